This design comes from an exercise in tuning for small area on the open sky130 flow, not from production work. Where RTL was checked, it was by simulation tests only, not by an equivalence proof against the original. Runs are listed by start time; runs that overlapped did not see each other's results, and the first one shown may already differ from the original design. Some runs may be left out. An edit can pass the tests and still lose a function that they never use. For runs 6, 11, 12 and 14, only the layout was checked, not whether the RTL still works. Power figures rest on the tool's default switching activity, not on a simulated workload.

`constraint.sdc`:
```
create_clock -name core_clock -period 20.0 [get_ports {AUD_BCLK}]
set_input_delay 4.0000 -clock core_clock [delete_from_list [all_inputs] [get_ports {AUD_BCLK}]]
set_output_delay 4.0000 -clock core_clock [all_outputs]
set_load 0.01 [all_outputs]
```
`design.v`:
```
module distortion (
    input  wire signed [15:0] in_sample,
    input  wire [1:0]         mode,
    output reg  signed [15:0] out_sample
);
    function signed [31:0] abs32;
        input signed [31:0] x;
        begin
            if (x < 0)
                abs32 = -x;
            else
                abs32 = x;
        end
    endfunction
    function signed [15:0] sat16;
        input signed [31:0] x;
        begin
            if (x > 32'sd32767)
                sat16 = 16'sd32767;
            else if (x < -32'sd32768)
                sat16 = 16'sh8000;
            else
                sat16 = x[15:0];
        end
    endfunction
    reg signed [31:0] x;
    reg signed [31:0] x_gain;
    reg signed [31:0] y;
    reg signed [31:0] thr;
    reg signed [31:0] sgn;
    reg [31:0]        a;
    reg [31:0]        d;
    reg [31:0]        gate_thr;
    always @(*) begin
        x        = {{16{in_sample[15]}}, in_sample};
        x_gain   = 32'sd0;
        y        = 32'sd0;
        thr      = 32'sd32767;
        sgn      = 32'sd1;
        a        = 32'd0;
        d        = 32'd0;
        gate_thr = 32'd256;
        case (mode)
            2'b00: gate_thr = 32'd256;
            2'b01: gate_thr = 32'd512;
            2'b10: gate_thr = 32'd768;
            default: gate_thr = 32'd1024;
        endcase
        if (abs32(x) < gate_thr) begin
            out_sample = 16'sd0;
        end else begin
            case (mode)
                2'b00: begin
                    x_gain = x;
                    thr    = 32'sd32767;
                end
                2'b01: begin
                    x_gain = x <<< 1;
                    thr    = 32'sd20000;
                end
                2'b10: begin
                    x_gain = x <<< 2;
                    thr    = 32'sd13500;
                end
                default: begin
                    x_gain = x <<< 3;
                    thr    = 32'sd9000;
                end
            endcase
            if (x_gain < 0)
                sgn = -32'sd1;
            else
                sgn = 32'sd1;
            a = abs32(x_gain);
            if (mode == 2'b00) begin
                y = x_gain;
            end else if (a <= thr[31:0]) begin
                y = x_gain;
            end else if (a <= (thr <<< 1)) begin
                d = a - thr[31:0];
                y = sgn * (thr + (d >>> 2));
            end else begin
                y = sgn * (thr + (thr >>> 2));
            end
            out_sample = sat16(y);
        end
    end
endmodule
module audio_in(
    input  BCLK,                
    input  reset,               
    input  LRCLK,               
    input  ADCDAT,              
    output reg signed [15:0] left,
    output reg signed [15:0] right
);
    reg [15:0] shift_reg;
    reg [4:0]  bit_count;
    reg        lrclk_prev;
    always @(posedge BCLK) begin
        if (reset) begin
            shift_reg  <= 16'd0;
            bit_count  <= 5'd0;
            lrclk_prev <= 1'b0;
            left       <= 16'sd0;
            right      <= 16'sd0;
        end else begin
        lrclk_prev <= LRCLK;
        if (LRCLK != lrclk_prev) begin
            bit_count <= 5'd0;
        end else if (bit_count < 5'd16) begin
            shift_reg <= {shift_reg[14:0], ADCDAT};
            if (bit_count == 5'd15) begin
                if (LRCLK)
                    left  <= {shift_reg[14:0], ADCDAT};
                else
                    right <= {shift_reg[14:0], ADCDAT};
            end
            bit_count <= bit_count + 5'd1;
        end
        end
    end
endmodule
module audio_out(
    input                BCLK,         
    input                reset,        
    input                LRCLK,        
    input  signed [15:0] left,         
    input  signed [15:0] right,        
    output reg           DACDAT        
);
    reg [15:0] shift_reg;
    reg [4:0]  bit_count;
    reg        lrclk_prev;
    always @(posedge BCLK) begin
        if (reset) begin
            shift_reg  <= 16'd0;
            bit_count  <= 5'd0;
            lrclk_prev <= 1'b0;
            DACDAT     <= 1'b0;
        end else begin
        lrclk_prev <= LRCLK;
        if (LRCLK != lrclk_prev) begin
            bit_count <= 5'd0;
            if (LRCLK)
                shift_reg <= left;
            else
                shift_reg <= right;
            DACDAT <= 1'b0;
        end else if (bit_count < 5'd16) begin
            DACDAT    <= shift_reg[15];
            shift_reg <= {shift_reg[14:0], 1'b0};
            bit_count <= bit_count + 5'd1;
        end else begin
            DACDAT <= 1'b0;
        end
        end
    end
endmodule
module pedal_audio(
    input  wire        AUD_BCLK,
    input  wire        reset,
    input  wire [1:0]  SW,
    input  wire        AUD_ADCLRCK,
    input  wire        AUD_ADCDAT,
    output wire        AUD_DACLRCK,
    output wire        AUD_DACDAT
);
    wire signed [15:0] adc_left, adc_right;
    wire signed [15:0] dac_left, dac_right;
    reg [1:0] mode_bclk_ff1, mode_bclk_ff2;
    always @(posedge AUD_BCLK) begin
        if (reset) begin
            mode_bclk_ff1 <= 2'b00;
            mode_bclk_ff2 <= 2'b00;
        end else begin
            mode_bclk_ff1 <= SW;
            mode_bclk_ff2 <= mode_bclk_ff1;
        end
    end
    distortion u_dist_L (
        .in_sample(adc_left),
        .mode(mode_bclk_ff2),
        .out_sample(dac_left)
    );
    distortion u_dist_R (
        .in_sample(adc_right),
        .mode(mode_bclk_ff2),
        .out_sample(dac_right)
    );
    audio_in adc_interface (
        .BCLK(AUD_BCLK),
        .reset(reset),
        .LRCLK(AUD_ADCLRCK),
        .ADCDAT(AUD_ADCDAT),
        .left(adc_left),
        .right(adc_right)
    );
    audio_out dac_interface (
        .BCLK(AUD_BCLK),
        .reset(reset),
        .LRCLK(AUD_DACLRCK),
        .left(dac_left),
        .right(dac_right),
        .DACDAT(AUD_DACDAT)
    );
    assign AUD_DACLRCK = AUD_ADCLRCK;
endmodule
```
`run.sh`:
```
#!/bin/bash
# synth_recipe.tcl (not shown) runs the flow's synth.tcl, then flattens the netlist and writes it again
# the make line also repeats each setting of config.mk as NAME=value (left out here)
make -C /OpenROAD-flow-scripts/flow DESIGN_CONFIG=/design/flow/config.mk WORK_HOME=/design/flow/orfs CLKGATE_MAP_FILE= SYNTH_SCRIPT=/design/flow/synth_recipe.tcl finish
```
`config.mk`:
```
export PLATFORM = sky130hd
export DESIGN_NAME = pedal_audio
export DESIGN_NICKNAME = pedal_audio
export VERILOG_FILES = /design/flow/design.v
export SDC_FILE = /design/flow/constraint.sdc
export NUM_CORES = 4
export LEC_CHECK = 0
export CAP_MARGIN = 20
export CORE_MARGIN = 2
export CORE_UTILIZATION = 40
export SLEW_MARGIN = 20
```
==> results of run 1 <==
[logic make-up after synthesis]
kind of cell / Yosys count / synth area share (%)
mux: 41 / 1.49
simple gates: 735 / 12.2
compound gates: 745 / 17.5
fa+ha+maj: 797 / 43.9
xor+xnor: 299 / 9.27
flops: 79 / 5.60
buf+inv: 736 / 10.0
other cells: 1 / 0.0133
[critical path: cells and delay by family, from the launching register on]
kind                       cells  cell delay (ns)
AOI/OAI and AO/OA             22             5.14
xor gates and xnor gates       4             1.26
adders and majority gates     11             4.96
buffers and inverters          7             1.05
DFF                            1             0.76
muxes                          1             0.38
and+or+nand+nor               11             2.39
[cell type report]
type | count | area, µm²
Timing Repair Buffer | 36 | 283
Multi-Input combinational cell | 2619 | 23900
Fill cell | 7188 | 40500
Inverter | 620 | 2330
Clock inverter | 4 | 95.1
Clock buffer | 11 | 233
Sequential cell | 79 | 1580
Tap cell | 940 | 1180
[stage by stage]
stage	hold slack, ns	cells	util (%)	total power, mW	area [µm²]
final	0.442	4309	42.2	0.721	29600
after global routing	0.472	4309	42.2	0.783	29600
after CTS	0.451	4309	42.2	0.727	29600
after detailed placement	0.431	4294	41.7	0.537	29200
after global placement	0.436	4294	41.7	0.536	29200
after floorplan	0.414	3434	-	0.440	28300
[Yosys cell counts (all sizes together), types with 25 or more instances]
master	n
inv	617
ha	467
fa	326
nand2	301
a21oi	232
xnor2	219
nor2	147
o21ai	136
clkbuf	80
xor2	80
dfxtp	79
a21o	65
nand3	51
nor2b	37
buf	36
nor3	35
mux2i	32
nand4	29
a31oi	28
and3	26
o21a	26
a211oi	25
[placed cells by master (no fill, tap or decap), types with 19 or more instances in the layout]
cell type and count:
o21ai_0 130, nor3_1 34, nor2_1 146, fa_1 326
dfxtp_1 77, a21o_1 65, a22oi_1 19, nand3_1 51
buf_4 29, o21a_1 24, nand2_1 300, and3_1 25
o21bai_1 22, a31oi_1 28, xnor2_1 219, a211oi_1 25
inv_1 614, ha_1 465, mux2i_1 32, nor2b_1 37
nand4_1 29, xor2_1 80, a21oi_1 231
[final timing paths]
kind                                              endpoint  cells after the start                   startpoint  slack (ns)
setup reg to reg  dac_interface.shift_reg[10]$_SDFFE_PP0P_                     56  mode_bclk_ff2[0]$_SDFF_PP0_        3.83
hold / removal                 mode_bclk_ff2[1]$_SDFF_PP0_                      1  mode_bclk_ff1[1]$_SDFF_PP0_        0.44
setup / recovery  dac_interface.shift_reg[10]$_SDFFE_PP0P_                     56  mode_bclk_ff2[0]$_SDFF_PP0_        3.83
hold reg to reg                mode_bclk_ff2[1]$_SDFF_PP0_                      1  mode_bclk_ff1[1]$_SDFF_PP0_        0.44
[power by group]
group	total (mW)	internal [mW]	switching, mW
registers	0.165	0.161	0.00383
logic	0.369	0.141	0.228
clock network	0.187	0.121	0.0654
total	0.721	0.424	0.297
[per-layer routing]
layer	GRT usage [%]	part of all wire (%)	vias to the layer above
met2	35.7	49	472
met5	0	0	-
met3	0.801	3.3	78
met4	4.27	2.1	0
met1	27.4	46	11165
li1	-	-	11349
==> impl_metrics.py, run 1 <==
metrics = {
    "run_status": {
        "outcome": "timing/DRC/antenna clean",
    },
    "sta": {
        "relSlewSlack_pct": 36.3,
        "tns_ns": 0,
        "min_period_ns": 16.17,
        "period_share_pct": 80.9,
        "worst_slew_pin_slew_ns": 0.952,
        "max_freq_mhz": 61.8,
        "setup_slack_ns": 3.83,
        "fin_skew_ns": 0.00913,
        "rsz0062_at_grt": "no",
        "slew_viol_final": 0,
        "final_hold_viol_count": 0,
        "setup_viol": 0,
    },
    "layout": {
        "nets": 4164,
        "areaGrowthSynthToFinish_pct": 4.66,
        "num_antenna_cells": 0,
        "drive_gt1_share_pct": 3.12,
    },
    "yosys": {
        "async_reset_ff_share_pct": 0,
        "ys.flop_type": "dfxtp_1",
        "synth-edff-count": 0,
        "seq_area_frac_synth_pct": 5.60,
        "ys_ff_latch": 79,
        "syn_inst": 3433,
        "synth_area_mm2": 0.0282,
        "syn_avg_cell_area_um2": 8.23,
        "synth_top_area_share_pct": 23.1,
        "yosys_warnings": 4,
        "synth_area_leaders": "fa_1 (23%), ha_1 (21%), inv_1 (8.2%), xnor2_1 (6.8%), dfxtp_1 (5.6%)",
        "yosysUniqueCellTypes": 97,
        "yosysTopAreaCell": "fa_1",
    },
    "critical_path": {
        "critPathKind": "flop to flop",
        "endpoint_kind": "flop",
        "critPathRequiredTime_ns": 20.18,
        "critPathMaxFanout": 57,
        "cp_slowest_stage_delay_ns": 0.78,
        "path_common_cell": "fa_1",
        "worstPathArrival_ns": 16.35,
        "crit_path_start_kind": "flop",
        "cp_slowest_cell": "xnor2_1",
    },
    "grt": {
        "grtUsageTotal_pct": 20.2,
        "grt_pass1_wl_mm": 121,
        "grt_start_max_net_pins": 70,
        "grt_pass1_vias": 22989,
        "grt_antenna_before_repair": 0,
        "grt-ovfl-total": 0,
    },
    "clock_tree": {
        "cts_sinks": 79,
        "clockRootBuffer": "clkbuf_16",
        "clock_latency_ns": 0.34,
        "ctsResizeCount": 0,
        "postCtsSetupBuffers": 0,
        "clk_path_buf_depth": 2,
        "h-tree-depth": 3,
        "cts_tree": "done",
        "path_clk_slew_ns": 0.06,
        "numCtsBuffers": 9,
        "ctsHoldBuffers": 0,
    },
    "die": {
        "die_w_um": 270,
        "dieArea_mm2": 0.0728,
        "core-area_mm2": 0.0700,
        "start_util_pct": 40.3,
        "rows": 97,
        "pin_count": 8,
        "die_y_um": 270,
    },
    "route": {
        "drt.antenna.violating_nets": 0,
        "via_per_inst": 5.35,
        "drt-total-wl_mm": 73.5,
        "wire_per_inst_um": 17.0,
        "drtPass1Iterations": 7,
        "vias": 23064,
        "drt_iter0_drc": 1601,
        "drc": 0,
    },
    "run": {
        "drv_cap": 0,
    },
    "placement": {
        "hpwl_mm": 62.0,
        "place.gp.congestion": 0.934,
        "place_ws_ns": 3.88,
        "port_buffers": 7,
    },
    "power_and_ir_drop": {
        "ir_drop_mv": 0.0302,
        "p_leak_nw": 15.1,
        "power_density_mw_per_mm2": 24.4,
    },
    "worst_hold_path": {
        "hp-class": "flop to flop",
    },
}
==> run 2: changes to the inputs <==
==> design.v (replaced) <==
module distortion (
    input  wire signed [15:0] in_sample,
    input  wire [1:0]         mode,
    output wire signed [15:0] out_sample
);
    wire [15:0] x = in_sample;
    wire        s = x[15];
    function ge;
        input [15:0] v;
        input [15:0] c;
        integer i;
        reg r;
        begin
            r = 1'b1;
            for (i = 0; i < 16; i = i + 1)
                if (c[i]) r = v[i] & r;
                else      r = v[i] | r;
            ge = r;
        end
    endfunction
    wire m0 = (mode == 2'd0), m1 = (mode == 2'd1), m2 = (mode == 2'd2), m3 = (mode == 2'd3);
    wire pass = m0 & (s ? ~ge(x, 16'd65536 - (256) + 16'd1) : ge(x, (256))) | m1 & (s ? ~ge(x, 16'd65536 - (512) + 16'd1) : ge(x, (512))) | m2 & (s ? ~ge(x, 16'd65536 - (768) + 16'd1) : ge(x, (768))) | m3 & (s ? ~ge(x, 16'd65536 - (1024) + 16'd1) : ge(x, (1024)));
    wire lin_c = m1 & (s ? ge(x, 16'd65536 - (10000)) : ~ge(x, (10000) + 16'd1)) | m2 & (s ? ge(x, 16'd65536 - (3375)) : ~ge(x, (3375) + 16'd1)) | m3 & (s ? ge(x, 16'd65536 - (1125)) : ~ge(x, (1125) + 16'd1));
    wire mid_c = m1 & (s ? ge(x, 16'd65536 - (20000)) : ~ge(x, (20000) + 16'd1)) | m2 & (s ? ge(x, 16'd65536 - (6750)) : ~ge(x, (6750) + 16'd1)) | m3 & (s ? ge(x, 16'd65536 - (2250)) : ~ge(x, (2250) + 16'd1));
    wire lin  = pass & ~m0 & lin_c;
    wire mid  = pass & ~m0 & ~lin_c & mid_c;
    wire flat = pass & ~m0 & ~mid_c;
    wire z    = pass & m0;
    wire sr1 = mid & m1;
    wire s0  = z | mid & m2;
    wire sl1 = lin & m1 | mid & m3;
    wire sl2 = lin & m2;
    wire sl3 = lin & m3;
    wire [18:0] xe = {{3{s}}, x};
    reg  [15:0] a;
    integer i;
    always @(*) begin
        a[15] = xe[16] & sr1 | x[15] & s0 | x[14] & sl1 | x[13] & sl2 | x[12] & sl3;
        for (i = 0; i < 15; i = i + 1)
            a[i] = xe[i+1] & sr1 | x[i] & s0 | (i >= 1 ? x[i-1] : 1'b0) & sl1
                 | (i >= 2 ? x[i-2] : 1'b0) & sl2 | (i >= 3 ? x[i-3] : 1'b0) & sl3;
    end
    wire [15:0] k_mid = m1 ? (s ? -16'sd15000 : 16'sd15000)
                      : m2 ? (s ? -16'sd10125 : 16'sd10125)
                      :      (s ? -16'sd6750  : 16'sd6750);
    wire [15:0] k_flat = m1 ? (s ? -16'sd25000 : 16'sd25000)
                       : m2 ? (s ? -16'sd16875 : 16'sd16875)
                       :      (s ? -16'sd11250 : 16'sd11250);
    wire [15:0] b = (mid ? k_mid : 16'd0) | (flat ? k_flat : 16'd0);
    wire cin = mid & m1 & s & x[0];
    reg [15:0] sum;
    reg c;
    always @(*) begin
        c = cin;
        for (i = 0; i < 16; i = i + 1) begin
            sum[i] = a[i] ^ b[i] ^ c;
            c = a[i] & b[i] | a[i] & c | b[i] & c;
        end
    end
    assign out_sample = sum;
endmodule
module pedal_audio(
    input  wire        AUD_BCLK,
    input  wire        reset,
    input  wire [1:0]  SW,
    input  wire        AUD_ADCLRCK,
    input  wire        AUD_ADCDAT,
    output wire        AUD_DACLRCK,
    output wire        AUD_DACDAT
);
    reg [1:0] mode_bclk_ff1, mode_bclk_ff2;
    always @(posedge AUD_BCLK) begin
        if (reset) begin
            mode_bclk_ff1 <= 2'b00;
            mode_bclk_ff2 <= 2'b00;
        end else begin
            mode_bclk_ff1 <= SW;
            mode_bclk_ff2 <= mode_bclk_ff1;
        end
    end
    reg        lrclk_prev;
    reg [4:0]  bit_count;
    reg [15:0] cur, oth;
    reg        oth_ok;
    reg        dacdat;
    wire boundary = AUD_ADCLRCK ^ lrclk_prev;
    wire load     = boundary | reset;
    wire signed [15:0] dist_out;
    distortion u_dist (
        .in_sample(oth),
        .mode(mode_bclk_ff2),
        .out_sample(dist_out)
    );
    wire [15:0] load_val = dist_out & {16{oth_ok & ~reset}};
    always @(posedge AUD_BCLK) begin
        lrclk_prev <= AUD_ADCLRCK & ~reset;
        if (load)
            bit_count <= 5'd0;
        else if (!bit_count[4])
            bit_count <= bit_count + 5'd1;
        if (load)
            cur <= load_val;
        else if (!bit_count[4])
            cur <= {cur[14:0], AUD_ADCDAT};
        if (boundary)
            oth <= cur;
        if (reset)
            oth_ok <= 1'b0;
        else if (boundary)
            oth_ok <= bit_count[4];
        if (load)
            dacdat <= 1'b0;
        else
            dacdat <= cur[15] & ~bit_count[4];
    end
    assign AUD_DACDAT  = dacdat;
    assign AUD_DACLRCK = AUD_ADCLRCK;
endmodule
--- a/config.mk
+++ b/config.mk
@@ -6,4 +6,5 @@
 export NUM_CORES = 4
 export LEC_CHECK = 0
+export ABC_AREA = 1
 export CAP_MARGIN = 20
 export CORE_MARGIN = 2
==> impl_metrics.py, run 2 <==
metrics = {
    "grt": {
        "grt-ovfl-total": 0,
        "grt_pass1_vias": 2764,
        "grt_antenna_before_repair": 0,
        "grt_pass1_wl_mm": 14.0,
        "grtUsageTotal_pct": 19.7,
        "grt_start_max_net_pins": 21,
    },
    "layout": {
        "mostFrequentLayoutCells": "nand2_1 (110), inv_1 (41), nor2_1 (35)",
        "multi_input_area_mm2": 0.00190,
        "fillerInstances": 804,
        "layout_commonest_cell": "nand2_1",
        "areaGrowthSynthToFinish_pct": 6.55,
        "nets": 463,
        "drive_gt1_share_pct": 8.03,
        "regArea_mm2": 0.00120,
        "final_area_mm2": 0.00362,
        "num_antenna_cells": 0,
    },
    "critical_path": {
        "r2r-start": "oth[15]$_DFFE_PP_",
        "reg2reg_slack_ns": 11.15,
        "critPathRequiredTime_ns": 16.00,
        "path_common_cell": "clkdlybuf4s50_1",
        "cp_slowest_cell": "clkdlybuf4s50_1",
        "path_delay_family": "buffers and inverters",
        "r2r-end": "cur[15]$_DFFE_PP_",
        "crit_path_start_kind": "input pin",
        "crit_chain": "clkdlybuf4s50_1, clkdlybuf4s50_1",
        "cp_num_buf_inv": 2,
        "endpoint_kind": "output port",
        "cp_slowest_stage_delay_ns": 0.55,
        "ff2ff_path_depth": 33,
        "critPathKind": "input pin to output port",
        "critPathMaxFanout": 3,
        "worstPathArrival_ns": 5.06,
        "cp.depth": 2,
    },
    "die": {
        "pin_count": 8,
        "start_util_pct": 41.4,
        "dieArea_mm2": 0.00925,
        "core-area_mm2": 0.00822,
        "die_w_um": 96.2,
        "rows": 33,
        "die_y_um": 96.2,
    },
    "yosys": {
        "ys_top_cells_by_count": "nand2_1 (110), inv_1 (41), nor2_1 (35)",
        "async_reset_ff_share_pct": 0,
        "yosysUniqueCellTypes": 35,
        "synth_area_mm2": 0.00340,
        "synth-edff-count": 32,
        "ys_ff_latch": 44,
        "yosys_warnings": 12,
        "synth.most_common_cell": "nand2_1",
        "synth_area_leaders": "edfxtp_1 (28%), nand2_1 (12%), fa_1 (8.8%), dfxtp_1 (7.1%), inv_1 (4.5%)",
        "seq_area_frac_synth_pct": 35.3,
        "syn_avg_cell_area_um2": 7.76,
        "yosysTopAreaCell": "edfxtp_1",
        "syn_inst": 438,
        "ys.flop_type": "edfxtp_1",
        "synth_top_area_share_pct": 28.3,
    },
    "route": {
        "wire_per_inst_um": 15.5,
        "drtPass1Iterations": 5,
        "routed-wl-met2_mm": 3.89,
        "drt.antenna.violating_nets": 0,
        "drt-met1-wl_mm": 3.81,
        "via_per_inst": 5.48,
        "drt_iter0_drc": 274,
        "vias": 2963,
        "drc": 0,
        "route.met3.wl_um": 499,
        "drt-total-wl_mm": 8.37,
        "top_layer": "met4",
    },
    "sta": {
        "period_share_pct": 45.3,
        "max_freq_mhz": 110,
        "setup_slack_ns": 10.94,
        "tns_ns": 0,
        "fin_skew_ns": 0.0110,
        "rsz0062_at_grt": "no",
        "slew_viol_final": 0,
        "final_hold_viol_count": 0,
        "relSlewSlack_pct": 51.4,
        "setup_viol": 0,
        "min_period_ns": 9.06,
        "worst_slew_pin_slew_ns": 0.727,
        "whs_ns": 0.408,
    },
    "placement": {
        "hpwl_mm": 6.41,
        "place_ws_ns": 10.94,
        "dpl-instance-area_mm2": 0.00350,
        "port_buffers": 7,
        "place.gp.congestion": 0.905,
    },
    "clock_tree": {
        "postCtsSetupBuffers": 0,
        "clk_path_buf_depth": 2,
        "cts_sinks": 44,
        "h-tree-depth": 2,
        "ctsHoldBuffers": 0,
        "path_clk_slew_ns": 0.08,
        "clockRootBuffer": "clkbuf_8",
        "cts_tree": "done",
        "clock_latency_ns": 0.30,
        "ctsResizeCount": 0,
        "numCtsBuffers": 5,
    },
    "run_status": {
        "outcome": "timing/DRC/antenna clean",
    },
    "worst_hold_path": {
        "hp-class": "flop to flop",
        "min_from": "mode_bclk_ff1[1]$_SDFF_PP0_",
        "hold_depth": 2,
        "holdPathEnd": "mode_bclk_ff2[1]$_SDFF_PP0_",
    },
    "power_and_ir_drop": {
        "ir_drop_mv": 0.0400,
        "power_density_mw_per_mm2": 63.7,
        "p_leak_nw": 1.53,
        "power.total_mw": 0.231,
    },
    "run": {
        "drv_cap": 0,
    },
}
run 2: kinds of logic after synthesis:
logic type      after synthesis  share of synthesized area (%)
flops                        44                           35.3
buf+inv                      68                           8.80
fa+ha+maj                    22                           11.4
simple gates                209                           27.1
xor+xnor                      1                          0.258
compound gates               94                           17.1
run 2: layer usage:
layer  global-route usage [%]  vias to the layer above
li1                         -                     1477
met1                     27.0                     1372
met2                     30.8                       97
met3                     4.46                       17
met4                     6.19                        0
met5                        0                        -
run 2: worst max path at each step:
stage | to | startpoint | slack [ns]
2_1_floorplan | AUD_DACLRCK | AUD_ADCLRCK | 11.88
3_3_place_gp | AUD_DACLRCK | AUD_ADCLRCK | 10.94
3_5_place_dp | AUD_DACLRCK | AUD_ADCLRCK | 10.94
4_1_cts | AUD_DACLRCK | AUD_ADCLRCK | 10.94
5_1_grt | cur[15]$_DFFE_PP_ | oth[15]$_DFFE_PP_ | 10.62
6_report | AUD_DACLRCK | AUD_ADCLRCK | 10.94
run 2: report_power, final:
group          internal, mW  switching [mW]
Combinational        0.0158          0.0306
Sequential            0.103         0.00947
Clock                0.0409          0.0310
Total                 0.160          0.0710
run 2: stage by stage:
stage,util [%],std cells
4_1_cts,44.1,541
5_1_grt,44.1,541
2_1_floorplan,-,438
3_5_place_dp,42.6,533
6_report,44.1,541
3_3_place_gp,42.6,533
run 2: worst register-to-register path: cells and delay by family (launching register included):
| kind | cells | cell delay [ns] |
|---|---|---|
| fa+ha+maj | 15 | 5.46 |
| simple gates | 9 | 1.08 |
| buf+inv | 6 | 0.93 |
| flops | 1 | 0.80 |
| compound gates | 3 | 0.35 |
run 2: cell type report:
cell class | count | area share, %
multi-input combinational | 326 | 52.4
sequential | 44 | 33.2
inverter | 49 | 5.08
tap | 105 | 3.63
timing repair buffer | 9 | 2.35
clock buffer | 6 | 2.28
clock inverter | 2 | 1.07
==> run 3: changes to the inputs <==
==> design.v (replaced) <==
module distortion (
    input  wire signed [15:0] in_sample,
    input  wire [1:0]         mode,
    input  wire               en,
    output reg  [15:0]        v,        
    output wire               v16,      
    output reg                sh_neg,   
    output reg  [1:0]         sh_amt    
);
    wire [15:0] x = in_sample;
    wire        s = x[15];
    wire [14:0] u = x[14:0] ^ {15{s}};    
    function lev;
        input [14:0] a;
        input [14:0] c;
        integer i;
        reg r;
        begin
            r = 1'b1;
            for (i = 0; i < 15; i = i + 1)
                r = c[i] ? (~a[i] | r) : (~a[i] & r);
            lev = r;
        end
    endfunction
    reg [14:0] cg, cl, cm;
    always @(*) begin
        case ({mode, s})
            3'b000: begin cg = 15'd255;  cl = 15'd0;     cm = 15'd0;     end
            3'b001: begin cg = 15'd254;  cl = 15'd0;     cm = 15'd0;     end
            3'b010: begin cg = 15'd511;  cl = 15'd10000; cm = 15'd20000; end
            3'b011: begin cg = 15'd510;  cl = 15'd9999;  cm = 15'd19999; end
            3'b100: begin cg = 15'd767;  cl = 15'd3375;  cm = 15'd6750;  end
            3'b101: begin cg = 15'd766;  cl = 15'd3374;  cm = 15'd6749;  end
            3'b110: begin cg = 15'd1023; cl = 15'd1125;  cm = 15'd2250;  end
            default: begin cg = 15'd1022; cl = 15'd1124; cm = 15'd2249;  end
        endcase
    end
    wire m0    = (mode == 2'd0);
    wire pass  = en & ~lev(u, cg);
    wire lin_c = lev(u, cl);
    wire mid_c = lev(u, cm);
    wire z    = pass & m0;
    wire lin  = pass & ~m0 & lin_c;
    wire mid  = pass & ~m0 & ~lin_c & mid_c;
    wire flat = pass & ~m0 & ~mid_c;
    reg [15:0] k;
    always @(*) begin
        k = 16'd0;
        if (mid)
            case (mode)
                2'd1:    k = s ? -16'sd29999 : 16'sd30000;
                2'd2:    k = s ? -16'sd10125 : 16'sd10125;
                default: k = s ? -16'sd3375  : 16'sd3375;
            endcase
        else if (flat)
            case (mode)
                2'd1:    k = s ? -16'sd25000 : 16'sd25000;
                2'd2:    k = s ? -16'sd16875 : 16'sd16875;
                default: k = s ? -16'sd11250 : 16'sd11250;
            endcase
    end
    wire [15:0] a = x & {16{z | lin | mid}};
    integer i;
    reg c;
    always @(*) begin
        c = 1'b0;
        for (i = 0; i < 16; i = i + 1) begin
            v[i] = a[i] ^ k[i] ^ c;
            c = a[i] & k[i] | a[i] & c | k[i] & c;
        end
    end
    assign v16 = s & mid;
    always @(*) begin
        sh_neg = mid & (mode == 2'd1);
        if (lin)
            sh_amt = mode;
        else if (mid & (mode == 2'd3))
            sh_amt = 2'd1;
        else
            sh_amt = 2'd0;
    end
endmodule
module pedal_audio(
    input  wire        AUD_BCLK,
    input  wire        reset,
    input  wire [1:0]  SW,
    input  wire        AUD_ADCLRCK,
    input  wire        AUD_ADCDAT,
    output wire        AUD_DACLRCK,
    output wire        AUD_DACDAT
);
    reg [1:0] mode_bclk_ff1, mode_bclk_ff2;
    always @(posedge AUD_BCLK) begin
        if (reset) begin
            mode_bclk_ff1 <= 2'b00;
            mode_bclk_ff2 <= 2'b00;
        end else begin
            mode_bclk_ff1 <= SW;
            mode_bclk_ff2 <= mode_bclk_ff1;
        end
    end
    reg        lrclk_prev;
    reg [4:0]  bit_count;
    reg [16:0] cur;
    reg [15:0] oth;
    reg        oth_ok;
    reg        sh_neg;
    reg [1:0]  sh_amt;
    reg        dacdat;
    wire boundary = AUD_ADCLRCK ^ lrclk_prev;
    wire load     = boundary | reset;
    wire [15:0] d_v;
    wire        d_v16, d_sh_neg;
    wire [1:0]  d_sh_amt;
    distortion u_dist (
        .in_sample(oth),
        .mode(mode_bclk_ff2),
        .en(oth_ok & ~reset),
        .v(d_v),
        .v16(d_v16),
        .sh_neg(d_sh_neg),
        .sh_amt(d_sh_amt)
    );
    reg tap, late;
    always @(*) begin
        case (sh_amt)
            2'd0: tap = cur[15];
            2'd1: tap = cur[14];
            2'd2: tap = cur[13];
            default: tap = cur[12];
        endcase
        if (sh_neg)
            tap = cur[16];
        case (sh_amt)
            2'd0: late = 1'b0;
            2'd1: late = (bit_count[3:0] == 4'd15);
            2'd2: late = (bit_count[3:1] == 3'd7);
            default: late = (bit_count[3:2] == 2'd3) & (bit_count[1] | bit_count[0]);
        endcase
        if (sh_neg)
            late = 1'b0;
    end
    always @(posedge AUD_BCLK) begin
        lrclk_prev <= AUD_ADCLRCK & ~reset;
        if (load)
            bit_count <= 5'd0;
        else if (!bit_count[4])
            bit_count <= bit_count + 5'd1;
        if (load)
            cur <= {d_v16, d_v};
        else if (!bit_count[4])
            cur <= {cur[15:0], AUD_ADCDAT};
        if (boundary)
            oth <= cur[15:0];
        if (reset)
            oth_ok <= 1'b0;
        else if (boundary)
            oth_ok <= bit_count[4];
        if (load) begin
            sh_neg <= d_sh_neg;
            sh_amt <= d_sh_amt;
        end
        if (load)
            dacdat <= 1'b0;
        else
            dacdat <= tap & ~late & ~bit_count[4];
    end
    assign AUD_DACDAT  = dacdat;
    assign AUD_DACLRCK = AUD_ADCLRCK;
endmodule
==> impl_metrics.py, run 3 <==
metrics = {
    "yosys": {
        "synth_area_leaders": "edfxtp_1 (32%), nand2_1 (15%), fa_1 (8.3%), inv_1 (7.2%), dfxtp_1 (7.1%)",
        "yosys_warnings": 2,
        "synth_top_area_share_pct": 31.9,
        "yosysUniqueCellTypes": 40,
        "synth-edff-count": 36,
        "syn_avg_cell_area_um2": 7.95,
        "async_reset_ff_share_pct": 0,
        "ys.flop_type": "edfxtp_1",
        "yosysTopAreaCell": "edfxtp_1",
        "synth_area_mm2": 0.00339,
        "ys_top_cells_by_count": "nand2_1 (132), inv_1 (65), edfxtp_1 (36)",
        "synth.most_common_cell": "nand2_1",
        "ys_ff_latch": 48,
        "syn_inst": 426,
        "seq_area_frac_synth_pct": 39.0,
    },
    "placement": {
        "hpwl_mm": 5.50,
        "dpl-instance-area_mm2": 0.00352,
        "place.gp.congestion": 0.963,
        "port_buffers": 7,
        "place_ws_ns": 8.03,
        "place_inst": 528,
    },
    "critical_path": {
        "crit_path_start_kind": "input pin",
        "endpoint": "cur[15]$_DFFE_PP_",
        "cp_num_buf_inv": 10,
        "path_delay_family": "adder cells",
        "path_common_cell": "fa_1",
        "worstPathArrival_ns": 11.76,
        "critPathMaxFanout": 17,
        "reg2reg_slack_ns": 10.93,
        "critPathRequiredTime_ns": 20.06,
        "r2r-start": "mode_bclk_ff2[1]$_SDFF_PP0_",
        "critPathLaunch": "reset",
        "cp_slowest_stage_delay_ns": 0.55,
        "r2r-end": "cur[15]$_DFFE_PP_",
        "endpoint_kind": "flop",
        "cp_slowest_cell": "clkdlybuf4s50_1",
        "critPathKind": "input pin to flop",
        "cp.depth": 36,
        "ff2ff_path_depth": 46,
    },
    "layout": {
        "regMostFlops": "cur",
        "areaGrowthSynthToFinish_pct": 7.35,
        "regArea_mm2": 0.00132,
        "mostFrequentLayoutCells": "nand2_1 (132), inv_1 (65), edfxtp_1 (36)",
        "largest_reg_flops": 17,
        "multi_input_area_mm2": 0.00175,
        "nets": 458,
        "drive_gt1_share_pct": 7.19,
        "layout_commonest_cell": "nand2_1",
        "num_antenna_cells": 0,
        "final_area_mm2": 0.00364,
        "layout.cells.non_filler": 536,
        "fillerInstances": 835,
        "final_util_pct": 44.3,
    },
    "grt": {
        "grt_pass1_vias": 2482,
        "grt_antenna_before_repair": 0,
        "grt_pass1_wl_mm": 12.4,
        "grt-ovfl-total": 0,
        "grtUsageTotal_pct": 17.5,
        "grt_start_max_net_pins": 34,
    },
    "sta": {
        "setup_viol": 0,
        "tns_ns": 0,
        "whs_ns": 0.406,
        "setup_slack_ns": 8.30,
        "fin_skew_ns": 0.00850,
        "period_share_pct": 58.5,
        "min_period_ns": 11.70,
        "slew_viol_final": 0,
        "worst_slew_pin_slew_ns": 0.789,
        "rsz0062_at_grt": "no",
        "relSlewSlack_pct": 47.3,
        "final_hold_viol_count": 0,
        "max_freq_mhz": 85.4,
    },
    "power_and_ir_drop": {
        "p_leak_nw": 1.53,
        "power.total_mw": 0.228,
        "switchingPower_mw": 0.0673,
        "p_seq_share_pct": 52.2,
        "clockPowerShare_pct": 27.5,
        "p_int_mw": 0.160,
        "combPwrFrac_pct": 20.4,
        "power_density_mw_per_mm2": 62.6,
        "ir_drop_mv": 0.0502,
        "swShare_pct": 29.6,
    },
    "route": {
        "via_per_inst": 4.96,
        "vias": 2661,
        "drtPass1Iterations": 5,
        "wire_per_inst_um": 13.4,
        "drt_iter0_drc": 193,
        "drc": 0,
        "drt-total-wl_mm": 7.16,
        "drt.antenna.violating_nets": 0,
    },
    "clock_tree": {
        "postCtsSetupBuffers": 0,
        "cts_sinks": 48,
        "numCtsBuffers": 5,
        "path_clk_slew_ns": 0.08,
        "ctsResizeCount": 0,
        "clock_latency_ns": 0.30,
        "clk_path_buf_depth": 2,
        "ctsHoldBuffers": 0,
        "clockRootBuffer": "clkbuf_8",
        "h-tree-depth": 2,
        "cts_tree": "done",
    },
    "die": {
        "core-area_mm2": 0.00822,
        "die_y_um": 96.0,
        "dieArea_mm2": 0.00922,
        "rows": 33,
        "die_w_um": 96.0,
        "pin_count": 8,
        "start_util_pct": 41.2,
    },
    "run": {
        "drv_cap": 0,
    },
    "run_status": {
        "outcome": "timing/DRC/antenna clean",
    },
    "worst_hold_path": {
        "hp-class": "flop to flop",
    },
}
==> run 3: cell families (layout without fill, tap and decap cells) <==
kind of cell	after synthesis	after routing	share of synthesized area (%)
buffers and inverters	80	85	10.3
adder cells (fa/ha/maj)	22	22	11.2
flip-flops	48	48	39.0
XOR/XNOR	12	12	3.32
AO/OA/AOI/OAI	70	70	12.1
AND/OR/NAND/NOR	194	194	24.1
==> run 3: how the worst min path moves through the flow <==
| stage | from | to | slack (ns) | cells past startpoint |
|---|---|---|---|---|
| after global placement | mode_bclk_ff1[1]$_SDFF_PP0_ | mode_bclk_ff2[1]$_SDFF_PP0_ | 0.39 | 2 |
| final | mode_bclk_ff1[1]$_SDFF_PP0_ | mode_bclk_ff2[1]$_SDFF_PP0_ | 0.41 | 2 |
| after CTS | mode_bclk_ff1[1]$_SDFF_PP0_ | mode_bclk_ff2[1]$_SDFF_PP0_ | 0.40 | 2 |
| after detailed placement | mode_bclk_ff1[1]$_SDFF_PP0_ | mode_bclk_ff2[1]$_SDFF_PP0_ | 0.39 | 2 |
| after global routing | mode_bclk_ff1[0]$_SDFF_PP0_ | mode_bclk_ff2[0]$_SDFF_PP0_ | 0.43 | 2 |
| after floorplan | mode_bclk_ff1[0]$_SDFF_PP0_ | mode_bclk_ff2[0]$_SDFF_PP0_ | 0.39 | 2 |
==> run 3: tightest hold or removal path, cell delays in order, from the launching register on <==
cell and delay, ns:
dfxtp_1 0.30, inv_1 0.04, nor2_1 0.03
==> run 3: power by group through the flow <==
stage,combinational (mW),sequential (mW),clock (mW)
after floorplan,0.0372,0.119,0
after global placement,0.0455,0.121,0
after detailed placement,0.0459,0.121,0
after CTS,0.0462,0.119,0.0638
after global routing,0.0534,0.120,0.0679
final,0.0463,0.119,0.0625
==> run 3: layout make-up <==
| class | instances | area share, % |
|---|---|---|
| Sequential cell | 48 | 36.3 |
| Multi-Input combinational cell | 298 | 48.0 |
| Tap cell | 105 | 3.61 |
| Inverter | 69 | 7.19 |
| Timing Repair Buffer | 8 | 2.13 |
| Clock buffer | 8 | 2.75 |
==> run 3: metal layers <==
layer / part of all wire (%) / track usage [%]
met1: 51 / 26.7
met2: 44 / 26.0
met3: 3.6 / 1.64
met4: 2.0 / 5.83
met5: 0 / 0
==> run 4: changes to the inputs <==
--- a/config.mk
+++ b/config.mk
@@ -10,3 +10,6 @@
 export CORE_MARGIN = 2
 export CORE_UTILIZATION = 40
+export CTS_BUF_LIST = sky130_fd_sc_hd__clkbuf_16
+export CTS_CLUSTER_DIAMETER = 500
+export CTS_CLUSTER_SIZE = 64
 export SLEW_MARGIN = 20
==> impl_metrics.py, run 4 <==
metrics = {
    "run_status": {
        "outcome": "timing/DRC/antenna clean",
    },
    "sta": {
        "slew_viol_final": 0,
        "tns_ns": 0,
        "min_period_ns": 11.72,
        "setup_slack_ns": 8.28,
        "final_hold_viol_count": 0,
        "fin_skew_ns": 0.00633,
        "setup_viol": 0,
        "period_share_pct": 58.6,
        "whs_ns": 0.403,
        "worst_slew_pin_slew_ns": 0.779,
        "relSlewSlack_pct": 48.0,
        "rsz0062_at_grt": "no",
        "max_freq_mhz": 85.3,
    },
    "yosys": {
        "ys_top_cells_by_count": "nand2_1 (132), inv_1 (65), edfxtp_1 (36)",
        "synth_top_area_share_pct": 31.9,
        "synthAdderAreaFrac_pct": 11.2,
        "synth.mux.area_fraction_pct": 0,
        "synth.most_common_cell": "nand2_1",
        "ys.flop_type": "edfxtp_1",
        "yosys_warnings": 2,
        "yosysUniqueCellTypes": 40,
        "syn_avg_cell_area_um2": 7.95,
        "seq_area_frac_synth_pct": 39.0,
        "yosys.area_share.xor_xnor_pct": 3.32,
        "synth-compound-area-share_pct": 12.1,
        "yosysTopAreaCell": "edfxtp_1",
        "synth_top_family_by_area": "simple AND/OR/NAND/NOR gates",
        "syn_inst": 426,
        "synth-edff-count": 36,
        "synth_area_mm2": 0.00339,
        "ys_ff_latch": 48,
        "async_reset_ff_share_pct": 0,
        "synth_area_leaders": "edfxtp_1 (32%), nand2_1 (15%), fa_1 (8.3%), inv_1 (7.2%), dfxtp_1 (7.1%)",
        "yosys.area_share.simple_pct": 24.1,
    },
    "layout": {
        "largest_reg_flops": 17,
        "layout.cells.non_filler": 536,
        "num_antenna_cells": 0,
        "areaGrowthSynthToFinish_pct": 8.42,
        "drive_gt1_share_pct": 7.19,
        "layout_commonest_cell": "nand2_1",
        "mostFrequentLayoutCells": "nand2_1 (132), inv_1 (66), edfxtp_1 (36)",
        "regMostFlops": "cur",
        "final_area_mm2": 0.00367,
        "final_util_pct": 44.7,
        "nets": 458,
    },
    "placement": {
        "place.gp.congestion": 0.963,
        "place_ws_ns": 8.03,
        "port_buffers": 7,
        "hpwl_mm": 5.50,
        "place_inst": 528,
        "dpl-instance-area_mm2": 0.00352,
    },
    "critical_path": {
        "critPathKind": "input pin to flop",
        "r2r-start": "mode_bclk_ff2[1]$_SDFF_PP0_",
        "ff2ff_path_depth": 46,
        "critPathRequiredTime_ns": 20.04,
        "crit_path_start_kind": "input pin",
        "path_common_cell": "fa_1",
        "endpoint_kind": "flop",
        "cp_slowest_cell": "clkdlybuf4s50_1",
        "critPathMaxFanout": 17,
        "cp_slowest_stage_delay_ns": 0.55,
        "reg2reg_slack_ns": 10.94,
        "worstPathArrival_ns": 11.76,
        "r2r-end": "cur[15]$_DFFE_PP_",
    },
    "route": {
        "wire_per_inst_um": 13.4,
        "drt-met1-wl_mm": 3.58,
        "drt.antenna.violating_nets": 0,
        "via_per_inst": 4.98,
        "vias": 2669,
        "drt_iter0_drc": 154,
        "drt-total-wl_mm": 7.17,
        "drtPass1Iterations": 5,
        "top_layer": "met4",
        "route.met3.wl_um": 359,
        "routed-wl-met2_mm": 3.05,
        "drc": 0,
    },
    "grt": {
        "grt_start_max_net_pins": 34,
        "grtUsageTotal_pct": 17.6,
        "grt-ovfl-total": 0,
        "grt_pass1_wl_mm": 12.5,
        "grt_pass1_vias": 2535,
        "grt_antenna_before_repair": 0,
    },
    "die": {
        "core-area_mm2": 0.00822,
        "start_util_pct": 41.2,
        "dieArea_mm2": 0.00922,
        "die_y_um": 96.0,
        "rows": 33,
        "pin_count": 8,
        "die_w_um": 96.0,
    },
    "power_and_ir_drop": {
        "power_density_mw_per_mm2": 66.6,
        "power.total_mw": 0.244,
        "p_leak_nw": 1.56,
        "ir_drop_mv": 0.0548,
    },
    "clock_tree": {
        "h-tree-depth": 2,
        "clockRootBuffer": "clkbuf_16",
        "postCtsSetupBuffers": 0,
        "ctsResizeCount": 0,
        "clock_latency_ns": 0.29,
        "ctsHoldBuffers": 0,
        "cts_sinks": 48,
        "cts_tree": "done",
        "numCtsBuffers": 5,
        "path_clk_slew_ns": 0.06,
        "clk_path_buf_depth": 2,
    },
    "worst_hold_path": {
        "hold_depth": 2,
        "hp-class": "flop to flop",
        "min_from": "mode_bclk_ff1[0]$_SDFF_PP0_",
        "holdPathEnd": "mode_bclk_ff2[0]$_SDFF_PP0_",
    },
    "run": {
        "drv_cap": 0,
    },
}
run 4: power breakdown:
part	internal, mW	switching [mW]
combinational	0.0153	0.0309
clock	0.0452	0.0340
sequential	0.114	0.00540
run 4: logic make-up (layout without fill, tap and decap cells):
| family | count (synthesis) | in the layout |
|---|---|---|
| compound gates | 70 | 70 |
| buf+inv | 80 | 85 |
| simple gates | 194 | 194 |
| fa+ha+maj | 22 | 22 |
| flops | 48 | 48 |
| xor+xnor | 12 | 12 |
run 4: layer usage:
layer,up-vias,global-route usage (%)
met5,-,0
met4,0,6.43
met3,11,2.27
met2,73,25.9
met1,1217,26.3
li1,1368,-
run 4: critical path, delay by kind of cell:
kind,cells,cell delay [ns]
fa+ha+maj,15,5.17
buf+inv,10,1.21
simple gates,10,1.19
compound gates,1,0.16
run 4: worst max-delay path by stage:
stage,slack (ns),endpoint,startpoint
after floorplan,9.34,cur[15]$_DFFE_PP_,reset
after global placement,8.29,cur[15]$_DFFE_PP_,reset
after detailed placement,8.03,cur[15]$_DFFE_PP_,reset
after CTS,8.30,cur[15]$_DFFE_PP_,reset
after global routing,7.73,cur[15]$_DFFE_PP_,reset
final,8.28,cur[15]$_DFFE_PP_,reset
run 4: final cells by class:
cell class              count  area (µm²)
repair buffers              8        77.6
flip-flops and latches     48        1320
inverters                  69         262
well taps                 105         131
fillers                   831        4540
clock buffers               5         125
clock inverters             3        11.3
multi-input cells         298        1750
==> run 5: changes to the inputs <==
--- a/config.mk
+++ b/config.mk
@@ -10,6 +10,6 @@
 export CORE_MARGIN = 2
 export CORE_UTILIZATION = 40
-export CTS_BUF_LIST = sky130_fd_sc_hd__clkbuf_16
-export CTS_CLUSTER_DIAMETER = 500
-export CTS_CLUSTER_SIZE = 64
+export CTS_BUF_LIST = sky130_fd_sc_hd__clkbuf_8
+export CTS_CLUSTER_DIAMETER = 200
+export CTS_CLUSTER_SIZE = 30
 export SLEW_MARGIN = 20
==> impl_metrics.py, run 5 <==
metrics = {
    "grt": {
        "globalRouteMet1Util_pct": 26.7,
        "grtUsageTotal_pct": 17.5,
        "grt-ovfl-total": 0,
        "grt_pass1_vias": 2482,
        "grt_busiest_layer": "met1",
        "grt_pass1_wl_mm": 12.4,
        "gr-usage-met3_pct": 1.64,
        "grt_start_max_net_pins": 34,
        "grt_antenna_before_repair": 0,
        "gr-usage-met2_pct": 26.0,
    },
    "yosys": {
        "ys_top_cells_by_count": "nand2_1 (132), inv_1 (65), edfxtp_1 (36)",
        "synth-edff-count": 36,
        "seq_area_frac_synth_pct": 39.0,
        "synth-compound-area-share_pct": 12.1,
        "synth.mux.area_fraction_pct": 0,
        "synth_top_area_share_pct": 31.9,
        "synth_area_mm2": 0.00339,
        "syn_avg_cell_area_um2": 7.95,
        "synth_top_family_by_area": "simple AND/OR/NAND/NOR gates",
        "yosysUniqueCellTypes": 40,
        "syn_inst": 426,
        "async_reset_ff_share_pct": 0,
        "yosys_warnings": 2,
        "synth.most_common_cell": "nand2_1",
        "synth_area_leaders": "edfxtp_1 (32%), nand2_1 (15%), fa_1 (8.3%), inv_1 (7.2%), dfxtp_1 (7.1%)",
        "yosys.area_share.xor_xnor_pct": 3.32,
        "ys.flop_type": "edfxtp_1",
        "ys_ff_latch": 48,
        "yosys.area_share.simple_pct": 24.1,
        "yosysTopAreaCell": "edfxtp_1",
        "synthAdderAreaFrac_pct": 11.2,
    },
    "sta": {
        "worst_slew_pin_slew_ns": 0.789,
        "slew_viol_final": 0,
        "fin_skew_ns": 0.00850,
        "setup_slack_ns": 8.30,
        "setup_viol": 0,
        "max_freq_mhz": 85.4,
        "whs_ns": 0.406,
        "relSlewSlack_pct": 47.3,
        "period_share_pct": 58.5,
        "final_hold_viol_count": 0,
        "tns_ns": 0,
        "rsz0062_at_grt": "no",
        "min_period_ns": 11.70,
    },
    "layout": {
        "layout_commonest_cell": "nand2_1",
        "final_util_pct": 44.3,
        "num_antenna_cells": 0,
        "final_area_mm2": 0.00364,
        "mostFrequentLayoutCells": "nand2_1 (132), inv_1 (66), edfxtp_1 (36)",
        "regArea_mm2": 0.00132,
        "regMostFlops": "cur",
        "areaGrowthSynthToFinish_pct": 7.35,
        "multi_input_area_mm2": 0.00175,
        "nets": 458,
        "fillerInstances": 835,
        "drive_gt1_share_pct": 7.19,
        "largest_reg_flops": 17,
    },
    "die": {
        "rows": 33,
        "die_y_um": 96.0,
        "pin_count": 8,
        "dieArea_mm2": 0.00922,
        "start_util_pct": 41.2,
        "die_w_um": 96.0,
        "core-area_mm2": 0.00822,
    },
    "route": {
        "drt.antenna.violating_nets": 0,
        "vias": 2661,
        "wire_per_inst_um": 13.4,
        "drc": 0,
        "via_per_inst": 4.96,
        "drt_iter0_drc": 193,
        "drtPass1Iterations": 5,
        "drt-total-wl_mm": 7.16,
    },
    "power_and_ir_drop": {
        "switchingPower_mw": 0.0673,
        "p_leak_nw": 1.54,
        "clockPowerShare_pct": 27.3,
        "combPwrFrac_pct": 20.4,
        "ir_drop_mv": 0.0498,
        "p_int_mw": 0.160,
        "power_density_mw_per_mm2": 62.5,
        "p_seq_share_pct": 52.3,
        "swShare_pct": 29.6,
    },
    "clock_tree": {
        "h-tree-depth": 2,
        "path_clk_slew_ns": 0.08,
        "clk_path_buf_depth": 2,
        "clock_latency_ns": 0.30,
        "clockRootBuffer": "clkbuf_8",
        "ctsHoldBuffers": 0,
        "numCtsBuffers": 5,
        "cts_tree": "done",
        "ctsResizeCount": 0,
        "postCtsSetupBuffers": 0,
        "cts_sinks": 48,
    },
    "critical_path": {
        "path_common_cell": "fa_1",
        "cp_slowest_cell": "clkdlybuf4s50_1",
        "crit_path_start_kind": "input pin",
        "path_delay_family": "adder cells",
        "critPathKind": "input pin to flop",
        "critPathRequiredTime_ns": 20.06,
        "cp_slowest_stage_delay_ns": 0.55,
        "worstPathArrival_ns": 11.76,
        "critPathMaxFanout": 17,
        "endpoint_kind": "flop",
        "cp_num_buf_inv": 10,
    },
    "placement": {
        "port_buffers": 7,
        "place.gp.congestion": 0.963,
        "place_ws_ns": 8.03,
        "hpwl_mm": 5.50,
        "dpl-instance-area_mm2": 0.00352,
    },
    "worst_hold_path": {
        "hp-class": "flop to flop",
    },
    "run_status": {
        "outcome": "timing/DRC/antenna clean",
    },
    "run": {
        "drv_cap": 0,
    },
}
[run 5: cell counts after synthesis]
No cell type changed its count.
[run 5: worst reg2reg max path: cells and delay by family (launching register included)]
kind	cells	cell delay, ns
AO/OA/AOI/OAI	2	0.29
adder cells (fa/ha/maj)	15	5.17
buffers and inverters	9	0.86
flip-flops	1	0.71
AND/OR/NAND/NOR	20	1.75
[run 5: final timing paths]
path,from,endpoint,slack [ns],cells after the start
worst max register to register,mode_bclk_ff2[1]$_SDFF_PP0_,cur[15]$_DFFE_PP_,10.93,46
worst min-delay path,mode_bclk_ff1[1]$_SDFF_PP0_,mode_bclk_ff2[1]$_SDFF_PP0_,0.41,2
worst min register to register,mode_bclk_ff1[1]$_SDFF_PP0_,mode_bclk_ff2[1]$_SDFF_PP0_,0.41,2
worst max-delay path,reset,cur[15]$_DFFE_PP_,8.30,36
[run 5: metal layers]
layer  vias up  part of all wire (%)
met2        62                    44
met3        10                   3.6
li1       1363                     -
met1      1226                    51
met5         -                     0
met4         0                   2.0
[run 5: through the flow]
stage / std cells / power, mW
after floorplan: 426 / 0.156
after global placement: 528 / 0.167
after global routing: 536 / 0.241
final: 536 / 0.227
after CTS: 536 / 0.228
after detailed placement: 528 / 0.167
[run 5: cell type report]
cell class / instances / share of cell area (%)
Inverter: 69 / 7.19
Multi-Input combinational cell: 298 / 48.0
Timing Repair Buffer: 8 / 2.13
Sequential cell: 48 / 36.3
Tap cell: 105 / 3.61
Clock buffer: 7 / 2.65
Clock inverter: 1 / 0.103
[run 5: cells by family (layout without fill, tap and decap cells)]
logic type / count (synthesis) / count (layout)
XOR/XNOR: 12 / 12
flip-flops: 48 / 48
AND/OR/NAND/NOR: 194 / 194
AO/OA/AOI/OAI: 70 / 70
adder cells (fa/ha/maj): 22 / 22
buffers and inverters: 80 / 85
[run 5: power groups by stage]
stage	logic (mW)	registers, mW	clock network [mW]
after global routing	0.0534	0.120	0.0675
after global placement	0.0455	0.121	0
final	0.0463	0.119	0.0620
after CTS	0.0462	0.119	0.0633
after floorplan	0.0372	0.119	0
after detailed placement	0.0459	0.121	0
==> run 6: changes to the inputs <==
--- a/design.v
+++ b/design.v
@@ -36,8 +36,26 @@
         endcase
     end
+    function le_s;
+        input [14:0] v;
+        input [14:0] c;
+        input        sg;
+        integer i;
+        reg r;
+        reg [14:0] c1;
+        begin
+            c1 = c - 15'd1;
+            r = 1'b1;
+            for (i = 0; i < 15; i = i + 1)
+                if (c[i] & c1[i])        r = ~v[i] | r;
+                else if (!c[i] && !c1[i]) r = ~v[i] & r;
+                else if (c[i])           r = sg ? (~v[i] & r) : (~v[i] | r);
+                else                     r = sg ? (~v[i] | r) : (~v[i] & r);
+            le_s = r;
+        end
+    endfunction
     wire m0    = (mode == 2'd0);
-    wire pass  = en & ~lev(u, cg);
-    wire lin_c = lev(u, cl);
-    wire mid_c = lev(u, cm);
+    wire pass  = en & ~(mode==0 ? le_s(u,15'd255,s) : mode==1 ? le_s(u,15'd511,s) : mode==2 ? le_s(u,15'd767,s) : le_s(u,15'd1023,s));
+    wire lin_c = mode==1 ? le_s(u,15'd10000,s) : mode==2 ? le_s(u,15'd3375,s) : le_s(u,15'd1125,s);
+    wire mid_c = mode==1 ? le_s(u,15'd20000,s) : mode==2 ? le_s(u,15'd6750,s) : le_s(u,15'd2250,s);
     wire z    = pass & m0;
     wire lin  = pass & ~m0 & lin_c;
@@ -92,11 +110,6 @@
     reg [1:0] mode_bclk_ff1, mode_bclk_ff2;
     always @(posedge AUD_BCLK) begin
-        if (reset) begin
-            mode_bclk_ff1 <= 2'b00;
-            mode_bclk_ff2 <= 2'b00;
-        end else begin
-            mode_bclk_ff1 <= SW;
-            mode_bclk_ff2 <= mode_bclk_ff1;
-        end
+        mode_bclk_ff1 <= SW;
+        mode_bclk_ff2 <= mode_bclk_ff1;
     end
     reg        lrclk_prev;
@@ -146,5 +159,9 @@
             bit_count <= 5'd0;
         else if (!bit_count[4])
-            bit_count <= bit_count + 5'd1;
+            bit_count <= {bit_count[4] | (&bit_count[3:0]),
+                          bit_count[3] ^ (&bit_count[2:0]),
+                          bit_count[2] ^ (&bit_count[1:0]),
+                          bit_count[1] ^ bit_count[0],
+                          ~bit_count[0]};
         if (load)
             cur <= {d_v16, d_v};
--- a/config.mk
+++ b/config.mk
@@ -10,6 +10,4 @@
 export CORE_MARGIN = 2
 export CORE_UTILIZATION = 40
-export CTS_BUF_LIST = sky130_fd_sc_hd__clkbuf_8
-export CTS_CLUSTER_DIAMETER = 200
-export CTS_CLUSTER_SIZE = 30
+export CTS_BUF_LIST = sky130_fd_sc_hd__clkbuf_4 sky130_fd_sc_hd__clkbuf_8
 export SLEW_MARGIN = 20
==> impl_metrics.py, run 6 <==
metrics = {
    "run_status": {
        "outcome": "timing/DRC/antenna clean",
    },
    "run": {
        "drv_cap": 0,
    },
    "layout": {
        "regMostFlops": "cur",
        "areaGrowthSynthToFinish_pct": 8.50,
        "fillerInstances": 744,
        "mostFrequentLayoutCells": "nand2_1 (122), inv_1 (45), edfxtp_1 (36)",
        "layout_commonest_cell": "nand2_1",
        "num_antenna_cells": 0,
        "drive_gt1_share_pct": 9.34,
        "largest_reg_flops": 17,
        "nets": 424,
    },
    "yosys": {
        "ys_ff_latch": 48,
        "yosysTopAreaCell": "edfxtp_1",
        "ys.flop_type": "edfxtp_1",
        "synth_top_area_share_pct": 33.1,
        "yosysUniqueCellTypes": 41,
        "synth.most_common_cell": "nand2_1",
        "syn_avg_cell_area_um2": 8.47,
        "seq_area_frac_synth_pct": 40.4,
        "syn_inst": 386,
        "synth-edff-count": 36,
        "yosys_warnings": 2,
        "synth_area_leaders": "edfxtp_1 (33%), nand2_1 (14%), fa_1 (8.6%), dfxtp_1 (7.4%), inv_1 (5.2%)",
        "synth_area_mm2": 0.00327,
        "async_reset_ff_share_pct": 0,
        "ys_top_cells_by_count": "nand2_1 (122), inv_1 (45), edfxtp_1 (36)",
    },
    "die": {
        "pin_count": 8,
        "dieArea_mm2": 0.00891,
        "die_y_um": 94.4,
        "core-area_mm2": 0.00781,
        "die_w_um": 94.4,
        "start_util_pct": 41.9,
        "rows": 32,
    },
    "worst_hold_path": {
        "holdPathEnd": "mode_bclk_ff2[1]$_DFF_P_",
        "hold_depth": 0,
        "hp-class": "flop to flop",
        "min_from": "mode_bclk_ff1[1]$_DFF_P_",
    },
    "route": {
        "vias": 2499,
        "drt-total-wl_mm": 6.73,
        "drt.antenna.violating_nets": 0,
        "drc": 0,
        "wire_per_inst_um": 13.5,
        "drt_iter0_drc": 171,
        "via_per_inst": 5.02,
        "drtPass1Iterations": 4,
    },
    "power_and_ir_drop": {
        "clockPowerShare_pct": 30.0,
        "ir_drop_mv": 0.0484,
        "p_seq_share_pct": 48.2,
        "power_density_mw_per_mm2": 71.0,
        "combPwrFrac_pct": 21.8,
        "switchingPower_mw": 0.0738,
        "swShare_pct": 29.3,
        "p_int_mw": 0.178,
        "p_leak_nw": 1.47,
    },
    "critical_path": {
        "r2r-start": "oth[15]$_DFFE_PP_",
        "cp_slowest_stage_delay_ns": 0.43,
        "critPathKind": "input pin to flop",
        "cp_slowest_cell": "clkdlybuf4s50_1",
        "path_common_cell": "fa_1",
        "r2r-end": "cur[14]$_DFFE_PP_",
        "crit_path_start_kind": "input pin",
        "endpoint_kind": "flop",
        "ff2ff_path_depth": 37,
        "reg2reg_slack_ns": 11.90,
        "worstPathArrival_ns": 10.83,
        "critPathMaxFanout": 11,
        "critPathRequiredTime_ns": 20.03,
    },
    "sta": {
        "period_share_pct": 54.0,
        "rsz0062_at_grt": "no",
        "fin_skew_ns": 0.00796,
        "slew_viol_final": 0,
        "max_freq_mhz": 92.6,
        "relSlewSlack_pct": 44.3,
        "min_period_ns": 10.80,
        "tns_ns": 0,
        "final_hold_viol_count": 0,
        "setup_viol": 0,
        "whs_ns": 0.333,
        "worst_slew_pin_slew_ns": 0.834,
    },
    "grt": {
        "grt_pass1_wl_mm": 11.2,
        "grt_pass1_vias": 2275,
        "grt_antenna_before_repair": 0,
        "grt-ovfl-total": 0,
        "grtUsageTotal_pct": 16.4,
        "grt_start_max_net_pins": 28,
    },
    "clock_tree": {
        "numCtsBuffers": 5,
        "cts_sinks": 48,
        "ctsResizeCount": 0,
        "clockRootBuffer": "clkbuf_8",
        "postCtsSetupBuffers": 0,
        "clk_path_buf_depth": 2,
        "cts_tree": "done",
        "h-tree-depth": 2,
        "clock_latency_ns": 0.30,
        "path_clk_slew_ns": 0.09,
        "ctsHoldBuffers": 0,
    },
    "placement": {
        "port_buffers": 7,
        "place.gp.congestion": 0.913,
        "hpwl_mm": 5.31,
    },
}
[run 6: cell types whose count changed after synthesis, sizes merged, moves of 4 or more]
cell   change
o21ai     -10
o22ai      -5
nor2       +9
nand2     -13
xnor2      -4
inv       -19
nand3      +6
[run 6: cell type report]
type | instances | area [µm²] | share of cell area (%)
Clock buffer | 7 | 96.3 | 2.72
Inverter | 51 | 194 | 5.47
Sequential cell | 48 | 1320 | 37.3
Clock inverter | 1 | 30.0 | 0.847
Tap cell | 102 | 128 | 3.60
Timing Repair Buffer | 10 | 92.6 | 2.61
Multi-Input combinational cell | 279 | 1680 | 47.5
[run 6: worst max path at each step]
stage	startpoint	endpoint	slack, ns	depth (start not counted)
3_3_place_gp	reset	cur[14]$_DFFE_PP_	9.02	29
2_1_floorplan	reset	cur[14]$_DFFE_PP_	9.94	28
3_5_place_dp	reset	cur[14]$_DFFE_PP_	8.86	29
6_report	reset	cur[14]$_DFFE_PP_	9.20	29
4_1_cts	reset	cur[14]$_DFFE_PP_	9.24	29
5_1_grt	reset	cur[15]$_DFFE_PP_	8.86	32
[run 6: critical path, delay by kind of cell]
kind,cells,cell delay (ns)
AND/OR/NAND/NOR,6,0.79
adder cells (fa/ha/maj),15,4.99
buffers and inverters,6,0.83
AO/OA/AOI/OAI,2,0.22
[run 6: power by group through the flow]
stage                     registers [mW]  clock network [mW]  logic [mW]
final                              0.121              0.0756      0.0549
after global routing               0.122              0.0814      0.0619
after CTS                          0.121              0.0777      0.0548
after detailed placement           0.124                   0      0.0543
after global placement             0.123                   0      0.0544
after floorplan                    0.121                   0      0.0435
[run 6: kinds of logic after synthesis]
| group | Yosys count | share of synthesized area [%] |
|---|---|---|
| adders and majority gates | 23 | 12.0 |
| AOI/OAI and AO/OA | 48 | 8.69 |
| DFF | 48 | 40.4 |
| and+or+nand+nor | 200 | 26.8 |
| buffers and inverters | 59 | 8.04 |
| xor gates and xnor gates | 8 | 3.98 |
[run 6: per-layer routing]
layer  up-vias  share of wire [%]  global-route usage (%)
met5         -                  0                       0
met1      1184                 53                    25.1
met3         9                4.7                    2.55
li1       1263                  -                       -
met4         0                1.5                    5.19
met2        43                 41                    24.0
[run 6: per-stage QoR]
stage / std cells / util (%) / setup WS (ns) / power [mW] / instance area, µm²
after floorplan: 386 / - / 9.94 / 0.165 / 3270
after CTS: 498 / 45.4 / 9.24 / 0.254 / 3550
after global routing: 498 / 45.4 / 8.86 / 0.265 / 3550
final: 498 / 45.4 / 9.20 / 0.252 / 3550
after global placement: 490 / 43.8 / 9.02 / 0.178 / 3420
after detailed placement: 490 / 43.8 / 8.86 / 0.178 / 3420
==> run 7: changes to the inputs <==
==> design.v (replaced) <==
module distortion(in_sample, mode, en, v, neg, sh_neg, sh_amt);
  input [15:0] in_sample;
  wire [15:0] in_sample;
  input [1:0] mode;
  wire [1:0] mode;
  input en;
  wire en;
  output [15:0] v;
  wire [15:0] v;
  output neg;
  wire neg;
  output sh_neg;
  wire sh_neg;
  output [1:0] sh_amt;
  wire [1:0] sh_amt;
  wire _000_;
  wire _001_;
  wire _002_;
  wire _003_;
  wire _004_;
  wire _005_;
  wire _006_;
  wire _007_;
  wire _008_;
  wire _009_;
  wire _010_;
  wire _011_;
  wire _012_;
  wire _013_;
  wire _014_;
  wire _015_;
  wire _016_;
  wire _017_;
  wire _018_;
  wire _019_;
  wire _020_;
  wire _021_;
  wire _022_;
  wire _023_;
  wire _024_;
  wire _025_;
  wire _026_;
  wire _027_;
  wire _028_;
  wire _029_;
  wire _030_;
  wire _031_;
  wire _032_;
  wire _033_;
  wire _034_;
  wire _035_;
  wire _036_;
  wire _037_;
  wire _038_;
  wire _039_;
  wire _040_;
  wire _041_;
  wire _042_;
  wire _043_;
  wire _044_;
  wire _045_;
  wire _046_;
  wire _047_;
  wire _048_;
  wire _049_;
  wire _050_;
  wire _051_;
  wire _052_;
  wire _053_;
  wire _054_;
  wire _055_;
  wire _056_;
  wire _057_;
  wire _058_;
  wire _059_;
  wire _060_;
  wire _061_;
  wire _062_;
  wire _063_;
  wire _064_;
  wire _065_;
  wire _066_;
  wire _067_;
  wire _068_;
  wire _069_;
  wire _070_;
  wire _071_;
  wire _072_;
  wire _073_;
  wire _074_;
  wire _075_;
  wire _076_;
  wire _077_;
  wire _078_;
  wire _079_;
  wire _080_;
  wire _081_;
  wire _082_;
  wire _083_;
  wire _084_;
  wire _085_;
  wire _086_;
  wire _087_;
  wire _088_;
  wire _089_;
  wire _090_;
  wire _091_;
  wire _092_;
  wire _093_;
  wire _094_;
  wire _095_;
  wire _096_;
  wire _097_;
  wire _098_;
  wire _099_;
  wire [3:0] _0_;
  wire _100_;
  wire _101_;
  wire _102_;
  wire _103_;
  wire _104_;
  wire _105_;
  wire _106_;
  wire _107_;
  wire _108_;
  wire _109_;
  wire [3:0] _10_;
  wire _110_;
  wire _111_;
  wire _112_;
  wire _113_;
  wire _114_;
  wire _115_;
  wire _116_;
  wire _117_;
  wire _118_;
  wire _119_;
  wire [3:0] _11_;
  wire _120_;
  wire _121_;
  wire _122_;
  wire _123_;
  wire _124_;
  wire _125_;
  wire _126_;
  wire _127_;
  wire _128_;
  wire _129_;
  wire [3:0] _12_;
  wire _130_;
  wire _131_;
  wire _132_;
  wire _133_;
  wire _134_;
  wire _135_;
  wire _136_;
  wire _137_;
  wire _138_;
  wire _139_;
  wire [3:0] _13_;
  wire _140_;
  wire _141_;
  wire _142_;
  wire _143_;
  wire _144_;
  wire _145_;
  wire _146_;
  wire _147_;
  wire _148_;
  wire _149_;
  wire [3:0] _14_;
  wire _150_;
  wire _151_;
  wire _152_;
  wire _153_;
  wire _154_;
  wire _155_;
  wire _156_;
  wire _157_;
  wire _158_;
  wire _159_;
  wire [3:0] _15_;
  wire _160_;
  wire _161_;
  wire _162_;
  wire _163_;
  wire _164_;
  wire _165_;
  wire _166_;
  wire _167_;
  wire _168_;
  wire _169_;
  wire [3:0] _16_;
  wire _170_;
  wire _171_;
  wire _172_;
  wire _173_;
  wire _174_;
  wire _175_;
  wire _176_;
  wire _177_;
  wire _178_;
  wire _179_;
  wire [3:0] _17_;
  wire _180_;
  wire _181_;
  wire _182_;
  wire _183_;
  wire _184_;
  wire _185_;
  wire _186_;
  wire _187_;
  wire _188_;
  wire _189_;
  wire [3:0] _18_;
  wire _190_;
  wire _191_;
  wire _192_;
  wire _193_;
  wire _194_;
  wire _195_;
  wire _196_;
  wire _197_;
  wire _198_;
  wire _199_;
  wire [3:0] _19_;
  wire [3:0] _1_;
  wire _200_;
  wire _201_;
  wire _202_;
  wire _203_;
  wire _204_;
  wire _205_;
  wire _206_;
  wire _207_;
  wire _208_;
  wire _209_;
  wire [3:0] _20_;
  wire _210_;
  wire _211_;
  wire _212_;
  wire _213_;
  wire _214_;
  wire _215_;
  wire _216_;
  wire _217_;
  wire _218_;
  wire _219_;
  wire [3:0] _21_;
  wire _220_;
  wire _221_;
  wire _222_;
  wire _223_;
  wire _224_;
  wire _225_;
  wire _226_;
  wire _227_;
  wire _228_;
  wire _229_;
  wire [3:0] _22_;
  wire _230_;
  wire _231_;
  wire _232_;
  wire _233_;
  wire _234_;
  wire _235_;
  wire _236_;
  wire _237_;
  wire _238_;
  wire _239_;
  wire [3:0] _23_;
  wire _240_;
  wire _241_;
  wire _242_;
  wire _243_;
  wire _244_;
  wire _245_;
  wire _246_;
  wire _247_;
  wire _248_;
  wire _249_;
  wire [3:0] _24_;
  wire _250_;
  wire _251_;
  wire _252_;
  wire _253_;
  wire _254_;
  wire _255_;
  wire _256_;
  wire _257_;
  wire _258_;
  wire _259_;
  wire [3:0] _25_;
  wire _260_;
  wire _261_;
  wire _262_;
  wire _263_;
  wire _264_;
  wire _265_;
  wire [3:0] _266_;
  wire [3:0] _267_;
  wire [3:0] _268_;
  wire [3:0] _269_;
  wire [3:0] _26_;
  wire [3:0] _270_;
  wire [3:0] _271_;
  wire [3:0] _272_;
  wire [3:0] _273_;
  wire [3:0] _274_;
  wire [3:0] _275_;
  wire [3:0] _276_;
  wire [3:0] _277_;
  wire [3:0] _278_;
  wire [3:0] _279_;
  wire [3:0] _27_;
  wire [3:0] _280_;
  wire [3:0] _281_;
  wire [3:0] _282_;
  wire [3:0] _283_;
  wire [3:0] _284_;
  wire [3:0] _285_;
  wire [3:0] _286_;
  wire [3:0] _287_;
  wire [3:0] _288_;
  wire [3:0] _289_;
  wire [3:0] _28_;
  wire [3:0] _290_;
  wire [3:0] _291_;
  wire [3:0] _292_;
  wire [3:0] _293_;
  wire [3:0] _294_;
  wire [3:0] _295_;
  wire [3:0] _296_;
  wire [3:0] _297_;
  wire [3:0] _298_;
  wire [3:0] _299_;
  wire [3:0] _29_;
  wire [3:0] _2_;
  wire [3:0] _300_;
  wire [3:0] _301_;
  wire [3:0] _302_;
  wire [3:0] _303_;
  wire [3:0] _304_;
  wire [3:0] _305_;
  wire [3:0] _306_;
  wire [3:0] _307_;
  wire [3:0] _308_;
  wire [3:0] _309_;
  wire [3:0] _30_;
  wire [3:0] _310_;
  wire [3:0] _311_;
  wire [3:0] _312_;
  wire [3:0] _313_;
  wire [3:0] _314_;
  wire [3:0] _315_;
  wire [3:0] _316_;
  wire [3:0] _317_;
  wire [3:0] _318_;
  wire [3:0] _319_;
  wire [3:0] _31_;
  wire [3:0] _320_;
  wire [3:0] _321_;
  wire [3:0] _322_;
  wire [3:0] _323_;
  wire [3:0] _324_;
  wire [3:0] _325_;
  wire [3:0] _326_;
  wire [3:0] _327_;
  wire [3:0] _328_;
  wire [3:0] _329_;
  wire [3:0] _32_;
  wire [3:0] _330_;
  wire [3:0] _331_;
  wire [3:0] _332_;
  wire [3:0] _333_;
  wire [3:0] _334_;
  wire [3:0] _335_;
  wire [3:0] _336_;
  wire [3:0] _337_;
  wire [3:0] _338_;
  wire [3:0] _339_;
  wire [3:0] _33_;
  wire [3:0] _340_;
  wire [3:0] _341_;
  wire [3:0] _342_;
  wire [3:0] _343_;
  wire [3:0] _344_;
  wire [3:0] _345_;
  wire [3:0] _346_;
  wire [3:0] _347_;
  wire [3:0] _348_;
  wire [3:0] _349_;
  wire [3:0] _34_;
  wire [3:0] _350_;
  wire [3:0] _351_;
  wire [3:0] _352_;
  wire [3:0] _353_;
  wire [3:0] _354_;
  wire [3:0] _355_;
  wire [3:0] _356_;
  wire [3:0] _357_;
  wire [3:0] _358_;
  wire [3:0] _359_;
  wire [3:0] _35_;
  wire [3:0] _360_;
  wire [3:0] _361_;
  wire [3:0] _362_;
  wire [3:0] _363_;
  wire [3:0] _364_;
  wire [3:0] _365_;
  wire [3:0] _366_;
  wire [3:0] _367_;
  wire [3:0] _368_;
  wire [3:0] _369_;
  wire [3:0] _36_;
  wire [3:0] _370_;
  wire [3:0] _371_;
  wire [3:0] _372_;
  wire [3:0] _373_;
  wire [3:0] _374_;
  wire [3:0] _375_;
  wire [3:0] _376_;
  wire [3:0] _377_;
  wire [3:0] _378_;
  wire [3:0] _379_;
  wire [3:0] _37_;
  wire [3:0] _380_;
  wire [3:0] _381_;
  wire [3:0] _382_;
  wire [3:0] _383_;
  wire [3:0] _384_;
  wire [3:0] _385_;
  wire [3:0] _386_;
  wire [3:0] _387_;
  wire [3:0] _388_;
  wire [3:0] _389_;
  wire [3:0] _38_;
  wire [3:0] _390_;
  wire [3:0] _391_;
  wire [3:0] _392_;
  wire [3:0] _393_;
  wire [3:0] _394_;
  wire [3:0] _395_;
  wire [3:0] _396_;
  wire [3:0] _397_;
  wire [3:0] _398_;
  wire [3:0] _399_;
  wire [3:0] _39_;
  wire [3:0] _3_;
  wire [3:0] _400_;
  wire [3:0] _401_;
  wire [3:0] _402_;
  wire [3:0] _403_;
  wire [3:0] _404_;
  wire [3:0] _405_;
  wire [3:0] _406_;
  wire [3:0] _407_;
  wire [3:0] _408_;
  wire [3:0] _409_;
  wire [3:0] _40_;
  wire [3:0] _410_;
  wire [3:0] _411_;
  wire [3:0] _412_;
  wire [3:0] _413_;
  wire [3:0] _414_;
  wire [3:0] _415_;
  wire [3:0] _416_;
  wire [3:0] _417_;
  wire [3:0] _418_;
  wire [3:0] _419_;
  wire [3:0] _41_;
  wire [3:0] _420_;
  wire [3:0] _421_;
  wire [3:0] _422_;
  wire [3:0] _423_;
  wire [3:0] _424_;
  wire [3:0] _425_;
  wire [3:0] _426_;
  wire [3:0] _427_;
  wire [3:0] _428_;
  wire [3:0] _429_;
  wire [3:0] _42_;
  wire [3:0] _430_;
  wire [3:0] _431_;
  wire [3:0] _432_;
  wire [3:0] _433_;
  wire [3:0] _434_;
  wire [3:0] _435_;
  wire [3:0] _436_;
  wire [3:0] _437_;
  wire [3:0] _438_;
  wire [3:0] _439_;
  wire [3:0] _43_;
  wire [3:0] _440_;
  wire [3:0] _441_;
  wire [3:0] _442_;
  wire [3:0] _443_;
  wire [3:0] _444_;
  wire [3:0] _445_;
  wire [3:0] _446_;
  wire [3:0] _447_;
  wire [3:0] _448_;
  wire [3:0] _449_;
  wire [3:0] _44_;
  wire [3:0] _450_;
  wire [3:0] _45_;
  wire [3:0] _46_;
  wire [3:0] _47_;
  wire [3:0] _48_;
  wire [3:0] _49_;
  wire [3:0] _4_;
  wire [3:0] _50_;
  wire [3:0] _51_;
  wire [3:0] _52_;
  wire [3:0] _53_;
  wire [3:0] _54_;
  wire [3:0] _55_;
  wire [3:0] _56_;
  wire [3:0] _57_;
  wire [3:0] _58_;
  wire [3:0] _59_;
  wire [3:0] _5_;
  wire [3:0] _60_;
  wire [3:0] _61_;
  wire [3:0] _62_;
  wire [3:0] _63_;
  wire [3:0] _64_;
  wire [3:0] _65_;
  wire [3:0] _66_;
  wire [3:0] _67_;
  wire [3:0] _68_;
  wire [3:0] _69_;
  wire [3:0] _6_;
  wire [3:0] _70_;
  wire [3:0] _71_;
  wire [3:0] _72_;
  wire [3:0] _73_;
  wire [3:0] _74_;
  wire [3:0] _75_;
  wire [3:0] _76_;
  wire [3:0] _77_;
  wire [3:0] _78_;
  wire [3:0] _79_;
  wire [3:0] _7_;
  wire [3:0] _80_;
  wire [3:0] _81_;
  wire [3:0] _82_;
  wire [3:0] _83_;
  wire [3:0] _84_;
  wire [3:0] _85_;
  wire [3:0] _86_;
  wire [3:0] _87_;
  wire [3:0] _88_;
  wire [3:0] _89_;
  wire [3:0] _8_;
  wire [3:0] _90_;
  wire [3:0] _91_;
  wire [3:0] _92_;
  wire [3:0] _93_;
  wire [3:0] _94_;
  wire [3:0] _95_;
  wire [3:0] _96_;
  wire [3:0] _97_;
  wire [3:0] _98_;
  wire [3:0] _99_;
  wire [3:0] _9_;
  assign { _450_[3:1], v[0] } = 4'h1 >> { _205_, _204_ };
  assign { _449_[3:1], _205_ } = 4'h1 >> { _203_, _126_ };
  assign { _448_[3:1], _204_ } = 4'h8 >> { _203_, _126_ };
  assign { _447_[3:1], _203_ } = 4'h1 >> { _202_, _125_ };
  assign { _446_[3:1], _202_ } = 4'h2 >> { _124_, _122_ };
  assign { _445_[3:1], v[1] } = 4'h1 >> { _201_, _137_ };
  assign { _444_[3:1], _201_ } = 4'h2 >> { _136_, _127_ };
  assign { _443_[3:1], v[2] } = 4'he >> { _200_, _140_ };
  assign { _442_[3:1], _200_ } = 4'h2 >> { _139_, _117_ };
  assign { _441_[3:1], v[3] } = 4'he >> { _199_, _143_ };
  assign { _440_[3:1], _199_ } = 4'h2 >> { _142_, _116_ };
  assign { _439_[3:1], v[4] } = 4'h1 >> { _198_, _146_ };
  assign { _438_[3:1], _198_ } = 4'h4 >> { _197_, _144_ };
  assign { _437_[3:1], _197_ } = 4'h1 >> { _145_, _088_ };
  assign { _436_[3:1], v[5] } = 4'he >> { _196_, _149_ };
  assign { _435_[3:1], _196_ } = 4'h2 >> { _148_, _146_ };
  assign { _434_[3:1], v[6] } = 4'h1 >> { _195_, _152_ };
  assign { _433_[3:1], _195_ } = 4'h4 >> { _194_, _150_ };
  assign { _432_[3:1], _194_ } = 4'h1 >> { _151_, _086_ };
  assign { _431_[3:1], v[7] } = 4'he >> { _193_, _192_ };
  assign { _430_[3:1], _193_ } = 4'h4 >> { _191_, _152_ };
  assign { _429_[3:1], _192_ } = 4'h2 >> { _191_, _152_ };
  assign { _428_[3:1], _191_ } = 4'h1 >> { _107_, _106_ };
  assign { _427_[3:1], v[8] } = 4'he >> { _190_, _189_ };
  assign { _426_[3:1], _190_ } = 4'h2 >> { _188_, _154_ };
  assign { _425_[3:1], _189_ } = 4'h4 >> { _188_, _154_ };
  assign { _424_[3:1], _188_ } = 4'h1 >> { _187_, _103_ };
  assign { _423_[3:1], _187_ } = 4'h1 >> { _102_, _052_ };
  assign { _422_[3:1], v[9] } = 4'he >> { _186_, _185_ };
  assign { _421_[3:1], _186_ } = 4'h8 >> { _184_, _155_ };
  assign { _420_[3:1], _185_ } = 4'h1 >> { _184_, _155_ };
  assign { _419_[3:1], _184_ } = 4'h1 >> { _101_, _100_ };
  assign { _418_[3:1], v[10] } = 4'he >> { _183_, _182_ };
  assign { _417_[3:1], _183_ } = 4'h1 >> { _181_, _157_ };
  assign { _416_[3:1], _182_ } = 4'h8 >> { _181_, _157_ };
  assign { _415_[3:1], _181_ } = 4'h1 >> { _180_, _096_ };
  assign { _414_[3:1], _180_ } = 4'h1 >> { _179_, _077_ };
  assign { _413_[3:1], _179_ } = 4'h4 >> { _082_, _257_ };
  assign { _412_[3:1], v[11] } = 4'h1 >> { _178_, _162_ };
  assign { _411_[3:1], _178_ } = 4'h2 >> { _161_, _158_ };
  assign { _410_[3:1], v[12] } = 4'he >> { _177_, _165_ };
  assign { _409_[3:1], _177_ } = 4'h2 >> { _164_, _162_ };
  assign { _408_[3:1], v[13] } = 4'h1 >> { _176_, _175_ };
  assign { _407_[3:1], _176_ } = 4'h8 >> { _174_, _083_ };
  assign { _406_[3:1], _175_ } = 4'h1 >> { _174_, _083_ };
  assign { _405_[3:1], _174_ } = 4'h1 >> { _166_, _089_ };
  assign { _404_[3:1], v[14] } = 4'h1 >> { _173_, _090_ };
  assign { _403_[3:1], _173_ } = 4'h8 >> { _172_, _167_ };
  assign { _402_[3:1], _172_ } = 4'h1 >> { _171_, _170_ };
  assign { _401_[3:1], _171_ } = 4'h2 >> { _169_, _168_ };
  assign { _400_[3:1], _170_ } = 4'h4 >> { _169_, _168_ };
  assign { _399_[3:1], _169_ } = 4'h4 >> { _085_, _078_ };
  assign { _398_[3:1], _168_ } = 4'h4 >> { _082_, _263_ };
  assign { _0_[3:1], _167_ } = 4'h1 >> { _166_, _090_ };
  assign { _1_[3:1], _166_ } = 4'h1 >> { _165_, _092_ };
  assign { _2_[3:1], _165_ } = 4'h4 >> { _164_, _162_ };
  assign { _3_[3:1], _164_ } = 4'h1 >> { _163_, _092_ };
  assign { _4_[3:1], _163_ } = 4'h8 >> { _091_, sh_neg };
  assign { _5_[3:1], _162_ } = 4'h1 >> { _161_, _095_ };
  assign { _6_[3:1], _161_ } = 4'h8 >> { _160_, _158_ };
  assign { _7_[3:1], _160_ } = 4'h1 >> { _159_, _095_ };
  assign { _8_[3:1], _159_ } = 4'h8 >> { _094_, _093_ };
  assign { _9_[3:1], _158_ } = 4'h4 >> { _157_, _096_ };
  assign { _10_[3:1], _157_ } = 4'h1 >> { _156_, _100_ };
  assign { _11_[3:1], _156_ } = 4'h1 >> { _155_, _101_ };
  assign { _12_[3:1], _155_ } = 4'h1 >> { _154_, _103_ };
  assign { _13_[3:1], _154_ } = 4'h1 >> { _153_, _106_ };
  assign { _14_[3:1], _153_ } = 4'h1 >> { _152_, _107_ };
  assign { _15_[3:1], _152_ } = 4'h8 >> { _151_, _150_ };
  assign { _16_[3:1], _151_ } = 4'h4 >> { _082_, _234_ };
  assign { _17_[3:1], _150_ } = 4'h1 >> { _149_, _110_ };
  assign { _18_[3:1], _149_ } = 4'h4 >> { _148_, _146_ };
  assign { _19_[3:1], _148_ } = 4'h1 >> { _147_, _110_ };
  assign { _20_[3:1], _147_ } = 4'h8 >> { _109_, _108_ };
  assign { _21_[3:1], _146_ } = 4'h8 >> { _145_, _144_ };
  assign { _22_[3:1], _145_ } = 4'h4 >> { _082_, _221_ };
  assign { _23_[3:1], _144_ } = 4'h1 >> { _143_, _115_ };
  assign { _24_[3:1], _143_ } = 4'h4 >> { _142_, _116_ };
  assign { _25_[3:1], _142_ } = 4'h1 >> { _141_, _115_ };
  assign { _26_[3:1], _141_ } = 4'h2 >> { _140_, _077_ };
  assign { _27_[3:1], _140_ } = 4'h4 >> { _139_, _117_ };
  assign { _28_[3:1], _139_ } = 4'h4 >> { _138_, _137_ };
  assign { _29_[3:1], _138_ } = 4'h1 >> { _134_, _130_ };
  assign { _30_[3:1], _137_ } = 4'h4 >> { _136_, _127_ };
  assign { _31_[3:1], _136_ } = 4'h1 >> { _135_, _134_ };
  assign { _32_[3:1], _135_ } = 4'h4 >> { _133_, _128_ };
  assign { _33_[3:1], _134_ } = 4'h2 >> { _133_, _128_ };
  assign { _34_[3:1], _133_ } = 4'h1 >> { _132_, _131_ };
  assign { _35_[3:1], _132_ } = 4'h2 >> { _118_, _086_ };
  assign { _36_[3:1], _131_ } = 4'h2 >> { _130_, mode[0] };
  assign { _37_[3:1], _130_ } = 4'h1 >> { _129_, _077_ };
  assign { _38_[3:1], _129_ } = 4'h8 >> { _111_, _081_ };
  assign { _39_[3:1], _128_ } = 4'h8 >> { _082_, _213_ };
  assign { _40_[3:1], _127_ } = 4'h1 >> { _126_, _125_ };
  assign { _41_[3:1], _126_ } = 4'h4 >> { sh_neg, in_sample[15] };
  assign { _42_[3:1], _125_ } = 4'h4 >> { _124_, _122_ };
  assign { _43_[3:1], _124_ } = 4'h8 >> { _123_, _082_ };
  assign { _44_[3:1], _123_ } = 4'h1 >> { _027_, _210_ };
  assign { _45_[3:1], _122_ } = 4'h1 >> { _121_, _077_ };
  assign { _46_[3:1], _121_ } = 4'h2 >> { _120_, _081_ };
  assign { _47_[3:1], _120_ } = 4'h1 >> { _119_, _118_ };
  assign { _48_[3:1], _119_ } = 4'h1 >> { mode[0], in_sample[15] };
  assign { _49_[3:1], _118_ } = 4'h8 >> { mode[0], in_sample[15] };
  assign { _50_[3:1], _117_ } = 4'h4 >> { _082_, _225_ };
  assign { _51_[3:1], _116_ } = 4'h4 >> { _082_, _209_ };
  assign { _52_[3:1], _115_ } = 4'h1 >> { _114_, _077_ };
  assign { _53_[3:1], _114_ } = 4'h8 >> { _113_, _081_ };
  assign { _54_[3:1], _113_ } = 4'h4 >> { _112_, _111_ };
  assign { _55_[3:1], _112_ } = 4'h1 >> { _084_, _206_ };
  assign { _56_[3:1], _111_ } = 4'h2 >> { mode[1], in_sample[15] };
  assign { _57_[3:1], _110_ } = 4'h1 >> { _109_, _108_ };
  assign { _58_[3:1], _109_ } = 4'h4 >> { _082_, _218_ };
  assign { _59_[3:1], _108_ } = 4'h2 >> { _097_, _052_ };
  assign { _60_[3:1], _107_ } = 4'h8 >> { _104_, _097_ };
  assign { _61_[3:1], _106_ } = 4'h4 >> { _105_, _097_ };
  assign { _62_[3:1], _105_ } = 4'h1 >> { _104_, _081_ };
  assign { _63_[3:1], _104_ } = 4'h4 >> { _082_, _231_ };
  assign { _64_[3:1], _103_ } = 4'h8 >> { _102_, _052_ };
  assign { _65_[3:1], _102_ } = 4'h4 >> { _082_, _245_ };
  assign { _66_[3:1], _101_ } = 4'h2 >> { _099_, _098_ };
  assign { _67_[3:1], _100_ } = 4'h4 >> { _099_, _098_ };
  assign { _68_[3:1], _099_ } = 4'h4 >> { _082_, _250_ };
  assign { _69_[3:1], _098_ } = 4'h1 >> { _097_, _088_ };
  assign { _70_[3:1], _097_ } = 4'h4 >> { _078_, mode[0] };
  assign { _71_[3:1], _096_ } = 4'h4 >> { _077_, _257_ };
  assign { _72_[3:1], _095_ } = 4'h1 >> { _094_, _093_ };
  assign { _73_[3:1], _094_ } = 4'h8 >> { _084_, _052_ };
  assign { _74_[3:1], _093_ } = 4'h4 >> { _082_, _002_ };
  assign { _75_[3:1], _092_ } = 4'h1 >> { _091_, sh_neg };
  assign { _76_[3:1], _091_ } = 4'h4 >> { _082_, _005_ };
  assign { _77_[3:1], _090_ } = 4'h2 >> { _089_, _083_ };
  assign { _78_[3:1], _089_ } = 4'h1 >> { _088_, _087_ };
  assign { _79_[3:1], _088_ } = 4'h8 >> { _084_, _081_ };
  assign { _80_[3:1], _087_ } = 4'h2 >> { _086_, _085_ };
  assign { _81_[3:1], _086_ } = 4'h8 >> { _081_, mode[1] };
  assign { _82_[3:1], _085_ } = 4'h2 >> { _084_, _052_ };
  assign { _83_[3:1], _084_ } = 4'h8 >> mode;
  assign { _84_[3:1], _083_ } = 4'h4 >> { _082_, _260_ };
  assign { _85_[3:1], _082_ } = 4'h2 >> { _081_, _011_ };
  assign { _86_[3:1], _081_ } = 4'h8 >> { _076_, _012_ };
  assign { _87_[3:1], neg } = 4'h8 >> { _011_, in_sample[15] };
  assign { _88_[3:1], sh_neg } = 4'h4 >> { _077_, mode[1] };
  assign { _89_[3:1], sh_amt[1] } = 4'h8 >> { _079_, mode[1] };
  assign { _90_[3:1], sh_amt[0] } = 4'h2 >> { _080_, mode[0] };
  assign { _91_[3:1], _080_ } = 4'h1 >> { _079_, _078_ };
  assign { _92_[3:1], _079_ } = 4'h8 >> { _051_, _012_ };
  assign { _93_[3:1], _078_ } = 4'h8 >> { _077_, mode[1] };
  assign { _94_[3:1], _077_ } = 4'h2 >> { _076_, _052_ };
  assign { _95_[3:1], _076_ } = 4'h1 >> { _075_, _062_ };
  assign { _96_[3:1], _075_ } = 4'h4 >> { _074_, _068_ };
  assign { _97_[3:1], _074_ } = 4'h2 >> { _073_, _264_ };
  assign { _98_[3:1], _073_ } = 4'h4 >> { _072_, _071_ };
  assign { _99_[3:1], _072_ } = 4'h2 >> { _006_, mode[0] };
  assign { _266_[3:1], _071_ } = 4'h4 >> { _070_, _236_ };
  assign { _267_[3:1], _070_ } = 4'h8 >> { _069_, _034_ };
  assign { _268_[3:1], _069_ } = 4'h8 >> { _005_, _257_ };
  assign { _269_[3:1], _068_ } = 4'h4 >> { _067_, _066_ };
  assign { _270_[3:1], _067_ } = 4'h1 >> { _005_, _002_ };
  assign { _271_[3:1], _066_ } = 4'h2 >> { _065_, _257_ };
  assign { _272_[3:1], _065_ } = 4'h4 >> { _064_, _063_ };
  assign { _273_[3:1], _064_ } = 4'h1 >> { _056_, _250_ };
  assign { _274_[3:1], _063_ } = 4'h8 >> { _055_, _015_ };
  assign { _275_[3:1], _062_ } = 4'h1 >> { _061_, mode[1] };
  assign { _276_[3:1], _061_ } = 4'h1 >> { _060_, _263_ };
  assign { _277_[3:1], _060_ } = 4'h2 >> { _059_, _047_ };
  assign { _278_[3:1], _059_ } = 4'h4 >> { _058_, _057_ };
  assign { _279_[3:1], _058_ } = 4'h4 >> { _020_, _002_ };
  assign { _280_[3:1], _057_ } = 4'h4 >> { _056_, _054_ };
  assign { _281_[3:1], _056_ } = 4'h8 >> { _055_, _234_ };
  assign { _282_[3:1], _055_ } = 4'h8 >> { _245_, _231_ };
  assign { _283_[3:1], _054_ } = 4'h1 >> { _053_, _218_ };
  assign { _284_[3:1], _053_ } = 4'h8 >> { _026_, _239_ };
  assign { _285_[3:1], _052_ } = 4'h2 >> { _051_, _012_ };
  assign { _286_[3:1], _051_ } = 4'h2 >> { _050_, _263_ };
  assign { _287_[3:1], _050_ } = 4'h1 >> { _049_, _025_ };
  assign { _288_[3:1], _049_ } = 4'h4 >> { _048_, _045_ };
  assign { _289_[3:1], _048_ } = 4'h4 >> { _047_, _046_ };
  assign { _290_[3:1], _047_ } = 4'h8 >> { _005_, _260_ };
  assign { _291_[3:1], _046_ } = 4'h2 >> { _002_, mode[0] };
  assign { _292_[3:1], _045_ } = 4'h1 >> { _044_, _257_ };
  assign { _293_[3:1], _044_ } = 4'h1 >> { _043_, _037_ };
  assign { _294_[3:1], _043_ } = 4'h4 >> { _042_, _041_ };
  assign { _295_[3:1], _042_ } = 4'h1 >> { _034_, _002_ };
  assign { _296_[3:1], _041_ } = 4'h8 >> { _040_, _038_ };
  assign { _297_[3:1], _040_ } = 4'h2 >> { _039_, _017_ };
  assign { _298_[3:1], _039_ } = 4'h1 >> { _221_, _218_ };
  assign { _299_[3:1], _038_ } = 4'h4 >> { _250_, _240_ };
  assign { _300_[3:1], _037_ } = 4'h2 >> { _036_, mode[0] };
  assign { _301_[3:1], _036_ } = 4'h4 >> { _035_, _033_ };
  assign { _302_[3:1], _035_ } = 4'h8 >> { _034_, _231_ };
  assign { _303_[3:1], _034_ } = 4'h8 >> { _250_, _245_ };
  assign { _304_[3:1], _033_ } = 4'h4 >> { _032_, _031_ };
  assign { _305_[3:1], _032_ } = 4'h1 >> { _234_, _218_ };
  assign { _306_[3:1], _031_ } = 4'h2 >> { _030_, _026_ };
  assign { _307_[3:1], _030_ } = 4'h1 >> { _029_, _225_ };
  assign { _308_[3:1], _029_ } = 4'h1 >> { _028_, _237_ };
  assign { _309_[3:1], _028_ } = 4'h2 >> { _027_, in_sample[1] };
  assign { _310_[3:1], _027_ } = 4'h8 >> { in_sample[0], in_sample[15] };
  assign { _311_[3:1], _026_ } = 4'h8 >> { _221_, _209_ };
  assign { _312_[3:1], _025_ } = 4'h1 >> { _024_, mode[1] };
  assign { _313_[3:1], _024_ } = 4'h1 >> { _023_, _260_ };
  assign { _314_[3:1], _023_ } = 4'h2 >> { _022_, _006_ };
  assign { _315_[3:1], _022_ } = 4'h4 >> { _021_, _019_ };
  assign { _316_[3:1], _021_ } = 4'h4 >> { _020_, _245_ };
  assign { _317_[3:1], _020_ } = 4'h1 >> { _257_, _250_ };
  assign { _318_[3:1], _019_ } = 4'h8 >> { _018_, _015_ };
  assign { _319_[3:1], _018_ } = 4'h4 >> { _017_, _016_ };
  assign { _320_[3:1], _017_ } = 4'h8 >> { _234_, _231_ };
  assign { _321_[3:1], _016_ } = 4'h1 >> { _239_, _221_ };
  assign { _322_[3:1], _015_ } = 4'h2 >> { _014_, _218_ };
  assign { _323_[3:1], _014_ } = 4'h8 >> { _013_, _226_ };
  assign { _324_[3:1], _013_ } = 4'h2 >> { _221_, _214_ };
  assign { _325_[3:1], _012_ } = 4'h4 >> { _011_, _206_ };
  assign { _326_[3:1], _011_ } = 4'h2 >> { _010_, en };
  assign { _327_[3:1], _010_ } = 4'h4 >> { _009_, _254_ };
  assign { _328_[3:1], _009_ } = 4'h8 >> { _008_, _265_ };
  assign { _329_[3:1], _008_ } = 4'h2 >> { _007_, _006_ };
  assign { _330_[3:1], _007_ } = 4'h1 >> { _250_, mode[1] };
  assign { _331_[3:1], _006_ } = 4'h8 >> { _005_, _002_ };
  assign { _332_[3:1], _005_ } = 4'h1 >> { _004_, _003_ };
  assign { _333_[3:1], _004_ } = 4'h4 >> { in_sample[15], in_sample[12] };
  assign { _334_[3:1], _003_ } = 4'h2 >> { in_sample[15], in_sample[12] };
  assign { _335_[3:1], _002_ } = 4'h1 >> { _001_, _000_ };
  assign { _336_[3:1], _001_ } = 4'h4 >> { in_sample[11], in_sample[15] };
  assign { _337_[3:1], _000_ } = 4'h2 >> { in_sample[11], in_sample[15] };
  assign { _338_[3:1], _265_ } = 4'h8 >> { _264_, _257_ };
  assign { _339_[3:1], _264_ } = 4'h8 >> { _263_, _260_ };
  assign { _340_[3:1], _263_ } = 4'h1 >> { _262_, _261_ };
  assign { _341_[3:1], _262_ } = 4'h4 >> { in_sample[14], in_sample[15] };
  assign { _342_[3:1], _261_ } = 4'h2 >> { in_sample[14], in_sample[15] };
  assign { _343_[3:1], _260_ } = 4'h1 >> { _259_, _258_ };
  assign { _344_[3:1], _259_ } = 4'h4 >> { in_sample[13], in_sample[15] };
  assign { _345_[3:1], _258_ } = 4'h2 >> { in_sample[13], in_sample[15] };
  assign { _346_[3:1], _257_ } = 4'h1 >> { _256_, _255_ };
  assign { _347_[3:1], _256_ } = 4'h4 >> { in_sample[10], in_sample[15] };
  assign { _348_[3:1], _255_ } = 4'h2 >> { in_sample[10], in_sample[15] };
  assign { _349_[3:1], _254_ } = 4'h4 >> { _253_, _247_ };
  assign { _350_[3:1], _253_ } = 4'h1 >> { _252_, _251_ };
  assign { _351_[3:1], _252_ } = 4'h8 >> { mode[0], in_sample[8] };
  assign { _352_[3:1], _251_ } = 4'h8 >> { _250_, mode[1] };
  assign { _353_[3:1], _250_ } = 4'h1 >> { _249_, _248_ };
  assign { _354_[3:1], _249_ } = 4'h4 >> { in_sample[9], in_sample[15] };
  assign { _355_[3:1], _248_ } = 4'h2 >> { in_sample[9], in_sample[15] };
  assign { _356_[3:1], _247_ } = 4'h1 >> { _246_, _242_ };
  assign { _357_[3:1], _246_ } = 4'h1 >> { _245_, mode[0] };
  assign { _358_[3:1], _245_ } = 4'h1 >> { _244_, _243_ };
  assign { _359_[3:1], _244_ } = 4'h4 >> { in_sample[8], in_sample[15] };
  assign { _360_[3:1], _243_ } = 4'h2 >> { in_sample[8], in_sample[15] };
  assign { _361_[3:1], _242_ } = 4'h8 >> { _241_, _236_ };
  assign { _362_[3:1], _241_ } = 4'h4 >> { _240_, in_sample[4] };
  assign { _363_[3:1], _240_ } = 4'h8 >> { _239_, _216_ };
  assign { _364_[3:1], _239_ } = 4'h8 >> { _238_, _237_ };
  assign { _365_[3:1], _238_ } = 4'h1 >> { in_sample[0], in_sample[3] };
  assign { _366_[3:1], _237_ } = 4'h1 >> { in_sample[1], in_sample[2] };
  assign { _367_[3:1], _236_ } = 4'h4 >> { _235_, _228_ };
  assign { _368_[3:1], _235_ } = 4'h1 >> { _234_, _231_ };
  assign { _369_[3:1], _234_ } = 4'h1 >> { _233_, _232_ };
  assign { _370_[3:1], _233_ } = 4'h4 >> { in_sample[6], in_sample[15] };
  assign { _371_[3:1], _232_ } = 4'h2 >> { in_sample[6], in_sample[15] };
  assign { _372_[3:1], _231_ } = 4'h1 >> { _230_, _229_ };
  assign { _373_[3:1], _230_ } = 4'h4 >> { in_sample[7], in_sample[15] };
  assign { _374_[3:1], _229_ } = 4'h2 >> { in_sample[7], in_sample[15] };
  assign { _375_[3:1], _228_ } = 4'h4 >> { _227_, _215_ };
  assign { _376_[3:1], _227_ } = 4'h2 >> { _226_, _222_ };
  assign { _377_[3:1], _226_ } = 4'h1 >> { _225_, _209_ };
  assign { _378_[3:1], _225_ } = 4'h1 >> { _224_, _223_ };
  assign { _379_[3:1], _224_ } = 4'h4 >> { in_sample[2], in_sample[15] };
  assign { _380_[3:1], _223_ } = 4'h2 >> { in_sample[2], in_sample[15] };
  assign { _381_[3:1], _222_ } = 4'h8 >> { _221_, _218_ };
  assign { _382_[3:1], _221_ } = 4'h1 >> { _220_, _219_ };
  assign { _383_[3:1], _220_ } = 4'h4 >> { in_sample[4], in_sample[15] };
  assign { _384_[3:1], _219_ } = 4'h2 >> { in_sample[4], in_sample[15] };
  assign { _385_[3:1], _218_ } = 4'h1 >> { _217_, _216_ };
  assign { _386_[3:1], _217_ } = 4'h4 >> { in_sample[5], in_sample[15] };
  assign { _387_[3:1], _216_ } = 4'h2 >> { in_sample[5], in_sample[15] };
  assign { _388_[3:1], _215_ } = 4'h4 >> { _214_, _209_ };
  assign { _389_[3:1], _214_ } = 4'h4 >> { _213_, _210_ };
  assign { _390_[3:1], _213_ } = 4'h1 >> { _212_, _211_ };
  assign { _391_[3:1], _212_ } = 4'h8 >> { in_sample[1], in_sample[15] };
  assign { _392_[3:1], _211_ } = 4'h1 >> { in_sample[1], in_sample[15] };
  assign { _393_[3:1], _210_ } = 4'h1 >> { in_sample[0], in_sample[15] };
  assign { _394_[3:1], _209_ } = 4'h1 >> { _208_, _207_ };
  assign { _395_[3:1], _208_ } = 4'h4 >> { in_sample[3], in_sample[15] };
  assign { _396_[3:1], _207_ } = 4'h2 >> { in_sample[3], in_sample[15] };
  assign { _397_[3:1], _206_ } = 4'h1 >> mode;
  assign _0_[0] = _167_;
  assign _1_[0] = _166_;
  assign _2_[0] = _165_;
  assign _3_[0] = _164_;
  assign _4_[0] = _163_;
  assign _5_[0] = _162_;
  assign _6_[0] = _161_;
  assign _7_[0] = _160_;
  assign _8_[0] = _159_;
  assign _9_[0] = _158_;
  assign _10_[0] = _157_;
  assign _11_[0] = _156_;
  assign _12_[0] = _155_;
  assign _13_[0] = _154_;
  assign _14_[0] = _153_;
  assign _15_[0] = _152_;
  assign _16_[0] = _151_;
  assign _17_[0] = _150_;
  assign _18_[0] = _149_;
  assign _19_[0] = _148_;
  assign _20_[0] = _147_;
  assign _21_[0] = _146_;
  assign _22_[0] = _145_;
  assign _23_[0] = _144_;
  assign _24_[0] = _143_;
  assign _25_[0] = _142_;
  assign _26_[0] = _141_;
  assign _27_[0] = _140_;
  assign _28_[0] = _139_;
  assign _29_[0] = _138_;
  assign _30_[0] = _137_;
  assign _31_[0] = _136_;
  assign _32_[0] = _135_;
  assign _33_[0] = _134_;
  assign _34_[0] = _133_;
  assign _35_[0] = _132_;
  assign _36_[0] = _131_;
  assign _37_[0] = _130_;
  assign _38_[0] = _129_;
  assign _39_[0] = _128_;
  assign _40_[0] = _127_;
  assign _41_[0] = _126_;
  assign _42_[0] = _125_;
  assign _43_[0] = _124_;
  assign _44_[0] = _123_;
  assign _45_[0] = _122_;
  assign _46_[0] = _121_;
  assign _47_[0] = _120_;
  assign _48_[0] = _119_;
  assign _49_[0] = _118_;
  assign _50_[0] = _117_;
  assign _51_[0] = _116_;
  assign _52_[0] = _115_;
  assign _53_[0] = _114_;
  assign _54_[0] = _113_;
  assign _55_[0] = _112_;
  assign _56_[0] = _111_;
  assign _57_[0] = _110_;
  assign _58_[0] = _109_;
  assign _59_[0] = _108_;
  assign _60_[0] = _107_;
  assign _61_[0] = _106_;
  assign _62_[0] = _105_;
  assign _63_[0] = _104_;
  assign _64_[0] = _103_;
  assign _65_[0] = _102_;
  assign _66_[0] = _101_;
  assign _67_[0] = _100_;
  assign _68_[0] = _099_;
  assign _69_[0] = _098_;
  assign _70_[0] = _097_;
  assign _71_[0] = _096_;
  assign _72_[0] = _095_;
  assign _73_[0] = _094_;
  assign _74_[0] = _093_;
  assign _75_[0] = _092_;
  assign _76_[0] = _091_;
  assign _77_[0] = _090_;
  assign _78_[0] = _089_;
  assign _79_[0] = _088_;
  assign _80_[0] = _087_;
  assign _81_[0] = _086_;
  assign _82_[0] = _085_;
  assign _83_[0] = _084_;
  assign _84_[0] = _083_;
  assign _85_[0] = _082_;
  assign _86_[0] = _081_;
  assign _87_[0] = neg;
  assign _88_[0] = sh_neg;
  assign _89_[0] = sh_amt[1];
  assign _90_[0] = sh_amt[0];
  assign _91_[0] = _080_;
  assign _92_[0] = _079_;
  assign _93_[0] = _078_;
  assign _94_[0] = _077_;
  assign _95_[0] = _076_;
  assign _96_[0] = _075_;
  assign _97_[0] = _074_;
  assign _98_[0] = _073_;
  assign _99_[0] = _072_;
  assign _266_[0] = _071_;
  assign _267_[0] = _070_;
  assign _268_[0] = _069_;
  assign _269_[0] = _068_;
  assign _270_[0] = _067_;
  assign _271_[0] = _066_;
  assign _272_[0] = _065_;
  assign _273_[0] = _064_;
  assign _274_[0] = _063_;
  assign _275_[0] = _062_;
  assign _276_[0] = _061_;
  assign _277_[0] = _060_;
  assign _278_[0] = _059_;
  assign _279_[0] = _058_;
  assign _280_[0] = _057_;
  assign _281_[0] = _056_;
  assign _282_[0] = _055_;
  assign _283_[0] = _054_;
  assign _284_[0] = _053_;
  assign _285_[0] = _052_;
  assign _286_[0] = _051_;
  assign _287_[0] = _050_;
  assign _288_[0] = _049_;
  assign _289_[0] = _048_;
  assign _290_[0] = _047_;
  assign _291_[0] = _046_;
  assign _292_[0] = _045_;
  assign _293_[0] = _044_;
  assign _294_[0] = _043_;
  assign _295_[0] = _042_;
  assign _296_[0] = _041_;
  assign _297_[0] = _040_;
  assign _298_[0] = _039_;
  assign _299_[0] = _038_;
  assign _300_[0] = _037_;
  assign _301_[0] = _036_;
  assign _302_[0] = _035_;
  assign _303_[0] = _034_;
  assign _304_[0] = _033_;
  assign _305_[0] = _032_;
  assign _306_[0] = _031_;
  assign _307_[0] = _030_;
  assign _308_[0] = _029_;
  assign _309_[0] = _028_;
  assign _310_[0] = _027_;
  assign _311_[0] = _026_;
  assign _312_[0] = _025_;
  assign _313_[0] = _024_;
  assign _314_[0] = _023_;
  assign _315_[0] = _022_;
  assign _316_[0] = _021_;
  assign _317_[0] = _020_;
  assign _318_[0] = _019_;
  assign _319_[0] = _018_;
  assign _320_[0] = _017_;
  assign _321_[0] = _016_;
  assign _322_[0] = _015_;
  assign _323_[0] = _014_;
  assign _324_[0] = _013_;
  assign _325_[0] = _012_;
  assign _326_[0] = _011_;
  assign _327_[0] = _010_;
  assign _328_[0] = _009_;
  assign _329_[0] = _008_;
  assign _330_[0] = _007_;
  assign _331_[0] = _006_;
  assign _332_[0] = _005_;
  assign _333_[0] = _004_;
  assign _334_[0] = _003_;
  assign _335_[0] = _002_;
  assign _336_[0] = _001_;
  assign _337_[0] = _000_;
  assign _338_[0] = _265_;
  assign _339_[0] = _264_;
  assign _340_[0] = _263_;
  assign _341_[0] = _262_;
  assign _342_[0] = _261_;
  assign _343_[0] = _260_;
  assign _344_[0] = _259_;
  assign _345_[0] = _258_;
  assign _346_[0] = _257_;
  assign _347_[0] = _256_;
  assign _348_[0] = _255_;
  assign _349_[0] = _254_;
  assign _350_[0] = _253_;
  assign _351_[0] = _252_;
  assign _352_[0] = _251_;
  assign _353_[0] = _250_;
  assign _354_[0] = _249_;
  assign _355_[0] = _248_;
  assign _356_[0] = _247_;
  assign _357_[0] = _246_;
  assign _358_[0] = _245_;
  assign _359_[0] = _244_;
  assign _360_[0] = _243_;
  assign _361_[0] = _242_;
  assign _362_[0] = _241_;
  assign _363_[0] = _240_;
  assign _364_[0] = _239_;
  assign _365_[0] = _238_;
  assign _366_[0] = _237_;
  assign _367_[0] = _236_;
  assign _368_[0] = _235_;
  assign _369_[0] = _234_;
  assign _370_[0] = _233_;
  assign _371_[0] = _232_;
  assign _372_[0] = _231_;
  assign _373_[0] = _230_;
  assign _374_[0] = _229_;
  assign _375_[0] = _228_;
  assign _376_[0] = _227_;
  assign _377_[0] = _226_;
  assign _378_[0] = _225_;
  assign _379_[0] = _224_;
  assign _380_[0] = _223_;
  assign _381_[0] = _222_;
  assign _382_[0] = _221_;
  assign _383_[0] = _220_;
  assign _384_[0] = _219_;
  assign _385_[0] = _218_;
  assign _386_[0] = _217_;
  assign _387_[0] = _216_;
  assign _388_[0] = _215_;
  assign _389_[0] = _214_;
  assign _390_[0] = _213_;
  assign _391_[0] = _212_;
  assign _392_[0] = _211_;
  assign _393_[0] = _210_;
  assign _394_[0] = _209_;
  assign _395_[0] = _208_;
  assign _396_[0] = _207_;
  assign _397_[0] = _206_;
  assign _398_[0] = _168_;
  assign _399_[0] = _169_;
  assign _400_[0] = _170_;
  assign _401_[0] = _171_;
  assign _402_[0] = _172_;
  assign _403_[0] = _173_;
  assign _404_[0] = v[14];
  assign _405_[0] = _174_;
  assign _406_[0] = _175_;
  assign _407_[0] = _176_;
  assign _408_[0] = v[13];
  assign _409_[0] = _177_;
  assign _410_[0] = v[12];
  assign _411_[0] = _178_;
  assign _412_[0] = v[11];
  assign _413_[0] = _179_;
  assign _414_[0] = _180_;
  assign _415_[0] = _181_;
  assign _416_[0] = _182_;
  assign _417_[0] = _183_;
  assign _418_[0] = v[10];
  assign _419_[0] = _184_;
  assign _420_[0] = _185_;
  assign _421_[0] = _186_;
  assign _422_[0] = v[9];
  assign _423_[0] = _187_;
  assign _424_[0] = _188_;
  assign _425_[0] = _189_;
  assign _426_[0] = _190_;
  assign _427_[0] = v[8];
  assign _428_[0] = _191_;
  assign _429_[0] = _192_;
  assign _430_[0] = _193_;
  assign _431_[0] = v[7];
  assign _432_[0] = _194_;
  assign _433_[0] = _195_;
  assign _434_[0] = v[6];
  assign _435_[0] = _196_;
  assign _436_[0] = v[5];
  assign _437_[0] = _197_;
  assign _438_[0] = _198_;
  assign _439_[0] = v[4];
  assign _440_[0] = _199_;
  assign _441_[0] = v[3];
  assign _442_[0] = _200_;
  assign _443_[0] = v[2];
  assign _444_[0] = _201_;
  assign _445_[0] = v[1];
  assign _446_[0] = _202_;
  assign _447_[0] = _203_;
  assign _448_[0] = _204_;
  assign _449_[0] = _205_;
  assign _450_[0] = v[0];
  assign v[15] = sh_neg;
endmodule
module pedal_audio(
    input  wire        AUD_BCLK,
    input  wire        reset,
    input  wire [1:0]  SW,
    input  wire        AUD_ADCLRCK,
    input  wire        AUD_ADCDAT,
    output wire        AUD_DACLRCK,
    output wire        AUD_DACDAT
);
    reg [1:0] mode_bclk_ff1, mode_bclk_ff2;
    always @(posedge AUD_BCLK) begin
        mode_bclk_ff1 <= SW;
        mode_bclk_ff2 <= mode_bclk_ff1;
    end
    reg        lrclk_prev;
    reg [4:0]  bit_count;
    reg [16:0] cur;
    reg [15:0] oth;
    reg        oth_ok;
    reg        sh_neg;
    reg        neg;
    reg [1:0]  sh_amt;
    reg        dacdat;
    wire boundary = AUD_ADCLRCK ^ lrclk_prev;
    wire load     = boundary | reset;
    wire [15:0] d_v;
    wire        d_neg, d_sh_neg;
    wire [1:0]  d_sh_amt;
    distortion u_dist (
        .in_sample(oth),
        .mode(mode_bclk_ff2),
        .en(oth_ok & ~reset),
        .v(d_v),
        .neg(d_neg),
        .sh_neg(d_sh_neg),
        .sh_amt(d_sh_amt)
    );
    reg tap, late;
    always @(*) begin
        case (sh_amt)
            2'd0: tap = cur[15];
            2'd1: tap = cur[14];
            2'd2: tap = cur[13];
            default: tap = cur[12];
        endcase
        if (sh_neg)
            tap = cur[16];
        case (sh_amt)
            2'd0: late = 1'b0;
            2'd1: late = (bit_count[3:0] == 4'd15);
            2'd2: late = (bit_count[3:1] == 3'd7);
            default: late = (bit_count[3:2] == 2'd3) & (bit_count[1] | bit_count[0]);
        endcase
        if (sh_neg)
            late = 1'b0;
    end
    always @(posedge AUD_BCLK) begin
        lrclk_prev <= AUD_ADCLRCK & ~reset;
        if (load)
            bit_count <= 5'd0;
        else if (!bit_count[4])
            bit_count <= {bit_count[4] | (&bit_count[3:0]),
                          bit_count[3] ^ (&bit_count[2:0]),
                          bit_count[2] ^ (&bit_count[1:0]),
                          bit_count[1] ^ bit_count[0],
                          ~bit_count[0]};
        if (load)
            cur <= {1'b0, d_v};
        else if (!bit_count[4])
            cur <= {cur[15:0], AUD_ADCDAT};
        if (boundary)
            oth <= cur[15:0];
        if (reset)
            oth_ok <= 1'b0;
        else if (boundary)
            oth_ok <= bit_count[4];
        if (load) begin
            neg    <= d_neg;
            sh_neg <= d_sh_neg;
            sh_amt <= d_sh_amt;
        end
        if (load)
            dacdat <= 1'b0;
        else
            dacdat <= (tap ^ neg) & ~late & ~bit_count[4];
    end
    assign AUD_DACDAT  = dacdat;
    assign AUD_DACLRCK = AUD_ADCLRCK;
endmodule
--- a/config.mk
+++ b/config.mk
@@ -10,4 +10,3 @@
 export CORE_MARGIN = 2
 export CORE_UTILIZATION = 40
-export CTS_BUF_LIST = sky130_fd_sc_hd__clkbuf_4 sky130_fd_sc_hd__clkbuf_8
 export SLEW_MARGIN = 20
==> impl_metrics.py, run 7 <==
metrics = {
    "route": {
        "drt.antenna.violating_nets": 0,
        "drt-total-wl_mm": 6.75,
        "wire_per_inst_um": 13.5,
        "drtPass1Iterations": 4,
        "vias": 2470,
        "drt_iter0_drc": 194,
        "via_per_inst": 4.94,
        "drc": 0,
    },
    "die": {
        "die_w_um": 92.3,
        "die_y_um": 92.3,
        "dieArea_mm2": 0.00852,
        "core-area_mm2": 0.00765,
        "rows": 32,
        "pin_count": 8,
        "start_util_pct": 40.8,
    },
    "power_and_ir_drop": {
        "swShare_pct": 31.3,
        "p_int_mw": 0.164,
        "switchingPower_mw": 0.0748,
        "p_leak_nw": 1.54,
        "p_seq_share_pct": 52.0,
        "ir_drop_mv": 0.0333,
        "clockPowerShare_pct": 25.6,
        "combPwrFrac_pct": 22.3,
        "power_density_mw_per_mm2": 70.5,
    },
    "sta": {
        "final_hold_viol_count": 0,
        "period_share_pct": 45.9,
        "fin_skew_ns": 0.00634,
        "tns_ns": 0,
        "max_freq_mhz": 109,
        "slew_viol_final": 0,
        "relSlewSlack_pct": 44.8,
        "setup_viol": 0,
        "rsz0062_at_grt": "no",
        "min_period_ns": 9.17,
        "worst_slew_pin_slew_ns": 0.827,
    },
    "critical_path": {
        "ff2ff_path_depth": 40,
        "r2r-start": "oth[15]$_DFFE_PP_",
        "critPathLaunch": "AUD_ADCLRCK",
        "cp_slowest_cell": "clkdlybuf4s50_1",
        "r2r-end": "cur[14]$_DFFE_PP_",
        "critPathMaxFanout": 3,
        "path_common_cell": "clkdlybuf4s50_1",
        "cp_slowest_stage_delay_ns": 0.59,
        "reg2reg_slack_ns": 14.04,
        "worstPathArrival_ns": 5.17,
        "path_delay_family": "buffers and inverters",
        "crit_chain": "clkdlybuf4s50_1, clkdlybuf4s50_1",
        "cp_num_buf_inv": 2,
        "critPathKind": "input pin to output port",
        "endpoint_kind": "output port",
        "crit_path_start_kind": "input pin",
        "critPathRequiredTime_ns": 16.00,
    },
    "yosys": {
        "async_reset_ff_share_pct": 0,
        "synth.most_common_cell": "nand2_1",
        "syn_avg_cell_area_um2": 8.04,
        "ys.flop_type": "edfxtp_1",
        "syn_inst": 388,
        "synth_area_leaders": "edfxtp_1 (35%), nand2_1 (15%), dfxtp_1 (8.3%), ha_1 (6.4%), inv_1 (5.3%)",
        "yosysTopAreaCell": "edfxtp_1",
        "synth_area_mm2": 0.00312,
        "seq_area_frac_synth_pct": 43.0,
        "yosys_warnings": 1,
        "synth-edff-count": 36,
        "synth_top_area_share_pct": 34.7,
        "yosysUniqueCellTypes": 38,
        "ys_ff_latch": 49,
        "ys_top_cells_by_count": "nand2_1 (125), inv_1 (44), edfxtp_1 (36), nor2_1 (36), nand3_1 (30)",
    },
    "layout": {
        "fillerInstances": 781,
        "final_area_mm2": 0.00339,
        "drive_gt1_share_pct": 9.55,
        "num_antenna_cells": 0,
        "mostFrequentLayoutCells": "nand2_1 (125), inv_1 (44), nor2_1 (36), edfxtp_1 (36), nand3_1 (30)",
        "layout_commonest_cell": "nand2_1",
        "areaGrowthSynthToFinish_pct": 8.71,
        "nets": 422,
        "regMostFlops": "cur",
        "largest_reg_flops": 17,
    },
    "clock_tree": {
        "path_clk_slew_ns": 0.09,
        "h-tree-depth": 2,
        "clk_path_buf_depth": 2,
        "clock_latency_ns": 0.30,
        "cts_tree": "done",
        "postCtsSetupBuffers": 0,
        "ctsResizeCount": 0,
        "cts_sinks": 49,
        "numCtsBuffers": 5,
        "clockRootBuffer": "clkbuf_8",
        "ctsHoldBuffers": 0,
    },
    "worst_hold_path": {
        "holdPathEnd": "mode_bclk_ff2[0]$_DFF_P_",
        "hp-class": "flop to flop",
        "hold_depth": 0,
        "min_from": "mode_bclk_ff1[0]$_DFF_P_",
    },
    "placement": {
        "dpl-instance-area_mm2": 0.00328,
        "hpwl_mm": 5.03,
        "port_buffers": 7,
        "place.gp.congestion": 0.890,
    },
    "grt": {
        "gr-usage-met2_pct": 27.6,
        "globalRouteMet1Util_pct": 24.0,
        "grt_antenna_before_repair": 0,
        "gr-usage-met3_pct": 2.44,
        "grt_busiest_layer": "met2",
        "grt_pass1_vias": 2413,
        "grt-ovfl-total": 0,
        "grt_start_max_net_pins": 27,
        "grt_pass1_wl_mm": 11.4,
        "grtUsageTotal_pct": 17.2,
    },
    "run": {
        "drv_cap": 0,
    },
    "run_status": {
        "outcome": "timing/DRC/antenna clean",
    },
}
==> run 7: changes by cell type in the layout (fill, tap and decap cells not counted), sizes merged, moves of 3 or more <==
cell,delta
fa,-11
nand2,+9
nand4,-3
o21ai,-12
and2,-3
ha,+7
nand3,+11
a211oi,+3
nand3b,-3
clkinv,+3
==> run 7: worst max-delay path by stage <==
stage                              to  cells past startpoint
floorplan                 AUD_DACLRCK                      1
global placement          AUD_DACLRCK                      2
detailed placement        AUD_DACLRCK                      2
CTS                       AUD_DACLRCK                      2
global route        cur[13]$_DFFE_PP_                     34
finish                    AUD_DACLRCK                      2
==> run 7: layout make-up <==
class	count	area, µm²	area share (%)
multi-input combinational	280	1540	45.5
sequential	49	1340	39.6
inverter	52	198	5.83
tap	102	128	3.77
timing repair buffer	9	85.1	2.51
clock buffer	6	82.6	2.44
clock inverter	2	13.8	0.406
==> run 7: power groups by stage <==
| stage | combinational (mW) | sequential (mW) | clock (mW) |
|---|---|---|---|
| 3_5_place_dp | 0.0532 | 0.127 | 0 |
| 4_1_cts | 0.0535 | 0.124 | 0.0635 |
| 6_report | 0.0534 | 0.124 | 0.0613 |
| 5_1_grt | 0.0616 | 0.126 | 0.0670 |
| 3_3_place_gp | 0.0526 | 0.127 | 0 |
| 2_1_floorplan | 0.0416 | 0.125 | 0 |
==> run 7: kinds of logic after synthesis <==
group                    count (synthesis)  synth area share [%]
flip-flops                              49                  43.0
adder cells (fa/ha/maj)                 19                  8.35
AO/OA/AOI/OAI                           42                  7.78
XOR/XNOR                                 9                  3.97
AND/OR/NAND/NOR                        210                  28.7
buffers and inverters                   59                  8.15
==> run 7: per-stage QoR <==
stage	power [mW]	util, %	hold WS, ns	instances	setup WS (ns)
final	0.239	44.3	0.332	500	10.83
after global routing	0.254	44.3	0.351	500	10.72
after CTS	0.242	44.2	0.337	500	10.90
after detailed placement	0.180	42.9	0.312	492	10.90
after global placement	0.179	42.9	0.311	492	10.91
after floorplan	0.167	-	0.310	388	11.88
==> run 7: routing by layer <==
metal	share of wire [%]	vias up	routed length [µm]
li1	-	1270	-
met1	48	1147	3220
met2	46	43	3130
met3	3.7	10	252
met4	2.2	0	146
met5	0	-	0
==> run 8: changes to the inputs <==
==> flow/run.sh (new file) <==
#!/bin/bash
# Own layout flow: the standard flow (standard.sh), with
#  * area-only ABC mapping in synthesis (flow/abc_area_only.tcl),
#  * the smallest buffer on each port,
#  * clock tree synthesis without dummy loads.
# Each step's full output is in orfs/logs/; make's output is in flow_make.log.
set -euo pipefail
W=$(pwd)
F=$W/flow
export AREA_ABC_SCRIPT=$F/area.script
cat $F/abc_area_only.tcl $W/synth_recipe.tcl > $W/area_synth.tcl
sed "s#$W/synth_recipe.tcl#$W/area_synth.tcl#g" $W/standard.sh > $W/area_standard.sh
grep -q area_synth.tcl $W/area_standard.sh
cat >> $W/config.mk <<'EOC'
export BUFFER_PORTS_ARGS = -buffer_cell sky130_fd_sc_hd__buf_1
export CTS_ARGS = -sink_clustering_enable -repair_clock_nets -dont_use_dummy_load -buf_list sky130_fd_sc_hd__clkbuf_8
EOC
bash $W/area_standard.sh > $W/flow_make.log 2>&1
==> flow/abc_area_only.tcl (new file) <==
# Area-only technology mapping: ABC gets flow/area.script (plain area
# mapping) in place of ORFS's script, which also buffers and upsizes gates
# for speed; the clock period here leaves a wide margin. Everything else in
# the standard synthesis is unchanged, so the registers keep their names and
# cell types.
proc abc {args} {
  set i [lsearch -exact $args -script]
  if { $i >= 0 } {
    set args [lreplace $args [expr {$i + 1}] [expr {$i + 1}] $::env(AREA_ABC_SCRIPT)]
  }
  set j [lsearch -exact $args -D]
  if { $j >= 0 } {
    set args [lreplace $args $j [expr {$j + 1}]]
  }
  yosys abc {*}$args
}
==> flow/area.script (new file) <==
strash
dch
map -a
topo
==> standard.sh (new file) <==
#!/bin/bash
# synth_recipe.tcl (not shown) runs the flow's synth.tcl, then flattens the netlist and writes it again
# the make line also repeats each setting of config.mk as NAME=value (left out here)
make -C /OpenROAD-flow-scripts/flow DESIGN_CONFIG=/design/flow/config.mk WORK_HOME=/design/flow/orfs CLKGATE_MAP_FILE= SYNTH_SCRIPT=/design/flow/synth_recipe.tcl "${@:-finish}"
--- a/config.mk
+++ b/config.mk
@@ -11,2 +11,4 @@
 export CORE_UTILIZATION = 40
 export SLEW_MARGIN = 20
+export BUFFER_PORTS_ARGS = -buffer_cell sky130_fd_sc_hd__buf_1
+export CTS_ARGS = -sink_clustering_enable -repair_clock_nets -dont_use_dummy_load -buf_list sky130_fd_sc_hd__clkbuf_8
removed: run.sh
==> impl_metrics.py, run 8 <==
metrics = {
    "yosys": {
        "synth_top_area_share_pct": 38.2,
        "syn_inst": 328,
        "synth-edff-count": 36,
        "synth-compound-area-share_pct": 12.5,
        "ys_ff_latch": 49,
        "synth.most_common_cell": "nand2_1",
        "async_reset_ff_share_pct": 0,
        "synthAdderAreaFrac_pct": 9.20,
        "seq_area_frac_synth_pct": 47.4,
        "yosys.area_share.xor_xnor_pct": 4.03,
        "yosysTopAreaCell": "edfxtp_1",
        "synth_top_family_by_area": "simple AND/OR/NAND/NOR gates",
        "ys.flop_type": "edfxtp_1",
        "synth_area_mm2": 0.00283,
        "synth.mux.area_fraction_pct": 0,
        "yosys_warnings": 1,
        "yosys.area_share.simple_pct": 20.7,
        "syn_avg_cell_area_um2": 8.62,
        "synth_area_leaders": "edfxtp_1 (38%), nand2_1 (9.8%), dfxtp_1 (9.2%), ha_1 (7.1%), clkinv_1 (5.8%)",
        "ys_top_cells_by_count": "nand2_1 (74), clkinv_1 (44), nor2_1 (38)",
        "yosysUniqueCellTypes": 30,
    },
    "layout": {
        "layout_commonest_cell": "nand2_1",
        "drive_gt1_share_pct": 4.41,
        "num_antenna_cells": 0,
        "mostFrequentLayoutCells": "nand2_1 (74), clkinv_1 (44), nor2_1 (38)",
        "regArea_mm2": 0.00134,
        "fillerInstances": 684,
        "largest_reg_flops": 17,
        "regMostFlops": "cur",
        "areaGrowthSynthToFinish_pct": 8.27,
        "multi_input_area_mm2": 0.00133,
        "nets": 367,
    },
    "grt": {
        "grt_start_max_net_pins": 30,
        "grt-ovfl-total": 0,
        "grt_pass1_wl_mm": 10.5,
        "grtUsageTotal_pct": 17.8,
        "grt_pass1_vias": 2200,
        "grt_antenna_before_repair": 0,
    },
    "critical_path": {
        "endpoint": "cur[14]$_DFFE_PP_",
        "ff2ff_path_depth": 38,
        "cp_slowest_stage_delay_ns": 0.57,
        "critPathMaxFanout": 7,
        "cp_slowest_cell": "nor3b_1",
        "r2r-end": "cur[14]$_DFFE_PP_",
        "critPathLaunch": "reset",
        "critPathRequiredTime_ns": 20.04,
        "endpoint_kind": "flop",
        "r2r-start": "oth[15]$_DFFE_PP_",
        "path_common_cell": "nand2_1",
        "reg2reg_slack_ns": 12.04,
        "worstPathArrival_ns": 9.08,
        "crit_path_start_kind": "input pin",
        "critPathKind": "input pin to flop",
    },
    "die": {
        "dieArea_mm2": 0.00776,
        "start_util_pct": 41.4,
        "pin_count": 8,
        "die_w_um": 88.1,
        "core-area_mm2": 0.00683,
        "rows": 30,
        "die_y_um": 88.1,
    },
    "clock_tree": {
        "ctsResizeCount": 0,
        "postCtsSetupBuffers": 0,
        "path_clk_slew_ns": 0.08,
        "h-tree-depth": 2,
        "numCtsBuffers": 5,
        "clockRootBuffer": "clkbuf_8",
        "clock_latency_ns": 0.30,
        "clk_path_buf_depth": 2,
        "cts_tree": "done",
        "cts_sinks": 49,
        "ctsHoldBuffers": 0,
    },
    "route": {
        "drt.antenna.violating_nets": 0,
        "vias": 2261,
        "via_per_inst": 5.19,
        "drt_iter0_drc": 176,
        "wire_per_inst_um": 14.2,
        "drt-total-wl_mm": 6.18,
        "drc": 0,
        "drtPass1Iterations": 5,
    },
    "sta": {
        "whs_ns": 0.333,
        "min_period_ns": 9.04,
        "worst_slew_pin_slew_ns": 0.841,
        "max_freq_mhz": 111,
        "final_hold_viol_count": 0,
        "setup_viol": 0,
        "rsz0062_at_grt": "no",
        "period_share_pct": 45.2,
        "tns_ns": 0,
        "relSlewSlack_pct": 43.9,
        "slew_viol_final": 0,
        "fin_skew_ns": 0.0122,
    },
    "run_status": {
        "outcome": "timing/DRC/antenna clean",
    },
    "placement": {
        "place.gp.congestion": 0.978,
        "hpwl_mm": 4.65,
        "port_buffers": 7,
    },
    "power_and_ir_drop": {
        "ir_drop_mv": 0.0413,
        "p_leak_nw": 1.19,
        "power_density_mw_per_mm2": 71.7,
    },
    "worst_hold_path": {
        "hp-class": "flop to flop",
    },
    "run": {
        "drv_cap": 0,
    },
}
## run 8: cell type report
cell class,instances,share of cell area [%]
Timing Repair Buffer,8,1.10
Clock buffer,5,2.25
Tap cell,96,3.92
Multi-Input combinational cell,234,43.5
Sequential cell,49,43.8
Inverter,44,5.39
## run 8: kinds of logic (layout without fill, tap and decap cells)
kind of cell,count (synthesis),after routing
simple gates,142,142
flops,49,49
fa+ha+maj,19,19
xor+xnor,13,13
buf+inv,45,57
compound gates,60,60
## run 8: critical path, delay by kind of cell
| family | cells | cell delay, ns |
|---|---|---|
| compound gates | 8 | 1.05 |
| simple gates | 12 | 1.84 |
| fa+ha+maj | 7 | 1.81 |
| buf+inv | 4 | 0.39 |
## run 8: how the worst min path moves through the flow
| stage | start | cells after the start | slack (ns) | to |
|---|---|---|---|---|
| after global placement | mode_bclk_ff1[0]$_DFF_P_ | 0 | 0.31 | mode_bclk_ff2[0]$_DFF_P_ |
| final | mode_bclk_ff1[1]$_DFF_P_ | 0 | 0.33 | mode_bclk_ff2[1]$_DFF_P_ |
| after floorplan | mode_bclk_ff1[0]$_DFF_P_ | 0 | 0.31 | mode_bclk_ff2[0]$_DFF_P_ |
| after detailed placement | mode_bclk_ff1[1]$_DFF_P_ | 0 | 0.31 | mode_bclk_ff2[1]$_DFF_P_ |
| after global routing | mode_bclk_ff1[1]$_DFF_P_ | 0 | 0.34 | mode_bclk_ff2[1]$_DFF_P_ |
| after CTS | mode_bclk_ff1[1]$_DFF_P_ | 0 | 0.33 | mode_bclk_ff2[1]$_DFF_P_ |
## run 8: metal layers
layer  share of wire, %  wire length [µm]  vias to the layer above  global-route usage, %
li1                   -                 -                     1136                      -
met4                2.1               127                        0                   6.06
met2                 43              2650                       77                   27.5
met1                 49              3000                     1037                   25.4
met5                  0                 0                        -                      0
met3                6.5               404                       11                   3.20
## run 8: through the flow
stage / power [mW] / std cells / cell area [µm²] / setup slack [ns] / utilization [%]
finish: 0.219 / 436 / 3060 / 10.96 / 44.8
floorplan: 0.157 / 328 / 2830 / 11.49 / -
detailed placement: 0.170 / 431 / 2980 / 10.62 / 43.6
CTS: 0.221 / 436 / 3050 / 10.92 / 44.7
global route: 0.232 / 436 / 3060 / 10.26 / 44.8
global placement: 0.170 / 431 / 2980 / 10.62 / 43.6
## run 8: where the power goes
part | internal [mW] | switching, mW | leakage (nW)
Sequential | 0.119 | 0.00682 | 0.511
Clock | 0.0226 | 0.0288 | 0.0359
Combinational | 0.0138 | 0.0286 | 0.640
Total | 0.155 | 0.0643 | 1.19
==> run 9: changes to the inputs <==
--- a/flow/run.sh
+++ b/flow/run.sh
@@ -14,5 +14,5 @@
 cat >> $W/config.mk <<'EOC'
 export BUFFER_PORTS_ARGS = -buffer_cell sky130_fd_sc_hd__buf_1
-export CTS_ARGS = -sink_clustering_enable -repair_clock_nets -dont_use_dummy_load -buf_list sky130_fd_sc_hd__clkbuf_8
+export CTS_ARGS = -sink_clustering_enable -repair_clock_nets -dont_use_dummy_load -buf_list sky130_fd_sc_hd__clkbuf_2 -root_buf sky130_fd_sc_hd__clkbuf_8
 EOC
 bash $W/area_standard.sh > $W/flow_make.log 2>&1
==> flow/area.script (replaced) <==
strash
dch
amap
topo
--- a/config.mk
+++ b/config.mk
@@ -12,3 +12,3 @@
 export SLEW_MARGIN = 20
 export BUFFER_PORTS_ARGS = -buffer_cell sky130_fd_sc_hd__buf_1
-export CTS_ARGS = -sink_clustering_enable -repair_clock_nets -dont_use_dummy_load -buf_list sky130_fd_sc_hd__clkbuf_8
+export CTS_ARGS = -sink_clustering_enable -repair_clock_nets -dont_use_dummy_load -buf_list sky130_fd_sc_hd__clkbuf_2 -root_buf sky130_fd_sc_hd__clkbuf_8
==> impl_metrics.py, run 9 <==
metrics = {
    "layout": {
        "layout_commonest_cell": "nor2_1",
        "num_antenna_cells": 0,
        "areaGrowthSynthToFinish_pct": 7.50,
        "mostFrequentLayoutCells": "nor2_1 (53), edfxtp_1 (36), nand2_1 (30)",
        "fillerInstances": 643,
        "regMostFlops": "cur",
        "drive_gt1_share_pct": 2.30,
        "largest_reg_flops": 17,
        "nets": 332,
    },
    "sta": {
        "setup_viol": 0,
        "worst_slew_pin_slew_ns": 0.931,
        "rsz0062_at_grt": "no",
        "relSlewSlack_pct": 37.9,
        "slew_viol_final": 0,
        "period_share_pct": 47.0,
        "tns_ns": 0,
        "fin_skew_ns": 0.0171,
        "min_period_ns": 9.41,
        "whs_ns": 0.333,
        "final_hold_viol_count": 0,
        "max_freq_mhz": 106,
    },
    "yosys": {
        "async_reset_ff_share_pct": 0,
        "yosysUniqueCellTypes": 40,
        "synth_area_leaders": "edfxtp_1 (39%), dfxtp_1 (9.5%), ha_1 (7.3%), nor2_1 (7.2%), nand2_1 (4.1%)",
        "ys_top_cells_by_count": "nor2_1 (53), edfxtp_1 (36), nand2_1 (30)",
        "seq_area_frac_synth_pct": 48.7,
        "ys_ff_latch": 49,
        "synth_top_area_share_pct": 39.3,
        "syn_inst": 293,
        "synth-edff-count": 36,
        "syn_avg_cell_area_um2": 9.40,
        "synth_area_mm2": 0.00275,
        "yosys_warnings": 1,
        "ys.flop_type": "edfxtp_1",
        "yosysTopAreaCell": "edfxtp_1",
        "synth.most_common_cell": "nor2_1",
    },
    "die": {
        "pin_count": 8,
        "start_util_pct": 41.0,
        "die_y_um": 87.0,
        "core-area_mm2": 0.00672,
        "die_w_um": 87.0,
        "rows": 30,
        "dieArea_mm2": 0.00756,
    },
    "clock_tree": {
        "postCtsSetupBuffers": 0,
        "path_clk_slew_ns": 0.09,
        "ctsResizeCount": 0,
        "numCtsBuffers": 5,
        "clock_latency_ns": 0.29,
        "cts_tree": "done",
        "cts_sinks": 49,
        "ctsHoldBuffers": 0,
        "clk_path_buf_depth": 2,
        "h-tree-depth": 2,
        "clockRootBuffer": "clkbuf_8",
    },
    "route": {
        "drtPass1Iterations": 4,
        "vias": 2118,
        "drt_iter0_drc": 135,
        "via_per_inst": 5.50,
        "drt.antenna.violating_nets": 0,
        "drt-total-wl_mm": 5.79,
        "drc": 0,
        "wire_per_inst_um": 15.0,
    },
    "critical_path": {
        "path_common_cell": "nor2_1",
        "critPathKind": "input pin to flop",
        "critPathLaunch": "reset",
        "worstPathArrival_ns": 9.56,
        "critPathMaxFanout": 19,
        "cp_slowest_cell": "or2_0",
        "crit_path_start_kind": "input pin",
        "r2r-start": "oth[15]$_DFFE_PP_",
        "endpoint_kind": "flop",
        "critPathRequiredTime_ns": 20.15,
        "cp_slowest_stage_delay_ns": 0.75,
    },
    "placement": {
        "port_buffers": 7,
        "place.gp.congestion": 0.915,
        "hpwl_mm": 4.32,
    },
    "power_and_ir_drop": {
        "p_leak_nw": 1.09,
        "ir_drop_mv": 0.0411,
        "power_density_mw_per_mm2": 71.9,
    },
    "grt": {
        "grt_pass1_vias": 1925,
        "grt_antenna_before_repair": 0,
        "grt-ovfl-total": 0,
        "grt_start_max_net_pins": 24,
        "grt_pass1_wl_mm": 9.73,
        "grtUsageTotal_pct": 16.7,
    },
    "worst_hold_path": {
        "hp-class": "flop to flop",
        "min_from": "mode_bclk_ff1[1]$_DFF_P_",
    },
    "run": {
        "drv_cap": 0,
    },
    "run_status": {
        "outcome": "timing/DRC/antenna clean",
    },
}
==> run 9: path summary, 6_finish.rpt <==
kind                         endpoint  slack (ns)  cells after the start
max                 cur[13]$_DFFE_PP_       10.59                     29
min reg2reg  mode_bclk_ff2[1]$_DFF_P_        0.33                      0
max reg2reg         cur[13]$_DFFE_PP_       11.55                     35
min          mode_bclk_ff2[1]$_DFF_P_        0.33                      0
==> run 9: cell families (layout without fill, tap and decap cells) <==
group           Yosys count  count (layout)  synth area share (%)
simple gates            116             116                  18.4
compound gates           79              79                  19.2
flops                    49              49                  48.7
buf+inv                  30              42                  4.23
fa+ha+maj                19              19                  9.45
==> run 9: final cells by class <==
| type | instances | area (µm²) | share of cell area (%) |
|---|---|---|---|
| multi-input combinational | 214 | 1310 | 44.2 |
| inverter | 29 | 109 | 3.68 |
| sequential | 49 | 1340 | 45.3 |
| timing repair buffer | 8 | 33.8 | 1.14 |
| clock buffer | 5 | 68.8 | 2.32 |
| tap | 80 | 100 | 3.38 |
==> run 9: stage by stage <==
stage | instances | setup slack (ns) | power, mW | utilization, % | area (µm²)
finish | 385 | 10.59 | 0.213 | 44.1 | 2960
floorplan | 293 | 11.07 | 0.152 | - | 2750
CTS | 385 | 10.69 | 0.214 | 43.9 | 2950
global route | 385 | 9.99 | 0.225 | 44.1 | 2960
detailed placement | 380 | 10.39 | 0.163 | 42.9 | 2880
global placement | 380 | 10.54 | 0.163 | 42.9 | 2880
==> run 9: where the power goes <==
part,total [mW],switching (mW),internal [mW]
registers,0.124,0.00592,0.118
clock network,0.0513,0.0287,0.0226
logic,0.0374,0.0249,0.0125
total,0.213,0.0595,0.153
==> run 9: critical path: cells and delay by family <==
kind,cells,cell delay [ns]
AO/OA/AOI/OAI,5,0.68
buffers and inverters,1,0.12
AND/OR/NAND/NOR,16,2.95
adder cells (fa/ha/maj),7,1.80
==> run 9: routing by layer <==
| metal | share of wire, % | vias to the layer above | track usage [%] |
|---|---|---|---|
| met5 | 0 | - | 0 |
| met4 | 1.3 | 0 | 4.40 |
| met3 | 3.1 | 6 | 2.84 |
| met2 | 43 | 36 | 24.4 |
| met1 | 53 | 976 | 25.4 |
| li1 | - | 1100 | - |
==> run 10: changes to the inputs <==
--- a/flow/run.sh
+++ b/flow/run.sh
@@ -14,5 +14,5 @@
 cat >> $W/config.mk <<'EOC'
 export BUFFER_PORTS_ARGS = -buffer_cell sky130_fd_sc_hd__buf_1
-export CTS_ARGS = -sink_clustering_enable -repair_clock_nets -dont_use_dummy_load -buf_list sky130_fd_sc_hd__clkbuf_2 -root_buf sky130_fd_sc_hd__clkbuf_8
+export CTS_ARGS = -sink_clustering_enable -repair_clock_nets -dont_use_dummy_load -buf_list sky130_fd_sc_hd__clkbuf_4 -root_buf sky130_fd_sc_hd__clkbuf_8
 EOC
 bash $W/area_standard.sh > $W/flow_make.log 2>&1
--- a/config.mk
+++ b/config.mk
@@ -12,3 +12,3 @@
 export SLEW_MARGIN = 20
 export BUFFER_PORTS_ARGS = -buffer_cell sky130_fd_sc_hd__buf_1
-export CTS_ARGS = -sink_clustering_enable -repair_clock_nets -dont_use_dummy_load -buf_list sky130_fd_sc_hd__clkbuf_2 -root_buf sky130_fd_sc_hd__clkbuf_8
+export CTS_ARGS = -sink_clustering_enable -repair_clock_nets -dont_use_dummy_load -buf_list sky130_fd_sc_hd__clkbuf_4 -root_buf sky130_fd_sc_hd__clkbuf_8
==> impl_metrics.py, run 10 <==
metrics = {
    "route": {
        "wire_per_inst_um": 15.0,
        "drtPass1Iterations": 4,
        "drt_iter0_drc": 135,
        "drt.antenna.violating_nets": 0,
        "via_per_inst": 5.50,
        "drt-total-wl_mm": 5.79,
        "drc": 0,
        "vias": 2118,
    },
    "sta": {
        "final_hold_viol_count": 0,
        "relSlewSlack_pct": 37.9,
        "period_share_pct": 47.0,
        "tns_ns": 0,
        "slew_viol_final": 0,
        "rsz0062_at_grt": "no",
        "fin_skew_ns": 0.0171,
        "max_freq_mhz": 106,
        "whs_ns": 0.333,
        "worst_slew_pin_slew_ns": 0.931,
        "min_period_ns": 9.41,
        "setup_viol": 0,
        "setup_slack_ns": 10.59,
    },
    "layout": {
        "fillerInstances": 643,
        "mostFrequentLayoutCells": "nor2_1 (53), edfxtp_1 (36), nand2_1 (30)",
        "largest_reg_flops": 17,
        "regMostFlops": "cur",
        "final_util_pct": 44.1,
        "nets": 332,
        "final_area_mm2": 0.00296,
        "regArea_mm2": 0.00134,
        "layout.cells.non_filler": 385,
        "multi_input_area_mm2": 0.00131,
        "areaGrowthSynthToFinish_pct": 7.50,
        "num_antenna_cells": 0,
        "drive_gt1_share_pct": 2.30,
        "layout_commonest_cell": "nor2_1",
    },
    "critical_path": {
        "cp_slowest_cell": "or2_0",
        "endpoint_kind": "flop",
        "critPathRequiredTime_ns": 20.15,
        "crit_path_start_kind": "input pin",
        "cp_num_buf_inv": 1,
        "critPathMaxFanout": 19,
        "worstPathArrival_ns": 9.56,
        "critPathKind": "input pin to flop",
        "path_common_cell": "nor2_1",
        "path_delay_family": "simple AND/OR/NAND/NOR gates",
        "cp_slowest_stage_delay_ns": 0.75,
    },
    "grt": {
        "grt_pass1_wl_mm": 9.73,
        "grtUsageTotal_pct": 16.7,
        "grt_start_max_net_pins": 24,
        "grt_antenna_before_repair": 0,
        "grt-ovfl-total": 0,
        "grt_pass1_vias": 1925,
    },
    "die": {
        "dieArea_mm2": 0.00756,
        "die_y_um": 87.0,
        "start_util_pct": 41.0,
        "core-area_mm2": 0.00672,
        "die_w_um": 87.0,
        "rows": 30,
        "pin_count": 8,
    },
    "yosys": {
        "syn_inst": 293,
        "yosysUniqueCellTypes": 40,
        "synth.most_common_cell": "nor2_1",
        "syn_avg_cell_area_um2": 9.40,
        "synth_area_leaders": "edfxtp_1 (39%), dfxtp_1 (9.5%), ha_1 (7.3%), nor2_1 (7.2%), nand2_1 (4.1%)",
        "synth_top_area_share_pct": 39.3,
        "ys.flop_type": "edfxtp_1",
        "yosysTopAreaCell": "edfxtp_1",
        "async_reset_ff_share_pct": 0,
        "yosys_warnings": 1,
        "synth-edff-count": 36,
        "seq_area_frac_synth_pct": 48.7,
        "synth_area_mm2": 0.00275,
        "ys_top_cells_by_count": "nor2_1 (53), edfxtp_1 (36), nand2_1 (30)",
        "ys_ff_latch": 49,
    },
    "power_and_ir_drop": {
        "p_leak_nw": 1.09,
        "ir_drop_mv": 0.0411,
        "power.total_mw": 0.213,
        "power_density_mw_per_mm2": 71.9,
    },
    "placement": {
        "port_buffers": 7,
        "place_ws_ns": 10.39,
        "place_inst": 380,
        "dpl-instance-area_mm2": 0.00288,
        "place.gp.congestion": 0.915,
        "hpwl_mm": 4.32,
    },
    "clock_tree": {
        "clock_latency_ns": 0.29,
        "postCtsSetupBuffers": 0,
        "clk_path_buf_depth": 2,
        "clockRootBuffer": "clkbuf_8",
        "cts_tree": "done",
        "path_clk_slew_ns": 0.09,
        "ctsResizeCount": 0,
        "h-tree-depth": 2,
        "numCtsBuffers": 5,
        "cts_sinks": 49,
        "ctsHoldBuffers": 0,
    },
    "run": {
        "drv_cap": 0,
    },
    "run_status": {
        "outcome": "timing/DRC/antenna clean",
    },
    "worst_hold_path": {
        "hp-class": "flop to flop",
    },
}
[run 10: layout make-up]
class                      count  share of cell area [%]
sequential                    49                    45.3
multi-input combinational    214                    44.2
inverter                      29                    3.68
tap                           80                    3.38
clock buffer                   5                    2.32
timing repair buffer           8                    1.14
[run 10: kinds of logic after synthesis]
family / synth area share (%)
compound gates: 19.2
simple gates: 18.4
fa+ha+maj: 9.45
flops: 48.7
buf+inv: 4.23
[run 10: metal layers]
metal	global-route usage [%]	routed length, µm	vias to the layer above
li1	-	-	1100
met1	25.4	3050	976
met2	24.4	2470	36
met3	2.84	182	6
met4	4.40	78	0
met5	0	0	-
[run 10: worst paths after layout]
path | startpoint | depth (start not counted) | slack (ns) | to
max | reset | 29 | 10.59 | cur[13]$_DFFE_PP_
min | mode_bclk_ff1[1]$_DFF_P_ | 0 | 0.33 | mode_bclk_ff2[1]$_DFF_P_
min reg2reg | mode_bclk_ff1[1]$_DFF_P_ | 0 | 0.33 | mode_bclk_ff2[1]$_DFF_P_
max reg2reg | oth[15]$_DFFE_PP_ | 35 | 11.55 | cur[13]$_DFFE_PP_
[run 10: power breakdown]
group	switching (mW)	internal, mW	total (mW)	leakage (nW)
Clock	0.0287	0.0226	0.0513	0.0359
Combinational	0.0249	0.0125	0.0374	0.543
Sequential	0.00592	0.118	0.124	0.511
Total	0.0595	0.153	0.213	1.09
==> run 11: changes to the inputs <==
--- a/design.v
+++ b/design.v
@@ -1193,4 +1193,9 @@
             late = 1'b0;
     end
+    wire        c_shift = ~load & ~bit_count[4];
+    wire        c_hold  = ~load & bit_count[4];
+    wire [16:0] cur_next = ({17{load}} & {1'b0, d_v})
+                         | ({17{c_shift}} & {cur[15:0], AUD_ADCDAT})
+                         | ({17{c_hold}} & cur);
     always @(posedge AUD_BCLK) begin
         lrclk_prev <= AUD_ADCLRCK & ~reset;
@@ -1203,8 +1208,5 @@
                           bit_count[1] ^ bit_count[0],
                           ~bit_count[0]};
-        if (load)
-            cur <= {1'b0, d_v};
-        else if (!bit_count[4])
-            cur <= {cur[15:0], AUD_ADCDAT};
+        cur <= cur_next;
         if (boundary)
             oth <= cur[15:0];
--- a/flow/run.sh
+++ b/flow/run.sh
@@ -14,5 +14,5 @@
 cat >> $W/config.mk <<'EOC'
 export BUFFER_PORTS_ARGS = -buffer_cell sky130_fd_sc_hd__buf_1
-export CTS_ARGS = -sink_clustering_enable -repair_clock_nets -dont_use_dummy_load -buf_list sky130_fd_sc_hd__clkbuf_4 -root_buf sky130_fd_sc_hd__clkbuf_8
+export CTS_ARGS = -sink_clustering_enable -repair_clock_nets -dont_use_dummy_load -buf_list sky130_fd_sc_hd__clkbuf_2 -root_buf sky130_fd_sc_hd__clkbuf_8
 EOC
 bash $W/area_standard.sh > $W/flow_make.log 2>&1
--- a/config.mk
+++ b/config.mk
@@ -12,3 +12,3 @@
 export SLEW_MARGIN = 20
 export BUFFER_PORTS_ARGS = -buffer_cell sky130_fd_sc_hd__buf_1
-export CTS_ARGS = -sink_clustering_enable -repair_clock_nets -dont_use_dummy_load -buf_list sky130_fd_sc_hd__clkbuf_4 -root_buf sky130_fd_sc_hd__clkbuf_8
+export CTS_ARGS = -sink_clustering_enable -repair_clock_nets -dont_use_dummy_load -buf_list sky130_fd_sc_hd__clkbuf_2 -root_buf sky130_fd_sc_hd__clkbuf_8
==> impl_metrics.py, run 11 <==
metrics = {
    "critical_path": {
        "reg2reg_slack_ns": 11.08,
        "ff2ff_path_depth": 38,
        "critPathMaxFanout": 19,
        "endpoint_kind": "flop",
        "worstPathArrival_ns": 10.31,
        "critPathLaunch": "reset",
        "critPathKind": "input pin to flop",
        "cp_slowest_cell": "or2_0",
        "critPathRequiredTime_ns": 20.20,
        "crit_path_start_kind": "input pin",
        "endpoint": "cur[13]$_DFF_P_",
        "r2r-end": "cur[13]$_DFF_P_",
        "r2r-start": "oth[15]$_DFFE_PP_",
        "cp_slowest_stage_delay_ns": 0.76,
    },
    "layout": {
        "areaGrowthSynthToFinish_pct": 8.14,
        "mostFrequentLayoutCells": "nor2_1 (60), clkinv_1 (41), dfxtp_1 (29)",
        "largest_reg_flops": 17,
        "drive_gt1_share_pct": 3.14,
        "num_antenna_cells": 0,
        "layout.cells.non_filler": 395,
        "layout_commonest_cell": "nor2_1",
        "nets": 345,
        "regMostFlops": "cur",
    },
    "power_and_ir_drop": {
        "ir_drop_mv": 0.0365,
        "p_leak_nw": 1.04,
        "power_density_mw_per_mm2": 70.1,
        "power.total_mw": 0.203,
    },
    "route": {
        "drt.antenna.violating_nets": 0,
        "drt-total-wl_mm": 5.97,
        "drt_iter0_drc": 204,
        "drc": 0,
        "vias": 2240,
        "wire_per_inst_um": 15.1,
        "via_per_inst": 5.67,
        "drtPass1Iterations": 5,
    },
    "placement": {
        "place.gp.congestion": 0.927,
        "hpwl_mm": 4.52,
        "port_buffers": 7,
        "place_inst": 390,
    },
    "yosys": {
        "async_reset_ff_share_pct": 0,
        "synth.most_common_cell": "nor2_1",
        "synth_area_leaders": "edfxtp_1 (22%), dfxtp_1 (22%), nor2_1 (8.4%), ha_1 (7.5%), clkinv_1 (5.8%)",
        "seq_area_frac_synth_pct": 44.2,
        "yosysTopAreaCell": "edfxtp_1",
        "syn_avg_cell_area_um2": 8.82,
        "synth_top_area_share_pct": 22.5,
        "synth_area_mm2": 0.00267,
        "ys.flop_type": "dfxtp_1",
        "yosysUniqueCellTypes": 37,
        "synth-edff-count": 20,
        "yosys_warnings": 1,
        "syn_inst": 303,
        "ys_ff_latch": 49,
        "ys_top_cells_by_count": "nor2_1 (60), clkinv_1 (41), dfxtp_1 (29)",
    },
    "grt": {
        "grt-ovfl-total": 0,
        "grt_antenna_before_repair": 0,
        "grt_start_max_net_pins": 20,
        "grtUsageTotal_pct": 17.9,
        "grt_pass1_vias": 2164,
        "grt_pass1_wl_mm": 10.5,
    },
    "clock_tree": {
        "cts_tree": "done",
        "path_clk_slew_ns": 0.09,
        "numCtsBuffers": 5,
        "h-tree-depth": 2,
        "postCtsSetupBuffers": 0,
        "ctsResizeCount": 0,
        "clk_path_buf_depth": 2,
        "clock_latency_ns": 0.30,
        "clockRootBuffer": "clkbuf_8",
        "cts_sinks": 49,
        "ctsHoldBuffers": 0,
    },
    "run": {
        "drv_cap": 0,
    },
    "sta": {
        "tns_ns": 0,
        "min_period_ns": 10.10,
        "slew_viol_final": 0,
        "relSlewSlack_pct": 38.7,
        "setup_viol": 0,
        "fin_skew_ns": 0.0181,
        "period_share_pct": 50.5,
        "worst_slew_pin_slew_ns": 0.920,
        "max_freq_mhz": 99.0,
        "rsz0062_at_grt": "no",
        "final_hold_viol_count": 0,
    },
    "die": {
        "start_util_pct": 41.6,
        "die_w_um": 85.8,
        "rows": 29,
        "die_y_um": 85.8,
        "dieArea_mm2": 0.00735,
        "pin_count": 8,
        "core-area_mm2": 0.00642,
    },
    "worst_hold_path": {
        "hp-class": "flop to flop",
    },
    "run_status": {
        "outcome": "timing/DRC/antenna clean",
    },
}
## run 11: cell types whose count changed in the layout (fill, tap and decap cells not counted), sizes merged, moves of 5 or more
cell    delta
nand3      +5
a221o      +9
nor2       +7
dfxtp     +16
nand2     -18
edfxtp    -16
clkinv    +12
nor3       +8
## run 11: worst max-delay path: cells and delay by family
| kind | cells | cell delay, ns |
|---|---|---|
| AOI/OAI and AO/OA | 6 | 0.82 |
| buffers and inverters | 5 | 0.38 |
| adders and majority gates | 7 | 2.00 |
| and+or+nand+nor | 13 | 3.05 |
## run 11: cell type report
class	count	area [µm²]
multi-input cells	212	1340
inverters	41	154
clock buffers	5	68.8
fillers	641	3530
repair buffers	11	56.3
well taps	77	96.3
flip-flops and latches	49	1180
## run 11: worst min path at each step
stage,endpoint,slack [ns],cells past startpoint,start
CTS,mode_bclk_ff2[0]$_DFF_P_,0.33,0,mode_bclk_ff1[0]$_DFF_P_
detailed placement,mode_bclk_ff2[1]$_DFF_P_,0.32,0,mode_bclk_ff1[1]$_DFF_P_
global route,mode_bclk_ff2[1]$_DFF_P_,0.35,0,mode_bclk_ff1[1]$_DFF_P_
finish,mode_bclk_ff2[0]$_DFF_P_,0.33,0,mode_bclk_ff1[0]$_DFF_P_
global placement,mode_bclk_ff2[0]$_DFF_P_,0.31,0,mode_bclk_ff1[0]$_DFF_P_
floorplan,mode_bclk_ff2[0]$_DFF_P_,0.31,0,mode_bclk_ff1[0]$_DFF_P_
## run 11: metrics by stage
stage / cell area, µm² / utilization (%) / hold slack (ns) / setup WS (ns)
floorplan: 2670 / - / 0.310 / 10.42
global route: 2890 / 45.0 / 0.346 / 9.28
detailed placement: 2820 / 44.0 / 0.316 / 9.58
CTS: 2890 / 45.0 / 0.333 / 9.90
finish: 2890 / 45.0 / 0.331 / 9.90
global placement: 2820 / 44.0 / 0.311 / 9.79
## run 11: routing by layer
| metal | share of wire (%) | track usage, % | vias up |
|---|---|---|---|
| li1 | - | - | 1137 |
| met1 | 53 | 26.7 | 1056 |
| met2 | 42 | 26.4 | 38 |
| met3 | 2.8 | 2.60 | 9 |
| met4 | 2.0 | 6.20 | 0 |
| met5 | 0 | 0 | - |
## run 11: logic make-up (layout without fill, tap and decap cells)
group | count (synthesis) | count (layout) | synth area share, %
and+or+nand+nor | 109 | 109 | 17.7
AOI/OAI and AO/OA | 83 | 83 | 22.0
DFF | 49 | 49 | 44.2
buffers and inverters | 42 | 57 | 6.04
adders and majority gates | 19 | 19 | 9.73
xor gates and xnor gates | 1 | 1 | 0.328
## run 11: power breakdown
group | internal (mW) | total (mW) | leakage [nW] | switching (mW)
Sequential | 0.111 | 0.117 | 0.449 | 0.00589
Combinational | 0.0113 | 0.0332 | 0.556 | 0.0219
Clock | 0.0226 | 0.0521 | 0.0359 | 0.0295
==> run 12: changes to the inputs <==
--- a/config.mk
+++ b/config.mk
@@ -7,8 +7,8 @@
 export LEC_CHECK = 0
 export ABC_AREA = 1
-export CAP_MARGIN = 20
+export CAP_MARGIN = 0
 export CORE_MARGIN = 2
 export CORE_UTILIZATION = 40
-export SLEW_MARGIN = 20
+export SLEW_MARGIN = 0
 export BUFFER_PORTS_ARGS = -buffer_cell sky130_fd_sc_hd__buf_1
 export CTS_ARGS = -sink_clustering_enable -repair_clock_nets -dont_use_dummy_load -buf_list sky130_fd_sc_hd__clkbuf_2 -root_buf sky130_fd_sc_hd__clkbuf_8
==> impl_metrics.py, run 12 <==
metrics = {
    "layout": {
        "drive_gt1_share_pct": 3.14,
        "regArea_mm2": 0.00118,
        "areaGrowthSynthToFinish_pct": 8.14,
        "num_antenna_cells": 0,
        "mostFrequentLayoutCells": "nor2_1 (60), clkinv_1 (41), dfxtp_1 (29)",
        "multi_input_area_mm2": 0.00134,
        "final_util_pct": 45.0,
        "final_area_mm2": 0.00289,
        "regMostFlops": "cur",
        "fillerInstances": 641,
        "nets": 345,
        "layout_commonest_cell": "nor2_1",
        "largest_reg_flops": 17,
    },
    "sta": {
        "relSlewSlack_pct": 38.7,
        "worst_slew_pin_slew_ns": 0.920,
        "max_freq_mhz": 99.0,
        "final_hold_viol_count": 0,
        "tns_ns": 0,
        "setup_viol": 0,
        "rsz0062_at_grt": "no",
        "period_share_pct": 50.5,
        "fin_skew_ns": 0.0181,
        "slew_viol_final": 0,
        "min_period_ns": 10.10,
        "setup_slack_ns": 9.90,
    },
    "worst_hold_path": {
        "hold_depth": 0,
        "holdPathEnd": "mode_bclk_ff2[0]$_DFF_P_",
        "min_from": "mode_bclk_ff1[0]$_DFF_P_",
        "hp-class": "flop to flop",
    },
    "critical_path": {
        "cp_num_buf_inv": 5,
        "cp_slowest_stage_delay_ns": 0.76,
        "critPathMaxFanout": 19,
        "r2r-end": "cur[13]$_DFF_P_",
        "ff2ff_path_depth": 38,
        "critPathRequiredTime_ns": 20.20,
        "endpoint_kind": "flop",
        "worstPathArrival_ns": 10.31,
        "reg2reg_slack_ns": 11.08,
        "r2r-start": "oth[15]$_DFFE_PP_",
        "crit_path_start_kind": "input pin",
        "cp_slowest_cell": "or2_0",
        "path_delay_family": "simple AND/OR/NAND/NOR gates",
        "critPathKind": "input pin to flop",
    },
    "placement": {
        "place.gp.congestion": 0.927,
        "place_ws_ns": 9.58,
        "dpl-instance-area_mm2": 0.00282,
        "port_buffers": 7,
        "hpwl_mm": 4.52,
    },
    "clock_tree": {
        "cts_sinks": 49,
        "clockRootBuffer": "clkbuf_8",
        "clock_latency_ns": 0.30,
        "h-tree-depth": 2,
        "path_clk_slew_ns": 0.09,
        "ctsResizeCount": 0,
        "postCtsSetupBuffers": 0,
        "ctsHoldBuffers": 0,
        "clk_path_buf_depth": 2,
        "numCtsBuffers": 5,
        "cts_tree": "done",
    },
    "yosys": {
        "synth_top_area_share_pct": 22.5,
        "ys_ff_latch": 49,
        "syn_inst": 303,
        "synth_area_leaders": "edfxtp_1 (22%), dfxtp_1 (22%), nor2_1 (8.4%), ha_1 (7.5%), clkinv_1 (5.8%)",
        "syn_avg_cell_area_um2": 8.82,
        "seq_area_frac_synth_pct": 44.2,
        "synth_area_mm2": 0.00267,
        "yosysTopAreaCell": "edfxtp_1",
        "synth-edff-count": 20,
        "async_reset_ff_share_pct": 0,
        "yosys_warnings": 1,
        "ys.flop_type": "dfxtp_1",
        "yosysUniqueCellTypes": 37,
        "ys_top_cells_by_count": "nor2_1 (60), clkinv_1 (41), dfxtp_1 (29)",
        "synth.most_common_cell": "nor2_1",
    },
    "route": {
        "drt-total-wl_mm": 5.97,
        "wire_per_inst_um": 15.1,
        "drt.antenna.violating_nets": 0,
        "drtPass1Iterations": 5,
        "via_per_inst": 5.67,
        "vias": 2240,
        "drt_iter0_drc": 204,
        "drc": 0,
    },
    "grt": {
        "grt-ovfl-total": 0,
        "grt_pass1_vias": 2164,
        "gr-usage-met3_pct": 2.60,
        "grt_antenna_before_repair": 0,
        "grt_pass1_wl_mm": 10.5,
        "gr-usage-met2_pct": 26.4,
        "globalRouteMet1Util_pct": 26.7,
        "grtUsageTotal_pct": 17.9,
        "grt_start_max_net_pins": 20,
        "grt_busiest_layer": "met1",
    },
    "die": {
        "rows": 29,
        "core-area_mm2": 0.00642,
        "die_y_um": 85.8,
        "die_w_um": 85.8,
        "start_util_pct": 41.6,
        "dieArea_mm2": 0.00735,
        "pin_count": 8,
    },
    "power_and_ir_drop": {
        "switchingPower_mw": 0.0573,
        "power_density_mw_per_mm2": 70.1,
        "p_seq_share_pct": 57.9,
        "ir_drop_mv": 0.0365,
        "p_int_mw": 0.145,
        "combPwrFrac_pct": 16.4,
        "swShare_pct": 28.3,
        "p_leak_nw": 1.04,
        "clockPowerShare_pct": 25.7,
    },
    "run": {
        "drv_cap": 0,
    },
    "run_status": {
        "outcome": "timing/DRC/antenna clean",
    },
}
[run 12: cell counts in the layout (fill, tap and decap cells not counted)]
No cell type changed its count.
[run 12: through the flow]
| step | power, mW | hold slack, ns | instances |
|---|---|---|---|
| finish | 0.203 | 0.331 | 395 |
| global route | 0.213 | 0.346 | 395 |
| CTS | 0.203 | 0.333 | 395 |
| detailed placement | 0.152 | 0.316 | 390 |
| global placement | 0.152 | 0.311 | 390 |
| floorplan | 0.142 | 0.310 | 303 |
[run 12: area by class of cell]
cell class	instances	share of cell area, %
Multi-Input combinational cell	212	46.2
Sequential cell	49	40.8
Inverter	41	5.32
Tap cell	77	3.33
Clock buffer	5	2.38
Timing Repair Buffer	11	1.95
[run 12: power groups by stage]
stage	combinational (mW)	clock [mW]	sequential, mW
2_1_floorplan	0.0243	0	0.118
3_3_place_gp	0.0329	0	0.119
3_5_place_dp	0.0328	0	0.119
4_1_cts	0.0331	0.0529	0.117
5_1_grt	0.0379	0.0568	0.118
6_report	0.0332	0.0521	0.117
[run 12: worst max path at each step]
stage                      from               to  depth (start not counted)
after global routing      reset  cur[13]$_DFF_P_                         31
after floorplan           reset  cur[13]$_DFF_P_                         30
final                     reset  cur[13]$_DFF_P_                         31
after detailed placement  reset  cur[13]$_DFF_P_                         31
after global placement    reset  cur[13]$_DFF_P_                         31
after CTS                 reset  cur[13]$_DFF_P_                         31
[run 12: layer usage]
layer	part of all wire [%]	vias up	wire length, µm
li1	-	1137	-
met1	53	1056	3180
met2	42	38	2500
met3	2.8	9	169
met4	2.0	0	119
met5	0	-	0
[run 12: worst reg2reg max path, delay by kind of cell (launching register included)]
| kind | cells | cell delay, ns |
|---|---|---|
| compound gates | 12 | 2.64 |
| simple gates | 13 | 2.21 |
| fa+ha+maj | 7 | 2.05 |
| buf+inv | 6 | 1.17 |
| flops | 1 | 0.73 |
[run 12: kinds of logic (layout without fill, tap and decap cells)]
logic type	after synthesis	in the layout	synth area share, %
and+or+nand+nor	109	109	17.7
AOI/OAI and AO/OA	83	83	22.0
DFF	49	49	44.2
buffers and inverters	42	57	6.04
adders and majority gates	19	19	9.73
xor gates and xnor gates	1	1	0.328
==> run 13: changes to the inputs <==
==> design.v (replaced) <==
module distortion(in_sample, mode, en, v, neg, sh_neg, sh_amt);
  input [15:0] in_sample;
  wire [15:0] in_sample;
  input [1:0] mode;
  wire [1:0] mode;
  input en;
  wire en;
  output [15:0] v;
  wire [15:0] v;
  output neg;
  wire neg;
  output sh_neg;
  wire sh_neg;
  output [1:0] sh_amt;
  wire [1:0] sh_amt;
  wire _0_;
  wire _100_;
  wire _101_;
  wire _102_;
  wire _103_;
  wire _104_;
  wire _105_;
  wire _106_;
  wire _107_;
  wire _108_;
  wire _109_;
  wire _10_;
  wire _110_;
  wire _111_;
  wire _112_;
  wire _113_;
  wire _114_;
  wire _115_;
  wire _116_;
  wire _117_;
  wire _118_;
  wire _119_;
  wire _11_;
  wire _120_;
  wire _121_;
  wire _122_;
  wire _123_;
  wire _124_;
  wire _125_;
  wire _126_;
  wire _127_;
  wire _128_;
  wire _129_;
  wire _12_;
  wire _130_;
  wire _131_;
  wire _132_;
  wire _133_;
  wire _134_;
  wire _135_;
  wire _136_;
  wire _137_;
  wire _138_;
  wire _139_;
  wire _13_;
  wire _140_;
  wire _141_;
  wire _142_;
  wire _143_;
  wire _144_;
  wire _145_;
  wire _146_;
  wire _147_;
  wire _148_;
  wire _149_;
  wire _14_;
  wire _150_;
  wire _151_;
  wire _152_;
  wire _153_;
  wire _154_;
  wire _155_;
  wire _156_;
  wire _157_;
  wire _158_;
  wire _159_;
  wire _15_;
  wire _160_;
  wire _161_;
  wire _162_;
  wire _163_;
  wire _164_;
  wire _165_;
  wire _166_;
  wire _167_;
  wire _168_;
  wire _169_;
  wire _16_;
  wire _170_;
  wire _171_;
  wire _172_;
  wire _173_;
  wire _174_;
  wire _175_;
  wire _176_;
  wire _177_;
  wire _178_;
  wire _179_;
  wire _17_;
  wire _180_;
  wire _181_;
  wire _182_;
  wire _183_;
  wire _184_;
  wire _185_;
  wire _186_;
  wire _187_;
  wire _188_;
  wire _189_;
  wire _18_;
  wire _190_;
  wire _191_;
  wire _192_;
  wire _193_;
  wire _194_;
  wire _195_;
  wire _196_;
  wire _197_;
  wire _198_;
  wire _199_;
  wire _19_;
  wire _1_;
  wire _200_;
  wire _201_;
  wire _202_;
  wire _203_;
  wire _204_;
  wire _205_;
  wire _206_;
  wire _207_;
  wire _208_;
  wire _209_;
  wire _20_;
  wire _210_;
  wire _211_;
  wire _212_;
  wire _213_;
  wire _214_;
  wire _215_;
  wire _216_;
  wire _217_;
  wire _218_;
  wire _219_;
  wire _21_;
  wire _220_;
  wire _221_;
  wire _222_;
  wire _223_;
  wire _224_;
  wire _225_;
  wire _226_;
  wire _227_;
  wire _228_;
  wire _229_;
  wire _22_;
  wire _230_;
  wire _231_;
  wire _232_;
  wire _233_;
  wire _234_;
  wire _235_;
  wire _236_;
  wire _237_;
  wire _238_;
  wire _239_;
  wire _23_;
  wire _240_;
  wire _241_;
  wire _242_;
  wire _243_;
  wire _244_;
  wire _245_;
  wire _246_;
  wire _247_;
  wire _248_;
  wire _249_;
  wire _24_;
  wire _250_;
  wire _251_;
  wire _252_;
  wire _253_;
  wire _254_;
  wire _255_;
  wire _256_;
  wire _257_;
  wire _258_;
  wire _259_;
  wire _25_;
  wire _26_;
  wire _27_;
  wire _28_;
  wire _29_;
  wire _2_;
  wire _30_;
  wire _31_;
  wire _32_;
  wire _33_;
  wire _34_;
  wire _35_;
  wire _36_;
  wire _37_;
  wire _38_;
  wire _39_;
  wire _3_;
  wire _40_;
  wire _41_;
  wire _42_;
  wire _43_;
  wire _44_;
  wire _45_;
  wire _46_;
  wire _47_;
  wire _48_;
  wire _49_;
  wire _4_;
  wire _50_;
  wire _51_;
  wire _52_;
  wire _53_;
  wire _54_;
  wire _55_;
  wire _56_;
  wire _57_;
  wire _58_;
  wire _59_;
  wire _5_;
  wire _60_;
  wire _61_;
  wire _62_;
  wire _63_;
  wire _64_;
  wire _65_;
  wire _66_;
  wire _67_;
  wire _68_;
  wire _69_;
  wire _6_;
  wire _70_;
  wire _71_;
  wire _72_;
  wire _73_;
  wire _74_;
  wire _75_;
  wire _76_;
  wire _77_;
  wire _78_;
  wire _79_;
  wire _7_;
  wire _80_;
  wire _81_;
  wire _82_;
  wire _83_;
  wire _84_;
  wire _85_;
  wire _86_;
  wire _87_;
  wire _88_;
  wire _89_;
  wire _8_;
  wire _90_;
  wire _91_;
  wire _92_;
  wire _93_;
  wire _94_;
  wire _95_;
  wire _96_;
  wire _97_;
  wire _98_;
  wire _99_;
  wire _9_;
  assign _220_ = 4'h1 >> { in_sample[8], in_sample[15] };
  assign _219_ = 4'h8 >> { in_sample[8], in_sample[15] };
  assign _218_ = 4'h1 >> { _219_, _220_ };
  assign _217_ = 4'h4 >> { _218_, mode[0] };
  assign _216_ = 4'h1 >> { in_sample[6], in_sample[15] };
  assign _215_ = 4'h8 >> { in_sample[6], in_sample[15] };
  assign _214_ = 4'h1 >> { _215_, _216_ };
  assign _213_ = 4'h1 >> { in_sample[7], in_sample[15] };
  assign _212_ = 4'h8 >> { in_sample[7], in_sample[15] };
  assign _211_ = 4'h1 >> { _212_, _213_ };
  assign _210_ = 4'h8 >> { _211_, _214_ };
  assign _209_ = 4'h2 >> { in_sample[5], in_sample[15] };
  assign _208_ = 4'h1 >> { in_sample[2], in_sample[3] };
  assign _207_ = 4'h1 >> { in_sample[0], in_sample[1] };
  assign _206_ = 4'h8 >> { _207_, _208_ };
  assign _205_ = 4'h8 >> { _206_, _209_ };
  assign _204_ = 4'h4 >> { _205_, in_sample[4] };
  assign _203_ = 4'h8 >> { _204_, _210_ };
  assign _202_ = 4'h1 >> { _203_, _217_ };
  assign _201_ = 4'h1 >> { in_sample[9], in_sample[15] };
  assign _200_ = 4'h8 >> { in_sample[9], in_sample[15] };
  assign _199_ = 4'h1 >> { _200_, _201_ };
  assign _198_ = 4'h2 >> { _199_, mode[1] };
  assign _197_ = 4'h2 >> { _218_, mode[0] };
  assign _196_ = 4'h1 >> { _197_, _198_ };
  assign _195_ = 4'h4 >> { _196_, _202_ };
  assign _194_ = 4'h1 >> { in_sample[10], in_sample[15] };
  assign _193_ = 4'h8 >> { in_sample[10], in_sample[15] };
  assign _192_ = 4'h1 >> { _193_, _194_ };
  assign _191_ = 4'h4 >> { _199_, mode[1] };
  assign _190_ = 4'h1 >> { _191_, _192_ };
  assign _189_ = 4'h1 >> { in_sample[13], in_sample[15] };
  assign _188_ = 4'h8 >> { in_sample[13], in_sample[15] };
  assign _187_ = 4'h1 >> { _188_, _189_ };
  assign _186_ = 4'h2 >> { in_sample[14], in_sample[15] };
  assign _185_ = 4'h4 >> { in_sample[14], in_sample[15] };
  assign _184_ = 4'h1 >> { _185_, _186_ };
  assign _183_ = 4'h4 >> { _184_, _187_ };
  assign _182_ = 4'h1 >> { in_sample[11], in_sample[15] };
  assign _181_ = 4'h8 >> { in_sample[11], in_sample[15] };
  assign _180_ = 4'h1 >> { _181_, _182_ };
  assign _179_ = 4'h1 >> { in_sample[12], in_sample[15] };
  assign _178_ = 4'h8 >> { in_sample[12], in_sample[15] };
  assign _177_ = 4'h1 >> { _178_, _179_ };
  assign _176_ = 4'h1 >> { _177_, _180_ };
  assign _175_ = 4'h8 >> { _176_, _183_ };
  assign _174_ = 4'h8 >> { _175_, _190_ };
  assign _173_ = 4'h4 >> { _174_, _195_ };
  assign _172_ = 4'h2 >> { _173_, en };
  assign _171_ = 4'h1 >> mode;
  assign _170_ = 4'h2 >> { _171_, _172_ };
  assign _169_ = 4'h4 >> { in_sample[5], in_sample[15] };
  assign _168_ = 4'h1 >> { _169_, _209_ };
  assign _167_ = 4'h2 >> { in_sample[1], in_sample[15] };
  assign _166_ = 4'h4 >> { in_sample[0], in_sample[15] };
  assign _165_ = 4'h8 >> { _166_, in_sample[1] };
  assign _164_ = 4'h1 >> { _165_, _167_ };
  assign _163_ = 4'h4 >> { in_sample[2], in_sample[15] };
  assign _162_ = 4'h1 >> { _163_, _208_ };
  assign _161_ = 4'h1 >> { in_sample[4], in_sample[15] };
  assign _160_ = 4'h2 >> { in_sample[3], in_sample[4] };
  assign _159_ = 4'h1 >> { _160_, _161_ };
  assign _158_ = 4'h4 >> { _159_, _162_ };
  assign _157_ = 4'h4 >> { _158_, _164_ };
  assign _156_ = 4'h2 >> { _157_, _168_ };
  assign _155_ = 4'h1 >> { _211_, _214_ };
  assign _154_ = 4'h8 >> { in_sample[4], in_sample[15] };
  assign _153_ = 4'h1 >> { _154_, _161_ };
  assign _152_ = 4'h4 >> { _153_, _206_ };
  assign _151_ = 4'h2 >> { _152_, _155_ };
  assign _150_ = 4'h8 >> { _151_, _156_ };
  assign _149_ = 4'h8 >> { _192_, _199_ };
  assign _148_ = 4'h8 >> { _149_, _218_ };
  assign _147_ = 4'h4 >> { _148_, _150_ };
  assign _146_ = 4'h2 >> { _147_, _176_ };
  assign _145_ = 4'h2 >> { _146_, _187_ };
  assign _144_ = 4'h1 >> { _145_, mode[1] };
  assign _143_ = 4'h2 >> { in_sample[3], in_sample[15] };
  assign _142_ = 4'h4 >> { in_sample[3], in_sample[15] };
  assign _141_ = 4'h1 >> { _142_, _143_ };
  assign _140_ = 4'h4 >> { _141_, _153_ };
  assign _139_ = 4'h2 >> { in_sample[2], in_sample[15] };
  assign _138_ = 4'h1 >> { _139_, _163_ };
  assign _137_ = 4'h4 >> { in_sample[1], in_sample[15] };
  assign _136_ = 4'h1 >> { _137_, _167_ };
  assign _135_ = 4'h2 >> { in_sample[0], in_sample[15] };
  assign _134_ = 4'h2 >> { _135_, _136_ };
  assign _133_ = 4'h1 >> { _134_, _138_ };
  assign _132_ = 4'h2 >> { _133_, _140_ };
  assign _131_ = 4'h2 >> { _168_, _214_ };
  assign _130_ = 4'h4 >> { _131_, _132_ };
  assign _129_ = 4'h1 >> { _211_, _218_ };
  assign _128_ = 4'h4 >> { _129_, _199_ };
  assign _127_ = 4'h4 >> { _128_, _130_ };
  assign _126_ = 4'h2 >> { _127_, mode[0] };
  assign _125_ = 4'h1 >> { _199_, _205_ };
  assign _124_ = 4'h4 >> { _153_, _168_ };
  assign _123_ = 4'h2 >> { _124_, _155_ };
  assign _122_ = 4'h8 >> { _123_, _125_ };
  assign _121_ = 4'h1 >> { _199_, _218_ };
  assign _120_ = 4'h2 >> { _121_, _180_ };
  assign _119_ = 4'h4 >> { _120_, _122_ };
  assign _118_ = 4'h1 >> { _119_, _126_ };
  assign _117_ = 4'h2 >> { _118_, _192_ };
  assign _116_ = 4'h1 >> { _177_, _187_ };
  assign _115_ = 4'h8 >> { _180_, mode[0] };
  assign _114_ = 4'h2 >> { _115_, _116_ };
  assign _113_ = 4'h4 >> { _114_, _117_ };
  assign _112_ = 4'h1 >> { _113_, _144_ };
  assign _111_ = 4'h2 >> { _112_, _184_ };
  assign _110_ = 4'h8 >> { _111_, _170_ };
  assign _109_ = 4'h8 >> { _110_, mode[0] };
  assign _108_ = 4'h2 >> { _111_, _170_ };
  assign _107_ = 4'h8 >> { _129_, _156_ };
  assign _106_ = 4'h4 >> { _129_, _214_ };
  assign _105_ = 4'h2 >> { _106_, _199_ };
  assign _104_ = 4'h4 >> { _105_, _107_ };
  assign _103_ = 4'h1 >> { _104_, _192_ };
  assign _102_ = 4'h2 >> { _103_, _180_ };
  assign _101_ = 4'h1 >> { _102_, mode[0] };
  assign _100_ = 4'h8 >> { _138_, _164_ };
  assign _99_ = 4'h1 >> { _100_, _141_ };
  assign _98_ = 4'h2 >> { _153_, _168_ };
  assign _97_ = 4'h4 >> { _98_, _99_ };
  assign _96_ = 4'h2 >> { _97_, _210_ };
  assign _95_ = 4'h4 >> { _121_, _192_ };
  assign _94_ = 4'h4 >> { _95_, _96_ };
  assign _93_ = 4'h2 >> { _94_, _115_ };
  assign _92_ = 4'h1 >> { _93_, _177_ };
  assign _91_ = 4'h1 >> { _92_, _101_ };
  assign _90_ = 4'h2 >> { _91_, _183_ };
  assign _89_ = 4'h8 >> { _140_, _206_ };
  assign _88_ = 4'h1 >> { _89_, _168_ };
  assign _87_ = 4'h2 >> { _88_, _106_ };
  assign _86_ = 4'h8 >> { _149_, _180_ };
  assign _85_ = 4'h4 >> { _86_, _87_ };
  assign _84_ = 4'h2 >> { _85_, _116_ };
  assign _83_ = 4'h1 >> { _84_, _184_ };
  assign _82_ = 4'h1 >> { _83_, mode[1] };
  assign _81_ = 4'h1 >> { _82_, _90_ };
  assign _80_ = 4'h2 >> { _81_, _108_ };
  assign _79_ = 4'h8 >> mode;
  assign _78_ = 4'h8 >> { _79_, _80_ };
  assign sh_amt[0] = 4'he >> { _78_, _109_ };
  assign sh_amt[1] = 4'h8 >> { _110_, mode[1] };
  assign sh_neg = 4'h4 >> { _80_, mode[1] };
  assign neg = 4'h8 >> { _172_, in_sample[15] };
  assign _77_ = 4'h8 >> { _79_, _108_ };
  assign _76_ = 4'h8 >> { _81_, _170_ };
  assign _75_ = 4'h2 >> { _76_, _172_ };
  assign _74_ = 4'h8 >> { _75_, _180_ };
  assign _73_ = 4'h1 >> { _74_, _77_ };
  assign _72_ = 4'h8 >> { _74_, _77_ };
  assign _71_ = 4'h8 >> { _80_, _192_ };
  assign _70_ = 4'h8 >> { _80_, _218_ };
  assign _69_ = 4'h4 >> { _80_, mode[0] };
  assign _68_ = 4'h8 >> { _172_, _211_ };
  assign _67_ = 4'h1 >> { _68_, _76_ };
  assign _66_ = 4'h4 >> { _67_, _69_ };
  assign _65_ = 4'h8 >> { _69_, _211_ };
  assign _64_ = 4'h4 >> { _76_, mode[1] };
  assign _63_ = 4'h8 >> { _172_, _214_ };
  assign _62_ = 4'h1 >> { _63_, _76_ };
  assign _61_ = 4'h1 >> { _62_, _64_ };
  assign _60_ = 4'h4 >> { _75_, _168_ };
  assign _59_ = 4'h4 >> { _75_, _141_ };
  assign _58_ = 4'h8 >> { _59_, _80_ };
  assign _57_ = 4'h1 >> { _64_, _80_ };
  assign _56_ = 4'h4 >> { _75_, _138_ };
  assign _55_ = 4'h4 >> { _75_, _136_ };
  assign _54_ = 4'h4 >> { _76_, mode[0] };
  assign _53_ = 4'h1 >> { _54_, _80_ };
  assign _52_ = 4'h4 >> { _53_, _64_ };
  assign _51_ = 4'h1 >> { _52_, _69_ };
  assign _50_ = 4'h1 >> { _51_, _55_ };
  assign _49_ = 4'h1 >> { _76_, sh_neg };
  assign _48_ = 4'h2 >> { _49_, mode[0] };
  assign _47_ = 4'h1 >> { _48_, _80_ };
  assign _46_ = 4'h1 >> { _135_, _166_ };
  assign _45_ = 4'h2 >> { _46_, _75_ };
  assign _44_ = 4'h4 >> { _45_, _47_ };
  assign _43_ = 4'h1 >> { _49_, in_sample[15] };
  assign _42_ = 4'h2 >> { _45_, _47_ };
  assign _41_ = 4'h1 >> { _42_, _44_ };
  assign _40_ = 4'h8 >> { _41_, _43_ };
  assign _39_ = 4'h1 >> { _40_, _44_ };
  assign _38_ = 4'h8 >> { _51_, _55_ };
  assign _37_ = 4'h1 >> { _38_, _50_ };
  assign _36_ = 4'h8 >> { _37_, _39_ };
  assign _35_ = 4'h1 >> { _36_, _50_ };
  assign _34_ = 4'h1 >> { _35_, _57_ };
  assign _33_ = 4'h4 >> { _34_, _56_ };
  assign _32_ = 4'h1 >> { _33_, _57_ };
  assign _31_ = 4'h4 >> { _53_, _59_ };
  assign _30_ = 4'h1 >> { _31_, _58_ };
  assign _29_ = 4'h8 >> { _30_, _32_ };
  assign _28_ = 4'h1 >> { _29_, _58_ };
  assign _27_ = 4'h2 >> { _28_, _153_ };
  assign _26_ = 4'h8 >> { _27_, _60_ };
  assign _25_ = 4'h1 >> { _27_, _60_ };
  assign _24_ = 4'h2 >> { _69_, _108_ };
  assign _23_ = 4'h4 >> { _24_, _25_ };
  assign _22_ = 4'h1 >> { _23_, _26_ };
  assign _21_ = 4'h2 >> { _22_, _61_ };
  assign _20_ = 4'h1 >> { _21_, _65_ };
  assign _19_ = 4'h1 >> { _20_, _66_ };
  assign _18_ = 4'h1 >> { _19_, _70_ };
  assign _17_ = 4'h8 >> { _76_, _79_ };
  assign _16_ = 4'h1 >> { _17_, _69_ };
  assign _15_ = 4'h1 >> { _16_, _18_ };
  assign _14_ = 4'h8 >> { _75_, _199_ };
  assign _13_ = 4'h8 >> { _16_, _18_ };
  assign _12_ = 4'h1 >> { _13_, _15_ };
  assign _11_ = 4'h8 >> { _12_, _14_ };
  assign _10_ = 4'h1 >> { _11_, _15_ };
  assign _9_ = 4'h4 >> { _10_, _71_ };
  assign _8_ = 4'h4 >> { _9_, _72_ };
  assign _7_ = 4'h1 >> { _8_, _73_ };
  assign _6_ = 4'h8 >> { _7_, sh_neg };
  assign _5_ = 4'h1 >> { _7_, sh_neg };
  assign _4_ = 4'h2 >> { _5_, _177_ };
  assign _3_ = 4'h1 >> { _4_, _6_ };
  assign _2_ = 4'h1 >> { _3_, _187_ };
  assign _1_ = 4'h4 >> { _51_, _75_ };
  assign _0_ = 4'h4 >> { _75_, _184_ };
  assign _259_ = 4'h4 >> { _0_, _51_ };
  assign _258_ = 4'h1 >> { _259_, _1_ };
  assign v[14] = 4'hb >> { _258_, _2_ };
  assign _257_ = 4'h8 >> { _75_, _187_ };
  assign _256_ = 4'h1 >> { _48_, _69_ };
  assign _255_ = 4'h4 >> { _256_, _257_ };
  assign _254_ = 4'h2 >> { _256_, _257_ };
  assign _253_ = 4'h1 >> { _254_, _255_ };
  assign _252_ = 4'h2 >> { _253_, _3_ };
  assign v[13] = 4'h1 >> { _252_, _2_ };
  assign _251_ = 4'h8 >> { _75_, _177_ };
  assign _250_ = 4'h1 >> { _5_, _6_ };
  assign _249_ = 4'h4 >> { _250_, _251_ };
  assign _248_ = 4'h2 >> { _250_, _251_ };
  assign v[12] = 4'he >> { _248_, _249_ };
  assign _247_ = 4'h8 >> { _9_, _73_ };
  assign v[11] = 4'h1 >> { _247_, _7_ };
  assign _246_ = 4'h8 >> { _75_, _192_ };
  assign _245_ = 4'h1 >> { _246_, _80_ };
  assign _244_ = 4'h1 >> { _245_, _71_ };
  assign _243_ = 4'h1 >> { _244_, _10_ };
  assign _242_ = 4'h8 >> { _244_, _10_ };
  assign v[10] = 4'he >> { _242_, _243_ };
  assign _241_ = 4'h1 >> { _12_, _14_ };
  assign v[9] = 4'h1 >> { _241_, _11_ };
  assign _240_ = 4'h8 >> { _75_, _218_ };
  assign _239_ = 4'h1 >> { _240_, _108_ };
  assign _238_ = 4'h1 >> { _239_, _70_ };
  assign _237_ = 4'h4 >> { _238_, _19_ };
  assign _236_ = 4'h2 >> { _238_, _19_ };
  assign v[8] = 4'he >> { _236_, _237_ };
  assign _235_ = 4'h1 >> { _65_, _66_ };
  assign _234_ = 4'h8 >> { _235_, _21_ };
  assign _233_ = 4'h1 >> { _235_, _21_ };
  assign v[7] = 4'h1 >> { _233_, _234_ };
  assign _232_ = 4'h4 >> { _22_, _61_ };
  assign v[6] = 4'h1 >> { _232_, _21_ };
  assign _231_ = 4'h1 >> { _25_, _26_ };
  assign _230_ = 4'h8 >> { _231_, _24_ };
  assign _229_ = 4'h1 >> { _231_, _24_ };
  assign v[5] = 4'h1 >> { _229_, _230_ };
  assign _228_ = 4'h8 >> { _75_, _153_ };
  assign _227_ = 4'h1 >> { _228_, _17_ };
  assign _226_ = 4'h4 >> { _227_, _28_ };
  assign _225_ = 4'h2 >> { _227_, _28_ };
  assign v[4] = 4'he >> { _225_, _226_ };
  assign _224_ = 4'h1 >> { _30_, _32_ };
  assign v[3] = 4'h1 >> { _224_, _29_ };
  assign _223_ = 4'h2 >> { _34_, _56_ };
  assign v[2] = 4'he >> { _223_, _33_ };
  assign _222_ = 4'h1 >> { _37_, _39_ };
  assign v[1] = 4'he >> { _222_, _36_ };
  assign _221_ = 4'h1 >> { _41_, _43_ };
  assign v[0] = 4'h1 >> { _221_, _40_ };
  assign v[15] = sh_neg;
endmodule
module pedal_audio(
    input  wire        AUD_BCLK,
    input  wire        reset,
    input  wire [1:0]  SW,
    input  wire        AUD_ADCLRCK,
    input  wire        AUD_ADCDAT,
    output wire        AUD_DACLRCK,
    output wire        AUD_DACDAT
);
    reg [1:0] mode_bclk_ff1, mode_bclk_ff2;
    always @(posedge AUD_BCLK) begin
        mode_bclk_ff1 <= SW;
        mode_bclk_ff2 <= mode_bclk_ff1;
    end
    reg        lrclk_prev;
    reg [4:0]  bit_count;
    reg [16:0] cur;
    reg [15:0] oth;
    reg        oth_ok;
    reg        sh_neg;
    reg        neg;
    reg [1:0]  sh_amt;
    reg        dacdat;
    wire boundary = AUD_ADCLRCK ^ lrclk_prev;
    wire load     = boundary | reset;
    wire [15:0] d_v;
    wire        d_neg, d_sh_neg;
    wire [1:0]  d_sh_amt;
    distortion u_dist (
        .in_sample(oth),
        .mode(mode_bclk_ff2),
        .en(oth_ok & ~reset),
        .v(d_v),
        .neg(d_neg),
        .sh_neg(d_sh_neg),
        .sh_amt(d_sh_amt)
    );
    reg tap, late;
    always @(*) begin
        case (sh_amt)
            2'd0: tap = cur[15];
            2'd1: tap = cur[14];
            2'd2: tap = cur[13];
            default: tap = cur[12];
        endcase
        if (sh_neg)
            tap = cur[16];
        case (sh_amt)
            2'd0: late = 1'b0;
            2'd1: late = (bit_count[3:0] == 4'd15);
            2'd2: late = (bit_count[3:1] == 3'd7);
            default: late = (bit_count[3:2] == 2'd3) & (bit_count[1] | bit_count[0]);
        endcase
        if (sh_neg)
            late = 1'b0;
    end
    wire        c_shift = ~load & ~bit_count[4];
    wire        c_hold  = ~load & bit_count[4];
    wire [16:0] cur_next = ({17{load}} & {1'b0, d_v})
                         | ({17{c_shift}} & {cur[15:0], AUD_ADCDAT})
                         | ({17{c_hold}} & cur);
    always @(posedge AUD_BCLK) begin
        lrclk_prev <= AUD_ADCLRCK & ~reset;
        if (load)
            bit_count <= 5'd0;
        else if (!bit_count[4])
            bit_count <= {bit_count[4] | (&bit_count[3:0]),
                          bit_count[3] ^ (&bit_count[2:0]),
                          bit_count[2] ^ (&bit_count[1:0]),
                          bit_count[1] ^ bit_count[0],
                          ~bit_count[0]};
        cur <= cur_next;
        if (boundary)
            oth <= cur[15:0];
        if (reset)
            oth_ok <= 1'b0;
        else if (boundary)
            oth_ok <= bit_count[4];
        if (load) begin
            neg    <= d_neg;
            sh_neg <= d_sh_neg;
            sh_amt <= d_sh_amt;
        end
        if (load)
            dacdat <= 1'b0;
        else
            dacdat <= (tap ^ neg) & ~late & ~bit_count[4];
    end
    assign AUD_DACDAT  = dacdat;
    assign AUD_DACLRCK = AUD_ADCLRCK;
endmodule
--- a/config.mk
+++ b/config.mk
@@ -7,8 +7,8 @@
 export LEC_CHECK = 0
 export ABC_AREA = 1
-export CAP_MARGIN = 0
+export CAP_MARGIN = 20
 export CORE_MARGIN = 2
 export CORE_UTILIZATION = 40
-export SLEW_MARGIN = 0
+export SLEW_MARGIN = 20
 export BUFFER_PORTS_ARGS = -buffer_cell sky130_fd_sc_hd__buf_1
 export CTS_ARGS = -sink_clustering_enable -repair_clock_nets -dont_use_dummy_load -buf_list sky130_fd_sc_hd__clkbuf_2 -root_buf sky130_fd_sc_hd__clkbuf_8
==> impl_metrics.py, run 13 <==
metrics = {
    "run_status": {
        "outcome": "timing/DRC/antenna clean",
    },
    "critical_path": {
        "critPathRequiredTime_ns": 20.20,
        "reg2reg_slack_ns": 10.78,
        "cp_slowest_stage_delay_ns": 0.80,
        "cp_slowest_cell": "nor3b_1",
        "path_common_cell": "nor2_1",
        "crit_path_start_kind": "input pin",
        "ff2ff_path_depth": 41,
        "worstPathArrival_ns": 11.23,
        "critPathMaxFanout": 7,
        "endpoint_kind": "flop",
        "critPathKind": "input pin to flop",
    },
    "layout": {
        "mostFrequentLayoutCells": "nor2_1 (54), clkinv_1 (38), dfxtp_1 (29)",
        "areaGrowthSynthToFinish_pct": 8.38,
        "nets": 339,
        "regMostFlops": "cur",
        "final_util_pct": 44.8,
        "layout_commonest_cell": "nor2_1",
        "drive_gt1_share_pct": 3.16,
        "largest_reg_flops": 17,
        "num_antenna_cells": 0,
    },
    "sta": {
        "min_period_ns": 11.03,
        "fin_skew_ns": 0.0192,
        "rsz0062_at_grt": "no",
        "max_freq_mhz": 90.7,
        "slew_viol_final": 0,
        "final_hold_viol_count": 0,
        "setup_viol": 0,
        "relSlewSlack_pct": 36.1,
        "tns_ns": 0,
        "worst_slew_pin_slew_ns": 0.957,
        "period_share_pct": 55.1,
        "setup_slack_ns": 8.97,
    },
    "yosys": {
        "yosysTopAreaCell": "edfxtp_1",
        "synth_area_mm2": 0.00264,
        "synth_area_leaders": "edfxtp_1 (23%), dfxtp_1 (22%), nor2_1 (7.7%), clkinv_1 (5.4%), ha_1 (5.2%)",
        "ys_top_cells_by_count": "nor2_1 (54), clkinv_1 (38), dfxtp_1 (29)",
        "ys.flop_type": "dfxtp_1",
        "yosysUniqueCellTypes": 37,
        "synth.most_common_cell": "nor2_1",
        "syn_inst": 301,
        "seq_area_frac_synth_pct": 44.7,
        "syn_avg_cell_area_um2": 8.78,
        "ys_ff_latch": 49,
        "yosys_warnings": 1,
        "async_reset_ff_share_pct": 0,
        "synth_top_area_share_pct": 22.7,
        "synth-edff-count": 20,
    },
    "placement": {
        "port_buffers": 7,
        "hpwl_mm": 4.60,
        "place_ws_ns": 8.75,
        "place.gp.congestion": 0.853,
    },
    "grt": {
        "grt_start_max_net_pins": 22,
        "grt_pass1_wl_mm": 10.4,
        "grt_antenna_before_repair": 0,
        "grt_pass1_vias": 2039,
        "grtUsageTotal_pct": 18.0,
        "grt-ovfl-total": 0,
    },
    "die": {
        "dieArea_mm2": 0.00727,
        "rows": 29,
        "die_y_um": 85.3,
        "pin_count": 8,
        "start_util_pct": 41.4,
        "die_w_um": 85.3,
        "core-area_mm2": 0.00639,
    },
    "route": {
        "drtPass1Iterations": 4,
        "vias": 2191,
        "drt-total-wl_mm": 6.19,
        "wire_per_inst_um": 15.7,
        "via_per_inst": 5.58,
        "drc": 0,
        "drt.antenna.violating_nets": 0,
        "drt_iter0_drc": 228,
    },
    "worst_hold_path": {
        "hp-class": "flop to flop",
        "hold_depth": 0,
    },
    "clock_tree": {
        "clock_latency_ns": 0.30,
        "ctsResizeCount": 0,
        "h-tree-depth": 2,
        "cts_sinks": 49,
        "postCtsSetupBuffers": 0,
        "clockRootBuffer": "clkbuf_8",
        "clk_path_buf_depth": 2,
        "ctsHoldBuffers": 0,
        "path_clk_slew_ns": 0.09,
        "numCtsBuffers": 5,
        "cts_tree": "done",
    },
    "run": {
        "drv_cap": 0,
    },
    "power_and_ir_drop": {
        "power_density_mw_per_mm2": 71.7,
        "p_leak_nw": 1.02,
        "ir_drop_mv": 0.0348,
    },
}
==> run 13: stage by stage <==
step	cell area, µm²	hold WS (ns)	cells	power, mW
6_report	2860	0.330	393	0.205
5_1_grt	2860	0.339	393	0.216
4_1_cts	2860	0.330	393	0.207
3_5_place_dp	2800	0.313	388	0.155
3_3_place_gp	2780	0.311	387	0.154
2_1_floorplan	2640	0.310	301	0.144
==> run 13: path summary, 6_finish.rpt <==
| path | from | end |
|---|---|---|
| worst max register to register | oth[15]$_DFFE_PP_ | cur[13]$_DFF_P_ |
| worst min-delay path | mode_bclk_ff1[0]$_DFF_P_ | mode_bclk_ff2[0]$_DFF_P_ |
| worst max-delay path | reset | cur[13]$_DFF_P_ |
| worst min register to register | mode_bclk_ff1[0]$_DFF_P_ | mode_bclk_ff2[0]$_DFF_P_ |
==> run 13: report_power, final <==
group | switching (mW) | total [mW] | internal, mW | leakage [nW]
clock | 0.0299 | 0.0525 | 0.0226 | 0.0359
combinational | 0.0228 | 0.0348 | 0.0120 | 0.535
sequential | 0.00620 | 0.118 | 0.112 | 0.449
==> run 13: worst max-delay path, delay by kind of cell <==
kind | cells | cell delay, ns
AOI/OAI and AO/OA | 7 | 1.63
and+or+nand+nor | 13 | 2.67
buffers and inverters | 7 | 0.96
adders and majority gates | 8 | 1.97
==> run 13: layout make-up <==
| type | instances | area, µm² |
|---|---|---|
| tap | 77 | 96.3 |
| inverter | 38 | 143 |
| sequential | 49 | 1180 |
| fill | 627 | 3520 |
| timing repair buffer | 11 | 60.1 |
| clock buffer | 5 | 68.8 |
| multi-input combinational | 213 | 1320 |
==> run 13: kinds of logic (layout without fill, tap and decap cells) <==
family,after synthesis,after routing,synth area share (%)
AOI/OAI and AO/OA,99,99,25.5
and+or+nand+nor,99,99,15.9
adders and majority gates,15,15,8.24
buffers and inverters,39,54,5.68
DFF,49,49,44.7
==> run 13: metal layers <==
layer  up-vias  global-route usage, %  part of all wire, %
met1       991                   27.2                   52
met3        11                   3.21                  4.6
met2        51                   25.9                   42
met4         0                   5.63                  1.8
met5         -                      0                    0
li1       1138                      -                    -
==> run 14: changes to the inputs <==
==> design.v: back to that of run 11 <==
--- a/flow/run.sh
+++ b/flow/run.sh
@@ -14,5 +14,5 @@
 cat >> $W/config.mk <<'EOC'
 export BUFFER_PORTS_ARGS = -buffer_cell sky130_fd_sc_hd__buf_1
-export CTS_ARGS = -sink_clustering_enable -repair_clock_nets -dont_use_dummy_load -buf_list sky130_fd_sc_hd__clkbuf_2 -root_buf sky130_fd_sc_hd__clkbuf_8
+export CTS_ARGS = -sink_clustering_enable -dont_use_dummy_load -buf_list sky130_fd_sc_hd__clkbuf_4 -root_buf sky130_fd_sc_hd__clkbuf_8
 EOC
 bash $W/area_standard.sh > $W/flow_make.log 2>&1
==> config.mk (replaced) <==
export PLATFORM = sky130hd
export DESIGN_NAME = pedal_audio
export DESIGN_NICKNAME = pedal_audio
export VERILOG_FILES = /design/flow/design.v
export SDC_FILE = /design/flow/constraint.sdc
export NUM_CORES = 4
export LEC_CHECK = 0
export ABC_AREA = 1
export CAP_MARGIN = 0
export CORE_MARGIN = 2
export CORE_UTILIZATION = 40
export SLEW_MARGIN = 0
export BUFFER_PORTS_ARGS = -buffer_cell sky130_fd_sc_hd__buf_1
export CTS_ARGS = -sink_clustering_enable -dont_use_dummy_load -buf_list sky130_fd_sc_hd__clkbuf_4 -root_buf sky130_fd_sc_hd__clkbuf_8
==> impl_metrics.py, run 14 <==
metrics = {
    "power_and_ir_drop": {
        "ir_drop_mv": 0.0365,
        "p_seq_share_pct": 57.9,
        "p_leak_nw": 1.04,
        "swShare_pct": 28.3,
        "p_int_mw": 0.145,
        "power_density_mw_per_mm2": 70.1,
        "clockPowerShare_pct": 25.7,
        "switchingPower_mw": 0.0573,
        "combPwrFrac_pct": 16.4,
    },
    "sta": {
        "whs_ns": 0.331,
        "relSlewSlack_pct": 38.7,
        "final_hold_viol_count": 0,
        "period_share_pct": 50.5,
        "fin_skew_ns": 0.0181,
        "rsz0062_at_grt": "no",
        "min_period_ns": 10.10,
        "worst_slew_pin_slew_ns": 0.920,
        "slew_viol_final": 0,
        "max_freq_mhz": 99.0,
        "setup_viol": 0,
        "tns_ns": 0,
        "setup_slack_ns": 9.90,
    },
    "clock_tree": {
        "ctsResizeCount": 0,
        "numCtsBuffers": 5,
        "cts_tree": "done",
        "postCtsSetupBuffers": 0,
        "h-tree-depth": 2,
        "clockRootBuffer": "clkbuf_8",
        "ctsHoldBuffers": 0,
        "clk_path_buf_depth": 2,
        "clock_latency_ns": 0.30,
        "path_clk_slew_ns": 0.09,
        "cts_sinks": 49,
    },
    "critical_path": {
        "ff2ff_path_depth": 38,
        "critPathKind": "input pin to flop",
        "crit_path_start_kind": "input pin",
        "r2r-end": "cur[13]$_DFF_P_",
        "r2r-start": "oth[15]$_DFFE_PP_",
        "critPathMaxFanout": 19,
        "reg2reg_slack_ns": 11.08,
        "worstPathArrival_ns": 10.31,
        "critPathLaunch": "reset",
        "path_delay_family": "simple AND/OR/NAND/NOR gates",
        "cp_num_buf_inv": 5,
        "cp_slowest_cell": "or2_0",
        "endpoint_kind": "flop",
        "critPathRequiredTime_ns": 20.20,
        "cp_slowest_stage_delay_ns": 0.76,
    },
    "yosys": {
        "synth_top_area_share_pct": 22.5,
        "synth_area_mm2": 0.00267,
        "synth_area_leaders": "edfxtp_1 (22%), dfxtp_1 (22%), nor2_1 (8.4%), ha_1 (7.5%), clkinv_1 (5.8%)",
        "ys_top_cells_by_count": "nor2_1 (60), clkinv_1 (41), dfxtp_1 (29)",
        "ys_ff_latch": 49,
        "syn_avg_cell_area_um2": 8.82,
        "syn_inst": 303,
        "async_reset_ff_share_pct": 0,
        "yosys_warnings": 1,
        "ys.flop_type": "dfxtp_1",
        "seq_area_frac_synth_pct": 44.2,
        "yosysTopAreaCell": "edfxtp_1",
        "synth.most_common_cell": "nor2_1",
        "yosysUniqueCellTypes": 37,
        "synth-edff-count": 20,
    },
    "route": {
        "drt_iter0_drc": 204,
        "drt.antenna.violating_nets": 0,
        "vias": 2240,
        "drtPass1Iterations": 5,
        "wire_per_inst_um": 15.1,
        "drt-total-wl_mm": 5.97,
        "via_per_inst": 5.67,
        "drc": 0,
    },
    "layout": {
        "fillerInstances": 641,
        "regMostFlops": "cur",
        "mostFrequentLayoutCells": "nor2_1 (60), clkinv_1 (41), dfxtp_1 (29)",
        "drive_gt1_share_pct": 3.14,
        "num_antenna_cells": 0,
        "multi_input_area_mm2": 0.00134,
        "regArea_mm2": 0.00118,
        "largest_reg_flops": 17,
        "areaGrowthSynthToFinish_pct": 8.14,
        "nets": 345,
        "layout_commonest_cell": "nor2_1",
    },
    "worst_hold_path": {
        "hold_depth": 0,
        "holdPathEnd": "mode_bclk_ff2[0]$_DFF_P_",
        "hp-class": "flop to flop",
        "min_from": "mode_bclk_ff1[0]$_DFF_P_",
    },
    "placement": {
        "hpwl_mm": 4.52,
        "place.gp.congestion": 0.927,
        "port_buffers": 7,
        "place_ws_ns": 9.58,
    },
    "grt": {
        "grtUsageTotal_pct": 17.9,
        "grt_pass1_vias": 2164,
        "grt_start_max_net_pins": 20,
        "grt_pass1_wl_mm": 10.5,
        "grt-ovfl-total": 0,
        "grt_antenna_before_repair": 0,
    },
    "die": {
        "dieArea_mm2": 0.00735,
        "die_w_um": 85.8,
        "die_y_um": 85.8,
        "start_util_pct": 41.6,
        "core-area_mm2": 0.00642,
        "pin_count": 8,
        "rows": 29,
    },
    "run_status": {
        "outcome": "timing/DRC/antenna clean",
    },
    "run": {
        "drv_cap": 0,
    },
}
[run 14: power by group through the flow]
| stage | clock, mW | combinational, mW | sequential [mW] |
|---|---|---|---|
| CTS | 0.0529 | 0.0331 | 0.117 |
| global route | 0.0568 | 0.0379 | 0.118 |
| detailed placement | 0 | 0.0328 | 0.119 |
| finish | 0.0521 | 0.0332 | 0.117 |
| global placement | 0 | 0.0329 | 0.119 |
| floorplan | 0 | 0.0243 | 0.118 |
[run 14: routing by layer]
metal  wire length (µm)  up-vias  GRT usage, %  part of all wire [%]
met2               2500       38          26.4                    42
li1                   -     1137             -                     -
met1               3180     1056          26.7                    53
met4                119        0          6.20                   2.0
met3                169        9          2.60                   2.8
met5                  0        -             0                     0
[run 14: worst max-delay path by stage]
| stage | slack [ns] | cells past startpoint | to |
|---|---|---|---|
| after global placement | 9.79 | 31 | cur[13]$_DFF_P_ |
| after global routing | 9.28 | 31 | cur[13]$_DFF_P_ |
| after detailed placement | 9.58 | 31 | cur[13]$_DFF_P_ |
| final | 9.90 | 31 | cur[13]$_DFF_P_ |
| after CTS | 9.90 | 31 | cur[13]$_DFF_P_ |
| after floorplan | 10.42 | 30 | cur[13]$_DFF_P_ |
[run 14: stage by stage]
step | util (%) | instance area [µm²] | instances | total power, mW
5_1_grt | 45.0 | 2890 | 395 | 0.213
6_report | 45.0 | 2890 | 395 | 0.203
4_1_cts | 45.0 | 2890 | 395 | 0.203
3_5_place_dp | 44.0 | 2820 | 390 | 0.152
2_1_floorplan | - | 2670 | 303 | 0.142
3_3_place_gp | 44.0 | 2820 | 390 | 0.152
[run 14: logic make-up after synthesis]
| family | Yosys count | share of synthesized area (%) |
|---|---|---|
| DFF | 49 | 44.2 |
| AOI/OAI and AO/OA | 83 | 22.0 |
| adders and majority gates | 19 | 9.73 |
| xor gates and xnor gates | 1 | 0.328 |
| buffers and inverters | 42 | 6.04 |
| and+or+nand+nor | 109 | 17.7 |
[run 14: area by class of cell]
type                    instances  share of cell area, %
clock buffers                   5                   2.38
inverters                      41                   5.32
repair buffers                 11                   1.95
well taps                      77                   3.33
flip-flops and latches         49                   40.8
multi-input cells             212                   46.2
==> run 15: changes to the inputs <==
==> design.v: back to that of run 13 <==
--- a/flow/run.sh
+++ b/flow/run.sh
@@ -14,5 +14,5 @@
 cat >> $W/config.mk <<'EOC'
 export BUFFER_PORTS_ARGS = -buffer_cell sky130_fd_sc_hd__buf_1
-export CTS_ARGS = -sink_clustering_enable -dont_use_dummy_load -buf_list sky130_fd_sc_hd__clkbuf_4 -root_buf sky130_fd_sc_hd__clkbuf_8
+export CTS_ARGS = -sink_clustering_enable -repair_clock_nets -dont_use_dummy_load -buf_list sky130_fd_sc_hd__clkbuf_2 -root_buf sky130_fd_sc_hd__clkbuf_8
 EOC
 bash $W/area_standard.sh > $W/flow_make.log 2>&1
==> config.mk (replaced) <==
export PLATFORM = sky130hd
export DESIGN_NAME = pedal_audio
export DESIGN_NICKNAME = pedal_audio
export VERILOG_FILES = /design/flow/design.v
export SDC_FILE = /design/flow/constraint.sdc
export NUM_CORES = 4
export LEC_CHECK = 0
export ABC_AREA = 1
export CAP_MARGIN = 20
export CORE_MARGIN = 2
export CORE_UTILIZATION = 40
export GPL_TIMING_DRIVEN = 0
export SLEW_MARGIN = 20
export BUFFER_PORTS_ARGS = -buffer_cell sky130_fd_sc_hd__buf_1
export CTS_ARGS = -sink_clustering_enable -repair_clock_nets -dont_use_dummy_load -buf_list sky130_fd_sc_hd__clkbuf_2 -root_buf sky130_fd_sc_hd__clkbuf_8
==> impl_metrics.py, run 15 <==
metrics = {
    "die": {
        "core-area_mm2": 0.00639,
        "start_util_pct": 41.4,
        "rows": 29,
        "pin_count": 8,
        "dieArea_mm2": 0.00727,
        "die_y_um": 85.3,
        "die_w_um": 85.3,
    },
    "critical_path": {
        "crit_path_start_kind": "input pin",
        "critPathLaunch": "reset",
        "cp_slowest_stage_delay_ns": 0.71,
        "critPathMaxFanout": 7,
        "path_common_cell": "nor2_1",
        "endpoint": "cur[13]$_DFF_P_",
        "cp_slowest_cell": "nor3b_1",
        "reg2reg_slack_ns": 10.82,
        "r2r-start": "oth[15]$_DFFE_PP_",
        "critPathKind": "input pin to flop",
        "ff2ff_path_depth": 41,
        "worstPathArrival_ns": 11.22,
        "r2r-end": "cur[13]$_DFF_P_",
        "critPathRequiredTime_ns": 20.20,
        "endpoint_kind": "flop",
    },
    "layout": {
        "regArea_mm2": 0.00118,
        "drive_gt1_share_pct": 3.49,
        "final_area_mm2": 0.00287,
        "layout_commonest_cell": "nor2_1",
        "largest_reg_flops": 17,
        "regMostFlops": "cur",
        "final_util_pct": 44.9,
        "nets": 338,
        "mostFrequentLayoutCells": "nor2_1 (52), clkinv_1 (38), dfxtp_1 (29)",
        "multi_input_area_mm2": 0.00132,
        "num_antenna_cells": 0,
        "fillerInstances": 631,
        "areaGrowthSynthToFinish_pct": 8.43,
    },
    "yosys": {
        "synth_top_area_share_pct": 22.7,
        "synth.most_common_cell": "nor2_1",
        "ys.flop_type": "dfxtp_1",
        "seq_area_frac_synth_pct": 44.7,
        "synth_area_mm2": 0.00264,
        "ys_ff_latch": 49,
        "yosysTopAreaCell": "edfxtp_1",
        "syn_avg_cell_area_um2": 8.78,
        "async_reset_ff_share_pct": 0,
        "ys_top_cells_by_count": "nor2_1 (54), clkinv_1 (38), dfxtp_1 (29)",
        "yosysUniqueCellTypes": 37,
        "synth-edff-count": 20,
        "yosys_warnings": 1,
        "syn_inst": 301,
        "synth_area_leaders": "edfxtp_1 (23%), dfxtp_1 (22%), nor2_1 (7.7%), clkinv_1 (5.4%), ha_1 (5.2%)",
    },
    "sta": {
        "final_hold_viol_count": 0,
        "setup_viol": 0,
        "min_period_ns": 11.03,
        "whs_ns": 0.329,
        "worst_slew_pin_slew_ns": 0.941,
        "fin_skew_ns": 0.0141,
        "slew_viol_final": 0,
        "relSlewSlack_pct": 37.0,
        "rsz0062_at_grt": "no",
        "period_share_pct": 55.1,
        "tns_ns": 0,
        "max_freq_mhz": 90.7,
    },
    "route": {
        "drc": 0,
        "vias": 2181,
        "drt.antenna.violating_nets": 0,
        "drt-total-wl_mm": 6.15,
        "wire_per_inst_um": 15.7,
        "drtPass1Iterations": 6,
        "via_per_inst": 5.56,
        "drt_iter0_drc": 213,
    },
    "clock_tree": {
        "numCtsBuffers": 5,
        "ctsResizeCount": 0,
        "cts_sinks": 49,
        "ctsHoldBuffers": 0,
        "postCtsSetupBuffers": 0,
        "clk_path_buf_depth": 2,
        "clockRootBuffer": "clkbuf_8",
        "h-tree-depth": 2,
        "clock_latency_ns": 0.30,
        "cts_tree": "done",
        "path_clk_slew_ns": 0.09,
    },
    "grt": {
        "grtUsageTotal_pct": 18.3,
        "grt-ovfl-total": 0,
        "grt_start_max_net_pins": 22,
        "grt_pass1_wl_mm": 10.5,
        "grt_pass1_vias": 2049,
        "grt_antenna_before_repair": 0,
    },
    "power_and_ir_drop": {
        "power.total_mw": 0.205,
        "ir_drop_mv": 0.0398,
        "power_density_mw_per_mm2": 71.4,
        "p_leak_nw": 1.01,
    },
    "run_status": {
        "outcome": "timing/DRC/antenna clean",
    },
    "placement": {
        "dpl-instance-area_mm2": 0.00280,
        "hpwl_mm": 4.62,
        "place.gp.congestion": 0.929,
        "port_buffers": 7,
    },
    "worst_hold_path": {
        "hp-class": "flop to flop",
    },
    "run": {
        "drv_cap": 0,
    },
}
-- run 15: changes by cell type in the layout (fill, tap and decap cells not counted), moves of 3 or more --
cell,previous run,this run
a211oi_1,5,9
a221o_1,9,6
a22oi_1,4,8
buf_4,4,1
clkinv_1,41,38
ha_1,16,11
nand2_1,12,22
nor2_1,60,52
nor3_1,16,5
o21a_1,0,4
o21ai_0,15,21
o22ai_1,3,6
o311ai_0,3,0
or2_0,8,4
-- run 15: final cells by class --
class / instances / area share (%)
multi-input combinational: 213 / 46.1
sequential: 49 / 41.2
inverter: 38 / 4.98
tap: 77 / 3.36
clock buffer: 5 / 2.40
timing repair buffer: 9 / 1.70
buffer: 1 / 0.262
-- run 15: per-stage QoR --
step | worst slack, ns | instances
after floorplan | 10.12 | 301
after global placement | 8.63 | 385
after detailed placement | 8.69 | 387
after CTS | 9.03 | 392
after global routing | 8.01 | 392
final | 8.97 | 392
-- run 15: report_power, final --
group          internal (mW)  switching, mW  leakage (nW)  total (mW)
sequential             0.112        0.00617         0.449       0.118
combinational         0.0120         0.0226         0.529      0.0346
clock                 0.0226         0.0294        0.0359      0.0519
-- run 15: cells by family after synthesis --
| kind of cell | count (synthesis) | synth area share, % |
|---|---|---|
| AO/OA/AOI/OAI | 99 | 25.5 |
| AND/OR/NAND/NOR | 99 | 15.9 |
| flip-flops | 49 | 44.7 |
| buffers and inverters | 39 | 5.68 |
| adder cells (fa/ha/maj) | 15 | 8.24 |
-- run 15: routing by layer --
metal  track usage, %  vias to the layer above  wire (µm)
met1             27.1                      984       3120
met2             27.7                       54       2670
li1                 -                     1134          -
met5                0                        -          0
met3             3.40                        9        275
met4             4.47                        0         85
-- run 15: how the worst min path moves through the flow --
stage	startpoint	end	slack [ns]	cells after the start
2_1_floorplan	mode_bclk_ff1[0]$_DFF_P_	mode_bclk_ff2[0]$_DFF_P_	0.31	0
3_3_place_gp	mode_bclk_ff1[0]$_DFF_P_	mode_bclk_ff2[0]$_DFF_P_	0.31	0
3_5_place_dp	mode_bclk_ff1[1]$_DFF_P_	mode_bclk_ff2[1]$_DFF_P_	0.31	0
4_1_cts	mode_bclk_ff1[0]$_DFF_P_	mode_bclk_ff2[0]$_DFF_P_	0.33	0
5_1_grt	mode_bclk_ff1[0]$_DFF_P_	mode_bclk_ff2[0]$_DFF_P_	0.34	0
6_report	mode_bclk_ff1[0]$_DFF_P_	mode_bclk_ff2[0]$_DFF_P_	0.33	0
-- run 15: worst max-delay path: cells and delay by family --
kind	cells	cell delay (ns)
compound gates	7	1.68
fa+ha+maj	8	1.95
buf+inv	7	1.01
simple gates	13	2.60
==> run 16: changes to the inputs <==
==> flow/abc_area_only.tcl (replaced) <==
# Area-only technology mapping. ABC gets flow/area.script (plain area
# mapping) in place of ORFS's script, which also buffers and upsizes gates
# for speed; the clock period here leaves a wide margin. Full and half adders
# are not extracted into fixed fa/ha cells first, so ABC maps that logic
# with the rest. Everything else in the standard synthesis is unchanged, so
# the registers keep their names and cell types.
unset -nocomplain ::env(ADDER_MAP_FILE)
proc abc {args} {
  set i [lsearch -exact $args -script]
  if { $i >= 0 } {
    set args [lreplace $args [expr {$i + 1}] [expr {$i + 1}] $::env(AREA_ABC_SCRIPT)]
  }
  set j [lsearch -exact $args -D]
  if { $j >= 0 } {
    set args [lreplace $args $j [expr {$j + 1}]]
  }
  yosys abc {*}$args
}
--- a/config.mk
+++ b/config.mk
@@ -10,5 +10,4 @@
 export CORE_MARGIN = 2
 export CORE_UTILIZATION = 40
-export GPL_TIMING_DRIVEN = 0
 export SLEW_MARGIN = 20
 export BUFFER_PORTS_ARGS = -buffer_cell sky130_fd_sc_hd__buf_1
==> impl_metrics.py, run 16 <==
metrics = {
    "run_status": {
        "outcome": "timing/DRC/antenna clean",
    },
    "run": {
        "drv_cap": 0,
    },
    "yosys": {
        "yosysTopAreaCell": "edfxtp_1",
        "syn_inst": 332,
        "seq_area_frac_synth_pct": 45.4,
        "ys.flop_type": "dfxtp_1",
        "async_reset_ff_share_pct": 0,
        "synth-edff-count": 20,
        "synth_top_area_share_pct": 23.1,
        "ys_top_cells_by_count": "nor2_1 (66), clkinv_1 (46), nand2_1 (32)",
        "syn_avg_cell_area_um2": 7.84,
        "synth_area_leaders": "edfxtp_1 (23%), dfxtp_1 (22%), nor2_1 (9.5%), clkinv_1 (6.6%), o21ai_0 (5.8%)",
        "synth_area_mm2": 0.00260,
        "yosys_warnings": 1,
        "ys_ff_latch": 49,
        "synth.most_common_cell": "nor2_1",
        "yosysUniqueCellTypes": 34,
    },
    "critical_path": {
        "critPathRequiredTime_ns": 20.22,
        "endpoint_kind": "flop",
        "critPathKind": "input pin to flop",
        "critPathMaxFanout": 7,
        "cp_slowest_stage_delay_ns": 0.41,
        "crit_path_start_kind": "input pin",
        "cp_slowest_cell": "nor2b_1",
        "worstPathArrival_ns": 10.17,
        "path_common_cell": "nor2_1",
    },
    "sta": {
        "tns_ns": 0,
        "final_hold_viol_count": 0,
        "fin_skew_ns": 0.0170,
        "rsz0062_at_grt": "no",
        "whs_ns": 0.331,
        "relSlewSlack_pct": 30.6,
        "slew_viol_final": 0,
        "period_share_pct": 49.8,
        "setup_viol": 0,
        "worst_slew_pin_slew_ns": 1.04,
        "max_freq_mhz": 100,
        "min_period_ns": 9.96,
    },
    "clock_tree": {
        "cts_sinks": 49,
        "ctsHoldBuffers": 0,
        "clk_path_buf_depth": 2,
        "path_clk_slew_ns": 0.09,
        "clockRootBuffer": "clkbuf_8",
        "numCtsBuffers": 5,
        "ctsResizeCount": 0,
        "postCtsSetupBuffers": 0,
        "clock_latency_ns": 0.30,
        "cts_tree": "done",
        "h-tree-depth": 2,
    },
    "layout": {
        "final_util_pct": 44.4,
        "drive_gt1_share_pct": 2.03,
        "mostFrequentLayoutCells": "nor2_1 (66), clkinv_1 (46), nand2_1 (32)",
        "num_antenna_cells": 0,
        "largest_reg_flops": 17,
        "regMostFlops": "cur",
        "layout_commonest_cell": "nor2_1",
        "nets": 352,
        "fillerInstances": 662,
        "areaGrowthSynthToFinish_pct": 7.79,
    },
    "power_and_ir_drop": {
        "p_leak_nw": 0.899,
        "power_density_mw_per_mm2": 72.9,
        "ir_drop_mv": 0.0468,
    },
    "route": {
        "drtPass1Iterations": 6,
        "vias": 2339,
        "drt-total-wl_mm": 6.09,
        "drt.antenna.violating_nets": 0,
        "via_per_inst": 5.56,
        "drc": 0,
        "wire_per_inst_um": 14.5,
        "drt_iter0_drc": 153,
    },
    "die": {
        "core-area_mm2": 0.00631,
        "pin_count": 8,
        "die_w_um": 84.6,
        "rows": 29,
        "dieArea_mm2": 0.00716,
        "start_util_pct": 41.2,
        "die_y_um": 84.6,
    },
    "placement": {
        "place.gp.congestion": 0.927,
        "hpwl_mm": 4.59,
        "port_buffers": 7,
    },
    "grt": {
        "grt_antenna_before_repair": 0,
        "grt_pass1_wl_mm": 10.1,
        "grt-ovfl-total": 0,
        "grt_pass1_vias": 2068,
        "grt_start_max_net_pins": 21,
        "grtUsageTotal_pct": 17.7,
    },
    "worst_hold_path": {
        "hp-class": "flop to flop",
    },
}
-- run 16: cell count changes after synthesis, sizes merged, moves of 4 or more --
cell    previous run  this run
o32a               1         6
clkinv            38        46
a21oi             18        29
ha                11         0
a221o              6         0
o21ai             21        30
o221ai             1         9
a222oi             4         0
fa                 4         0
nand2             22        32
a211oi             9         5
a22oi              8         1
nor2              54        66
-- run 16: logic make-up after synthesis --
| family | share of synthesized area (%) |
|---|---|
| DFF | 45.4 |
| xor gates and xnor gates | 0.337 |
| AOI/OAI and AO/OA | 27.9 |
| buffers and inverters | 6.93 |
| and+or+nand+nor | 19.5 |
-- run 16: path summary, 6_finish.rpt --
check                                               from  cells past startpoint  slack, ns                        to
worst max-delay path                               reset                     35      10.04           cur[13]$_DFF_P_
worst min-delay path            mode_bclk_ff1[1]$_DFF_P_                      0       0.33  mode_bclk_ff2[1]$_DFF_P_
worst max register to register         oth[15]$_DFFE_PP_                     39      11.97           cur[13]$_DFF_P_
worst min register to register  mode_bclk_ff1[1]$_DFF_P_                      0       0.33  mode_bclk_ff2[1]$_DFF_P_
-- run 16: area by class of cell --
class / instances / area [µm²] / area share (%)
Multi-Input combinational cell: 236 / 1250 / 44.6
Sequential cell: 49 / 1180 / 42.1
Inverter: 46 / 173 / 6.16
Tap cell: 77 / 96.3 / 3.44
Clock buffer: 5 / 68.8 / 2.45
Timing Repair Buffer: 8 / 33.8 / 1.20
-- run 16: stage by stage --
step	area [µm²]	instances	setup WS, ns	total power, mW
2_1_floorplan	2600	332	10.89	0.144
3_3_place_gp	2730	416	10.11	0.154
3_5_place_dp	2730	416	9.90	0.154
4_1_cts	2800	421	10.18	0.205
5_1_grt	2800	421	9.10	0.215
6_report	2800	421	10.04	0.204
-- run 16: per-layer routing --
metal  up-vias  track usage [%]  share of wire [%]
li1       1217                -                  -
met2        54             27.3                 45
met1      1061             26.1                 49
met3         7             2.85                4.8
met4         0             4.47                1.2
met5         -                0                  0
-- run 16: critical path: cells and delay by family --
family | cells | cell delay (ns)
and+or+nand+nor | 19 | 3.24
AOI/OAI and AO/OA | 13 | 2.35
buffers and inverters | 3 | 0.55
-- run 16: power breakdown --
| group | total, mW | switching [mW] | leakage (nW) | internal, mW |
|---|---|---|---|---|
| logic | 0.0358 | 0.0246 | 0.414 | 0.0112 |
| clock network | 0.0522 | 0.0296 | 0.0359 | 0.0226 |
| registers | 0.116 | 0.00471 | 0.449 | 0.112 |
==> run 17: changes to the inputs <==
==> design.v (replaced) <==
module distortion (
    input  wire signed [15:0] in_sample,
    input  wire [1:0]         mode,
    input  wire               en,
    output reg  [15:0]        v,
    output wire               neg,
    output reg                sh_neg,
    output reg  [1:0]         sh_amt
);
    wire [15:0] x = in_sample;
    wire        s = x[15];
    wire [14:0] u = x[14:0] ^ {15{s}};    
    function le_s;
        input [14:0] v;
        input [14:0] c;
        input        sg;
        integer i;
        reg r;
        reg [14:0] c1;
        begin
            c1 = c - 15'd1;
            r = 1'b1;
            for (i = 0; i < 15; i = i + 1)
                if (c[i] & c1[i])         r = ~v[i] | r;
                else if (!c[i] && !c1[i]) r = ~v[i] & r;
                else if (c[i])            r = sg ? (~v[i] & r) : (~v[i] | r);
                else                      r = sg ? (~v[i] | r) : (~v[i] & r);
            le_s = r;
        end
    endfunction
    wire m0    = (mode == 2'd0);
    wire pass  = en & ~(mode == 2'd0 ? le_s(u, 15'd255, s) :
                        mode == 2'd1 ? le_s(u, 15'd511, s) :
                        mode == 2'd2 ? le_s(u, 15'd767, s) :
                                       le_s(u, 15'd1023, s));
    wire lin_c = mode == 2'd1 ? le_s(u, 15'd10000, s) :
                 mode == 2'd2 ? le_s(u, 15'd3375, s)  :
                                le_s(u, 15'd1125, s);
    wire mid_c = mode == 2'd1 ? le_s(u, 15'd20000, s) :
                 mode == 2'd2 ? le_s(u, 15'd6750, s)  :
                                le_s(u, 15'd2250, s);
    wire z    = pass & m0;
    wire lin  = pass & ~m0 & lin_c;
    wire mid  = pass & ~m0 & ~lin_c & mid_c;
    wire flat = pass & ~m0 & ~mid_c;
    reg [15:0] k;
    always @(*) begin
        k = 16'd0;
        if (mid)
            case (mode)
                2'd1:    k = 16'd29999;
                2'd2:    k = 16'd10125;
                default: k = 16'd3375;
            endcase
        else if (flat)
            case (mode)
                2'd1:    k = 16'd24999;
                2'd2:    k = 16'd16874;
                default: k = 16'd11249;
            endcase
    end
    wire [15:0] a = {1'b0, u & {15{z | lin | mid}}};
    integer i;
    reg c;
    always @(*) begin
        c = (mid & (mode == 2'd1) | flat) & ~s;
        for (i = 0; i < 16; i = i + 1) begin
            v[i] = a[i] ^ k[i] ^ c;
            c = a[i] & k[i] | a[i] & c | k[i] & c;
        end
    end
    assign neg = s & pass;
    always @(*) begin
        sh_neg = mid & (mode == 2'd1);
        if (lin)
            sh_amt = mode;
        else if (mid & (mode == 2'd3))
            sh_amt = 2'd1;
        else
            sh_amt = 2'd0;
    end
endmodule
module pedal_audio(
    input  wire        AUD_BCLK,
    input  wire        reset,
    input  wire [1:0]  SW,
    input  wire        AUD_ADCLRCK,
    input  wire        AUD_ADCDAT,
    output wire        AUD_DACLRCK,
    output wire        AUD_DACDAT
);
    reg [1:0] mode_bclk_ff1, mode_bclk_ff2;
    always @(posedge AUD_BCLK) begin
        mode_bclk_ff1 <= SW;
        mode_bclk_ff2 <= mode_bclk_ff1;
    end
    reg        lrclk_prev;
    reg [4:0]  bit_count;
    reg [16:0] cur;
    reg [15:0] oth;
    reg        oth_ok;
    reg        sh_neg;
    reg        neg;
    reg [1:0]  sh_amt;
    reg        dacdat;
    wire boundary = AUD_ADCLRCK ^ lrclk_prev;
    wire load     = boundary | reset;
    wire [15:0] d_v;
    wire        d_neg, d_sh_neg;
    wire [1:0]  d_sh_amt;
    distortion u_dist (
        .in_sample(oth),
        .mode(mode_bclk_ff2),
        .en(oth_ok & ~reset),
        .v(d_v),
        .neg(d_neg),
        .sh_neg(d_sh_neg),
        .sh_amt(d_sh_amt)
    );
    reg tap, late;
    always @(*) begin
        case (sh_amt)
            2'd0: tap = cur[15];
            2'd1: tap = cur[14];
            2'd2: tap = cur[13];
            default: tap = cur[12];
        endcase
        if (sh_neg)
            tap = cur[16];
        case (sh_amt)
            2'd0: late = 1'b0;
            2'd1: late = (bit_count[3:0] == 4'd15);
            2'd2: late = (bit_count[3:1] == 3'd7);
            default: late = (bit_count[3:2] == 2'd3) & (bit_count[1] | bit_count[0]);
        endcase
        if (sh_neg)
            late = 1'b0;
    end
    wire        c_shift = ~load & ~bit_count[4];
    wire        c_hold  = ~load & bit_count[4];
    wire [16:0] cur_next = ({17{load}} & {1'b0, d_v})
                         | ({17{c_shift}} & {cur[15:0], AUD_ADCDAT})
                         | ({17{c_hold}} & cur);
    always @(posedge AUD_BCLK) begin
        lrclk_prev <= AUD_ADCLRCK & ~reset;
        if (load)
            bit_count <= 5'd0;
        else if (!bit_count[4])
            bit_count <= {bit_count[4] | (&bit_count[3:0]),
                          bit_count[3] ^ (&bit_count[2:0]),
                          bit_count[2] ^ (&bit_count[1:0]),
                          bit_count[1] ^ bit_count[0],
                          ~bit_count[0]};
        cur <= cur_next;
        if (boundary)
            oth <= cur[15:0];
        if (reset)
            oth_ok <= 1'b0;
        else if (boundary)
            oth_ok <= bit_count[4];
        if (load) begin
            neg    <= d_neg;
            sh_neg <= d_sh_neg;
            sh_amt <= d_sh_amt;
        end
        if (load)
            dacdat <= 1'b0;
        else
            dacdat <= (tap ^ neg) & ~late & ~bit_count[4];
    end
    assign AUD_DACDAT  = dacdat;
    assign AUD_DACLRCK = AUD_ADCLRCK;
endmodule
==> impl_metrics.py, run 17 <==
metrics = {
    "placement": {
        "place.gp.congestion": 0.957,
        "dpl-instance-area_mm2": 0.00274,
        "hpwl_mm": 4.58,
        "place_inst": 409,
        "port_buffers": 7,
    },
    "clock_tree": {
        "ctsResizeCount": 0,
        "clock_latency_ns": 0.30,
        "clockRootBuffer": "clkbuf_8",
        "cts_sinks": 49,
        "clk_path_buf_depth": 2,
        "numCtsBuffers": 5,
        "postCtsSetupBuffers": 0,
        "cts_tree": "done",
        "ctsHoldBuffers": 0,
        "h-tree-depth": 2,
        "path_clk_slew_ns": 0.08,
    },
    "layout": {
        "largest_reg_flops": 17,
        "num_antenna_cells": 0,
        "layout.cells.non_filler": 414,
        "layout_commonest_cell": "nor2_1",
        "mostFrequentLayoutCells": "nor2_1 (75), a21oi_1 (30), clkinv_1 (29), dfxtp_1 (29), nand2_1 (26)",
        "nets": 345,
        "regArea_mm2": 0.00118,
        "areaGrowthSynthToFinish_pct": 8.70,
        "fillerInstances": 656,
        "final_area_mm2": 0.00281,
        "drive_gt1_share_pct": 2.97,
        "regMostFlops": "cur",
        "multi_input_area_mm2": 0.00130,
    },
    "grt": {
        "grt-ovfl-total": 0,
        "grt_antenna_before_repair": 0,
        "grtUsageTotal_pct": 18.5,
        "grt_pass1_wl_mm": 10.5,
        "grt_pass1_vias": 2220,
        "grt_start_max_net_pins": 23,
    },
    "critical_path": {
        "worstPathArrival_ns": 4.37,
        "r2r-end": "cur[14]$_DFF_P_",
        "crit_path_start_kind": "input pin",
        "r2r-start": "oth[15]$_DFFE_PP_",
        "ff2ff_path_depth": 34,
        "reg2reg_slack_ns": 13.40,
        "endpoint_kind": "output port",
        "critPathRequiredTime_ns": 16.00,
        "cp_num_buf_inv": 2,
        "cp_slowest_cell": "buf_1",
        "path_common_cell": "buf_1",
        "critPathMaxFanout": 4,
        "crit_chain": "buf_1, buf_1",
        "path_delay_family": "buffers and inverters",
        "critPathKind": "input pin to output port",
        "cp_slowest_stage_delay_ns": 0.19,
    },
    "power_and_ir_drop": {
        "ir_drop_mv": 0.0349,
        "p_leak_nw": 0.944,
        "power.total_mw": 0.199,
        "power_density_mw_per_mm2": 70.7,
    },
    "route": {
        "vias": 2411,
        "drt.antenna.violating_nets": 0,
        "wire_per_inst_um": 15.1,
        "drt_iter0_drc": 129,
        "drc": 0,
        "via_per_inst": 5.82,
        "drtPass1Iterations": 5,
        "drt-total-wl_mm": 6.23,
    },
    "die": {
        "core-area_mm2": 0.00631,
        "dieArea_mm2": 0.00713,
        "pin_count": 8,
        "die_w_um": 84.4,
        "die_y_um": 84.4,
        "rows": 29,
        "start_util_pct": 41.0,
    },
    "sta": {
        "period_share_pct": 41.9,
        "relSlewSlack_pct": 28.8,
        "rsz0062_at_grt": "no",
        "min_period_ns": 8.37,
        "tns_ns": 0,
        "setup_viol": 0,
        "final_hold_viol_count": 0,
        "slew_viol_final": 0,
        "worst_slew_pin_slew_ns": 1.06,
        "max_freq_mhz": 119,
        "fin_skew_ns": 0.0137,
    },
    "worst_hold_path": {
        "min_from": "mode_bclk_ff1[0]$_DFF_P_",
        "hold_depth": 0,
        "holdPathEnd": "mode_bclk_ff2[0]$_DFF_P_",
        "hp-class": "flop to flop",
    },
    "yosys": {
        "synth.most_common_cell": "nor2_1",
        "yosys_warnings": 2,
        "synth_top_family_by_area": "compound AO/OA/AOI/OAI gates",
        "syn_inst": 322,
        "seq_area_frac_synth_pct": 45.6,
        "ys_top_cells_by_count": "nor2_1 (75), a21oi_1 (31), clkinv_1 (29), dfxtp_1 (29), nand2_1 (26)",
        "synth_top_area_share_pct": 23.2,
        "synth.mux.area_fraction_pct": 0,
        "synth-compound-area-share_pct": 28.1,
        "async_reset_ff_share_pct": 0,
        "yosysTopAreaCell": "edfxtp_1",
        "synth_area_mm2": 0.00259,
        "synth_area_leaders": "edfxtp_1 (23%), dfxtp_1 (22%), nor2_1 (11%), a21oi_1 (6.0%), a221o_1 (5.8%)",
        "ys.flop_type": "dfxtp_1",
        "synth-edff-count": 20,
        "synthAdderAreaFrac_pct": 0,
        "yosys.area_share.simple_pct": 21.7,
        "ys_ff_latch": 49,
        "yosysUniqueCellTypes": 34,
        "syn_avg_cell_area_um2": 8.04,
        "yosys.area_share.xor_xnor_pct": 0,
    },
    "run": {
        "drv_cap": 0,
    },
    "run_status": {
        "outcome": "timing/DRC/antenna clean",
    },
}
[run 17: layout make-up]
cell class              count  share of cell area (%)
clock buffers               5                    2.45
inverters                  29                    3.87
multi-input cells         243                    46.3
flip-flops and latches     49                    42.0
well taps                  77                    3.43
repair buffers             11                    2.00
[run 17: how the worst max path moves through the flow]
stage	from	endpoint	slack (ns)	cells after the start
floorplan	AUD_ADCLRCK	AUD_DACLRCK	11.88	1
global placement	reset	cur[13]$_DFF_P_	11.63	26
detailed placement	reset	cur[13]$_DFF_P_	11.41	26
CTS	AUD_ADCLRCK	AUD_DACLRCK	11.67	2
global route	reset	cur[13]$_DFF_P_	10.87	26
finish	AUD_ADCLRCK	AUD_DACLRCK	11.63	2
[run 17: layer usage]
layer / global-route usage [%] / part of all wire [%]
met1: 24.7 / 49
met2: 30.2 / 46
met3: 3.34 / 3.0
met4: 6.93 / 2.1
met5: 0 / 0
[run 17: through the flow]
step / util, % / setup WS, ns / hold WS [ns]
after floorplan: - / 11.88 / 0.310
after global placement: 43.3 / 11.63 / 0.310
after detailed placement: 43.3 / 11.41 / 0.316
after CTS: 44.4 / 11.67 / 0.337
after global routing: 44.6 / 10.87 / 0.348
final: 44.6 / 11.63 / 0.334
[run 17: report_power, final]
part	internal (mW)	total [mW]	leakage (nW)	switching [mW]
sequential	0.111	0.115	0.449	0.00463
combinational	0.0104	0.0319	0.459	0.0215
clock	0.0226	0.0517	0.0359	0.0291
[run 17: kinds of logic (layout without fill, tap and decap cells)]
family,after synthesis,count (layout)
flops,49,49
buf+inv,30,45
simple gates,133,133
compound gates,110,110
==> run 18: changes to the inputs <==
--- a/flow/run.sh
+++ b/flow/run.sh
@@ -14,5 +14,5 @@
 cat >> $W/config.mk <<'EOC'
 export BUFFER_PORTS_ARGS = -buffer_cell sky130_fd_sc_hd__buf_1
-export CTS_ARGS = -sink_clustering_enable -repair_clock_nets -dont_use_dummy_load -buf_list sky130_fd_sc_hd__clkbuf_2 -root_buf sky130_fd_sc_hd__clkbuf_8
+export CTS_ARGS = -repair_clock_nets -dont_use_dummy_load -buf_list sky130_fd_sc_hd__clkbuf_16 -root_buf sky130_fd_sc_hd__clkbuf_16
 EOC
 bash $W/area_standard.sh > $W/flow_make.log 2>&1
--- a/config.mk
+++ b/config.mk
@@ -12,3 +12,3 @@
 export SLEW_MARGIN = 20
 export BUFFER_PORTS_ARGS = -buffer_cell sky130_fd_sc_hd__buf_1
-export CTS_ARGS = -sink_clustering_enable -repair_clock_nets -dont_use_dummy_load -buf_list sky130_fd_sc_hd__clkbuf_2 -root_buf sky130_fd_sc_hd__clkbuf_8
+export CTS_ARGS = -repair_clock_nets -dont_use_dummy_load -buf_list sky130_fd_sc_hd__clkbuf_16 -root_buf sky130_fd_sc_hd__clkbuf_16
==> impl_metrics.py, run 18 <==
metrics = {
    "layout": {
        "mostFrequentLayoutCells": "nor2_1 (75), a21oi_1 (30), clkinv_1 (29), dfxtp_1 (29), nand2_1 (26)",
        "regMostFlops": "cur",
        "nets": 345,
        "areaGrowthSynthToFinish_pct": 10.9,
        "layout_commonest_cell": "nor2_1",
        "largest_reg_flops": 17,
        "drive_gt1_share_pct": 2.97,
        "num_antenna_cells": 0,
        "final_util_pct": 45.4,
        "layout.cells.non_filler": 414,
    },
    "yosys": {
        "yosys_warnings": 2,
        "seq_area_frac_synth_pct": 45.6,
        "synth_top_area_share_pct": 23.2,
        "syn_avg_cell_area_um2": 8.04,
        "async_reset_ff_share_pct": 0,
        "yosysUniqueCellTypes": 34,
        "syn_inst": 322,
        "yosysTopAreaCell": "edfxtp_1",
        "synth_area_mm2": 0.00259,
        "synth-edff-count": 20,
        "ys_ff_latch": 49,
        "ys.flop_type": "dfxtp_1",
        "ys_top_cells_by_count": "nor2_1 (75), a21oi_1 (31), clkinv_1 (29), dfxtp_1 (29), nand2_1 (26)",
        "synth.most_common_cell": "nor2_1",
        "synth_area_leaders": "edfxtp_1 (23%), dfxtp_1 (22%), nor2_1 (11%), a21oi_1 (6.0%), a221o_1 (5.8%)",
    },
    "sta": {
        "tns_ns": 0,
        "period_share_pct": 42.0,
        "min_period_ns": 8.40,
        "worst_slew_pin_slew_ns": 1.01,
        "fin_skew_ns": 0.0108,
        "relSlewSlack_pct": 32.4,
        "slew_viol_final": 0,
        "max_freq_mhz": 119,
        "final_hold_viol_count": 0,
        "rsz0062_at_grt": "no",
        "whs_ns": 0.328,
        "setup_viol": 0,
    },
    "worst_hold_path": {
        "hold_depth": 0,
        "hp-class": "flop to flop",
    },
    "critical_path": {
        "r2r-end": "cur[14]$_DFF_P_",
        "reg2reg_slack_ns": 13.40,
        "critPathRequiredTime_ns": 20.18,
        "ff2ff_path_depth": 34,
        "r2r-start": "oth[15]$_DFFE_PP_",
        "worstPathArrival_ns": 8.58,
        "critPathLaunch": "reset",
        "crit_path_start_kind": "input pin",
        "critPathMaxFanout": 7,
        "critPathKind": "input pin to flop",
        "endpoint": "cur[13]$_DFF_P_",
        "endpoint_kind": "flop",
    },
    "clock_tree": {
        "postCtsSetupBuffers": 0,
        "clk_path_buf_depth": 2,
        "numCtsBuffers": 5,
        "ctsHoldBuffers": 0,
        "clock_latency_ns": 0.29,
        "path_clk_slew_ns": 0.06,
        "cts_sinks": 49,
        "ctsResizeCount": 0,
        "h-tree-depth": 2,
        "clockRootBuffer": "clkbuf_16",
        "cts_tree": "done",
    },
    "die": {
        "die_y_um": 84.4,
        "dieArea_mm2": 0.00713,
        "pin_count": 8,
        "die_w_um": 84.4,
        "start_util_pct": 41.0,
        "rows": 29,
        "core-area_mm2": 0.00631,
    },
    "grt": {
        "grt-ovfl-total": 0,
        "grt_pass1_vias": 2229,
        "grtUsageTotal_pct": 18.6,
        "grt_pass1_wl_mm": 10.5,
        "grt_start_max_net_pins": 23,
        "grt_antenna_before_repair": 0,
    },
    "route": {
        "drt_iter0_drc": 133,
        "vias": 2395,
        "drt-total-wl_mm": 6.24,
        "drc": 0,
        "drt.antenna.violating_nets": 0,
        "wire_per_inst_um": 15.1,
        "via_per_inst": 5.79,
        "drtPass1Iterations": 4,
    },
    "placement": {
        "hpwl_mm": 4.58,
        "place.gp.congestion": 0.957,
        "place_inst": 409,
        "port_buffers": 7,
    },
    "run_status": {
        "outcome": "timing/DRC/antenna clean",
    },
    "run": {
        "drv_cap": 0,
    },
    "power_and_ir_drop": {
        "p_leak_nw": 0.969,
        "power_density_mw_per_mm2": 77.8,
        "ir_drop_mv": 0.0450,
    },
}
[run 18: cell counts after synthesis]
No cell type changed its count.
[run 18: area by class of cell]
type                    count  area [µm²]
clock buffers               5         125
fillers                   647        3440
inverters                  29         109
multi-input cells         243        1300
flip-flops and latches     49        1180
well taps                  77        96.3
repair buffers             11        56.3
[run 18: through the flow]
stage	total power [mW]	instance area [µm²]	setup slack [ns]
2_1_floorplan	0.140	2590	11.88
3_3_place_gp	0.148	2740	11.63
3_5_place_dp	0.149	2740	11.41
4_1_cts	0.225	2860	11.67
5_1_grt	0.234	2870	10.85
6_report	0.223	2870	11.60
[run 18: report_power, final]
part	internal (mW)	total, mW	switching, mW
clock	0.0442	0.0758	0.0317
sequential	0.111	0.115	0.00460
combinational	0.0104	0.0319	0.0216
total	0.165	0.223	0.0579
[run 18: logic make-up after synthesis]
logic type	Yosys count	share of synthesized area, %
DFF	49	45.6
and+or+nand+nor	133	21.7
buffers and inverters	30	4.50
AOI/OAI and AO/OA	110	28.1
[run 18: worst min path at each step]
stage | startpoint | end | slack [ns]
after floorplan | mode_bclk_ff1[0]$_DFF_P_ | mode_bclk_ff2[0]$_DFF_P_ | 0.31
after global placement | mode_bclk_ff1[0]$_DFF_P_ | mode_bclk_ff2[0]$_DFF_P_ | 0.31
after detailed placement | mode_bclk_ff1[0]$_DFF_P_ | mode_bclk_ff2[0]$_DFF_P_ | 0.32
after CTS | mode_bclk_ff1[0]$_DFF_P_ | mode_bclk_ff2[0]$_DFF_P_ | 0.33
after global routing | mode_bclk_ff1[0]$_DFF_P_ | mode_bclk_ff2[0]$_DFF_P_ | 0.34
final | mode_bclk_ff1[0]$_DFF_P_ | mode_bclk_ff2[0]$_DFF_P_ | 0.33
[run 18: critical path, stage by stage]
cell and delay [ns]:
buf_1 0.12, nor3b_1 0.27, o21ai_0 0.19, nor2_1 0.27, nand2_1 0.22, nor2_1 0.38
o21ai_0 0.21, o22ai_1 0.23, a21oi_1 0.14, nand2_1 0.13, a21oi_1 0.09, nor2_1 0.17
clkinv_1 0.11, o21ai_0 0.22, nand2_1 0.13, o21ai_0 0.26, clkinv_1 0.17, nand2_1 0.09
nand2_1 0.05, o21ai_0 0.13, nor2_1 0.10, nor2_1 0.15, nor2_1 0.08, o21ai_0 0.29
a21oi_1 0.11, a221o_1 0.26
[run 18: per-layer routing]
layer  GRT usage [%]  up-vias  share of wire [%]
met1            25.2     1100                 49
met5               0        -                  0
met4            6.93        0                1.8
met3            3.34       11                3.2
li1                -     1236                  -
met2            30.0       48                 46

afterwards: timing with drivers on the ports:
No port has a modelled driver above. Below, the same layouts with a new extraction and two added sets of constraints. Step 1: set_driving_cell puts a clkbuf_16 on AUD_BCLK and a buf_2 on each other input, an assumption about the parent block. Step 2, shift: input delay + t, output delay - t, t = (earliest + latest rising clock arrival at the registers) / 2. This alone moves slack from input paths to output paths. a / b / c = ideal / step 1 / step 2; a / b = the first two.
run	t (ns)	setup WS [ns]	pins driven straight from the clock port
run 1	0.380	3.826 / 3.826 / 3.826	1
run 2	0.329	10.945 / 10.923 / 10.923	1
run 3	0.324	8.295 / 8.303 / 7.979	1
run 4	0.314	8.282 / 8.293 / 7.979	1
run 5	0.324	8.296 / 8.304 / 7.980	1
run 6	0.327	9.204 / 9.213 / 8.886	1
run 7	0.330	10.826 / 10.797 / 10.797	1
run 8	0.320	10.963 / 10.972 / 10.652	1
run 9	0.314	10.591 / 10.590 / 10.277	1
run 10	0.314	10.591 / 10.590 / 10.277	1
run 11	0.323	9.896 / 9.904 / 9.581	1
run 12	0.323	9.896 / 9.904 / 9.581	1
run 13	0.323	8.972 / 8.981 / 8.659	1
run 14	0.323	9.896 / 9.904 / 9.581	1
run 15	0.321	8.975 / 8.980 / 8.659	1
run 16	0.319	10.042 / 10.049 / 9.731	1
run 17	0.323	11.628 / 11.600 / 11.331	1
run 18	0.313	11.604 / 11.602 / 11.301	1
After both steps every run listed still meets setup and hold. The setup slack of run 6, which loses most, moves by +0.009 ns with the drivers and by -0.318 ns with both steps.
